This design comes from an exercise in tuning for small area on the open sky130 flow, not from production work. The RTL was checked by simulation tests, not by an equivalence proof against the original design. Runs are listed by start time; runs that overlapped did not see each other's results, and the first one shown may already differ from the original design. Some runs may be left out. An edit can pass the tests and still lose a function that they never use. No driver is modelled on the clock port, so clock power and skew are understated where the tree is cut down; a real chip needs a root buffer or a tree. Power figures rest on the tool's default switching activity, not on a simulated workload.

$ cat config.mk
export PLATFORM = sky130hd
export DESIGN_NAME = Stopwatch
export DESIGN_NICKNAME = Stopwatch
export VERILOG_FILES = /design/flow/design.v
export SDC_FILE = /design/flow/constraint.sdc
export NUM_CORES = 4
export LEC_CHECK = 0
export CAP_MARGIN = 20
export CORE_MARGIN = 2
export CORE_UTILIZATION = 40
export PLACE_DENSITY = 0.6
export SLEW_MARGIN = 20
$ cat design.v
`timescale 1ns / 1ps
module Display_decoder( output reg [7:0] DigitalCG, 
				   input	[3:0] number
					  );
	parameter	SPACE	 = 8'b0010_0000,			 
				ZERO	 = 8'b0011_0000,			 
				ONE		 = 8'b0011_0001,			 
				TWO		 = 8'b0011_0010,			 
				THREE	 = 8'b0011_0011,			 
				FOUR	 = 8'b0011_0100,		     
				FIVE	 = 8'b0011_0101,			 
				SIX		 = 8'b0011_0110,			 
				SEVEN	 = 8'b0011_0111,			 
				EIGHT	 = 8'b0011_1000,			 
				NINE	 = 8'b0011_1001;			 
	always@( * )									
	begin
		case( number )							
			4'h0:	DigitalCG = ZERO;			 
			4'h1:	DigitalCG = ONE;				 
			4'h2:	DigitalCG = TWO;				 
			4'h3: 	DigitalCG = THREE;			 
			4'h4: 	DigitalCG = FOUR;			 
			4'h5: 	DigitalCG = FIVE;			 
			4'h6: 	DigitalCG = SIX;				 
			4'h7: 	DigitalCG = SEVEN;			 
			4'h8: 	DigitalCG = EIGHT;			 
			4'h9: 	DigitalCG = NINE;			 
			4'ha: 	DigitalCG = ZERO;			
			default:DigitalCG = SPACE;			
		endcase
	end
endmodule
`timescale 1ns / 1ns
module LCD_Initialize( 
output [3:0] SF_D,		 
			output LCD_E,			 
			output [3:0] state,			 
			input init_exec,			 
			input clock,				 
			input reset				 
			);
	parameter 	INIT_IDLE	= 4'h1,
	WAITING_READY 	= 4'h2,
	WR_ENABLE_1		= 4'h3,
	WAITING_1		= 4'h4,
	WR_ENABLE_2		= 4'h5,
	WAITING_2		= 4'h6,
	WR_ENABLE_3		= 4'h7,
	WAITING_3		= 4'h8,
	WR_ENABLE_4		= 4'h9,
	WAITING_4		= 4'hA,
	INIT_DONE		= 4'hB;
	reg [3:0] init_state;
	reg [19:0] cnt_init;
	reg [3:0] DB_init; 	 
	reg en_init;         
	assign SF_D 	= DB_init;	
	assign LCD_E 	= en_init;
	always @( posedge clock )
	begin
		if( reset ) begin
				init_state <= INIT_IDLE;
				DB_init <= 4'b0;
				en_init <= 0;
				cnt_init <= 0;
			end
		else begin
			case ( init_state )
				INIT_IDLE:	begin
					DB_init <= 4'b0;
					en_init <= 0;
					cnt_init <= 0;
					if ( init_exec  )
						init_state <= WAITING_READY;
					else
						init_state <= INIT_IDLE;
				end
				WAITING_READY:begin	 
					en_init <= 0;
					if ( cnt_init <= 750000 ) begin
							DB_init <= 4'h0;
							cnt_init <= cnt_init + 1;
							init_state <= WAITING_READY;
						end
					else begin
							cnt_init <= 0;
							init_state <= WR_ENABLE_1;
						end
			end
				WR_ENABLE_1:begin
					DB_init <= 4'h3;	 
					en_init <= 1'b1;	 
					if ( cnt_init < 12 ) begin	 
							cnt_init <= cnt_init + 1;
							init_state <= WR_ENABLE_1;
						end
					else begin
							cnt_init <= 0;
							init_state <= WAITING_1;
						end
				end
				WAITING_1:	begin	 
					en_init <= 1'b0;			
					if ( cnt_init <= 205000 ) begin	 
							cnt_init <= cnt_init + 1;
							init_state <= WAITING_1;
						end
					else begin
							cnt_init <= 0;
							init_state <= WR_ENABLE_2;
						end
				end
				WR_ENABLE_2:begin
					DB_init <= 4'h3;			 
					en_init <= 1'b1;			 
					if ( cnt_init < 12 ) begin	 
						cnt_init <= cnt_init + 1;
						init_state <= WR_ENABLE_2;
						end
					else begin
							cnt_init <= 0;
							init_state <= WAITING_2;
						end
				end
				WAITING_2:begin
					en_init <= 1'b0;
					if ( cnt_init <= 5000 ) begin	 
							cnt_init <= cnt_init + 1;
							init_state <= WAITING_2;
						end
						else begin
							cnt_init <= 0;
							init_state <= WR_ENABLE_3;
						end
				end
				WR_ENABLE_3:begin	 
					DB_init <= 4'h3;			 
					en_init <= 1'b1;			 
					if ( cnt_init < 12 ) begin	 
																												cnt_init <= cnt_init + 1;
						init_state <= WR_ENABLE_3;
					end
					else begin
						cnt_init <= 0;
						init_state <= WAITING_3;
						end
				end
				WAITING_3:	begin	 
					en_init <= 1'b0;	
					if ( cnt_init <= 2000 ) begin	 
						cnt_init <= cnt_init + 1;
						init_state <= WAITING_3;
					end
					else begin
						cnt_init <= 0;
						init_state <= WR_ENABLE_4;
					end
				end
				WR_ENABLE_4:begin	 
					DB_init <= 4'h2;			 
					en_init <= 1'b1;			 
					if ( cnt_init < 12 ) begin	 
						cnt_init <= cnt_init + 1;
						init_state <= WR_ENABLE_4;
					end
					else begin
						cnt_init <= 0;
						init_state <= WAITING_4;
					end
				end
				WAITING_4:	begin	 
					en_init <= 1'b0;										
					if ( cnt_init <= 2000 ) begin
						cnt_init <= cnt_init + 1;
						init_state <= WAITING_4;
					end
					else begin
						DB_init <= 4'h0;		 
						en_init <= 0;
						cnt_init <= 0;
						init_state <= INIT_DONE;
					end
				end
				INIT_DONE:	begin
					if ( cnt_init < 5000 )	begin
						cnt_init <= cnt_init + 1;
						init_state <= INIT_DONE;
					end
					else begin
						cnt_init <= 0;
						init_state <= INIT_IDLE;
					end
				end
				default:begin
					init_state <= INIT_IDLE;
					DB_init <= 4'b0;
					en_init <= 0;
					cnt_init <= 0;
				end
			endcase
		end
	end
	assign state = init_state;
endmodule
`timescale 1ns / 1ps
module LCD_Display(     output [3:0] SF_D,
				    output LCD_E,		 
					output [10:0] delay,	 
					input tx_exec,		 
					input [7:0] tx_byte,	 
					input clock,			 
				    input reset			 
   				  );
	parameter 	TX_IDLE		= 8'H01,
				UPPER_SETUP	= 8'H02,
				UPPER_HOLD	= 8'H04,
				ONE_US		= 8'H08,
				LOWER_SETUP	= 8'H10,
				LOWER_HOLD	= 8'H20,
				FORTY_US	= 8'H40;
	reg [6:0] tx_state;
	reg [10:0] cnt_tx;
	reg enable;
	reg [3:0] nibble; 	
	assign SF_D 	= nibble;
	assign LCD_E 	= enable;	
	always @( posedge clock )
	begin
		if ( reset ) begin
			enable <= 1'b0;
			nibble <= 4'b0;
			tx_state <= TX_IDLE;
			cnt_tx <= 0;
		end
		else  begin
			case ( tx_state )
				TX_IDLE:			begin
										enable <= 1'b0;
										nibble <= 4'b0;
										cnt_tx <= 0;
										if ( tx_exec ) begin
											tx_state <= UPPER_SETUP;
										end
										else begin
											tx_state <= TX_IDLE;
										end
									end
				UPPER_SETUP:		begin	
										nibble <= tx_byte[7:4];
										if ( cnt_tx < 2 ) begin
											enable <= 1'b0;
											tx_state <= UPPER_SETUP;
											cnt_tx <= cnt_tx + 1;
										end
										else begin
											enable <= 1'b1;
											tx_state <= UPPER_HOLD;
											cnt_tx <= 0;
										end
									end
				UPPER_HOLD:			begin
										nibble <= tx_byte[7:4];
										if ( cnt_tx < 12 ) begin
											enable <= 1'b1;
											tx_state <= UPPER_HOLD;
											cnt_tx <= cnt_tx + 1;
										end
										else begin
											enable <= 1'b0;
											tx_state <= ONE_US;
											cnt_tx <= 0;
										end
									end
				ONE_US:				begin
										enable <= 1'b0;
										if ( cnt_tx <= 50 ) begin
											tx_state <= ONE_US;
											cnt_tx <= cnt_tx + 1;
										end
										else begin
											tx_state <= LOWER_SETUP;
											cnt_tx <= 0;
										end
									end
				LOWER_SETUP:		begin	
										nibble <= tx_byte[3:0];
										if ( cnt_tx < 2 ) begin
											enable <= 1'b0;
											tx_state <= LOWER_SETUP;
											cnt_tx <= cnt_tx + 1;
										end
										else begin
											enable <= 1'b1;
											tx_state <= LOWER_HOLD;
											cnt_tx <= 0;
										end
									end
				LOWER_HOLD:			begin
										nibble <= tx_byte[3:0];
										if ( cnt_tx < 12 ) begin
											enable <= 1'b1;
											tx_state <= LOWER_HOLD;
											cnt_tx <= cnt_tx + 1;
										end
										else begin
											enable <= 1'b0;
											tx_state <= FORTY_US;
											cnt_tx <= 0;
										end
									end
				FORTY_US:			begin
										enable <= 1'b0;
										if ( cnt_tx <= 2000 ) begin
											tx_state <= FORTY_US;
											cnt_tx <= cnt_tx + 1;
										end
										else begin
											tx_state <= TX_IDLE;
											cnt_tx <= 0;
										end
									end
				default:			begin
											enable <= 1'b0;
											nibble <= 4'b0;
											tx_state <= TX_IDLE;
											cnt_tx <= 0;
									end
			endcase
		end
	end
	assign delay = cnt_tx;
endmodule
`timescale 1ns / 1ps
module clock_10Hz(
				  output tick,
				  output reg clk_10Hz,	 
                  input  clk,	     	
                  input  rst			
                );
	parameter PULSESCOUNT = 5'd24,
	          RESETZERO = 5'h0;
	reg [4:0] counter;  
	always @(posedge clk)
	begin
		if ( rst ) begin
			counter <= 0;
			clk_10Hz <= 0;
		end
		else begin
			if ( counter < PULSESCOUNT )
			counter <= counter + 1'b1;
			else begin
				clk_10Hz <= ~clk_10Hz;
				counter <= RESETZERO;
			end
		end					
	end
	assign tick = ~rst & ~clk_10Hz & ~( counter < PULSESCOUNT );
endmodule
`timescale 1ns / 1ns
module Stopwatch ( output SF_CE0,			 
			  output LCD_RW,		      
			  output LCD_RS,			 
			  output [3:0] SF_D,		      
			  output LCD_E,			      
			  input clock,				 
			  input reset,				 
			  input restart				 
				  );
	parameter		DISPLAY_INIT	= 4'h1,
				FUNCTION_SET	= 4'h2,
				ENTRY_MODE_SET	= 4'h3,
				DISPLAY_ON_OFF	= 4'h4,
				DISPLAY_CLEAR	= 4'h5,
				CLEAR_EXECUTION	= 4'h6,
				IDLE_WAIT 		= 4'h7,
				SET_DD_RAM_ADDR	= 4'h8,
				LCD_LINE_1		= 4'h9,
				SET_NEWLINE		= 4'hA,
				LCD_LINE_2		= 4'hB;
	reg [26:0] cnt_2sec;
	reg [3:0] ctrl_state;
	reg [16:0] cnt_delay;	
     wire init_exec;
	wire [3:0] init_state;
	reg tx_exec;
	wire [10:0] tx_delay;
	reg select;
	wire [3:0] nibble; 
	wire [3:0] DB_init; 	
	wire enable;
	wire en_init;       	
	reg mux;			 
	reg [7:0] tx_byte;
	reg [7:0] tx_Line1;
	reg [7:0] tx_Line2;
	reg [3:0] cnt_1;	 
	reg [3:0] cnt_2;	 
	always @( * ) begin
		case ( ctrl_state )
			DISPLAY_INIT,
			FUNCTION_SET,
			ENTRY_MODE_SET,
			DISPLAY_ON_OFF,
			DISPLAY_CLEAR,
			SET_DD_RAM_ADDR,
			SET_NEWLINE:		select = 1'b0;	
			LCD_LINE_1,
			LCD_LINE_2:			select = 1'b1;	
			default: 			select = 1'b0;
 		endcase
	end
	always @( * ) begin
		case ( ctrl_state )
			FUNCTION_SET:		tx_byte = 8'b0010_1000;
			ENTRY_MODE_SET:		tx_byte = 8'b0000_0110;
			DISPLAY_ON_OFF:		tx_byte = 8'b0000_1100;
			DISPLAY_CLEAR:		tx_byte = 8'b0000_0001;
			SET_DD_RAM_ADDR:	tx_byte = 8'b1000_0000;
			SET_NEWLINE:		tx_byte = 8'b1100_0000; 
			LCD_LINE_1:			tx_byte = tx_Line1;
			LCD_LINE_2:			tx_byte = tx_Line2;
			default: 			tx_byte = 8'b0;
		endcase
	end
	always @(*)
	begin
		case ( cnt_1 )
			0:		tx_Line1 	= 8'b0101_0011;		 
			1:		tx_Line1	= 8'b0111_0100;		 
			2:		tx_Line1 	= 8'b0110_1111;		 
			3:		tx_Line1	= 8'b0111_0000;		 
			4:		tx_Line1	= 8'b0111_0111;		 
			5:		tx_Line1	= 8'b0110_0001;		 
			6:		tx_Line1	= 8'b0111_0100;		 
			7:		tx_Line1	= 8'b0110_0011;		 
			8:		tx_Line1	= 8'b0110_1000;		 
			default:tx_Line1 	= 8'b0;				 
		endcase
	end
	wire [7:0] buf_digit4;
	wire [7:0] buf_digit3;
	wire [7:0] buf_digit2;
	wire [7:0] buf_digit1;
	wire [7:0] buf_digit0;
	always @(*)
	begin
		case ( cnt_2 )
			0:		tx_Line2	= 8'h54;			 
			1: 		tx_Line2	= 8'h69;			 
			2:		tx_Line2	= 8'h6d;			 
			3:    tx_Line2	= 8'h65;			 
			4:		tx_Line2 	= 8'h3A;				 
			5:		tx_Line2 	= buf_digit4;			 
			6:		tx_Line2 	= buf_digit3;			 
			7:		tx_Line2 	= 8'h3A;				 
			8:		tx_Line2 	= buf_digit2;			 
			9:		tx_Line2 	= buf_digit1;			 
			10:		tx_Line2 	= 8'h3A;				 
			11:		tx_Line2 	= buf_digit0;			 
			default:tx_Line2 	= 8'b0;					 
		endcase
	end
	always @(*)
	begin
		case ( ctrl_state )
			DISPLAY_INIT:		mux = 1'b0;	 
			FUNCTION_SET,
			ENTRY_MODE_SET,
			DISPLAY_ON_OFF,
			DISPLAY_CLEAR,
			CLEAR_EXECUTION,
			IDLE_WAIT,
			SET_DD_RAM_ADDR,
			LCD_LINE_1,
			SET_NEWLINE,
			LCD_LINE_2:			mux = 1'b1;
			default:			mux = 1'b0;
		endcase
	end
	assign SF_CE0 	= 1'b1; 	 
	assign LCD_RW 	= 1'b0;		 
	assign LCD_RS 	= select;
	assign SF_D 	= ( mux ) ? nibble : DB_init;	
	assign LCD_E 	= ( mux ) ? enable : en_init;
	assign init_exec = ( ctrl_state == DISPLAY_INIT ) ? 1'b1 : 1'b0;
	always @( * )
	begin
		case ( ctrl_state )
			DISPLAY_INIT:		tx_exec = 1'b0;
			FUNCTION_SET,
			ENTRY_MODE_SET,
			DISPLAY_ON_OFF,
			DISPLAY_CLEAR:		tx_exec = 1'b1;
			IDLE_WAIT,
			CLEAR_EXECUTION:	tx_exec = 1'b0;
			SET_DD_RAM_ADDR,
			LCD_LINE_1,
			SET_NEWLINE,
			LCD_LINE_2:			tx_exec = 1'b1;
			default:			tx_exec = 1'b0;
		endcase
	end		
	LCD_Initialize m_init_proc( .SF_D(DB_init),			 
				   		.LCD_E(en_init),		      
						.state(init_state),		     
						.init_exec(init_exec),        
				   		.clock(clock),			 
				   		.reset(reset)				 
				     		 );
	LCD_Display	m_display(  .SF_D(nibble), 
							.LCD_E(enable),
							.delay(tx_delay),
							.tx_exec(tx_exec),
							.tx_byte(tx_byte),
							.clock(clock),
							.reset(reset)
   				  		 );
	always @( posedge clock )
	begin
		if( reset ) begin
			ctrl_state <= DISPLAY_INIT;
			cnt_delay <= 0;
			cnt_1 <= 0;
			cnt_2 <= 0;
			cnt_2sec <= 0;
		end
		else begin
			case ( ctrl_state )
				DISPLAY_INIT:		begin	 
										if ( init_state == 4'hB ) begin
											ctrl_state <= FUNCTION_SET;
											cnt_1 <= 0;
											cnt_2 <= 0;
										end
										else begin
											ctrl_state <= DISPLAY_INIT;
										end
									end
				FUNCTION_SET:		begin
										if ( tx_delay <= 2000 ) begin
											ctrl_state <= FUNCTION_SET;
										end
										else begin
											ctrl_state <= ENTRY_MODE_SET;
										end		
									end
				ENTRY_MODE_SET:		begin
										if ( tx_delay <= 2000 ) begin
											ctrl_state <= ENTRY_MODE_SET;
										end
										else begin
											ctrl_state <= DISPLAY_ON_OFF;
										end
									end
				DISPLAY_ON_OFF:		begin
										if ( tx_delay <= 2000 ) begin
											ctrl_state <= DISPLAY_ON_OFF;
										end
										else begin
											ctrl_state <= DISPLAY_CLEAR;
										end
									end
				DISPLAY_CLEAR:		begin 
										if ( tx_delay <= 2000 ) begin
											ctrl_state <= DISPLAY_CLEAR;
										end
										else begin
											ctrl_state <= CLEAR_EXECUTION;
											cnt_delay <= 0;
										end
									end
				CLEAR_EXECUTION:	begin
										if ( cnt_delay <= 82000 ) begin
											ctrl_state <= CLEAR_EXECUTION;
											cnt_delay <= cnt_delay + 1;
										end
										else begin
											ctrl_state <= IDLE_WAIT;
											cnt_delay <= 0;
											cnt_2sec <= 0;
										end
									end
				IDLE_WAIT:			begin  
										if ( cnt_2sec < 2000000 ) begin  
											ctrl_state <= IDLE_WAIT;
											cnt_2sec <= cnt_2sec + 1;
										end
										else begin
											ctrl_state <= SET_DD_RAM_ADDR;
											cnt_delay <= 0;
										end										
									end
				SET_DD_RAM_ADDR:	begin   
										if ( tx_delay <= 2000 ) begin
											ctrl_state <= SET_DD_RAM_ADDR;
										end
										else begin
											ctrl_state <= LCD_LINE_1;
											cnt_1 <= 0;
										end
									end
				LCD_LINE_1:			begin
										if ( tx_delay <= 2000 ) begin
											ctrl_state <= LCD_LINE_1;
										end
										else if ( cnt_1 < 8 )  
											begin
												ctrl_state <= LCD_LINE_1;
												cnt_1 <= cnt_1 + 1;
											end
											else begin	
												ctrl_state <= SET_NEWLINE;
												cnt_1 <= 0;
											end
									end
				SET_NEWLINE:		begin
										if ( tx_delay <= 2000 ) begin
											ctrl_state <= SET_NEWLINE;
										end
										else begin
											ctrl_state <= LCD_LINE_2;
											cnt_2 <= 0;
										end
									end	
				LCD_LINE_2:			begin
										if ( tx_delay <= 2000 ) begin
											ctrl_state <= LCD_LINE_2;
										end
										else if ( cnt_2 < 11 ) begin		 
												ctrl_state <= LCD_LINE_2;
												cnt_2 <= cnt_2 + 1;
											end
											else begin	
												ctrl_state <= SET_NEWLINE;
												cnt_2 <= 0;
											end
									end
				default:			begin
										ctrl_state <= DISPLAY_INIT;
										cnt_delay <= 0;
										cnt_1 <= 0;
										cnt_2 <= 0;
										cnt_2sec <= 0;
									end
			endcase
		end
	end
	wire tick_10Hz;
	clock_10Hz m_clk10Hz(
						.tick(tick_10Hz),
						.clk_10Hz(clk_10Hz),	 
						.clk(clock),	    
						.rst(reset)			
					   );
    reg [3:0] buf_num4;				 
	reg [3:0] buf_num3;			     
	reg [3:0] buf_num2;			     
	reg [3:0] buf_num1;			     
	reg [3:0] buf_num0;			     
	parameter	CARRYOUT = 4'b1001;
	always @(posedge clock)
	if ( tick_10Hz )
	if ( restart ) begin
	   buf_num4 <= 0;
		buf_num3 <= 0;
		buf_num2 <= 0;
		buf_num1 <= 0;
		buf_num0 <= 0;
	end
	else  begin
		buf_num0 <= buf_num0 + 1'b1;
		if ( buf_num0 == CARRYOUT )
		begin
			buf_num0 <= 4'b0000;
			buf_num1 <= buf_num1 + 1'b1;
			if ( buf_num1 == CARRYOUT )
			begin
				buf_num1 <= 4'b0000;
				buf_num2 <= buf_num2 + 1'b1;
				if ( buf_num2 == 4'b0101)
				begin
					buf_num2 <= 4'b0000;
					buf_num3 <= buf_num3 + 1'b1;
					if ( buf_num3 == CARRYOUT ) 
					begin
						buf_num3 <= 4'b0000;
						buf_num4 <= buf_num4 + 1;
						if (buf_num4 == 4'b0110)
						   buf_num4 <= 4'b0000;
					end
				end
			end
		end
	end
	Display_decoder m_decoder0( .DigitalCG(buf_digit0), .number(buf_num0) ),
					m_decoder1( .DigitalCG(buf_digit1), .number(buf_num1) ),
					m_decoder2( .DigitalCG(buf_digit2), .number(buf_num2) ),
					m_decoder3( .DigitalCG(buf_digit3), .number(buf_num3) ),
					m_decoder4( .DigitalCG(buf_digit4), .number(buf_num4) );
endmodule
$ cat constraint.sdc
create_clock -name core_clock -period 20.0 [get_ports {clock}]
set_input_delay 4.0000 -clock core_clock [delete_from_list [all_inputs] [get_ports {clock}]]
set_output_delay 4.0000 -clock core_clock [all_outputs]
set_load 0.01 [all_outputs]
$ cat run.sh
#!/bin/bash
# synth_recipe.tcl (not shown) runs the flow's synth.tcl, then flattens the netlist and writes it again
# the make line also repeats each setting of config.mk as NAME=value (left out here)
make -C /OpenROAD-flow-scripts/flow DESIGN_CONFIG=/design/flow/config.mk WORK_HOME=/design/flow/orfs CLKGATE_MAP_FILE= SYNTH_SCRIPT=/design/flow/synth_recipe.tcl finish
==> results of run 1 <==
-- layer usage --
| layer | GRT usage (%) | up-vias |
|---|---|---|
| li1 | - | 4073 |
| met1 | 24.57 | 3825 |
| met2 | 28.36 | 145 |
| met3 | 2.778 | 23 |
| met4 | 5.199 | 0 |
| met5 | 0 | - |
-- cells in the mapped netlist (all sizes together), types with 8 or more instances --
library cell,number
nor3b,14
nand2b,22
a31oi,18
buf,9
a211oi,10
o22ai,9
nand2,92
and3,17
nand3,57
o211ai,10
xnor2,20
a21oi,82
inv,46
o31ai,8
clkbuf,62
nor2,116
and2,16
nand4,18
xor2,22
dfxtp,147
edfxtp,20
or4,17
or3,27
o21ai,59
nor2b,18
ha,23
nor4,17
nor3,23
-- state kept, by name, summed over array words and instances, names as in the netlist, 5 cells and up --
register and flops:
cnt_delay 17, buf_digit2 5, tx_Line1 7, buf_digit4 5, m_display.cnt_tx 11, buf_digit1 5
m_clk10Hz.counter 5, m_display.tx_state 7, cnt_2sec 27, buf_digit0 5, m_init_proc.cnt_init 20, buf_digit3 5
-- power breakdown --
group	internal, mW	switching [mW]
registers	0.341	0.00499
logic	0.0109	0.0162
clock network	0.177	0.151
-- final cells by class --
cell class                 instances  share of cell area [%]
timing repair buffer              13                   1.127
inverter                          47                   1.765
clock buffer                      17                   4.256
sequential                       167                   35.45
clock inverter                    15                   1.602
tap                              285                   3.567
multi-input combinational        852                   52.23
-- final timing paths --
kind                         from                    to  slack, ns
max                         reset         buf_digit4[4]      13.46
min          m_clk10Hz.counter[0]  m_clk10Hz.counter[0]       0.45
max reg2reg         ctrl_state[2]           tx_Line1[4]      16.24
min reg2reg  m_clk10Hz.counter[0]  m_clk10Hz.counter[0]       0.45
-- logic make-up (layout without fill, tap and decap cells) --
logic type	count (synthesis)	after routing	synth area share [%]
flip-flops	167	167	38.47
buffers and inverters	118	92	4.931
XOR/XNOR	42	42	3.993
AND/OR/NAND/NOR	489	489	27.72
adder cells (fa/ha/maj)	24	24	3.233
AO/OA/AOI/OAI	289	289	20.86
other	2	2	0.08153
multiplexers	6	6	0.7063
-- worst reg2reg max path, stage by stage (launching register included) --
cell and delay, ns:
dfxtp_1 0.31, inv_1 0.07, ha_1 0.57, nand4bb_1 0.41
a2111oi_0 0.40, nor4b_1 0.63, nand2b_1 0.11, a21oi_1 0.31
inv_1 0.15, ha_1 0.24, or3_1 0.37, a21oi_1 0.13
-- through the flow --
stage          hold WS [ns]  instances
2_1_floorplan        0.4175       1137
3_3_place_gp         0.4332       1364
3_5_place_dp         0.4358       1364
4_1_cts              0.4528       1396
5_1_grt              0.4798       1396
6_report             0.4486       1396
-- layout by cell type (no fill, tap or decap), drive strengths merged, types with 9 or more instances in the layout --
cell    synthesis  routed
and2           16      16
o21ai          59      59
xor2           22      22
a31oi          18      18
dfxtp         147     147
nand2          92      92
edfxtp         20      20
nor4           17      17
clkbuf         62      17
nand3          57      57
inv            46      54
a21oi          82      82
a211oi         10      10
or3            27      27
or4            17      17
xnor2          20      20
nand4          18      18
o211ai         10      10
nand2b         22      22
and3           17      17
ha             23      23
nor3           23      23
nor2b          18      18
nor2          116     116
nor3b          14      14
o22ai           9       9
==> results.py, run 1 <==
metrics = {
    "outcome": {
        "status": "finished clean",
    },
    "timing": {
        "drv_slew": 0,
        "hold_viol": 0,
        "layout_setup_ws_ns": 13.46,
        "grt_setup_unrepaired": "no",
        "post-route-min-period_ns": 6.538,
        "worstMarginPinSlew_ns": 1.015,
        "fmax_mhz": 153.0,
        "skew_ns": 0.01189,
        "slew_headroom_pct": 31.69,
        "fin_crit_sh_pct": 32.69,
        "final-setup-viol-count": 0,
        "fin_setup_tns_ns": 0,
    },
    "worst_setup_path": {
        "start_kind": "input pin",
        "path_class": "in -> reg",
        "cp_num_buf_inv": 4,
        "worst-path-max-fanout": 57,
        "critPathMaxStageDelay_ns": 0.66,
        "cp-end-kind": "flip-flop",
        "crit_family": "simple AND/OR/NAND/NOR gates",
        "cp_slowest_cell": "nor2_1",
        "required_ns": 20.29,
        "r2r_cells": 11,
        "worst-path-stages": 10,
        "worstPathCellList": "buf_2 > buf_4 > or3_1 > clkinv_1 > nand2_1 > inv_1 > nand2b_1 > nor2_1 > o21a_1 > o211ai_1",
        "cp.arrival_ns": 6.83,
    },
    "floorplanning": {
        "initial_core_util_pct": 40.69,
        "die_x_um": 155.8,
        "rows": 55,
        "dieArea_um2": 24260,
        "core_area_um2": 22640,
        "ioPinCount": 11,
        "die_h_um": 155.8,
    },
    "power": {
        "power.density_nw_per_um2": 70.24,
        "power.leakage_nw": 3.398,
        "max-vdd-ir-drop_mv": 0.04245,
        "total_power_mw": 0.7021,
    },
    "clock_network": {
        "cts_root_buf": "clkbuf_16",
        "clock_path_buffers": 2,
        "cts_setup_buffers": 0,
        "cts_tree": "done",
        "cts_resized": 0,
        "cts_sinks": 167,
        "clk_pin_slew_ns": 0.07,
        "htree_num_levels": 4,
        "numCtsBuffers": 17,
        "ctsHoldBuffers": 0,
        "clk-insertion-delay-late_ns": 0.43,
    },
    "run": {
        "maxCapViolCount": 0,
    },
    "global_routing": {
        "antenna_found_initial": 0,
        "grt_usage_pct": 17.66,
        "gr-total-overflow": 0,
        "grt_first_pass_wirelength_um": 35960,
        "grt_pass1_vias": 7448,
        "grt_max_degree": 58,
    },
    "place": {
        "pre_cts_slack_ns": 13.02,
        "placed_cell_area_um2": 9410,
        "io_buffer_count": 8,
        "place.gp.congestion": 0.8165,
        "dp_hpwl_um": 14360,
    },
    "synthesis": {
        "ys_async_sr_fraction_pct": 0,
        "yosysWarnings": 6,
        "ys_ff_latch": 167,
        "synthTopCellsByArea": "dfxtp_1, edfxtp_1, nor2_1",
        "synth_top_flop_cell": "dfxtp_1",
        "synth_top_area_share_pct": 31.95,
        "yosysUniqueCellTypes": 78,
        "ys_seq_area_share_pct": 38.47,
        "synth_area_leader_cell": "dfxtp_1",
        "netlist_area_um2": 9211,
        "netlist_instances": 1137,
        "syn_avg_cell_area_um2": 8.101,
        "synth_edf_count": 20,
    },
    "detailed_routing": {
        "firstDrtPassIters": 6,
        "vias_per_cell": 5.778,
        "wl_met2_um": 9453,
        "drt-met1-wl_um": 10340,
        "wirelength_um": 20760,
        "drtIter0Drc": 495,
        "drcViolationCount": 0,
        "postRouteAntennaNets": 0,
        "wl_per_cell_um": 14.87,
        "top_layer": "met4",
        "wl_met3_um": 643,
        "route.vias.total": 8066,
    },
    "final_layout": {
        "insertedDiodeCount": 0,
        "seqCellArea_um2": 3543,
        "design_area_um2": 9996,
        "layout-drive-gt1-share_pct": 4.950,
        "synthToLayoutAreaGrowth_pct": 8.517,
        "final_util_pct": 44.15,
        "multiInputGateArea_um2": 5221,
        "nets": 1124,
        "fill_cells": 2209,
    },
    "min_path": {
        "hp-class": "reg -> reg",
        "whs_path_depth": 1,
    },
}
==> run 2: changes to the inputs <==
==> design.v (replaced) <==
`timescale 1ns / 1ns
module Stopwatch (output SF_CE0, output LCD_RW, output LCD_RS, output [3:0] SF_D, output LCD_E,
                  input clock, input reset, input restart);
  assign SF_CE0 = 1'b1;
  assign LCD_RW = 1'b0;
  reg [5:0] tk;
  wire tk_end = tk[5] & tk[4] & tk[0];
  wire tick = ~reset & tk_end;
  always @(posedge clock)
    if (reset) tk <= 6'd25;
    else if (tk_end) tk <= 6'd0;
    else tk <= tk + 6'd1;
  reg [3:0] d0, d1, d3; reg [2:0] d2, d4;
  always @(posedge clock)
    if (tick) begin
      if (restart) begin d0 <= 0; d1 <= 0; d2 <= 0; d3 <= 0; d4 <= 0; end
      else if (d0 != 4'd9) d0 <= d0 + 4'd1;
      else begin d0 <= 0;
        if (d1 != 4'd9) d1 <= d1 + 4'd1;
        else begin d1 <= 0;
          if (d2 != 3'd5) d2 <= d2 + 3'd1;
          else begin d2 <= 0;
            if (d3 != 4'd9) d3 <= d3 + 4'd1;
            else begin d3 <= 0;
              d4 <= (d4 == 3'd6) ? 3'd0 : d4 + 3'd1;
            end end end end
    end
  reg [20:0] c;
  reg [4:0] b;
  reg term;
  always @(*) begin
    case (b)
      5'd0: term = (c[0] & c[1] & c[2] & c[3] & c[5] & c[7] & c[8] & c[12] & c[13] & c[14] & c[16] & c[17] & c[19]);
      5'd1: term = (c[1] & c[2] & c[4] & c[6] & c[7] & c[13] & c[16] & c[17]);
      5'd2: term = (c[1] & c[2] & c[4] & c[7] & c[8] & c[9] & c[12]);
      5'd3: term = (c[1] & c[2] & c[3] & c[4] & c[6] & c[7] & c[8] & c[9] & c[10]);
      5'd4: term = (c[1] & c[5] & c[6] & c[7] & c[8] & c[9] & c[10]);
      5'd5: term = (c[1] & c[2] & c[5] & c[11]);
      5'd6: term = (c[1] & c[2] & c[5] & c[11]);
      5'd7: term = (c[1] & c[2] & c[5] & c[11]);
      5'd8: term = (c[0] & c[3] & c[4] & c[5] & c[6] & c[7] & c[10] & c[11] & c[14] & c[15] & c[16] & c[17] & c[18] & c[19] & c[20]);
      5'd9: term = (c[1] & c[2] & c[5] & c[11]);
      5'd10: term = (c[1] & c[2] & c[5] & c[11]);
      5'd11: term = (c[1] & c[2] & c[5] & c[11]);
      5'd12: term = (c[1] & c[2] & c[5] & c[11]);
      5'd13: term = (c[1] & c[2] & c[5] & c[11]);
      5'd14: term = (c[1] & c[2] & c[5] & c[11]);
      5'd15: term = (c[1] & c[2] & c[5] & c[11]);
      5'd16: term = (c[1] & c[2] & c[5] & c[11]);
      5'd17: term = (c[1] & c[2] & c[5] & c[11]);
      5'd18: term = (c[1] & c[2] & c[5] & c[11]);
      5'd19: term = (c[1] & c[2] & c[5] & c[11]);
      5'd20: term = (c[1] & c[2] & c[5] & c[11]);
      5'd21: term = (c[1] & c[2] & c[5] & c[11]);
      5'd22: term = (c[1] & c[2] & c[5] & c[11]);
      5'd23: term = (c[1] & c[2] & c[5] & c[11]);
      5'd24: term = (c[1] & c[2] & c[5] & c[11]);
      5'd25: term = (c[1] & c[2] & c[5] & c[11]);
      5'd26: term = (c[1] & c[2] & c[5] & c[11]);
      5'd27: term = (c[1] & c[2] & c[5] & c[11]);
      5'd28: term = (c[1] & c[2] & c[5] & c[11]);
      5'd29: term = (c[1] & c[2] & c[5] & c[11]);
      5'd30: term = (c[1] & c[2] & c[5] & c[11]);
      5'd31: term = (c[1] & c[2] & c[5] & c[11]);
      default: term = 1'b0;
    endcase
  end
  always @(posedge clock)
    if (reset) begin c <= 21'd0; b <= 5'd0; end
    else if (term) begin c <= 21'd0; b <= (b == 5'd31) ? 5'd19 : b + 5'd1; end
    else c <= c + 21'd1;
  wire wr = b >= 5'd5;
  wire ini = (b != 5'd0) & (b < 5'd5);
  wire [20:0] cs = c - 21'd0;
  wire lo7 = (cs[20:7] == 0);
  wire [6:0] q = cs[6:0];
  assign LCD_E = lo7 & (((b != 5'd0) & q >= 7'd4 && q <= 7'd16) | (wr & q >= 7'd72 && q <= 7'd84));
  reg rsv;
  always @(*) case (b) 5'd10, 5'd11, 5'd12, 5'd13, 5'd14, 5'd15, 5'd16, 5'd17, 5'd18, 5'd20, 5'd21, 5'd22, 5'd23, 5'd24, 5'd25, 5'd26, 5'd27, 5'd28, 5'd29, 5'd30, 5'd31: rsv = 1'b1; default: rsv = 1'b0; endcase
  assign LCD_RS = rsv;
  reg [3:0] hi, lo;
  always @(*) begin
    case (b)
      5'd1: begin hi = 4'h3; lo = 4'h0; end
      5'd2: begin hi = 4'h3; lo = 4'h0; end
      5'd3: begin hi = 4'h3; lo = 4'h0; end
      5'd4: begin hi = 4'h2; lo = 4'h0; end
      5'd5: begin hi = 4'h2; lo = 4'h8; end
      5'd6: begin hi = 4'h0; lo = 4'h6; end
      5'd7: begin hi = 4'h0; lo = 4'hc; end
      5'd8: begin hi = 4'h0; lo = 4'h1; end
      5'd9: begin hi = 4'h8; lo = 4'h0; end
      5'd10: begin hi = 4'h5; lo = 4'h3; end
      5'd11: begin hi = 4'h7; lo = 4'h4; end
      5'd12: begin hi = 4'h6; lo = 4'hf; end
      5'd13: begin hi = 4'h7; lo = 4'h0; end
      5'd14: begin hi = 4'h7; lo = 4'h7; end
      5'd15: begin hi = 4'h6; lo = 4'h1; end
      5'd16: begin hi = 4'h7; lo = 4'h4; end
      5'd17: begin hi = 4'h6; lo = 4'h3; end
      5'd18: begin hi = 4'h6; lo = 4'h8; end
      5'd19: begin hi = 4'hc; lo = 4'h0; end
      5'd20: begin hi = 4'h5; lo = 4'h4; end
      5'd21: begin hi = 4'h6; lo = 4'h9; end
      5'd22: begin hi = 4'h6; lo = 4'hd; end
      5'd23: begin hi = 4'h6; lo = 4'h5; end
      5'd24: begin hi = 4'h3; lo = 4'ha; end
      5'd25: begin hi = 4'h3; lo = {1'b0,d4}; end
      5'd26: begin hi = 4'h3; lo = d3; end
      5'd27: begin hi = 4'h3; lo = 4'ha; end
      5'd28: begin hi = 4'h3; lo = {1'b0,d2}; end
      5'd29: begin hi = 4'h3; lo = d1; end
      5'd30: begin hi = 4'h3; lo = 4'ha; end
      5'd31: begin hi = 4'h3; lo = d0; end
      default: begin hi = 4'h0; lo = 4'h0; end
    endcase
  end
  reg [3:0] dq;
  assign SF_D = dq;
  always @(posedge clock)
    if (reset) dq <= 4'h0;
    else if (wr & lo7 & q == 7'd0) dq <= 4'h0;
    else if (wr & lo7 & q >= 7'd1 && q <= 7'd16) dq <= hi;
    else if (wr & lo7 & q >= 7'd69 && q <= 7'd84) dq <= lo;
    else if (ini & lo7 & q == 7'd3) dq <= hi;
    else if (b == 5'd4 & (c[0] & c[5] & c[6] & c[7] & c[8] & c[9] & c[10])) dq <= 4'h0;
    else if (b == 5'd8 & (c[0] & c[1] & c[2] & c[5] & c[11])) dq <= 4'h0;
endmodule
==> run 2 against run 1 <==
Effect of this change:
- still clean on timing, DRC and antenna
- sequential power fell by 66%
- clock skew fell by 0.00095 ns
- core utilization decreased by 1.0 points
- die area decreased by 58%
- routed wire length is 57% lower
- sequential share of layout area shrank 2.8 points
- non-clock buffer count shrank 3
- synthesized area shrank 60%
- total power is 73% lower
- flip-flop and latch count fell by 112
- critical path type is now reg -> out
==> results.py, run 2 <==
metrics = {
    "worst_setup_path": {
        "r2r_slack_ns": 16.31,
        "cp_slowest_cell": "clkdlybuf4s50_1",
        "r2r_cells": 8,
        "worstPathCellList": "inv_1 > ha_1 > a21oi_1 > o311ai_0 > o32ai_1 > clkdlybuf4s50_1",
        "cp-end-kind": "output pin",
        "start_kind": "flip-flop",
        "critPathMaxStageDelay_ns": 0.59,
        "path_class": "reg -> out",
        "crit_family": "buffers and inverters",
        "r2r_start": "b[0]",
        "cp.arrival_ns": 2.64,
        "cp_num_buf_inv": 2,
        "worst-path-max-fanout": 16,
        "required_ns": 16.00,
        "timing.rr.end": "LCD_RS",
    },
    "global_routing": {
        "grt_pass1_vias": 3006,
        "gr-total-overflow": 0,
        "grt_max_degree": 35,
        "grt_first_pass_wirelength_um": 14800,
        "grt_usage_pct": 18.02,
        "antenna_found_initial": 0,
    },
    "final_layout": {
        "largest_reg_flops": 21,
        "largest_register": "c",
        "fill_cells": 934,
        "final_common_cell": "nor2_1",
        "layout-drive-gt1-share_pct": 3.812,
        "insertedDiodeCount": 0,
        "seqCellArea_um2": 1281,
        "multiInputGateArea_um2": 2263,
        "final_cell_mix": "nor2_1, nand2_1, dfxtp_1",
        "largestRegisters": "c x21, tk x6, b x5",
        "nets": 467,
        "synthToLayoutAreaGrowth_pct": 5.722,
    },
    "synthesis": {
        "synthTopCellsByArea": "dfxtp_1, edfxtp_1, ha_1",
        "synth_area_leader_cell": "dfxtp_1",
        "ys_seq_area_share_pct": 34.47,
        "ys_async_sr_fraction_pct": 0,
        "netlist_area_um2": 3717,
        "yosysMostFrequentCell": "nor2_1",
        "synthTopCellsByCount": "nor2_1, nand2_1, dfxtp_1",
        "synth_edf_count": 18,
        "synth_top_flop_cell": "dfxtp_1",
        "ys_ff_latch": 55,
        "netlist_instances": 455,
        "synth_top_area_share_pct": 19.93,
        "yosysWarnings": 1,
        "syn_avg_cell_area_um2": 8.170,
        "yosysUniqueCellTypes": 70,
    },
    "power": {
        "max-vdd-ir-drop_mv": 0.03113,
        "swShare_pct": 23.15,
        "power.density_nw_per_um2": 49.09,
        "power.leakage_nw": 1.373,
        "p_clk_share_pct": 34.1,
        "p_comb_share_pct": 4.2,
        "p_sw_mw": 0.04466,
        "pwr-share-seq_pct": 61.7,
        "p_int_mw": 0.1483,
    },
    "run": {
        "maxCapViolCount": 0,
    },
    "floorplanning": {
        "dieArea_um2": 10080,
        "ioPinCount": 11,
        "rows": 35,
        "initial_core_util_pct": 40.81,
        "die_h_um": 100.4,
        "core_area_um2": 9109,
        "die_x_um": 100.4,
    },
    "clock_network": {
        "numCtsBuffers": 5,
        "ctsHoldBuffers": 0,
        "htree_num_levels": 2,
        "cts_resized": 0,
        "cts_tree": "done",
        "cts_sinks": 55,
        "cts_setup_buffers": 0,
        "clk_pin_slew_ns": 0.10,
        "clock_path_buffers": 2,
        "cts_root_buf": "clkbuf_8",
        "clk-insertion-delay-late_ns": 0.31,
    },
    "min_path": {
        "min_from": "tk[0]",
        "hp-class": "reg -> reg",
        "hold_path_end": "tk[0]",
        "whs_path_depth": 1,
    },
    "timing": {
        "fin_setup_tns_ns": 0,
        "fin_crit_sh_pct": 33.20,
        "post-route-min-period_ns": 6.641,
        "worstMarginPinSlew_ns": 0.9731,
        "slew_headroom_pct": 34.10,
        "layout_setup_ws_ns": 13.36,
        "final-setup-viol-count": 0,
        "grt_setup_unrepaired": "no",
        "hold_viol": 0,
        "fmax_mhz": 150.6,
        "skew_ns": 0.01093,
        "drv_slew": 0,
    },
    "detailed_routing": {
        "drtIter0Drc": 320,
        "postRouteAntennaNets": 0,
        "vias_per_cell": 5.898,
        "wl_per_cell_um": 15.84,
        "drcViolationCount": 0,
        "firstDrtPassIters": 7,
        "route.vias.total": 3285,
        "wirelength_um": 8823,
    },
    "place": {
        "io_buffer_count": 8,
        "pre_cts_slack_ns": 13.70,
        "place.gp.congestion": 0.9458,
        "dp_hpwl_um": 6456,
    },
    "outcome": {
        "status": "finished clean",
    },
}
[run 2: per-layer routing]
layer | vias up | part of all wire, % | global-route usage [%]
met5 | - | 0 | 0
met4 | 0 | 1.2 | 4.742
met3 | 10 | 4.2 | 2.716
met2 | 80 | 44 | 27.41
met1 | 1571 | 51 | 26.63
li1 | 1624 | - | -
[run 2: worst reg2reg max path, cell delays in order (launching register included)]
cell and delay, ns:
dfxtp_1 0.39, inv_1 0.17, ha_1 0.52, nor4bb_1 0.64, nand4_1 0.23, o311ai_1 0.85, nor3_4 0.14, or3_1 0.40
a32o_1 0.26
[run 2: cells by family (layout without fill, tap and decap cells)]
group / after synthesis / in the layout / synth area share [%]
compound gates: 92 / 92 / 17.57
xor+xnor: 28 / 28 / 6.597
fa+ha+maj: 19 / 19 / 6.395
buf+inv: 42 / 33 / 4.644
flops: 55 / 55 / 34.47
mux: 3 / 3 / 0.8078
other cells: 2 / 2 / 0.2020
simple gates: 214 / 214 / 29.32
[run 2: layout make-up]
cell class              count  area share (%)
clock buffers               7           2.197
clock inverters             1          0.2229
multi-input cells         358           57.59
flip-flops and latches     55           32.60
inverters                  15           1.433
well taps                 111           3.534
repair buffers             10           2.420
[run 2: power by group through the flow]
stage | registers (mW) | clock network (mW) | logic [mW]
after CTS | 0.119 | 0.0689 | 0.00813
after global routing | 0.119 | 0.0726 | 0.00921
after floorplan | 0.120 | 0 | 0.00724
after detailed placement | 0.122 | 0 | 0.00808
final | 0.119 | 0.0658 | 0.00801
after global placement | 0.121 | 0 | 0.00789
[run 2: how the worst max path moves through the flow]
stage               depth (start not counted)    end  slack (ns)  start
finish                                      6  LCD_E       13.36   b[0]
global route                                6  LCD_E       13.14   b[0]
CTS                                         6  LCD_E       13.33   b[0]
detailed placement                          6  LCD_E       13.70   b[0]
global placement                            6  LCD_E       13.77   b[0]
floorplan                                   6  LCD_E       14.34   b[0]
[run 2: per-stage QoR]
step / hold WS, ns / std cells / utilization, % / total power, mW / area [um^2]
finish: 0.4670 / 557 / 43.15 / 0.1929 / 3930
global route: 0.5059 / 557 / 43.15 / 0.2013 / 3930
CTS: 0.4739 / 557 / 43.15 / 0.1961 / 3930
detailed placement: 0.4463 / 549 / 42.10 / 0.1297 / 3835
global placement: 0.4343 / 549 / 42.10 / 0.1294 / 3835
floorplan: 0.4088 / 455 / - / 0.1274 / 3717
==> run 3: changes to the inputs <==
==> design.v (replaced) <==
`timescale 1ns / 1ns
module Stopwatch (output SF_CE0, output LCD_RW, output LCD_RS, output [3:0] SF_D, output LCD_E,
                  input clock, input reset, input restart);
  assign SF_CE0 = 1'b1;
  assign LCD_RW = 1'b0;
  reg [5:0] tk;
  wire tk_end = tk[5] & tk[4] & tk[0];
  wire tick = ~reset & tk_end;
  wire [5:0] tk_cy = {tk[4:0] & tk_cy[4:0], 1'b1};
  always @(posedge clock)
    if (reset) tk <= 6'd25;
    else if (tk_end) tk <= 6'd0;
    else tk <= tk ^ tk_cy;
  reg [3:0] d0, d1, d3; reg [2:0] d2, d4;
  wire c0 = d0[3] & d0[0];
  wire c1 = c0 & d1[3] & d1[0];
  wire c2 = c1 & d2[2] & d2[0];
  wire c3 = c2 & d3[3] & d3[0];
  function [3:0] inc10(input [3:0] d);
    inc10 = {d[3] ? ~d[0] : &d[2:0], d[2] ^ (d[1] & d[0]), ~d[3] & (d[1] ^ d[0]), ~d[0]};
  endfunction
  always @(posedge clock)
    if (tick) begin
      if (restart) begin d0 <= 0; d1 <= 0; d2 <= 0; d3 <= 0; d4 <= 0; end
      else begin
        d0 <= inc10(d0);
        if (c0) d1 <= inc10(d1);
        if (c1) d2 <= d2[2] ? {~d2[0], 1'b0, ~d2[0]} : {d2[1] & d2[0], d2[1] ^ d2[0], ~d2[0]};
        if (c2) d3 <= inc10(d3);
        if (c3) d4 <= (d4[2] & d4[1]) ? 3'd0 : {d4[2] ^ (d4[1] & d4[0]), d4[1] ^ d4[0], ~d4[0]};
      end
    end
  reg [20:0] c;
  reg [4:0] b;
  reg term;
  always @(*) begin
    case (b)
      5'd0: term = (c[0] & c[3] & c[4] & c[6] & c[7] & c[8] & c[12] & c[13] & c[14] & c[16] & c[17] & c[19]);
      5'd1: term = (c[8] & c[13] & c[16] & c[17]);
      5'd2: term = (c[6] & c[7] & c[8] & c[9] & c[12]);
      5'd3: term = (c[3] & c[11]);
      5'd4: term = (c[2] & c[3] & c[11]);
      5'd8: term = (c[0] & c[1] & c[5] & c[8] & c[10] & c[11] & c[14] & c[15] & c[16] & c[17] & c[18] & c[19] & c[20]);
      default: term = (c[4] & c[6] & c[11]);
    endcase
  end
  wire [20:0] c_cy = {c[19:0] & c_cy[19:0], 1'b1};
  wire [4:0] b_cy = {b[3:0] & b_cy[3:0], 1'b1};
  always @(posedge clock)
    if (reset) begin c <= 21'd42; b <= 5'd0; end
    else if (term) begin c <= 21'd42; b <= (&b) ? 5'd19 : b ^ b_cy; end
    else c <= c ^ c_cy;
  wire wr = b[4] | b[3] | (b[2] & (b[1] | b[0]));
  wire ini = ~wr & (b != 5'd0);
  wire lo7 = ~|c[20:7];
  wire [6:0] q = c[6:0];
  wire w0 = (q == 7'd42);
  wire wU = (q == 7'd43) | (q == 7'd44) | (q == 7'd45) | (q == 7'd46) | (q == 7'd47) | (q == 7'd48) | (q == 7'd49) | (q == 7'd50) | (q == 7'd51) | (q == 7'd52) | (q == 7'd53) | (q == 7'd54) | (q == 7'd55) | (q == 7'd56) | (q == 7'd57) | (q == 7'd58);
  wire wL = (q == 7'd111) | (q == 7'd112) | (q == 7'd113) | (q == 7'd114) | (q == 7'd115) | (q == 7'd116) | (q == 7'd117) | (q == 7'd118) | (q == 7'd119) | (q == 7'd120) | (q == 7'd121) | (q == 7'd122) | (q == 7'd123) | (q == 7'd124) | (q == 7'd125) | (q == 7'd126);
  wire wE1 = (q == 7'd46) | (q == 7'd47) | (q == 7'd48) | (q == 7'd49) | (q == 7'd50) | (q == 7'd51) | (q == 7'd52) | (q == 7'd53) | (q == 7'd54) | (q == 7'd55) | (q == 7'd56) | (q == 7'd57) | (q == 7'd58);
  wire wE2 = (q == 7'd114) | (q == 7'd115) | (q == 7'd116) | (q == 7'd117) | (q == 7'd118) | (q == 7'd119) | (q == 7'd120) | (q == 7'd121) | (q == 7'd122) | (q == 7'd123) | (q == 7'd124) | (q == 7'd125) | (q == 7'd126);
  wire w3 = (q == 7'd45);
  assign LCD_E = lo7 & ((b != 5'd0) & wE1 | wr & wE2);
  assign LCD_RS = (b == 5'd10) | (b == 5'd11) | (b == 5'd12) | (b == 5'd13) | (b == 5'd14) | (b == 5'd15) | (b == 5'd16) | (b == 5'd17) | (b == 5'd18) | (b == 5'd20) | (b == 5'd21) | (b == 5'd22) | (b == 5'd23) | (b == 5'd24) | (b == 5'd25) | (b == 5'd26) | (b == 5'd27) | (b == 5'd28) | (b == 5'd29) | (b == 5'd30) | (b == 5'd31);
  wire [3:0] hi, lo;
  assign hi[0] = (b == 5'd1) | (b == 5'd2) | (b == 5'd3) | (b == 5'd10) | (b == 5'd11) | (b == 5'd13) | (b == 5'd14) | (b == 5'd16) | (b == 5'd20) | (b == 5'd24) | (b == 5'd25) | (b == 5'd26) | (b == 5'd27) | (b == 5'd28) | (b == 5'd29) | (b == 5'd30) | (b == 5'd31);
  assign lo[0] = (b == 5'd8) | (b == 5'd10) | (b == 5'd12) | (b == 5'd14) | (b == 5'd15) | (b == 5'd17) | (b == 5'd21) | (b == 5'd22) | (b == 5'd23) | (b == 5'd25 & d4[0]) | (b == 5'd26 & d3[0]) | (b == 5'd28 & d2[0]) | (b == 5'd29 & d1[0]) | (b == 5'd31 & d0[0]);
  assign hi[1] = (b == 5'd1) | (b == 5'd2) | (b == 5'd3) | (b == 5'd4) | (b == 5'd5) | (b == 5'd11) | (b == 5'd12) | (b == 5'd13) | (b == 5'd14) | (b == 5'd15) | (b == 5'd16) | (b == 5'd17) | (b == 5'd18) | (b == 5'd21) | (b == 5'd22) | (b == 5'd23) | (b == 5'd24) | (b == 5'd25) | (b == 5'd26) | (b == 5'd27) | (b == 5'd28) | (b == 5'd29) | (b == 5'd30) | (b == 5'd31);
  assign lo[1] = (b == 5'd6) | (b == 5'd10) | (b == 5'd12) | (b == 5'd14) | (b == 5'd17) | (b == 5'd24) | (b == 5'd25 & d4[1]) | (b == 5'd26 & d3[1]) | (b == 5'd27) | (b == 5'd28 & d2[1]) | (b == 5'd29 & d1[1]) | (b == 5'd30) | (b == 5'd31 & d0[1]);
  assign hi[2] = (b == 5'd10) | (b == 5'd11) | (b == 5'd12) | (b == 5'd13) | (b == 5'd14) | (b == 5'd15) | (b == 5'd16) | (b == 5'd17) | (b == 5'd18) | (b == 5'd19) | (b == 5'd20) | (b == 5'd21) | (b == 5'd22) | (b == 5'd23);
  assign lo[2] = (b == 5'd6) | (b == 5'd7) | (b == 5'd11) | (b == 5'd12) | (b == 5'd14) | (b == 5'd16) | (b == 5'd20) | (b == 5'd22) | (b == 5'd23) | (b == 5'd25 & d4[2]) | (b == 5'd26 & d3[2]) | (b == 5'd28 & d2[2]) | (b == 5'd29 & d1[2]) | (b == 5'd31 & d0[2]);
  assign hi[3] = (b == 5'd9) | (b == 5'd19);
  assign lo[3] = (b == 5'd5) | (b == 5'd7) | (b == 5'd12) | (b == 5'd18) | (b == 5'd21) | (b == 5'd22) | (b == 5'd24) | (b == 5'd26 & d3[3]) | (b == 5'd27) | (b == 5'd29 & d1[3]) | (b == 5'd30) | (b == 5'd31 & d0[3]);
  reg [3:0] dq;
  assign SF_D = dq;
  always @(posedge clock)
    if (reset) dq <= 4'h0;
    else if (lo7 & wr & w0) dq <= 4'h0;
    else if (lo7 & (wr & wU | ini & w3)) dq <= hi;
    else if (lo7 & wr & wL) dq <= lo;
    else if (b == 5'd4 & (c[0] & c[1] & c[3] & c[11])) dq <= 4'h0;
    else if (b == 5'd8 & (c[0] & c[4] & c[6] & c[11])) dq <= 4'h0;
endmodule
==> flow/run.sh (new file) <==
#!/bin/bash
# Own layout flow: the standard synthesis, then the combinational logic between the
# registers is re-mapped for area with ABC (registers, their names and cell types are kept),
# then the standard layout steps from floorplan to finish.
set -euo pipefail
W=$PWD
R=$W/orfs/results/$FLOW_PLATFORM/Stopwatch/base
LIB=$FLOW_HOME/platforms/$FLOW_PLATFORM/lib/sky130_fd_sc_hd__tt_025C_1v80.lib
YOSYS=$(command -v yosys || echo "$FLOW_HOME/../tools/install/yosys/bin/yosys")

# 1. standard synthesis
bash standard.sh synth > $W/1_standard_synth.log 2>&1

# 2. area re-mapping of the combinational logic
cp $R/1_2_yosys.v $W/std_1_2_yosys.v
best=""
bestarea=""
for s in $W/flow/abc_*.script; do
  n=$(basename $s .script)
  sed -e "s#@LIB@#$LIB#g" -e "s#@IN@#$W/std_1_2_yosys.v#g" -e "s#@OUT@#$W/rs_$n.v#g" \
      -e "s#@SCRIPT@#$s#g" $W/flow/resynth.ys > $W/rs_$n.ys
  if "$YOSYS" -s $W/rs_$n.ys > $W/2_resynth_$n.log 2>&1; then
    a=$(grep "Chip area" $W/2_resynth_$n.log | tail -1 | awk '{print $NF}')
    echo "$n $a" >> $W/2_resynth_areas.txt
    if [[ -z "$bestarea" ]] || awk "BEGIN{exit !($a < $bestarea)}"; then best=$n; bestarea=$a; fi
  fi
done
echo "chosen $best $bestarea" >> $W/2_resynth_areas.txt
if [[ -n "$best" ]]; then
  cp $W/rs_$best.v $R/1_2_yosys.v
  touch $R/1_2_yosys.v
fi

# 3. standard layout from the re-mapped netlist
bash standard.sh finish > $W/3_standard_layout.log 2>&1
==> flow/abc_a1.script (new file) <==
strash
dch
amap
topo
==> flow/abc_ds1.script (new file) <==
strash
&get -n
&deepsyn -T 20
&put
dch -f
amap
topo
==> flow/abc_ds2.script (new file) <==
strash
&get -n
&deepsyn -T 20 -S 7
&put
dch
amap
topo
==> flow/resynth.ys (new file) <==
read_liberty -ignore_miss_func @LIB@
read_verilog @IN@
hierarchy -top Stopwatch
blackbox sky130_fd_sc_hd__dfxtp_1 sky130_fd_sc_hd__dfxtp_2 sky130_fd_sc_hd__dfxtp_4 sky130_fd_sc_hd__edfxtp_1 sky130_fd_sc_hd__dfrtp_1 sky130_fd_sc_hd__dfstp_1 sky130_fd_sc_hd__dfxbp_1 sky130_fd_sc_hd__edfxbp_1
flatten
opt -purge
abc -liberty @LIB@ -script @SCRIPT@ -dont_use sky130_fd_sc_hd__lpflow_bleeder_1 -dont_use sky130_fd_sc_hd__lpflow_clkbufkapwr_1 -dont_use sky130_fd_sc_hd__lpflow_clkbufkapwr_16 -dont_use sky130_fd_sc_hd__lpflow_clkbufkapwr_2 -dont_use sky130_fd_sc_hd__lpflow_clkbufkapwr_4 -dont_use sky130_fd_sc_hd__lpflow_clkbufkapwr_8 -dont_use sky130_fd_sc_hd__lpflow_clkinvkapwr_1 -dont_use sky130_fd_sc_hd__lpflow_clkinvkapwr_16 -dont_use sky130_fd_sc_hd__lpflow_clkinvkapwr_2 -dont_use sky130_fd_sc_hd__lpflow_clkinvkapwr_4 -dont_use sky130_fd_sc_hd__lpflow_clkinvkapwr_8 -dont_use sky130_fd_sc_hd__lpflow_decapkapwr_12 -dont_use sky130_fd_sc_hd__lpflow_decapkapwr_3 -dont_use sky130_fd_sc_hd__lpflow_decapkapwr_4 -dont_use sky130_fd_sc_hd__lpflow_decapkapwr_6 -dont_use sky130_fd_sc_hd__lpflow_decapkapwr_8 -dont_use sky130_fd_sc_hd__lpflow_inputiso0n_1 -dont_use sky130_fd_sc_hd__lpflow_inputiso0p_1 -dont_use sky130_fd_sc_hd__lpflow_inputiso1n_1 -dont_use sky130_fd_sc_hd__lpflow_inputiso1p_1 -dont_use sky130_fd_sc_hd__lpflow_inputisolatch_1 -dont_use sky130_fd_sc_hd__lpflow_isobufsrc_1 -dont_use sky130_fd_sc_hd__lpflow_isobufsrc_16 -dont_use sky130_fd_sc_hd__lpflow_isobufsrc_2 -dont_use sky130_fd_sc_hd__lpflow_isobufsrc_4 -dont_use sky130_fd_sc_hd__lpflow_isobufsrc_8 -dont_use sky130_fd_sc_hd__lpflow_isobufsrckapwr_16 -dont_use sky130_fd_sc_hd__lpflow_lsbuf_lh_hl_isowell_tap_1 -dont_use sky130_fd_sc_hd__lpflow_lsbuf_lh_hl_isowell_tap_2 -dont_use sky130_fd_sc_hd__lpflow_lsbuf_lh_hl_isowell_tap_4 -dont_use sky130_fd_sc_hd__lpflow_lsbuf_lh_isowell_4 -dont_use sky130_fd_sc_hd__lpflow_lsbuf_lh_isowell_tap_1 -dont_use sky130_fd_sc_hd__lpflow_lsbuf_lh_isowell_tap_2 -dont_use sky130_fd_sc_hd__lpflow_lsbuf_lh_isowell_tap_4 -dont_use sky130_fd_sc_hd__probe_p_8 -dont_use sky130_fd_sc_hd__probec_p_8 
opt_clean -purge
hilomap -singleton -hicell sky130_fd_sc_hd__conb_1 HI -locell sky130_fd_sc_hd__conb_1 LO
splitnets
opt_clean -purge
tee -o @OUT@.stat stat -liberty @LIB@
write_verilog -noattr -nohex -nodec @OUT@
==> standard.sh (new file) <==
#!/bin/bash
# synth_recipe.tcl (not shown) runs the flow's synth.tcl, then flattens the netlist and writes it again
# the make line also repeats each setting of config.mk as NAME=value (left out here)
make -C /OpenROAD-flow-scripts/flow DESIGN_CONFIG=/design/flow/config.mk WORK_HOME=/design/flow/orfs CLKGATE_MAP_FILE= SYNTH_SCRIPT=/design/flow/synth_recipe.tcl "${@:-finish}"
removed: run.sh
==> run 3 against run 2 <==
Effect of this change:
- sequential power hardly changed
- total power decreased by 3.4%
- non-clock buffer count decreased by 2
- largest cell class unchanged
==> results.py, run 3 <==
metrics = {
    "min_path": {
        "hold_path_end": "tk[0]",
        "whs_path_depth": 1,
        "hp-class": "reg -> reg",
        "min_from": "tk[0]",
    },
    "place": {
        "pre_cts_slack_ns": 13.01,
        "dp_hpwl_um": 4747,
        "place.gp.congestion": 0.8951,
        "dp_cells": 418,
        "io_buffer_count": 8,
    },
    "final_layout": {
        "final_cell_mix": "nor2_1, clkinv_1, dfxtp_1",
        "nets": 351,
        "synthToLayoutAreaGrowth_pct": 10.03,
        "fill_cells": 623,
        "largestRegisters": "c x21, tk x6, b x5",
        "largest_reg_flops": 21,
        "final_cells": 426,
        "insertedDiodeCount": 0,
        "largest_register": "c",
        "layout-drive-gt1-share_pct": 1.719,
        "multiInputGateArea_um2": 1264,
        "seqCellArea_um2": 1261,
        "final_util_pct": 45.77,
        "final_common_cell": "nor2_1",
    },
    "clock_network": {
        "numCtsBuffers": 5,
        "clock_path_buffers": 2,
        "cts_tree": "done",
        "clk_pin_slew_ns": 0.10,
        "clk-insertion-delay-late_ns": 0.30,
        "cts_setup_buffers": 0,
        "cts_resized": 0,
        "cts_root_buf": "clkbuf_8",
        "ctsHoldBuffers": 0,
        "cts_sinks": 54,
        "htree_num_levels": 2,
    },
    "timing": {
        "worstMarginPinSlew_ns": 0.8018,
        "hold_viol": 0,
        "drv_slew": 0,
        "fin_crit_sh_pct": 35.51,
        "layout_setup_ws_ns": 12.90,
        "skew_ns": 0.008588,
        "grt_setup_unrepaired": "no",
        "fin_setup_tns_ns": 0,
        "fmax_mhz": 140.8,
        "post-route-min-period_ns": 7.102,
        "final-setup-viol-count": 0,
        "slew_headroom_pct": 45.79,
    },
    "synthesis": {
        "syn_avg_cell_area_um2": 7.977,
        "netlist_area_um2": 2656,
        "netlist_instances": 333,
        "yosysWarnings": 1,
    },
    "detailed_routing": {
        "wl_per_cell_um": 14.49,
        "wirelength_um": 6171,
        "vias_per_cell": 5.631,
        "route.vias.total": 2399,
        "firstDrtPassIters": 4,
        "postRouteAntennaNets": 0,
        "drtIter0Drc": 174,
        "drcViolationCount": 0,
    },
    "global_routing": {
        "gr-total-overflow": 0,
        "grt_usage_pct": 17.99,
        "grt_pass1_vias": 2294,
        "grt_max_degree": 19,
        "grt_first_pass_wirelength_um": 10620,
        "antenna_found_initial": 0,
    },
    "worst_setup_path": {
        "path_class": "reg -> out",
        "cp_common_cell": "nor2_1",
        "worst-path-max-fanout": 10,
        "required_ns": 16.00,
        "worstPathCellList": "clkinv_1 > nand2_1 > nor2_1 > nor2_1 > nor2_1 > nor4_1 > clkinv_1 > o32ai_1 > clkdlybuf4s50_1",
        "critPathMaxStageDelay_ns": 0.57,
        "r2r_cells": 19,
        "cp_slowest_cell": "clkdlybuf4s50_1",
        "r2r_start": "c[0]",
        "timing.rr.end": "c[20]",
        "start_kind": "flip-flop",
        "cp_num_buf_inv": 3,
        "cp.arrival_ns": 3.10,
        "cp-end-kind": "output pin",
        "crit_family": "buffers and inverters",
        "r2r_slack_ns": 16.65,
    },
    "floorplanning": {
        "ioPinCount": 11,
        "die_x_um": 85.49,
        "core_area_um2": 6386,
        "rows": 29,
        "die_h_um": 85.49,
        "initial_core_util_pct": 41.59,
        "dieArea_um2": 7309,
    },
    "power": {
        "max-vdd-ir-drop_mv": 0.03496,
        "power.density_nw_per_um2": 63.75,
        "power.leakage_nw": 0.9464,
    },
    "outcome": {
        "status": "finished clean",
    },
    "run": {
        "maxCapViolCount": 0,
    },
}
==> run 3: worst max-delay path by stage <==
stage                     depth (start not counted)    end  slack (ns)     from
after floorplan                                   5  LCD_E       13.90    c[17]
after global placement                            6  d4[0]       13.21  restart
after detailed placement                          6  d4[0]       13.01  restart
after CTS                                         9  LCD_E       12.89     b[1]
after global routing                              9  LCD_E       12.52     b[1]
final                                             9  LCD_E       12.90     b[1]
==> run 3: area by class of cell <==
cell class	count	area share, %
multi-input combinational	244	43.24
tap	77	3.296
timing repair buffer	8	2.740
clock inverter	2	0.2568
sequential	54	43.15
clock buffer	6	2.825
inverter	35	4.495
==> run 3: layer usage <==
| metal | vias up | part of all wire (%) | wire length, um | track usage [%] |
|---|---|---|---|---|
| met5 | - | 0 | 0 | 0 |
| met4 | 0 | 1.6 | 97 | 6.349 |
| met3 | 10 | 4.6 | 281 | 2.887 |
| met2 | 71 | 43 | 2657 | 27.06 |
| met1 | 1088 | 51 | 3136 | 26.26 |
| li1 | 1230 | - | - | - |
==> run 3: through the flow <==
step / cell area [um^2] / hold WS [ns] / power (mW)
floorplan: 2656 / 0.3887 / 0.1242
global placement: 2833 / 0.4097 / 0.1272
detailed placement: 2833 / 0.4197 / 0.1273
CTS: 2923 / 0.4452 / 0.1892
global route: 2923 / 0.4593 / 0.1947
finish: 2923 / 0.4449 / 0.1863
==> run 3: where the power goes <==
| group | switching, mW | total [mW] | internal, mW |
|---|---|---|---|
| Clock | 0.0341 | 0.0615 | 0.0273 |
| Sequential | 0.00181 | 0.116 | 0.115 |
| Combinational | 0.00548 | 0.00848 | 0.00300 |
| Total | 0.0414 | 0.186 | 0.145 |
==> run 4: changes to the inputs <==
==> design.v (replaced) <==
`timescale 1ns / 1ns
module Stopwatch (output SF_CE0, output LCD_RW, output LCD_RS, output [3:0] SF_D, output LCD_E,
                  input clock, input reset, input restart);
  assign SF_CE0 = 1'b1;
  assign LCD_RW = 1'b0;
  reg [5:0] tk;
  wire tk_end = tk[5] & tk[4] & tk[0];
  wire tick = ~reset & tk_end;
  wire [5:0] tk_cy = {tk[4:0] & tk_cy[4:0], 1'b1};
  always @(posedge clock)
    if (reset) tk <= 6'd25;
    else if (tk_end) tk <= 6'd0;
    else tk <= tk ^ tk_cy;
  reg [3:0] d0, d1, d3; reg [2:0] d2, d4;
  wire e1 = tick & d0[3] & d0[0];
  wire e2 = e1 & d1[3] & d1[0];
  wire e3 = e2 & d2[2] & d2[0];
  wire e4 = e3 & d3[3] & d3[0];
  wire clr = tick & restart;
  function [3:0] t10(input [3:0] d);
    t10 = {d[3] ? d[0] : &d[2:0], d[1] & d[0], d[0] & ~d[3], 1'b1};
  endfunction
  function [2:0] t6(input [2:0] d);
    t6 = {d[2] ? d[0] : d[1] & d[0], ~d[2] & d[0], 1'b1};
  endfunction
  function [2:0] t7(input [2:0] d);
    t7 = {d[1] & (d[2] | d[0]), d[0] | (d[2] & d[1]), ~(d[2] & d[1])};
  endfunction
  always @(posedge clock) begin
    d0 <= clr ? 4'd0 : d0 ^ ({4{tick}} & t10(d0));
    d1 <= clr ? 4'd0 : d1 ^ ({4{e1}} & t10(d1));
    d2 <= clr ? 3'd0 : d2 ^ ({3{e2}} & t6(d2));
    d3 <= clr ? 4'd0 : d3 ^ ({4{e3}} & t10(d3));
    d4 <= clr ? 3'd0 : d4 ^ ({3{e4}} & t7(d4));
  end
  reg [20:0] c;
  reg [4:0] b;
  wire term = (((b == 5'd0)) & (c[0] & c[3] & c[4] & c[6] & c[7] & c[8] & c[12] & c[13] & c[14] & c[16] & c[17] & c[19])) | (((b == 5'd1)) & (c[8] & c[13] & c[16] & c[17])) | (((b == 5'd2)) & (c[6] & c[7] & c[8] & c[9] & c[12])) | (((b == 5'd3)) & (c[3] & c[11])) | (((b == 5'd4)) & (c[2] & c[3] & c[11])) | (~((b == 5'd0) | (b == 5'd1) | (b == 5'd2) | (b == 5'd3) | (b == 5'd4) | (b == 5'd8)) & (c[4] & c[6] & c[11])) | (((b == 5'd8)) & (c[0] & c[1] & c[5] & c[8] & c[10] & c[11] & c[14] & c[15] & c[16] & c[17] & c[18] & c[19] & c[20]));
  wire [20:0] c_cy = {c[19:0] & c_cy[19:0], 1'b1};
  wire [4:0] b_nx = {((b == 5'd15) | (b == 5'd16) | (b == 5'd17) | (b == 5'd18) | (b == 5'd19) | (b == 5'd20) | (b == 5'd21) | (b == 5'd22) | (b == 5'd23) | (b == 5'd24) | (b == 5'd25) | (b == 5'd26) | (b == 5'd27) | (b == 5'd28) | (b == 5'd29) | (b == 5'd30) | (b == 5'd31)), ((b == 5'd7) | (b == 5'd8) | (b == 5'd9) | (b == 5'd10) | (b == 5'd11) | (b == 5'd12) | (b == 5'd13) | (b == 5'd14) | (b == 5'd23) | (b == 5'd24) | (b == 5'd25) | (b == 5'd26) | (b == 5'd27) | (b == 5'd28) | (b == 5'd29) | (b == 5'd30)), ((b == 5'd3) | (b == 5'd4) | (b == 5'd5) | (b == 5'd6) | (b == 5'd11) | (b == 5'd12) | (b == 5'd13) | (b == 5'd14) | (b == 5'd19) | (b == 5'd20) | (b == 5'd21) | (b == 5'd22) | (b == 5'd27) | (b == 5'd28) | (b == 5'd29) | (b == 5'd30)), ((b == 5'd1) | (b == 5'd2) | (b == 5'd5) | (b == 5'd6) | (b == 5'd9) | (b == 5'd10) | (b == 5'd13) | (b == 5'd14) | (b == 5'd17) | (b == 5'd18) | (b == 5'd21) | (b == 5'd22) | (b == 5'd25) | (b == 5'd26) | (b == 5'd29) | (b == 5'd30) | (b == 5'd31)), ((b == 5'd0) | (b == 5'd2) | (b == 5'd4) | (b == 5'd6) | (b == 5'd8) | (b == 5'd10) | (b == 5'd12) | (b == 5'd14) | (b == 5'd16) | (b == 5'd18) | (b == 5'd20) | (b == 5'd22) | (b == 5'd24) | (b == 5'd26) | (b == 5'd28) | (b == 5'd30) | (b == 5'd31))};
  always @(posedge clock)
    if (reset) begin c <= 21'd42; b <= 5'd0; end
    else if (term) begin c <= 21'd42; b <= b_nx; end
    else c <= c ^ c_cy;
  wire wr = ((b == 5'd5) | (b == 5'd6) | (b == 5'd7) | (b == 5'd8) | (b == 5'd9) | (b == 5'd10) | (b == 5'd11) | (b == 5'd12) | (b == 5'd13) | (b == 5'd14) | (b == 5'd15) | (b == 5'd16) | (b == 5'd17) | (b == 5'd18) | (b == 5'd19) | (b == 5'd20) | (b == 5'd21) | (b == 5'd22) | (b == 5'd23) | (b == 5'd24) | (b == 5'd25) | (b == 5'd26) | (b == 5'd27) | (b == 5'd28) | (b == 5'd29) | (b == 5'd30) | (b == 5'd31));
  wire ini = ((b == 5'd1) | (b == 5'd2) | (b == 5'd3) | (b == 5'd4));
  wire lo7 = ~|c[20:7];
  wire [6:0] q = c[6:0];
  wire w0 = (q == 7'd42);
  wire wU = (q == 7'd43) | (q == 7'd44) | (q == 7'd45) | (q == 7'd46) | (q == 7'd47) | (q == 7'd48) | (q == 7'd49) | (q == 7'd50) | (q == 7'd51) | (q == 7'd52) | (q == 7'd53) | (q == 7'd54) | (q == 7'd55) | (q == 7'd56) | (q == 7'd57) | (q == 7'd58);
  wire wL = (q == 7'd111) | (q == 7'd112) | (q == 7'd113) | (q == 7'd114) | (q == 7'd115) | (q == 7'd116) | (q == 7'd117) | (q == 7'd118) | (q == 7'd119) | (q == 7'd120) | (q == 7'd121) | (q == 7'd122) | (q == 7'd123) | (q == 7'd124) | (q == 7'd125) | (q == 7'd126);
  wire wE1 = (q == 7'd46) | (q == 7'd47) | (q == 7'd48) | (q == 7'd49) | (q == 7'd50) | (q == 7'd51) | (q == 7'd52) | (q == 7'd53) | (q == 7'd54) | (q == 7'd55) | (q == 7'd56) | (q == 7'd57) | (q == 7'd58);
  wire wE2 = (q == 7'd114) | (q == 7'd115) | (q == 7'd116) | (q == 7'd117) | (q == 7'd118) | (q == 7'd119) | (q == 7'd120) | (q == 7'd121) | (q == 7'd122) | (q == 7'd123) | (q == 7'd124) | (q == 7'd125) | (q == 7'd126);
  wire w3 = (q == 7'd45);
  assign LCD_E = lo7 & ((wr | ini) & wE1 | wr & wE2);
  assign LCD_RS = ((b == 5'd10) | (b == 5'd11) | (b == 5'd12) | (b == 5'd13) | (b == 5'd14) | (b == 5'd15) | (b == 5'd16) | (b == 5'd17) | (b == 5'd18) | (b == 5'd20) | (b == 5'd21) | (b == 5'd22) | (b == 5'd23) | (b == 5'd24) | (b == 5'd25) | (b == 5'd26) | (b == 5'd27) | (b == 5'd28) | (b == 5'd29) | (b == 5'd30) | (b == 5'd31));
  wire [3:0] hi, lo;
  assign hi[0] = (b == 5'd1) | (b == 5'd2) | (b == 5'd3) | (b == 5'd10) | (b == 5'd11) | (b == 5'd13) | (b == 5'd14) | (b == 5'd16) | (b == 5'd20) | (b == 5'd24) | (b == 5'd25) | (b == 5'd26) | (b == 5'd27) | (b == 5'd28) | (b == 5'd29) | (b == 5'd30) | (b == 5'd31);
  assign lo[0] = (b == 5'd8) | (b == 5'd10) | (b == 5'd12) | (b == 5'd14) | (b == 5'd15) | (b == 5'd17) | (b == 5'd21) | (b == 5'd22) | (b == 5'd23) | ((b == 5'd25) & d4[0]) | ((b == 5'd26) & d3[0]) | ((b == 5'd28) & d2[0]) | ((b == 5'd29) & d1[0]) | ((b == 5'd31) & d0[0]);
  assign hi[1] = (b == 5'd1) | (b == 5'd2) | (b == 5'd3) | (b == 5'd4) | (b == 5'd5) | (b == 5'd11) | (b == 5'd12) | (b == 5'd13) | (b == 5'd14) | (b == 5'd15) | (b == 5'd16) | (b == 5'd17) | (b == 5'd18) | (b == 5'd21) | (b == 5'd22) | (b == 5'd23) | (b == 5'd24) | (b == 5'd25) | (b == 5'd26) | (b == 5'd27) | (b == 5'd28) | (b == 5'd29) | (b == 5'd30) | (b == 5'd31);
  assign lo[1] = (b == 5'd6) | (b == 5'd10) | (b == 5'd12) | (b == 5'd14) | (b == 5'd17) | (b == 5'd24) | ((b == 5'd25) & d4[1]) | ((b == 5'd26) & d3[1]) | (b == 5'd27) | ((b == 5'd28) & d2[1]) | ((b == 5'd29) & d1[1]) | (b == 5'd30) | ((b == 5'd31) & d0[1]);
  assign hi[2] = (b == 5'd10) | (b == 5'd11) | (b == 5'd12) | (b == 5'd13) | (b == 5'd14) | (b == 5'd15) | (b == 5'd16) | (b == 5'd17) | (b == 5'd18) | (b == 5'd19) | (b == 5'd20) | (b == 5'd21) | (b == 5'd22) | (b == 5'd23);
  assign lo[2] = (b == 5'd6) | (b == 5'd7) | (b == 5'd11) | (b == 5'd12) | (b == 5'd14) | (b == 5'd16) | (b == 5'd20) | (b == 5'd22) | (b == 5'd23) | ((b == 5'd25) & d4[2]) | ((b == 5'd26) & d3[2]) | ((b == 5'd28) & d2[2]) | ((b == 5'd29) & d1[2]) | ((b == 5'd31) & d0[2]);
  assign hi[3] = (b == 5'd9) | (b == 5'd19);
  assign lo[3] = (b == 5'd5) | (b == 5'd7) | (b == 5'd12) | (b == 5'd18) | (b == 5'd21) | (b == 5'd22) | (b == 5'd24) | ((b == 5'd26) & d3[3]) | (b == 5'd27) | ((b == 5'd29) & d1[3]) | (b == 5'd30) | ((b == 5'd31) & d0[3]);
  reg [3:0] dq;
  assign SF_D = dq;
  always @(posedge clock)
    if (reset) dq <= 4'h0;
    else if (lo7 & wr & w0) dq <= 4'h0;
    else if (lo7 & (wr & wU | ini & w3)) dq <= hi;
    else if (lo7 & wr & wL) dq <= lo;
    else if ((b == 5'd4) & (c[0] & c[1] & c[3] & c[11])) dq <= 4'h0;
    else if ((b == 5'd8) & (c[0] & c[4] & c[6] & c[11])) dq <= 4'h0;
endmodule
--- a/flow/run.sh
+++ b/flow/run.sh
@@ -34,2 +34,5 @@
 # 3. standard layout from the re-mapped netlist
-bash standard.sh finish > $W/3_standard_layout.log 2>&1
+bash standard.sh finish \
+  "BUFFER_PORTS_ARGS=-buffer_cell sky130_fd_sc_hd__buf_1" \
+  "CTS_ARGS=-sink_clustering_enable -repair_clock_nets -dont_use_dummy_load -buf_list sky130_fd_sc_hd__clkbuf_4 sky130_fd_sc_hd__clkbuf_8 -sink_clustering_size 30 -sink_clustering_max_diameter 100" \
+  > $W/3_standard_layout.log 2>&1
==> run 4 against run 3 <==
Effect of this change:
- the flow now stops in clock tree synthesis (4_1_cts)
- synthesized area fell by 3.6%
- synthesized cell count increased by 5.4%
==> results.py, run 4 <==
metrics = {
    "synthesis": {
        "netlist_instances": 351,
        "yosysWarnings": 1,
        "syn_avg_cell_area_um2": 7.297,
        "netlist_area_um2": 2561,
    },
    "floorplanning": {
        "ioPinCount": 11,
        "die_h_um": 84.02,
        "die_x_um": 84.02,
        "rows": 29,
        "initial_core_util_pct": 40.80,
    },
    "outcome": {
        "stop_error": "[ERROR STA-0564] clock_tree_synthesis positional arguments not supported.",
        "failed_stage": "clock tree synthesis (4_1_cts)",
        "status": "did not finish",
    },
    "place": {
        "io_buffer_count": 8,
        "place.gp.congestion": 0.9125,
        "dp_hpwl_um": 4674,
    },
}
[run 4: how the worst max path moves through the flow]
stage                     start    end  cells after the start
after detailed placement  reset  d4[1]                     16
after global placement    reset  d4[1]                     16
after floorplan           reset  d4[1]                     15
[run 4: power by group through the flow]
| stage | Combinational, mW | Sequential, mW | Clock [mW] |
|---|---|---|---|
| after floorplan | 0.00833 | 0.117 | 0 |
| after global placement | 0.0103 | 0.119 | 0 |
| after detailed placement | 0.0105 | 0.118 | 0 |
[run 4: per-stage QoR]
stage	instance area, um^2	instances	setup WS (ns)
after detailed placement	2688	436	13.67
after global placement	2688	436	13.78
after floorplan	2561	351	14.20
==> run 5: changes to the inputs <==
--- a/flow/run.sh
+++ b/flow/run.sh
@@ -36,3 +36,3 @@
   "BUFFER_PORTS_ARGS=-buffer_cell sky130_fd_sc_hd__buf_1" \
-  "CTS_ARGS=-sink_clustering_enable -repair_clock_nets -dont_use_dummy_load -buf_list sky130_fd_sc_hd__clkbuf_4 sky130_fd_sc_hd__clkbuf_8 -sink_clustering_size 30 -sink_clustering_max_diameter 100" \
+  "CTS_ARGS=-sink_clustering_enable -repair_clock_nets -dont_use_dummy_load -buf_list {sky130_fd_sc_hd__clkbuf_4 sky130_fd_sc_hd__clkbuf_8} -sink_clustering_size 30 -sink_clustering_max_diameter 100" \
   > $W/3_standard_layout.log 2>&1
==> run 5 against run 4 <==
Effect of this change:
- the run now finishes clean
- synthesized area unchanged
- synthesized cell count unchanged
==> results.py, run 5 <==
metrics = {
    "min_path": {
        "whs_path_depth": 1,
        "hp-class": "reg -> reg",
    },
    "detailed_routing": {
        "route.vias.total": 2506,
        "wirelength_um": 6209,
        "firstDrtPassIters": 4,
        "drcViolationCount": 0,
        "postRouteAntennaNets": 0,
        "wl_per_cell_um": 14.08,
        "drtIter0Drc": 208,
        "vias_per_cell": 5.683,
    },
    "power": {
        "p_int_mw": 0.1386,
        "p_sw_mw": 0.04187,
        "max-vdd-ir-drop_mv": 0.03967,
        "power.density_nw_per_um2": 65.47,
        "p_clk_share_pct": 30.0,
        "swShare_pct": 23.20,
        "pwr-share-seq_pct": 64.3,
        "power.leakage_nw": 0.9130,
        "p_comb_share_pct": 5.8,
    },
    "timing": {
        "slew_headroom_pct": 57.43,
        "fin_setup_tns_ns": 0,
        "fin_crit_sh_pct": 32.20,
        "final-setup-viol-count": 0,
        "grt_setup_unrepaired": "no",
        "post-route-min-period_ns": 6.441,
        "drv_slew": 0,
        "skew_ns": 0.02398,
        "hold_viol": 0,
        "worstMarginPinSlew_ns": 0.6305,
        "layout_setup_ws_ns": 13.56,
        "fmax_mhz": 155.3,
    },
    "global_routing": {
        "antenna_found_initial": 0,
        "grt_first_pass_wirelength_um": 10980,
        "grt_pass1_vias": 2358,
        "grt_usage_pct": 18.62,
        "gr-total-overflow": 0,
        "grt_max_degree": 17,
    },
    "floorplanning": {
        "rows": 29,
        "initial_core_util_pct": 40.80,
        "die_x_um": 84.02,
        "ioPinCount": 11,
        "die_h_um": 84.02,
        "core_area_um2": 6277,
        "dieArea_um2": 7059,
    },
    "worst_setup_path": {
        "r2r_slack_ns": 16.57,
        "cp_num_buf_inv": 2,
        "path_class": "reg -> out",
        "cp-end-kind": "output pin",
        "cp_slowest_cell": "or4_1",
        "worstPathCellList": "or4_1 > nor2_1 > nand3_1 > or2_0 > a211oi_1 > clkinv_1 > o32ai_1 > buf_1",
        "r2r_cells": 20,
        "cp.arrival_ns": 2.44,
        "critPathMaxStageDelay_ns": 0.53,
        "crit_family": "simple AND/OR/NAND/NOR gates",
        "worst-path-max-fanout": 3,
        "required_ns": 16.00,
        "start_kind": "flip-flop",
        "worst-path-stages": 8,
    },
    "final_layout": {
        "fill_cells": 667,
        "largest_register": "c",
        "final_cell_mix": "nor2_1, dfxtp_1, clkinv_1",
        "nets": 369,
        "final_cells": 441,
        "insertedDiodeCount": 0,
        "largest_reg_flops": 21,
        "synthToLayoutAreaGrowth_pct": 7.621,
        "multiInputGateArea_um2": 1304,
        "final_common_cell": "nor2_1",
        "largestRegisters": "c x21, tk x6, b x5",
        "seqCellArea_um2": 1081,
        "layout-drive-gt1-share_pct": 1.374,
    },
    "clock_network": {
        "clk-insertion-delay-late_ns": 0.31,
        "cts_root_buf": "clkbuf_8",
        "ctsHoldBuffers": 0,
        "numCtsBuffers": 5,
        "cts_sinks": 54,
        "clk_pin_slew_ns": 0.10,
        "htree_num_levels": 2,
        "cts_resized": 0,
        "clock_path_buffers": 2,
        "cts_setup_buffers": 0,
        "cts_tree": "done",
    },
    "outcome": {
        "status": "finished clean",
    },
    "synthesis": {
        "netlist_instances": 351,
        "syn_avg_cell_area_um2": 7.297,
        "netlist_area_um2": 2561,
        "yosysWarnings": 1,
    },
    "place": {
        "dp_cells": 436,
        "place.gp.congestion": 0.9125,
        "dp_hpwl_um": 4674,
        "pre_cts_slack_ns": 13.67,
        "io_buffer_count": 8,
    },
    "run": {
        "maxCapViolCount": 0,
    },
}
[run 5: final timing paths]
kind	end	start
worst min-delay path	tk[0]	tk[0]
worst min register to register	tk[0]	tk[0]
worst max register to register	c[20]	c[1]
worst max-delay path	LCD_E	c[13]
[run 5: through the flow]
step           instance area, um^2  power [mW]  hold WS, ns  utilization, %
2_1_floorplan                 2561      0.1256       0.3889               -
3_3_place_gp                  2688      0.1290       0.4178           42.81
3_5_place_dp                  2688      0.1289       0.4191           42.81
4_1_cts                       2756      0.1834       0.4432           43.91
5_1_grt                       2756      0.1886       0.4721           43.91
6_report                      2756      0.1805       0.4366           43.91
[run 5: cell type report]
cell class                 count  area share, %
clock buffer                   5          2.497
inverter                      47          6.400
multi-input combinational    250          47.30
sequential                    54          39.22
tap                           77          3.495
timing repair buffer           8          1.089
[run 5: metal layers]
| layer | routed length (um) | track usage [%] |
|---|---|---|
| met4 | 131 | 6.598 |
| met5 | 0 | 0 |
| met2 | 2794 | 29.15 |
| met1 | 3026 | 25.78 |
| met3 | 256 | 3.165 |
[run 5: power by group through the flow]
| stage | logic (mW) | clock network [mW] | registers [mW] |
|---|---|---|---|
| final | 0.0104 | 0.0541 | 0.116 |
| after global routing | 0.0123 | 0.0595 | 0.117 |
| after CTS | 0.0105 | 0.0569 | 0.116 |
| after detailed placement | 0.0105 | 0 | 0.118 |
| after global placement | 0.0103 | 0 | 0.119 |
| after floorplan | 0.00833 | 0 | 0.117 |
==> run 6: changes to the inputs <==
==> design.v (replaced) <==
`timescale 1ns / 1ns
module Stopwatch (output SF_CE0, output LCD_RW, output LCD_RS, output [3:0] SF_D, output LCD_E,
                  input clock, input reset, input restart);
  assign SF_CE0 = 1'b1;
  assign LCD_RW = 1'b0;
  reg [5:0] tk;
  wire tk_end = tk[5] & tk[3] & tk[1] & tk[0];
  wire tick = ~reset & tk_end;
  wire tk_in = (~tk[1] & ~tk[2] & tk[5]) | (~tk[0] & tk[1] & ~tk[5]) | (~tk[1] & tk[2] & ~tk[3] & ~tk[5]) |
               (tk[1] & ~tk[2] & ~tk[4] & ~tk[5]) | (tk[2] & tk[3] & ~tk[4] & ~tk[5]);
  always @(posedge clock)
    if (reset) tk <= 6'd35;
    else tk <= {tk[4:0], tk_in};
  reg [3:0] d0, d1, d3; reg [2:0] d2, d4;
  wire e1 = tick & d0[3] & d0[0];
  wire e2 = e1 & d1[3] & d1[0];
  wire e3 = e2 & d2[2] & d2[0];
  wire e4 = e3 & d3[3] & d3[0];
  wire clr = tick & restart;
  function [3:0] t10(input [3:0] d);
    t10 = {d[3] ? d[0] : &d[2:0], d[1] & d[0], d[0] & ~d[3], 1'b1};
  endfunction
  function [2:0] t6(input [2:0] d);
    t6 = {d[2] ? d[0] : d[1] & d[0], ~d[2] & d[0], 1'b1};
  endfunction
  function [2:0] t7(input [2:0] d);
    t7 = {d[1] & (d[2] | d[0]), d[0] | (d[2] & d[1]), ~(d[2] & d[1])};
  endfunction
  always @(posedge clock) begin
    d0 <= clr ? 4'd0 : d0 ^ ({4{tick}} & t10(d0));
    d1 <= clr ? 4'd0 : d1 ^ ({4{e1}} & t10(d1));
    d2 <= clr ? 3'd0 : d2 ^ ({3{e2}} & t6(d2));
    d3 <= clr ? 4'd0 : d3 ^ ({4{e3}} & t10(d3));
    d4 <= clr ? 3'd0 : d4 ^ ({3{e4}} & t7(d4));
  end
  reg [20:0] c;
  reg [4:0] b;
  wire term = (((b == 5'd30)) & (c[0] & c[3] & c[4] & c[6] & c[7] & c[8] & c[12] & c[13] & c[14] & c[16] & c[17] & c[19])) | (((b == 5'd26)) & (c[8] & c[13] & c[16] & c[17])) | (((b == 5'd28)) & (c[6] & c[7] & c[8] & c[9] & c[12])) | (((b == 5'd24)) & (c[3] & c[11])) | (((b == 5'd31)) & (c[2] & c[3] & c[11])) | (~((b == 5'd30) | (b == 5'd26) | (b == 5'd28) | (b == 5'd24) | (b == 5'd31) | (b == 5'd22)) & (c[4] & c[6] & c[11])) | (((b == 5'd22)) & (c[0] & c[1] & c[5] & c[8] & c[10] & c[11] & c[14] & c[15] & c[16] & c[17] & c[18] & c[19] & c[20]));
  wire [20:0] c_cy = {c[19:0] & c_cy[19:0], 1'b1};
  wire [4:0] b_nx = {((b == 5'd30) | (b == 5'd26) | (b == 5'd28) | (b == 5'd24) | (b == 5'd31) | (b == 5'd27) | (b == 5'd29) | (b == 5'd25) | (b == 5'd22) | (b == 5'd18) | (b == 5'd20) | (b == 5'd16) | (b == 5'd23) | (b == 5'd19) | (b == 5'd21)), ((b == 5'd30) | (b == 5'd26) | (b == 5'd28) | (b == 5'd24) | (b == 5'd31) | (b == 5'd27) | (b == 5'd29) | (b == 5'd17) | (b == 5'd14) | (b == 5'd10) | (b == 5'd12) | (b == 5'd8) | (b == 5'd15) | (b == 5'd11) | (b == 5'd13) | (b == 5'd1)), ((b == 5'd26) | (b == 5'd24) | (b == 5'd27) | (b == 5'd25) | (b == 5'd18) | (b == 5'd16) | (b == 5'd19) | (b == 5'd17) | (b == 5'd10) | (b == 5'd8) | (b == 5'd11) | (b == 5'd9) | (b == 5'd2) | (b == 5'd0) | (b == 5'd3)), ((b == 5'd30) | (b == 5'd24) | (b == 5'd31) | (b == 5'd25) | (b == 5'd22) | (b == 5'd16) | (b == 5'd23) | (b == 5'd17) | (b == 5'd14) | (b == 5'd8) | (b == 5'd15) | (b == 5'd9) | (b == 5'd6) | (b == 5'd0) | (b == 5'd7)), ((b == 5'd24) | (b == 5'd31) | (b == 5'd27) | (b == 5'd29) | (b == 5'd16) | (b == 5'd23) | (b == 5'd19) | (b == 5'd21) | (b == 5'd8) | (b == 5'd15) | (b == 5'd11) | (b == 5'd13) | (b == 5'd0) | (b == 5'd7) | (b == 5'd3) | (b == 5'd5))};
  always @(posedge clock)
    if (reset) begin c <= 21'd42; b <= 5'd30; end
    else if (term) begin c <= 21'd42; b <= b_nx; end
    else c <= c ^ c_cy;
  wire wr = ((b == 5'd27) | (b == 5'd29) | (b == 5'd25) | (b == 5'd22) | (b == 5'd18) | (b == 5'd20) | (b == 5'd16) | (b == 5'd23) | (b == 5'd19) | (b == 5'd21) | (b == 5'd17) | (b == 5'd14) | (b == 5'd10) | (b == 5'd12) | (b == 5'd8) | (b == 5'd15) | (b == 5'd11) | (b == 5'd13) | (b == 5'd9) | (b == 5'd6) | (b == 5'd2) | (b == 5'd4) | (b == 5'd0) | (b == 5'd7) | (b == 5'd3) | (b == 5'd5) | (b == 5'd1));
  wire ini = ((b == 5'd26) | (b == 5'd28) | (b == 5'd24) | (b == 5'd31));
  wire lo7 = ~|c[20:7];
  wire [6:0] q = c[6:0];
  wire w0 = (q == 7'd42);
  wire wU = (q == 7'd43) | (q == 7'd44) | (q == 7'd45) | (q == 7'd46) | (q == 7'd47) | (q == 7'd48) | (q == 7'd49) | (q == 7'd50) | (q == 7'd51) | (q == 7'd52) | (q == 7'd53) | (q == 7'd54) | (q == 7'd55) | (q == 7'd56) | (q == 7'd57) | (q == 7'd58);
  wire wL = (q == 7'd111) | (q == 7'd112) | (q == 7'd113) | (q == 7'd114) | (q == 7'd115) | (q == 7'd116) | (q == 7'd117) | (q == 7'd118) | (q == 7'd119) | (q == 7'd120) | (q == 7'd121) | (q == 7'd122) | (q == 7'd123) | (q == 7'd124) | (q == 7'd125) | (q == 7'd126);
  wire wE1 = (q == 7'd46) | (q == 7'd47) | (q == 7'd48) | (q == 7'd49) | (q == 7'd50) | (q == 7'd51) | (q == 7'd52) | (q == 7'd53) | (q == 7'd54) | (q == 7'd55) | (q == 7'd56) | (q == 7'd57) | (q == 7'd58);
  wire wE2 = (q == 7'd114) | (q == 7'd115) | (q == 7'd116) | (q == 7'd117) | (q == 7'd118) | (q == 7'd119) | (q == 7'd120) | (q == 7'd121) | (q == 7'd122) | (q == 7'd123) | (q == 7'd124) | (q == 7'd125) | (q == 7'd126);
  wire w3 = (q == 7'd45);
  assign LCD_E = lo7 & ((wr | ini) & wE1 | wr & wE2);
  assign LCD_RS = ((b == 5'd20) | (b == 5'd16) | (b == 5'd23) | (b == 5'd19) | (b == 5'd21) | (b == 5'd17) | (b == 5'd14) | (b == 5'd10) | (b == 5'd12) | (b == 5'd15) | (b == 5'd11) | (b == 5'd13) | (b == 5'd9) | (b == 5'd6) | (b == 5'd2) | (b == 5'd4) | (b == 5'd0) | (b == 5'd7) | (b == 5'd3) | (b == 5'd5) | (b == 5'd1));
  wire [3:0] hi, lo;
  assign hi[0] = (b == 5'd26) | (b == 5'd28) | (b == 5'd24) | (b == 5'd20) | (b == 5'd16) | (b == 5'd19) | (b == 5'd21) | (b == 5'd14) | (b == 5'd15) | (b == 5'd6) | (b == 5'd2) | (b == 5'd4) | (b == 5'd0) | (b == 5'd7) | (b == 5'd3) | (b == 5'd5) | (b == 5'd1);
  assign lo[0] = (b == 5'd22) | (b == 5'd20) | (b == 5'd23) | (b == 5'd21) | (b == 5'd17) | (b == 5'd10) | (b == 5'd11) | (b == 5'd13) | (b == 5'd9) | ((b == 5'd2) & d4[0]) | ((b == 5'd4) & d3[0]) | ((b == 5'd7) & d2[0]) | ((b == 5'd3) & d1[0]) | ((b == 5'd1) & d0[0]);
  assign hi[1] = (b == 5'd26) | (b == 5'd28) | (b == 5'd24) | (b == 5'd31) | (b == 5'd27) | (b == 5'd16) | (b == 5'd23) | (b == 5'd19) | (b == 5'd21) | (b == 5'd17) | (b == 5'd14) | (b == 5'd10) | (b == 5'd12) | (b == 5'd11) | (b == 5'd13) | (b == 5'd9) | (b == 5'd6) | (b == 5'd2) | (b == 5'd4) | (b == 5'd0) | (b == 5'd7) | (b == 5'd3) | (b == 5'd5) | (b == 5'd1);
  assign lo[1] = (b == 5'd29) | (b == 5'd20) | (b == 5'd23) | (b == 5'd21) | (b == 5'd10) | (b == 5'd6) | ((b == 5'd2) & d4[1]) | ((b == 5'd4) & d3[1]) | (b == 5'd0) | ((b == 5'd7) & d2[1]) | ((b == 5'd3) & d1[1]) | (b == 5'd5) | ((b == 5'd1) & d0[1]);
  assign hi[2] = (b == 5'd20) | (b == 5'd16) | (b == 5'd23) | (b == 5'd19) | (b == 5'd21) | (b == 5'd17) | (b == 5'd14) | (b == 5'd10) | (b == 5'd12) | (b == 5'd8) | (b == 5'd15) | (b == 5'd11) | (b == 5'd13) | (b == 5'd9);
  assign lo[2] = (b == 5'd29) | (b == 5'd25) | (b == 5'd16) | (b == 5'd23) | (b == 5'd21) | (b == 5'd14) | (b == 5'd15) | (b == 5'd13) | (b == 5'd9) | ((b == 5'd2) & d4[2]) | ((b == 5'd4) & d3[2]) | ((b == 5'd7) & d2[2]) | ((b == 5'd3) & d1[2]) | ((b == 5'd1) & d0[2]);
  assign hi[3] = (b == 5'd18) | (b == 5'd8);
  assign lo[3] = (b == 5'd27) | (b == 5'd25) | (b == 5'd23) | (b == 5'd12) | (b == 5'd11) | (b == 5'd13) | (b == 5'd6) | ((b == 5'd4) & d3[3]) | (b == 5'd0) | ((b == 5'd3) & d1[3]) | (b == 5'd5) | ((b == 5'd1) & d0[3]);
  reg [3:0] dq;
  assign SF_D = dq;
  always @(posedge clock)
    if (reset) dq <= 4'h0;
    else if (lo7 & wr & w0) dq <= 4'h0;
    else if (lo7 & (wr & wU | ini & w3)) dq <= hi;
    else if (lo7 & wr & wL) dq <= lo;
    else if ((b == 5'd31) & (c[0] & c[1] & c[3] & c[11])) dq <= 4'h0;
    else if (wr & (c[0] & c[4] & c[6] & c[11])) dq <= 4'h0;
endmodule
==> flow/run.sh (replaced) <==
#!/bin/bash
# Own layout flow: the standard synthesis, then the combinational logic between the
# registers is re-mapped for area with ABC (the registers, their names and cell types are
# kept), then the standard layout steps from floorplan to finish, with buf_1 port
# buffers and the root clock buffer removed so that the clock port drives the 4 leaf
# clock buffers (flow/post_cts.tcl).
set -euo pipefail
W=$PWD
R=$W/orfs/results/$FLOW_PLATFORM/Stopwatch/base
LIB=$FLOW_HOME/platforms/$FLOW_PLATFORM/lib/sky130_fd_sc_hd__tt_025C_1v80.lib
YOSYS=$(command -v yosys || echo "$FLOW_HOME/../tools/install/yosys/bin/yosys")

# 1. standard synthesis
bash standard.sh synth > $W/1_standard_synth.log 2>&1

# 2. area re-mapping of the combinational logic; several ABC runs, the smallest one that
#    ABC proves equivalent to its input is kept
cp $R/1_2_yosys.v $W/std_1_2_yosys.v
resynth() {
  local s=$1 n
  n=$(basename $s .script)
  sed -e "s#@PRE@#$W/pre_$n.blif#g" $s > $W/$n.abc
  sed -e "s#@LIB@#$LIB#g" -e "s#@IN@#$W/std_1_2_yosys.v#g" -e "s#@OUT@#$W/rs_$n.v#g" \
      -e "s#@SCRIPT@#$W/$n.abc#g" $W/flow/resynth.ys > $W/rs_$n.ys
  "$YOSYS" -s $W/rs_$n.ys > $W/2_resynth_$n.log 2>&1 || true
}
jobs=0
for s in $W/flow/abc_*.script; do
  resynth $s &
  jobs=$((jobs + 1))
  if (( jobs >= ${NUM_CORES:-4} )); then wait -n || true; jobs=$((jobs - 1)); fi
done
wait || true
best=""
bestarea=""
for s in $W/flow/abc_*.script; do
  n=$(basename $s .script)
  lg=$W/2_resynth_$n.log
  [[ -f $W/rs_$n.v ]] || continue
  grep -q "Networks are equivalent" $lg || continue
  grep -q "Chip area" $lg || continue
  # only library cells may remain
  if grep -q '$_' $W/rs_$n.v.stat; then continue; fi
  a=$(grep "Chip area" $lg | tail -1 | awk '{print $NF}')
  echo "$n $a" >> $W/2_resynth_areas.txt
  if [[ -z "$bestarea" ]] || awk "BEGIN{exit !($a < $bestarea)}"; then best=$n; bestarea=$a; fi
done
echo "chosen $best $bestarea" >> $W/2_resynth_areas.txt
if [[ -n "$best" ]]; then
  cp $W/rs_$best.v $R/1_2_yosys.v
  touch $R/1_2_yosys.v
fi

# 3. standard layout from the re-mapped netlist
bash standard.sh finish \
  "BUFFER_PORTS_ARGS=-buffer_cell sky130_fd_sc_hd__buf_1" \
  "CTS_ARGS=-sink_clustering_enable -repair_clock_nets -dont_use_dummy_load" \
  "POST_CTS_TCL=$W/flow/post_cts.tcl" LEAF_CLKBUF=sky130_fd_sc_hd__clkbuf_8 \
  > $W/3_standard_layout.log 2>&1
==> flow/abc_t10_s0.script (new file) <==
write_blif @PRE@
strash
&get -n
&deepsyn -T 10 -S 0
&put
dch -f
amap
topo
cec @PRE@
==> flow/abc_t10_s1.script (new file) <==
write_blif @PRE@
strash
&get -n
&deepsyn -T 10 -S 1
&put
dch -f
amap
topo
cec @PRE@
==> flow/abc_t10_s2.script (new file) <==
write_blif @PRE@
strash
&get -n
&deepsyn -T 10 -S 2
&put
dch -f
amap
topo
cec @PRE@
==> flow/abc_t10_s3.script (new file) <==
write_blif @PRE@
strash
&get -n
&deepsyn -T 10 -S 3
&put
dch -f
amap
topo
cec @PRE@
==> flow/abc_t15_s6.script (new file) <==
write_blif @PRE@
strash
&get -n
&deepsyn -T 15 -S 6
&put
dch -f
amap
topo
cec @PRE@
==> flow/abc_t20_s0.script (new file) <==
write_blif @PRE@
strash
&get -n
&deepsyn -T 20 -S 0
&put
dch -f
amap
topo
cec @PRE@
==> flow/abc_t20_s1.script (new file) <==
write_blif @PRE@
strash
&get -n
&deepsyn -T 20 -S 1
&put
dch -f
amap
topo
cec @PRE@
==> flow/abc_t20_s2.script (new file) <==
write_blif @PRE@
strash
&get -n
&deepsyn -T 20 -S 2
&put
dch -f
amap
topo
cec @PRE@
==> flow/abc_t20_s4.script (new file) <==
write_blif @PRE@
strash
&get -n
&deepsyn -T 20 -S 4
&put
dch -f
amap
topo
cec @PRE@
==> flow/abc_t25_s7.script (new file) <==
write_blif @PRE@
strash
&get -n
&deepsyn -T 25 -S 7
&put
dch -f
amap
topo
cec @PRE@
==> flow/abc_t30_s0.script (new file) <==
write_blif @PRE@
strash
&get -n
&deepsyn -T 30 -S 0
&put
dch -f
amap
topo
cec @PRE@
==> flow/abc_t30_s3.script (new file) <==
write_blif @PRE@
strash
&get -n
&deepsyn -T 30 -S 3
&put
dch -f
amap
topo
cec @PRE@
==> flow/abc_t40_s1.script (new file) <==
write_blif @PRE@
strash
&get -n
&deepsyn -T 40 -S 1
&put
dch -f
amap
topo
cec @PRE@
==> flow/abc_t40_s5.script (new file) <==
write_blif @PRE@
strash
&get -n
&deepsyn -T 40 -S 5
&put
dch -f
amap
topo
cec @PRE@
==> flow/abc_t5_s0.script (new file) <==
write_blif @PRE@
strash
&get -n
&deepsyn -T 5 -S 0
&put
dch -f
amap
topo
cec @PRE@
==> flow/abc_t60_s0.script (new file) <==
write_blif @PRE@
strash
&get -n
&deepsyn -T 60 -S 0
&put
dch -f
amap
topo
cec @PRE@
==> flow/post_cts.tcl (new file) <==
set block [ord::get_db_block]
set cnet [[$block findBTerm clock] getNet]
set roots {}
foreach it [$cnet getITerms] {
  if {[string match "*clkbuf*" [[[$it getInst] getMaster] getName]]} { lappend roots [$it getInst] }
}
if {[llength $roots] == 1} {
  set root [lindex $roots 0]
  set rnet [[$root findITerm X] getNet]
  set leaves {}
  foreach it [$rnet getITerms] {
    if {[$it getInst] ne $root} { lappend leaves $it }
  }
  if {[llength $leaves] <= 4} {
    foreach it $leaves {
      $it disconnect
      $it connect $cnet
    }
    odb::dbInst_destroy $root
    odb::dbNet_destroy $rnet
    foreach it $leaves {
      set inst [$it getInst]
      if {[string match "*clkbuf*" [[$inst getMaster] getName]]} { replace_cell [$inst getName] $::env(LEAF_CLKBUF) }
    }
    puts "post_cts: removed the root clock buffer, the clock drives [llength $leaves] leaf buffers"
    detailed_placement
    estimate_parasitics -placement
    report_clock_skew
  }
}
removed: flow/abc_a1.script
removed: flow/abc_ds1.script
removed: flow/abc_ds2.script
==> run 6 against run 5 <==
Effect of this change:
- flip-flop and latch count did not move
- combinational power increased by 45%
- largest cell class unchanged
- largest power group unchanged
- total power increased by 0.86%
- final cell count shrank 3.4%
- still clean
==> results.py, run 6 <==
metrics = {
    "final_layout": {
        "final_cells": 426,
        "nets": 356,
        "largestRegisters": "c x21, tk x6, b x5",
        "insertedDiodeCount": 0,
        "design_area_um2": 2699,
        "fill_cells": 619,
        "final_cell_mix": "nor2_1, dfxtp_1, clkinv_1",
        "largest_reg_flops": 21,
        "final_common_cell": "nor2_1",
        "largest_register": "c",
        "synthToLayoutAreaGrowth_pct": 7.100,
        "layout-drive-gt1-share_pct": 1.140,
    },
    "run": {
        "maxCapViolCount": 0,
    },
    "floorplanning": {
        "dieArea_um2": 6951,
        "rows": 28,
        "initial_core_util_pct": 42.06,
        "core_area_um2": 5991,
        "ioPinCount": 11,
        "die_h_um": 83.37,
        "die_x_um": 83.37,
    },
    "min_path": {
        "min_from": "tk[0]",
        "hp-class": "reg -> reg",
    },
    "power": {
        "power.density_nw_per_um2": 67.44,
        "max-vdd-ir-drop_mv": 0.03576,
        "power.leakage_nw": 0.9127,
    },
    "timing": {
        "skew_ns": 0.01540,
        "fmax_mhz": 147.7,
        "fin_crit_sh_pct": 33.86,
        "fin_setup_tns_ns": 0,
        "post-route-min-period_ns": 6.773,
        "grt_setup_unrepaired": "no",
        "hold_viol": 0,
        "final-setup-viol-count": 0,
        "slew_headroom_pct": 52.13,
        "drv_slew": 0,
        "worstMarginPinSlew_ns": 0.7088,
    },
    "worst_setup_path": {
        "worst-path-max-fanout": 4,
        "required_ns": 16.00,
        "cp_common_cell": "clkinv_1",
        "start_kind": "flip-flop",
        "crit_start": "c[5]",
        "worstPathCellList": "clkinv_1 > or4_1 > or3_1 > nor4_1 > clkinv_1 > o22ai_1 > buf_1",
        "cp_num_buf_inv": 3,
        "crit_family": "simple AND/OR/NAND/NOR gates",
        "cp.arrival_ns": 2.77,
        "critPathMaxStageDelay_ns": 0.58,
        "r2r_start": "b[3]",
        "cp-end-kind": "output pin",
        "path_class": "reg -> out",
        "cp_slowest_cell": "nor4_1",
    },
    "detailed_routing": {
        "wirelength_um": 6277,
        "drcViolationCount": 0,
        "drtIter0Drc": 187,
        "route.vias.total": 2391,
        "wl_per_cell_um": 14.73,
        "firstDrtPassIters": 5,
        "vias_per_cell": 5.613,
        "postRouteAntennaNets": 0,
    },
    "synthesis": {
        "netlist_instances": 339,
        "netlist_area_um2": 2520,
        "yosysWarnings": 1,
        "syn_avg_cell_area_um2": 7.433,
    },
    "place": {
        "dp_hpwl_um": 4888,
        "dp_cells": 422,
        "placed_cell_area_um2": 2644,
        "place.gp.congestion": 0.9477,
        "io_buffer_count": 8,
    },
    "global_routing": {
        "grt_pass1_vias": 2214,
        "gr-total-overflow": 0,
        "antenna_found_initial": 0,
        "grt_usage_pct": 18.53,
        "grt_max_degree": 20,
        "grt_first_pass_wirelength_um": 10700,
    },
    "clock_network": {
        "clk_pin_slew_ns": 0.10,
        "cts_sinks": 54,
        "clk-insertion-delay-late_ns": 0.15,
    },
    "outcome": {
        "status": "finished clean",
    },
}
run 6: worst paths after layout:
check                              to  slack [ns]  cells after the start
worst max-delay path            LCD_E       13.23                      7
worst min-delay path            tk[1]        0.45                      1
worst max register to register   c[5]       16.25                     12
worst min register to register  tk[1]        0.45                      1
run 6: layout make-up:
type                    instances  area [um^2]  area share, %
repair buffers                  8        30.03          1.113
well taps                      75        93.84          3.477
clock buffers                   4        55.05          2.040
flip-flops and latches         54         1081          40.06
multi-input cells             241         1274          47.20
inverters                      44        165.2          6.120
run 6: metrics by stage:
stage	utilization [%]	power, mW	hold slack, ns	worst slack, ns
after floorplan	-	0.1332	0.4110	13.81
after global placement	44.13	0.1379	0.4338	13.54
after detailed placement	44.13	0.1382	0.4400	13.44
after global routing	45.05	0.1910	0.5144	13.02
final	45.05	0.1820	0.4538	13.23
run 6: layer usage:
metal  GRT usage (%)  part of all wire, %  vias to the layer above
met4           4.769                 0.91                        0
met1           25.97                   48                     1088
met3           2.386                  3.8                        7
met5               0                    0                        -
met2           30.13                   47                       62
li1                -                    -                     1234
run 6: power breakdown:
group	switching, mW	leakage [nW]	total (mW)	internal, mW
sequential	0.00583	0.440	0.121	0.115
combinational	0.00932	0.444	0.0151	0.00580
clock	0.0280	0.0288	0.0464	0.0184
==> run 7: changes to the inputs <==
==> flow/abc_a10s0.script (new file) <==
write_blif @PRE@
strash
&get -n
&deepsyn -T 10 -S 0
&put
dch -f
amap
topo
cec @PRE@
==> flow/abc_a15s6.script (new file) <==
write_blif @PRE@
strash
&get -n
&deepsyn -T 15 -S 6
&put
dch -f
amap
topo
cec @PRE@
==> flow/abc_a30s0.script (new file) <==
write_blif @PRE@
strash
&get -n
&deepsyn -T 30 -S 0
&put
dch -f
amap
topo
cec @PRE@
==> flow/abc_n10s0.script (new file) <==
write_blif @PRE@
strash
&get -n
&deepsyn -T 10 -S 0
&put
&get -n
&dch -f
&nf -p -R 1000 -F 8 -C 32
&put
topo
cec @PRE@
==> flow/abc_n10s1.script (new file) <==
write_blif @PRE@
strash
&get -n
&deepsyn -T 10 -S 1
&put
&get -n
&dch -f
&nf -p -R 1000 -F 8 -C 32
&put
topo
cec @PRE@
==> flow/abc_n10s2.script (new file) <==
write_blif @PRE@
strash
&get -n
&deepsyn -T 10 -S 2
&put
&get -n
&dch -f
&nf -p -R 1000 -F 8 -C 32
&put
topo
cec @PRE@
==> flow/abc_n15s4.script (new file) <==
write_blif @PRE@
strash
&get -n
&deepsyn -T 15 -S 4
&put
&get -n
&dch -f
&nf -p -R 1000 -F 8 -C 32
&put
topo
cec @PRE@
==> flow/abc_n20s0.script (new file) <==
write_blif @PRE@
strash
&get -n
&deepsyn -T 20 -S 0
&put
&get -n
&dch -f
&nf -p -R 1000 -F 8 -C 32
&put
topo
cec @PRE@
==> flow/abc_n20s1.script (new file) <==
write_blif @PRE@
strash
&get -n
&deepsyn -T 20 -S 1
&put
&get -n
&dch -f
&nf -p -R 1000 -F 8 -C 32
&put
topo
cec @PRE@
==> flow/abc_n20s2.script (new file) <==
write_blif @PRE@
strash
&get -n
&deepsyn -T 20 -S 2
&put
&get -n
&dch -f
&nf -p -R 1000 -F 8 -C 32
&put
topo
cec @PRE@
==> flow/abc_n25s5.script (new file) <==
write_blif @PRE@
strash
&get -n
&deepsyn -T 25 -S 5
&put
&get -n
&dch -f
&nf -p -R 1000 -F 8 -C 32
&put
topo
cec @PRE@
==> flow/abc_n30s0.script (new file) <==
write_blif @PRE@
strash
&get -n
&deepsyn -T 30 -S 0
&put
&get -n
&dch -f
&nf -p -R 1000 -F 8 -C 32
&put
topo
cec @PRE@
==> flow/abc_n40s3.script (new file) <==
write_blif @PRE@
strash
&get -n
&deepsyn -T 40 -S 3
&put
&get -n
&dch -f
&nf -p -R 1000 -F 8 -C 32
&put
topo
cec @PRE@
==> flow/abc_x10s0.script (new file) <==
write_blif @PRE@
strash
&get -n
&deepsyn -T 10 -S 0
&put
&get -n
&dch -f
&nf -a -p -A 4 -R 1000
&put
topo
cec @PRE@
==> flow/abc_x20s1.script (new file) <==
write_blif @PRE@
strash
&get -n
&deepsyn -T 20 -S 1
&put
&get -n
&dch -f
&nf -a -p -A 4 -R 1000
&put
topo
cec @PRE@
==> flow/abc_x30s2.script (new file) <==
write_blif @PRE@
strash
&get -n
&deepsyn -T 30 -S 2
&put
&get -n
&dch -f
&nf -a -p -A 4 -R 1000
&put
topo
cec @PRE@
removed: flow/abc_t10_s0.script
removed: flow/abc_t10_s1.script
removed: flow/abc_t10_s2.script
removed: flow/abc_t10_s3.script
removed: flow/abc_t15_s6.script
removed: flow/abc_t20_s0.script
removed: flow/abc_t20_s1.script
removed: flow/abc_t20_s2.script
removed: flow/abc_t20_s4.script
removed: flow/abc_t25_s7.script
removed: flow/abc_t30_s0.script
removed: flow/abc_t30_s3.script
removed: flow/abc_t40_s1.script
removed: flow/abc_t40_s5.script
removed: flow/abc_t5_s0.script
removed: flow/abc_t60_s0.script
==> run 7 against run 6 <==
Effect of this change:
- highest routed layer unchanged
- die area fell by 0.47%
- global-route usage fell by 2.6 points
- clock-buffer cell count unchanged
- critical endpoint unchanged
==> results.py, run 7 <==
metrics = {
    "outcome": {
        "status": "finished clean",
    },
    "clock_network": {
        "cts_sinks": 54,
        "clk_pin_slew_ns": 0.09,
        "clk-insertion-delay-late_ns": 0.15,
    },
    "global_routing": {
        "grt_first_pass_wirelength_um": 9315,
        "gr-total-overflow": 0,
        "antenna_found_initial": 0,
        "grt_max_degree": 22,
        "grt_usage_pct": 15.91,
        "grt_pass1_vias": 1971,
    },
    "detailed_routing": {
        "vias_per_cell": 5.686,
        "wl_per_cell_um": 13.34,
        "postRouteAntennaNets": 0,
        "wirelength_um": 5428,
        "route.vias.total": 2314,
        "drcViolationCount": 0,
        "drtIter0Drc": 215,
        "firstDrtPassIters": 4,
    },
    "power": {
        "total_power_mw": 0.1691,
        "p_comb_share_pct": 5.5,
        "power.density_nw_per_um2": 62.96,
        "power.leakage_nw": 1.003,
        "pwr-share-seq_pct": 68.3,
        "max-vdd-ir-drop_mv": 0.03082,
        "p_clk_share_pct": 26.3,
        "p_sw_mw": 0.03539,
        "swShare_pct": 20.92,
        "p_int_mw": 0.1337,
    },
    "worst_setup_path": {
        "worst-path-max-fanout": 15,
        "cp.arrival_ns": 2.29,
        "cp-end-kind": "output pin",
        "timing.rr.end": "c[19]",
        "crit_family": "simple AND/OR/NAND/NOR gates",
        "r2r_cells": 12,
        "cp_num_buf_inv": 1,
        "critPathMaxStageDelay_ns": 0.64,
        "worstPathCellList": "nand2_1 > nand4_1 > nand2_1 > nor3_1 > o311ai_0 > o21ai_0 > buf_1",
        "start_kind": "flip-flop",
        "required_ns": 16.00,
        "cp_slowest_cell": "dfxtp_1",
        "cp_common_cell": "nand2_1",
        "path_class": "reg -> out",
        "r2r_start": "c[4]",
        "r2r_slack_ns": 16.44,
    },
    "floorplanning": {
        "initial_core_util_pct": 41.85,
        "ioPinCount": 11,
        "dieArea_um2": 6918,
        "die_h_um": 83.18,
        "rows": 28,
        "core_area_um2": 5991,
        "die_x_um": 83.18,
    },
    "timing": {
        "layout_setup_ws_ns": 13.71,
        "worstMarginPinSlew_ns": 0.8562,
        "grt_setup_unrepaired": "no",
        "final-setup-viol-count": 0,
        "fin_setup_tns_ns": 0,
        "hold_ws_ns": 0.4499,
        "skew_ns": 0.01544,
        "hold_viol": 0,
        "post-route-min-period_ns": 6.291,
        "slew_headroom_pct": 42.89,
        "fmax_mhz": 159.0,
        "fin_crit_sh_pct": 31.45,
        "drv_slew": 0,
    },
    "final_layout": {
        "nets": 337,
        "layout-drive-gt1-share_pct": 1.205,
        "final_cells": 407,
        "final_util_pct": 44.84,
        "largest_register": "c",
        "design_area_um2": 2686,
        "insertedDiodeCount": 0,
        "largestRegisters": "c x21, tk x6, b x5",
        "largest_reg_flops": 21,
        "fill_cells": 618,
        "synthToLayoutAreaGrowth_pct": 7.136,
        "final_common_cell": "dfxtp_1",
        "final_cell_mix": "dfxtp_1, nor2_1, a21oi_1",
    },
    "place": {
        "dp_cells": 403,
        "io_buffer_count": 8,
        "pre_cts_slack_ns": 13.57,
        "placed_cell_area_um2": 2631,
        "place.gp.congestion": 0.8407,
        "dp_hpwl_um": 3951,
    },
    "run": {
        "maxCapViolCount": 0,
    },
    "min_path": {
        "min_from": "tk[3]",
        "hold_path_end": "tk[4]",
        "whs_path_depth": 2,
        "hp-class": "reg -> reg",
    },
    "synthesis": {
        "netlist_instances": 320,
        "yosysWarnings": 1,
        "netlist_area_um2": 2507,
        "syn_avg_cell_area_um2": 7.836,
    },
}
## run 7: layer usage
metal / up-vias / routed length, um / share of wire, % / global-route usage [%]
li1: 1203 / - / - / -
met1: 1061 / 2952 / 54 / 24.57
met2: 47 / 2221 / 41 / 22.87
met3: 3 / 209 / 3.9 / 2.783
met4: 0 / 45 / 0.83 / 3.577
met5: - / 0 / 0 / 0
## run 7: cell type report
cell class | instances | area (um^2) | area share, %
Sequential cell | 54 | 1081 | 40.24
Inverter | 12 | 45.04 | 1.677
Tap cell | 75 | 93.84 | 3.493
Multi-Input combinational cell | 254 | 1381 | 51.42
Clock buffer | 4 | 55.05 | 2.049
Timing Repair Buffer | 8 | 30.03 | 1.118
## run 7: worst reg2reg max path, stage by stage (launching register included)
cell and delay [ns]:
dfxtp_1 0.51, nand2_1 0.13, nor4b_1 0.62, and3_1 0.30, and2_0 0.25, and3_1 0.26
and3_1 0.25, and3_1 0.22, and2_0 0.26, and3_1 0.24, and2_0 0.23, a21oi_1 0.09
o21a_1 0.14
## run 7: worst max-delay path by stage
stage / slack, ns / end / cells past startpoint / startpoint
floorplan: 14.17 / d4[2] / 10 / reset
global placement: 13.66 / d4[2] / 11 / reset
detailed placement: 13.57 / d4[2] / 11 / reset
global route: 13.44 / LCD_E / 7 / b[0]
finish: 13.71 / LCD_E / 7 / b[0]
## run 7: power by group through the flow
stage | Sequential, mW | Clock [mW] | Combinational, mW
finish | 0.115 | 0.0444 | 0.00923
global route | 0.116 | 0.0502 | 0.0106
detailed placement | 0.118 | 0 | 0.00926
global placement | 0.118 | 0 | 0.00925
floorplan | 0.117 | 0 | 0.00738
==> run 8: changes to the inputs <==
--- a/flow/run.sh
+++ b/flow/run.sh
@@ -50,2 +50,3 @@
   cp $W/rs_$best.v $R/1_2_yosys.v
+  python3 $W/flow/merge_ties.py $R/1_2_yosys.v >> $W/2_resynth_areas.txt 2>&1 || cp $W/rs_$best.v $R/1_2_yosys.v
   touch $R/1_2_yosys.v
==> flow/abc_n20s10.script (new file) <==
write_blif @PRE@
strash
&get -n
&deepsyn -T 20 -S 10
&put
&get -n
&dch -f
&nf -p -R 1000 -F 8 -C 32
&put
topo
cec @PRE@
==> flow/abc_n20s11.script (new file) <==
write_blif @PRE@
strash
&get -n
&deepsyn -T 20 -S 11
&put
&get -n
&dch -f
&nf -p -R 1000 -F 8 -C 32
&put
topo
cec @PRE@
==> flow/abc_n20s12.script (new file) <==
write_blif @PRE@
strash
&get -n
&deepsyn -T 20 -S 12
&put
&get -n
&dch -f
&nf -p -R 1000 -F 8 -C 32
&put
topo
cec @PRE@
==> flow/abc_n20s13.script (new file) <==
write_blif @PRE@
strash
&get -n
&deepsyn -T 20 -S 13
&put
&get -n
&dch -f
&nf -p -R 1000 -F 8 -C 32
&put
topo
cec @PRE@
==> flow/abc_n20s6.script (new file) <==
write_blif @PRE@
strash
&get -n
&deepsyn -T 20 -S 6
&put
&get -n
&dch -f
&nf -p -R 1000 -F 8 -C 32
&put
topo
cec @PRE@
==> flow/abc_n20s7.script (new file) <==
write_blif @PRE@
strash
&get -n
&deepsyn -T 20 -S 7
&put
&get -n
&dch -f
&nf -p -R 1000 -F 8 -C 32
&put
topo
cec @PRE@
==> flow/abc_n20s8.script (new file) <==
write_blif @PRE@
strash
&get -n
&deepsyn -T 20 -S 8
&put
&get -n
&dch -f
&nf -p -R 1000 -F 8 -C 32
&put
topo
cec @PRE@
==> flow/abc_n20s9.script (new file) <==
write_blif @PRE@
strash
&get -n
&deepsyn -T 20 -S 9
&put
&get -n
&dch -f
&nf -p -R 1000 -F 8 -C 32
&put
topo
cec @PRE@
==> flow/merge_ties.py (new file) <==
#!/usr/bin/env python3
# Merge a netlist's tie-high and tie-low conb_1 cells into one conb_1 that drives both nets.
import re, sys
path = sys.argv[1]
text = open(path).read()
pat = re.compile(r'\n(\s*)sky130_fd_sc_hd__conb_1\s+(\S+)\s*\(\s*\.(HI|LO)\(([^()]*)\)\s*\);')
ties = list(pat.finditer(text))
his = [m for m in ties if m.group(3) == 'HI']
los = [m for m in ties if m.group(3) == 'LO']
if len(his) == 1 and len(los) == 1:
    hi, lo = his[0], los[0]
    merged = '\n%ssky130_fd_sc_hd__conb_1 %s (\n%s  .HI(%s),\n%s  .LO(%s)\n%s);' % (
        hi.group(1), hi.group(2), hi.group(1), hi.group(4), hi.group(1), lo.group(4), hi.group(1))
    first, second = sorted([hi, lo], key=lambda m: m.start())
    keep = merged
    text = text[:first.start()] + (keep if first is hi else '') + text[first.end():second.start()] + (keep if second is hi else '') + text[second.end():]
    open(path, 'w').write(text)
    print('merged tie cells %s and %s' % (hi.group(2), lo.group(2)))
else:
    print('tie cells left as they are (%d HI, %d LO)' % (len(his), len(los)))
==> run 8 against run 7 <==
Effect of this change:
- clock-buffer cell count is the same
- synthesized area grew 0.25%
- routed wire length grew 8.7%
- non-clock buffer count is the same
- first-iteration DRC count shrank 2.8%
- die area grew 0.23%
- sequential share of layout area shrank 0.15 points
==> results.py, run 8 <==
metrics = {
    "outcome": {
        "status": "finished clean",
    },
    "detailed_routing": {
        "wirelength_um": 5898,
        "postRouteAntennaNets": 0,
        "firstDrtPassIters": 4,
        "wl_per_cell_um": 14.46,
        "drtIter0Drc": 209,
        "route.vias.total": 2351,
        "drcViolationCount": 0,
        "vias_per_cell": 5.762,
    },
    "global_routing": {
        "top_usage_layer": "met2",
        "grtUsageMet2_pct": 25.73,
        "met1_usage_pct": 25.09,
        "grt_pass1_vias": 2129,
        "grt_first_pass_wirelength_um": 10080,
        "grt_usage_pct": 17.39,
        "gr-total-overflow": 0,
        "antenna_found_initial": 0,
        "met3_usage_pct": 3.579,
        "grt_max_degree": 23,
    },
    "worst_setup_path": {
        "worstPathCellList": "buf_1 > nor2_1 > and3b_1 > and2_0 > and3_1 > and3_1 > and3_1 > and2_0 > a21boi_0 > o21ai_0 > a21oi_1",
        "path_class": "in -> reg",
        "cp-end-kind": "flip-flop",
        "cp_slowest_cell": "and3_1",
        "cp.arrival_ns": 6.47,
        "critPathMaxStageDelay_ns": 0.34,
        "worst-path-max-fanout": 14,
        "cp_common_cell": "and3_1",
        "start_kind": "input pin",
        "crit_family": "simple AND/OR/NAND/NOR gates",
        "cp_num_buf_inv": 1,
        "required_ns": 20.09,
    },
    "final_layout": {
        "largest_register": "c",
        "layout-drive-gt1-share_pct": 1.201,
        "largestRegisters": "c x21, tk x6, b x5",
        "nets": 338,
        "fill_cells": 607,
        "insertedDiodeCount": 0,
        "synthToLayoutAreaGrowth_pct": 7.267,
        "final_cell_mix": "dfxtp_1, a21oi_1, nor2_1",
        "final_cells": 408,
        "final_common_cell": "dfxtp_1",
        "largest_reg_flops": 21,
    },
    "power": {
        "p_sw_mw": 0.03677,
        "max-vdd-ir-drop_mv": 0.03503,
        "p_comb_share_pct": 5.2,
        "p_int_mw": 0.1337,
        "pwr-share-seq_pct": 67.8,
        "power.leakage_nw": 1.005,
        "power.density_nw_per_um2": 63.21,
        "p_clk_share_pct": 26.9,
        "swShare_pct": 21.58,
    },
    "timing": {
        "final-setup-viol-count": 0,
        "grt_setup_unrepaired": "no",
        "hold_viol": 0,
        "fin_setup_tns_ns": 0,
        "slew_headroom_pct": 48.02,
        "drv_slew": 0,
        "post-route-min-period_ns": 6.374,
        "skew_ns": 0.01361,
        "fmax_mhz": 156.9,
        "hold_ws_ns": 0.4448,
        "fin_crit_sh_pct": 31.87,
        "worstMarginPinSlew_ns": 0.7786,
    },
    "floorplanning": {
        "die_x_um": 83.27,
        "dieArea_um2": 6934,
        "core_area_um2": 5991,
        "die_h_um": 83.27,
        "rows": 28,
        "ioPinCount": 11,
        "initial_core_util_pct": 41.96,
    },
    "place": {
        "place.gp.congestion": 0.9002,
        "io_buffer_count": 8,
        "dp_hpwl_um": 4271,
        "dp_cells": 404,
    },
    "run": {
        "maxCapViolCount": 0,
    },
    "synthesis": {
        "netlist_area_um2": 2514,
        "syn_avg_cell_area_um2": 7.855,
        "yosysWarnings": 1,
        "netlist_instances": 320,
    },
    "clock_network": {
        "clk_pin_slew_ns": 0.09,
        "cts_sinks": 54,
        "clk-insertion-delay-late_ns": 0.15,
    },
    "min_path": {
        "hp-class": "reg -> reg",
    },
}
-- run 8: path summary, 6_finish.rpt --
path          from  endpoint  slack (ns)  depth (start not counted)
max reg2reg   c[1]     c[19]       16.50                         12
min          tk[3]     tk[4]        0.44                          2
max          reset     d4[0]       13.63                         11
min reg2reg  tk[3]     tk[4]        0.44                          2
-- run 8: through the flow --
step	worst slack (ns)	power [mW]	instance area [um^2]	utilization, %
floorplan	14.08	0.1237	2517	-
global placement	13.56	0.1270	2641	44.09
finish	13.63	0.1704	2696	45.01
detailed placement	13.44	0.1271	2641	44.09
global route	13.28	0.1783	2696	45.01
-- run 8: worst register-to-register path: cells and delay by family (launching register included) --
family	cells	cell delay, ns
AOI/OAI and AO/OA	2	0.22
DFF	1	0.51
and+or+nand+nor	10	2.68
-- run 8: area by class of cell --
| type | instances | area (um^2) | share of cell area [%] |
|---|---|---|---|
| timing repair buffer | 8 | 30.03 | 1.114 |
| multi-input combinational | 262 | 1418 | 52.58 |
| clock buffer | 4 | 55.05 | 2.042 |
| inverter | 5 | 18.77 | 0.6961 |
| sequential | 54 | 1081 | 40.09 |
| tap | 75 | 93.84 | 3.480 |
-- run 8: power groups by stage --
stage,registers [mW],logic [mW],clock network [mW]
final,0.116,0.00894,0.0459
after floorplan,0.117,0.00702,0
after global routing,0.117,0.0105,0.0513
after global placement,0.118,0.00892,0
after detailed placement,0.118,0.00895,0
-- run 8: routing by layer --
| metal | up-vias | wire, um |
|---|---|---|
| li1 | 1210 | - |
| met1 | 1077 | 2963 |
| met2 | 51 | 2553 |
| met3 | 13 | 248 |
| met4 | 0 | 133 |
| met5 | - | 0 |
==> run 9: changes to the inputs <==
--- a/flow/run.sh
+++ b/flow/run.sh
@@ -18,8 +18,34 @@
 cp $R/1_2_yosys.v $W/std_1_2_yosys.v
+# ABC scripts: deepsyn (time limit, seed) then a mapper; each ends with ABC's equivalence check
+mkscript() {  # name T S mapper
+  local m
+  case $4 in
+    amap) m='dch -f
+amap
+topo' ;;
+    nf) m='&get -n
+&dch -f
+&nf -p -R 1000 -F 8 -C 32
+&put
+topo' ;;
+    nfa) m='&get -n
+&dch -f
+&nf -a -p -A 4 -R 1000
+&put
+topo' ;;
+  esac
+  printf 'write_blif %s\nstrash\n&get -n\n&deepsyn -T %s -S %s\n&put\n%s\ncec %s\n' \
+    "$W/pre_$1.blif" "$2" "$3" "$m" "$W/pre_$1.blif" > $W/abc_$1.abc
+}
+names=()
+while read -r t sd mp; do
+  [[ -z "$t" || "$t" == \#* ]] && continue
+  n=${mp}_t${t}_s${sd}
+  mkscript $n $t $sd $mp
+  names+=($n)
+done < $W/flow/abc_runs.txt
 resynth() {
-  local s=$1 n
-  n=$(basename $s .script)
-  sed -e "s#@PRE@#$W/pre_$n.blif#g" $s > $W/$n.abc
+  local n=$1
   sed -e "s#@LIB@#$LIB#g" -e "s#@IN@#$W/std_1_2_yosys.v#g" -e "s#@OUT@#$W/rs_$n.v#g" \
-      -e "s#@SCRIPT@#$W/$n.abc#g" $W/flow/resynth.ys > $W/rs_$n.ys
+      -e "s#@SCRIPT@#$W/abc_$n.abc#g" $W/flow/resynth.ys > $W/rs_$n.ys
   "$YOSYS" -s $W/rs_$n.ys > $W/2_resynth_$n.log 2>&1 || true
@@ -27,4 +53,4 @@
 jobs=0
-for s in $W/flow/abc_*.script; do
-  resynth $s &
+for n in "${names[@]}"; do
+  resynth $n &
   jobs=$((jobs + 1))
@@ -35,4 +61,3 @@
 bestarea=""
-for s in $W/flow/abc_*.script; do
-  n=$(basename $s .script)
+for n in "${names[@]}"; do
   lg=$W/2_resynth_$n.log
==> flow/abc_runs.txt (new file) <==
# deepsyn time limit (s), deepsyn seed, mapper
10 0 nf
20 0 nf
30 0 nf
40 0 nf
10 1 nf
20 1 nf
30 1 nf
10 2 nf
20 2 nf
30 2 nf
10 3 nf
20 3 nf
40 3 nf
15 4 nf
25 5 nf
20 6 nf
20 7 nf
20 8 nf
20 9 nf
20 10 nf
20 11 nf
20 12 nf
20 13 nf
30 14 nf
30 15 nf
10 0 amap
30 0 amap
15 6 amap
20 3 amap
10 0 nfa
20 1 nfa
30 2 nfa
removed: flow/abc_a10s0.script
removed: flow/abc_a15s6.script
removed: flow/abc_a30s0.script
removed: flow/abc_n10s0.script
removed: flow/abc_n10s1.script
removed: flow/abc_n10s2.script
removed: flow/abc_n15s4.script
removed: flow/abc_n20s0.script
removed: flow/abc_n20s1.script
removed: flow/abc_n20s10.script
removed: flow/abc_n20s11.script
removed: flow/abc_n20s12.script
removed: flow/abc_n20s13.script
removed: flow/abc_n20s2.script
removed: flow/abc_n20s6.script
removed: flow/abc_n20s7.script
removed: flow/abc_n20s8.script
removed: flow/abc_n20s9.script
removed: flow/abc_n25s5.script
removed: flow/abc_n30s0.script
removed: flow/abc_n40s3.script
removed: flow/abc_x10s0.script
removed: flow/abc_x20s1.script
removed: flow/abc_x30s2.script
==> run 9 against run 8 <==
Effect of this change:
- clock-buffer cell count unchanged
- worst setup slack better by 0.091 ns
- die area down 0.37%
- maximum frequency up 1.5%
- sequential share of layout area up 0.15 points
- flip-flop and latch count unchanged
- core utilization down 0.17 points
==> results.py, run 9 <==
metrics = {
    "place": {
        "dp_cells": 403,
        "io_buffer_count": 8,
        "placed_cell_area_um2": 2631,
        "pre_cts_slack_ns": 13.59,
        "place.gp.congestion": 0.8298,
        "dp_hpwl_um": 3958,
    },
    "clock_network": {
        "clk_pin_slew_ns": 0.09,
        "clk-insertion-delay-late_ns": 0.15,
        "cts_sinks": 54,
    },
    "timing": {
        "hold_ws_ns": 0.4436,
        "fin_crit_sh_pct": 31.41,
        "fin_setup_tns_ns": 0,
        "skew_ns": 0.01472,
        "fmax_mhz": 159.2,
        "layout_setup_ws_ns": 13.72,
        "worstMarginPinSlew_ns": 0.8553,
        "hold_viol": 0,
        "slew_headroom_pct": 42.95,
        "drv_slew": 0,
        "grt_setup_unrepaired": "no",
        "final-setup-viol-count": 0,
        "post-route-min-period_ns": 6.283,
    },
    "final_layout": {
        "layout-drive-gt1-share_pct": 1.205,
        "insertedDiodeCount": 0,
        "final_cell_mix": "dfxtp_1, nor2_1, a21oi_1",
        "seqCellArea_um2": 1081,
        "final_common_cell": "dfxtp_1",
        "final_util_pct": 44.84,
        "multiInputGateArea_um2": 1381,
        "synthToLayoutAreaGrowth_pct": 7.297,
        "final_cells": 407,
        "design_area_um2": 2686,
        "fill_cells": 609,
        "largestRegisters": "c x21, tk x6, b x5",
        "largest_register": "c",
        "largest_reg_flops": 21,
        "nets": 337,
    },
    "global_routing": {
        "antenna_found_initial": 0,
        "gr-total-overflow": 0,
        "grt_max_degree": 22,
        "grt_usage_pct": 16.18,
        "grt_first_pass_wirelength_um": 9528,
        "grt_pass1_vias": 2003,
    },
    "floorplanning": {
        "core_area_um2": 5991,
        "ioPinCount": 11,
        "rows": 28,
        "die_x_um": 83.12,
        "initial_core_util_pct": 41.79,
        "die_h_um": 83.12,
        "dieArea_um2": 6908,
    },
    "detailed_routing": {
        "wl_per_cell_um": 13.37,
        "wirelength_um": 5441,
        "vias_per_cell": 5.683,
        "drtIter0Drc": 241,
        "route.vias.total": 2313,
        "drcViolationCount": 0,
        "postRouteAntennaNets": 0,
        "firstDrtPassIters": 4,
    },
    "worst_setup_path": {
        "cp-end-kind": "output pin",
        "worst-path-max-fanout": 15,
        "required_ns": 16.00,
        "path_class": "reg -> out",
        "cp.arrival_ns": 2.28,
        "start_kind": "flip-flop",
    },
    "synthesis": {
        "netlist_area_um2": 2504,
        "netlist_instances": 319,
        "yosysWarnings": 1,
        "syn_avg_cell_area_um2": 7.848,
    },
    "power": {
        "power.leakage_nw": 1.003,
        "pwr-share-seq_pct": 67.8,
        "p_sw_mw": 0.03675,
        "power.density_nw_per_um2": 63.48,
        "total_power_mw": 0.1705,
        "swShare_pct": 21.55,
        "p_clk_share_pct": 26.8,
        "p_comb_share_pct": 5.4,
        "p_int_mw": 0.1338,
        "max-vdd-ir-drop_mv": 0.03432,
    },
    "outcome": {
        "status": "finished clean",
    },
    "min_path": {
        "hp-class": "reg -> reg",
    },
    "run": {
        "maxCapViolCount": 0,
    },
}
## run 9: worst max-delay path, cell delays in order, from the launching register on
cell	delay, ns
dfxtp_1	0.66
nand2_1	0.25
nand4_1	0.23
nand2_1	0.08
nor3_1	0.41
o311ai_0	0.21
o21ai_0	0.11
buf_1	0.17
## run 9: final cells by class
type | count | area share [%]
inverter | 12 | 1.677
sequential | 54 | 40.24
clock buffer | 4 | 2.049
tap | 75 | 3.493
multi-input combinational | 254 | 51.42
timing repair buffer | 8 | 1.118
## run 9: final timing paths
kind	from	to	slack, ns	cells past startpoint
max	b[0]	LCD_E	13.72	7
min	tk[3]	tk[4]	0.44	2
max reg2reg	c[4]	c[19]	16.43	12
min reg2reg	tk[3]	tk[4]	0.44	2
## run 9: power by group through the flow
stage / Sequential (mW) / Clock (mW) / Combinational [mW]
6_report: 0.116 / 0.0457 / 0.00923
5_1_grt: 0.117 / 0.0523 / 0.0106
3_5_place_dp: 0.118 / 0 / 0.00935
3_3_place_gp: 0.118 / 0 / 0.00929
2_1_floorplan: 0.117 / 0 / 0.00738
## run 9: layer usage
metal,up-vias,part of all wire [%],GRT usage [%]
met4,0,0.88,3.130
met1,1058,54,24.97
li1,1204,-,-
met5,-,0,0
met2,46,40,23.68
met3,5,5.0,2.684
==> run 10: changes to the inputs <==
--- a/design.v
+++ b/design.v
@@ -67,9 +67,7 @@
   assign SF_D = dq;
+  wire dz = reset | lo7 & wr & w0 | (b == 5'd31) & (c[0] & c[1] & c[3] & c[11]) | wr & (c[0] & c[4] & c[6] & c[11]);
+  wire dl = lo7 & (wr & (wU | wL) | ini & w3);
   always @(posedge clock)
-    if (reset) dq <= 4'h0;
-    else if (lo7 & wr & w0) dq <= 4'h0;
-    else if (lo7 & (wr & wU | ini & w3)) dq <= hi;
-    else if (lo7 & wr & wL) dq <= lo;
-    else if ((b == 5'd31) & (c[0] & c[1] & c[3] & c[11])) dq <= 4'h0;
-    else if (wr & (c[0] & c[4] & c[6] & c[11])) dq <= 4'h0;
+    if (dz) dq <= 4'h0;
+    else if (dl) dq <= q[6] ? lo : hi;
 endmodule
--- a/flow/run.sh
+++ b/flow/run.sh
@@ -5,3 +5,4 @@
 # buffers and the root clock buffer removed so that the clock port drives the 4 leaf
-# clock buffers (flow/post_cts.tcl).
+# clock buffers (flow/post_cts.tcl), and one tie cell for both constant outputs
+# (flow/post_floorplan.tcl).
 set -euo pipefail
@@ -75,3 +76,2 @@
   cp $W/rs_$best.v $R/1_2_yosys.v
-  python3 $W/flow/merge_ties.py $R/1_2_yosys.v >> $W/2_resynth_areas.txt 2>&1 || cp $W/rs_$best.v $R/1_2_yosys.v
   touch $R/1_2_yosys.v
@@ -82,2 +82,3 @@
   "BUFFER_PORTS_ARGS=-buffer_cell sky130_fd_sc_hd__buf_1" \
+  "POST_FLOORPLAN_TCL=$W/flow/post_floorplan.tcl" \
   "CTS_ARGS=-sink_clustering_enable -repair_clock_nets -dont_use_dummy_load" \
==> flow/post_floorplan.tcl (new file) <==
# One conb_1 drives both constant outputs: the tie-low net moves to the LO pin of the
# tie-high cell and the tie-low cell is removed.
set block [ord::get_db_block]
set hi_inst ""
set lo_inst ""
set nties 0
foreach inst [$block getInsts] {
  if {[[$inst getMaster] getName] eq "sky130_fd_sc_hd__conb_1"} {
    incr nties
    set h [[$inst findITerm HI] getNet]
    set l [[$inst findITerm LO] getNet]
    if {$h ne "NULL" && $l eq "NULL"} { set hi_inst $inst }
    if {$l ne "NULL" && $h eq "NULL"} { set lo_inst $inst }
  }
}
if {$nties == 2 && $hi_inst ne "" && $lo_inst ne ""} {
  set lnet [[$lo_inst findITerm LO] getNet]
  [$lo_inst findITerm LO] disconnect
  odb::dbInst_destroy $lo_inst
  [$hi_inst findITerm LO] connect $lnet
  puts "post_floorplan: [$hi_inst getName] now drives both tie nets"
}
removed: flow/merge_ties.py
==> run 10 against run 9 <==
Effect of this change:
- still clean
- synthesized cell count down 2.5%
- core utilization down 0.17 points
- first-iteration DRC count down 1.7%
- final cell count down 2.5%
- critical endpoint is now d4[2]
- largest cell class unchanged
==> results.py, run 10 <==
metrics = {
    "synthesis": {
        "netlist_area_um2": 2501,
        "netlist_instances": 311,
        "yosysWarnings": 1,
        "syn_avg_cell_area_um2": 8.042,
    },
    "place": {
        "io_buffer_count": 8,
        "place.gp.congestion": 0.8553,
        "dp_cells": 393,
        "pre_cts_slack_ns": 13.31,
        "dp_hpwl_um": 4154,
        "placed_cell_area_um2": 2621,
    },
    "final_layout": {
        "insertedDiodeCount": 0,
        "final_common_cell": "dfxtp_1",
        "largest_reg_flops": 21,
        "seqCellArea_um2": 1081,
        "largest_register": "c",
        "final_util_pct": 44.67,
        "final_cell_mix": "dfxtp_1, a21oi_1, nand2_1",
        "nets": 328,
        "design_area_um2": 2676,
        "final_cells": 397,
        "layout-drive-gt1-share_pct": 1.242,
        "synthToLayoutAreaGrowth_pct": 7.004,
        "multiInputGateArea_um2": 1398,
        "largestRegisters": "c x21, tk x6, b x5",
        "fill_cells": 632,
    },
    "worst_setup_path": {
        "start_kind": "input pin",
        "path_class": "in -> reg",
        "cp_common_cell": "and3_1",
        "cp_slowest_cell": "and3_1",
        "critPathMaxStageDelay_ns": 0.33,
        "required_ns": 20.09,
        "worstPathCellList": "buf_1 > nor2b_1 > and4_1 > and2_0 > and3_1 > and3_1 > and3_1 > and2_0 > a21boi_0 > a32oi_1 > nor2_1",
        "crit_start": "reset",
        "cp.arrival_ns": 6.62,
        "worst-path-max-fanout": 14,
        "r2r_start": "c[0]",
        "cp_num_buf_inv": 1,
        "cp-end-kind": "flip-flop",
        "crit_family": "simple AND/OR/NAND/NOR gates",
    },
    "power": {
        "power.density_nw_per_um2": 63.68,
        "total_power_mw": 0.1704,
        "max-vdd-ir-drop_mv": 0.02613,
        "power.leakage_nw": 0.9347,
    },
    "detailed_routing": {
        "route.vias.total": 2332,
        "postRouteAntennaNets": 0,
        "firstDrtPassIters": 5,
        "drcViolationCount": 0,
        "wl_per_cell_um": 14.36,
        "drtIter0Drc": 237,
        "vias_per_cell": 5.874,
        "wirelength_um": 5700,
    },
    "clock_network": {
        "cts_sinks": 54,
        "clk-insertion-delay-late_ns": 0.15,
        "clk_pin_slew_ns": 0.08,
    },
    "floorplanning": {
        "rows": 28,
        "die_x_um": 83.08,
        "core_area_um2": 5991,
        "die_h_um": 83.08,
        "dieArea_um2": 6901,
        "initial_core_util_pct": 41.75,
        "ioPinCount": 11,
    },
    "global_routing": {
        "gr-total-overflow": 0,
        "grt_usage_pct": 16.75,
        "grt_first_pass_wirelength_um": 9936,
        "grt_pass1_vias": 2086,
        "grt_max_degree": 26,
        "antenna_found_initial": 0,
    },
    "timing": {
        "hold_ws_ns": 0.4658,
        "drv_slew": 0,
        "layout_setup_ws_ns": 13.46,
        "skew_ns": 0.01480,
        "fin_crit_sh_pct": 32.69,
        "fmax_mhz": 152.9,
        "grt_setup_unrepaired": "no",
        "worstMarginPinSlew_ns": 0.8014,
        "post-route-min-period_ns": 6.539,
        "slew_headroom_pct": 46.50,
        "fin_setup_tns_ns": 0,
        "final-setup-viol-count": 0,
        "hold_viol": 0,
    },
    "outcome": {
        "status": "finished clean",
    },
    "run": {
        "maxCapViolCount": 0,
    },
    "min_path": {
        "min_from": "dq[3]",
        "hp-class": "reg -> reg",
    },
}
[run 10: layout make-up]
| cell class | instances | share of cell area [%] |
|---|---|---|
| multi-input combinational | 251 | 52.22 |
| sequential | 54 | 40.39 |
| tap | 75 | 3.506 |
| clock buffer | 4 | 2.057 |
| timing repair buffer | 8 | 1.122 |
| inverter | 5 | 0.7013 |
[run 10: worst paths after layout]
path                end  slack [ns]  depth (start not counted)
setup / recovery  d4[2]       13.46                         11
hold / removal    dq[3]        0.47                          2
setup reg to reg  c[19]       16.62                         12
hold reg to reg   dq[3]        0.47                          2
[run 10: layer usage]
layer / up-vias / wire (um) / GRT usage, %
met3: 4 / 255 / 3.280
met1: 1082 / 3020 / 25.49
met2: 66 / 2390 / 24.63
li1: 1180 / - / -
met4: 0 / 33 / 3.130
met5: - / 0 / 0
[run 10: worst min-delay path, cell delays in order (launching register included)]
cell and delay (ns):
dfxtp_1 0.34, nand2_1 0.05, o21ai_0 0.06
[run 10: power breakdown]
part | leakage [nW] | total (mW) | switching, mW | internal [mW]
sequential | 0.438 | 0.116 | 0.00422 | 0.111
clock | 0.0288 | 0.0462 | 0.0277 | 0.0184
combinational | 0.467 | 0.00865 | 0.00509 | 0.00356
total | 0.935 | 0.170 | 0.0371 | 0.133
==> run 11: changes to the inputs <==
--- a/design.v
+++ b/design.v
@@ -67,7 +67,9 @@
   assign SF_D = dq;
-  wire dz = reset | lo7 & wr & w0 | (b == 5'd31) & (c[0] & c[1] & c[3] & c[11]) | wr & (c[0] & c[4] & c[6] & c[11]);
-  wire dl = lo7 & (wr & (wU | wL) | ini & w3);
   always @(posedge clock)
-    if (dz) dq <= 4'h0;
-    else if (dl) dq <= q[6] ? lo : hi;
+    if (reset) dq <= 4'h0;
+    else if (lo7 & wr & w0) dq <= 4'h0;
+    else if (lo7 & (wr & wU | ini & w3)) dq <= hi;
+    else if (lo7 & wr & wL) dq <= lo;
+    else if ((b == 5'd31) & (c[0] & c[1] & c[3] & c[11])) dq <= 4'h0;
+    else if (wr & (c[0] & c[4] & c[6] & c[11])) dq <= 4'h0;
 endmodule
==> run 11 against run 10 <==
Effect of this change:
- still clean on timing, DRC and antenna
- critical path depth shrank 1
- combinational power grew 7.1%
- design area grew 0.33%
- critical endpoint is now d4[1]
==> results.py, run 11 <==
metrics = {
    "outcome": {
        "status": "finished clean",
    },
    "detailed_routing": {
        "firstDrtPassIters": 5,
        "route.vias.total": 2342,
        "wirelength_um": 5668,
        "drcViolationCount": 0,
        "vias_per_cell": 5.768,
        "drtIter0Drc": 280,
        "wl_per_cell_um": 13.96,
        "postRouteAntennaNets": 0,
    },
    "timing": {
        "post-route-min-period_ns": 6.227,
        "fmax_mhz": 160.6,
        "drv_slew": 0,
        "fin_crit_sh_pct": 31.14,
        "final-setup-viol-count": 0,
        "fin_setup_tns_ns": 0,
        "hold_viol": 0,
        "grt_setup_unrepaired": "no",
        "skew_ns": 0.008929,
        "slew_headroom_pct": 47.80,
        "worstMarginPinSlew_ns": 0.7815,
        "layout_setup_ws_ns": 13.77,
    },
    "final_layout": {
        "layout-drive-gt1-share_pct": 1.511,
        "largest_reg_flops": 21,
        "largest_register": "c",
        "fill_cells": 601,
        "final_common_cell": "dfxtp_1",
        "synthToLayoutAreaGrowth_pct": 7.300,
        "final_cell_mix": "dfxtp_1, nor2_1, a21oi_1",
        "insertedDiodeCount": 0,
        "nets": 337,
        "largestRegisters": "c x21, tk x6, b x5",
    },
    "global_routing": {
        "antenna_found_initial": 0,
        "grt_first_pass_wirelength_um": 9756,
        "gr-total-overflow": 0,
        "grt_max_degree": 25,
        "grt_usage_pct": 16.64,
        "grt_pass1_vias": 2055,
    },
    "worst_setup_path": {
        "start_kind": "input pin",
        "critPathMaxStageDelay_ns": 0.35,
        "crit_path_end": "d4[1]",
        "worstPathCellList": "buf_1 > nor2_1 > and3b_1 > and2_0 > and3_1 > and3_1 > and3_1 > nand2_1 > o21ai_0 > nor3_1",
        "r2r_slack_ns": 16.64,
        "crit_start": "reset",
        "timing.rr.end": "c[19]",
        "required_ns": 20.04,
        "cp_num_buf_inv": 1,
        "crit_family": "simple AND/OR/NAND/NOR gates",
        "worst-path-stages": 10,
        "path_class": "in -> reg",
        "cp_common_cell": "and3_1",
        "r2r_cells": 13,
        "cp_slowest_cell": "and3_1",
        "cp.arrival_ns": 6.26,
        "cp-end-kind": "flip-flop",
        "worst-path-max-fanout": 14,
        "r2r_start": "c[1]",
    },
    "floorplanning": {
        "core_area_um2": 5991,
        "dieArea_um2": 6905,
        "initial_core_util_pct": 41.77,
        "die_x_um": 83.10,
        "die_h_um": 83.10,
        "rows": 28,
        "ioPinCount": 11,
    },
    "min_path": {
        "min_from": "tk[3]",
        "hp-class": "reg -> reg",
    },
    "clock_network": {
        "cts_sinks": 54,
        "clk_pin_slew_ns": 0.09,
        "clk-insertion-delay-late_ns": 0.15,
    },
    "place": {
        "dp_hpwl_um": 4065,
        "place.gp.congestion": 0.8297,
        "pre_cts_slack_ns": 13.65,
        "io_buffer_count": 8,
    },
    "run": {
        "maxCapViolCount": 0,
    },
    "power": {
        "power.density_nw_per_um2": 64.07,
        "power.leakage_nw": 1.001,
        "max-vdd-ir-drop_mv": 0.03530,
    },
    "synthesis": {
        "syn_avg_cell_area_um2": 7.845,
        "netlist_area_um2": 2502,
        "yosysWarnings": 1,
        "netlist_instances": 319,
    },
}
-- run 11: how the worst min path moves through the flow --
stage,endpoint,depth (start not counted)
after global placement,tk[4],2
final,tk[4],2
after global routing,tk[4],2
after detailed placement,tk[4],2
after floorplan,tk[1],1
-- run 11: layout make-up --
| class | instances | area (um^2) | area share [%] |
|---|---|---|---|
| Timing Repair Buffer | 9 | 37.54 | 1.398 |
| Tap cell | 75 | 93.84 | 3.495 |
| Inverter | 4 | 15.01 | 0.5592 |
| Sequential cell | 54 | 1081 | 40.26 |
| Multi-Input combinational cell | 260 | 1403 | 52.24 |
| Clock buffer | 4 | 55.05 | 2.050 |
-- run 11: routing by layer --
| layer | vias to the layer above | routed length (um) | GRT usage, % |
|---|---|---|---|
| li1 | 1213 | - | - |
| met2 | 56 | 2313 | 24.05 |
| met4 | 0 | 60 | 3.875 |
| met1 | 1066 | 3075 | 25.59 |
| met5 | - | 0 | 0 |
| met3 | 7 | 218 | 2.883 |
-- run 11: worst min-delay path: stages, from the launching register on --
cell      delay (ns)
dfxtp_1         0.32
clkinv_1        0.05
nor2_1          0.04
-- run 11: through the flow --
stage	cell area, um^2	instances	power [mW]	utilization (%)	hold slack, ns
2_1_floorplan	2502	319	0.1244	-	0.4183
5_1_grt	2685	406	0.1789	44.82	0.4815
3_5_place_dp	2630	402	0.1276	43.90	0.4366
3_3_place_gp	2630	402	0.1277	43.90	0.4322
6_report	2685	406	0.1720	44.82	0.4475
-- run 11: power breakdown --
group          leakage [nW]  switching (mW)  internal (mW)  total, mW
combinational         0.534         0.00520        0.00406    0.00926
sequential            0.438         0.00442          0.112      0.116
clock                0.0288          0.0284         0.0184     0.0468
==> run 12: changes to the inputs <==
--- a/design.v
+++ b/design.v
@@ -67,9 +67,7 @@
   assign SF_D = dq;
+  wire dz = reset | lo7 & wr & w0 | (b == 5'd31) & (c[0] & c[1] & c[3] & c[11]) | wr & (c[0] & c[4] & c[6] & c[11]);
+  wire dl = lo7 & (wr & (wU | wL) | ini & w3);
   always @(posedge clock)
-    if (reset) dq <= 4'h0;
-    else if (lo7 & wr & w0) dq <= 4'h0;
-    else if (lo7 & (wr & wU | ini & w3)) dq <= hi;
-    else if (lo7 & wr & wL) dq <= lo;
-    else if ((b == 5'd31) & (c[0] & c[1] & c[3] & c[11])) dq <= 4'h0;
-    else if (wr & (c[0] & c[4] & c[6] & c[11])) dq <= 4'h0;
+    if (dz) dq <= 4'h0;
+    else if (dl) dq <= q[6] ? lo : hi;
 endmodule
--- a/flow/run.sh
+++ b/flow/run.sh
@@ -5,3 +5,3 @@
 # buffers and the root clock buffer removed so that the clock port drives the 4 leaf
-# clock buffers (flow/post_cts.tcl), and one tie cell for both constant outputs
+# clock buffers, resized to buf_6 (flow/post_cts.tcl), and one tie cell for both constant outputs
 # (flow/post_floorplan.tcl).
@@ -84,3 +84,3 @@
   "CTS_ARGS=-sink_clustering_enable -repair_clock_nets -dont_use_dummy_load" \
-  "POST_CTS_TCL=$W/flow/post_cts.tcl" LEAF_CLKBUF=sky130_fd_sc_hd__clkbuf_8 \
+  "POST_CTS_TCL=$W/flow/post_cts.tcl" LEAF_CLKBUF=sky130_fd_sc_hd__buf_6 \
   > $W/3_standard_layout.log 2>&1
==> run 12 against run 11 <==
Effect of this change:
- register-to-register slack about the same
- clock-buffer cell count did not move
- worst hold slack gained 0.020 ns
- first-iteration DRC count decreased by 19%
- routed wire length about the same
- clock skew rose by 0.0050 ns
- sequential share of layout area up 0.28 points
- global-route usage up 0.16 points
- worst setup slack lost 0.32 ns
- synthesized area about the same
- synthesized cell count shrank 2.5%
- non-clock buffer count decreased by 1
- critical path type unchanged
- largest cell class unchanged
==> results.py, run 12 <==
metrics = {
    "power": {
        "total_power_mw": 0.1682,
        "power.leakage_nw": 0.9301,
        "max-vdd-ir-drop_mv": 0.02451,
        "power.density_nw_per_um2": 63.08,
    },
    "clock_network": {
        "clk-insertion-delay-late_ns": 0.13,
        "clk_pin_slew_ns": 0.09,
        "cts_sinks": 54,
    },
    "floorplanning": {
        "dieArea_um2": 6901,
        "rows": 28,
        "die_x_um": 83.08,
        "ioPinCount": 11,
        "die_h_um": 83.08,
        "initial_core_util_pct": 41.75,
        "core_area_um2": 5991,
    },
    "worst_setup_path": {
        "required_ns": 20.06,
        "worstPathCellList": "buf_1 > nor2b_1 > and4_1 > and2_0 > and3_1 > and3_1 > and3_1 > and2_0 > a21boi_0 > a32oi_1 > nor2_1",
        "critPathMaxStageDelay_ns": 0.33,
        "path_class": "in -> reg",
        "cp.arrival_ns": 6.62,
        "cp-end-kind": "flip-flop",
        "start_kind": "input pin",
        "cp_slowest_cell": "and3_1",
        "worst-path-max-fanout": 14,
        "cp_common_cell": "and3_1",
    },
    "detailed_routing": {
        "drcViolationCount": 0,
        "drtIter0Drc": 226,
        "route.vias.total": 2331,
        "wirelength_um": 5673,
        "wl_per_cell_um": 14.29,
        "vias_per_cell": 5.872,
        "postRouteAntennaNets": 0,
        "firstDrtPassIters": 4,
    },
    "global_routing": {
        "grt_first_pass_wirelength_um": 9942,
        "grt_pass1_vias": 2077,
        "gr-total-overflow": 0,
        "grt_max_degree": 26,
        "grt_usage_pct": 16.80,
        "antenna_found_initial": 0,
    },
    "place": {
        "place.gp.congestion": 0.8553,
        "dp_hpwl_um": 4154,
        "placed_cell_area_um2": 2621,
        "pre_cts_slack_ns": 13.31,
        "io_buffer_count": 8,
    },
    "final_layout": {
        "largest_reg_flops": 21,
        "final_common_cell": "dfxtp_1",
        "fill_cells": 634,
        "insertedDiodeCount": 0,
        "final_cell_mix": "dfxtp_1, a21oi_1, nand2_1",
        "seqCellArea_um2": 1081,
        "layout-drive-gt1-share_pct": 1.242,
        "largest_register": "c",
        "multiInputGateArea_um2": 1398,
        "design_area_um2": 2666,
        "synthToLayoutAreaGrowth_pct": 6.603,
        "nets": 328,
        "largestRegisters": "c x21, tk x6, b x5",
    },
    "timing": {
        "skew_ns": 0.01395,
        "grt_setup_unrepaired": "no",
        "post-route-min-period_ns": 6.551,
        "fin_setup_tns_ns": 0,
        "drv_slew": 0,
        "fmax_mhz": 152.6,
        "slew_headroom_pct": 47.73,
        "hold_viol": 0,
        "hold_ws_ns": 0.4675,
        "layout_setup_ws_ns": 13.45,
        "final-setup-viol-count": 0,
        "worstMarginPinSlew_ns": 0.7830,
        "fin_crit_sh_pct": 32.76,
    },
    "outcome": {
        "status": "finished clean",
    },
    "synthesis": {
        "syn_avg_cell_area_um2": 8.042,
        "netlist_instances": 311,
        "yosysWarnings": 1,
        "netlist_area_um2": 2501,
    },
    "run": {
        "maxCapViolCount": 0,
    },
    "min_path": {
        "hp-class": "reg -> reg",
    },
}
[run 12: path summary, 6_finish.rpt]
kind	from	end	cells past startpoint	slack [ns]
max	reset	d4[2]	11	13.45
min	dq[3]	dq[3]	2	0.47
min reg2reg	dq[3]	dq[3]	2	0.47
max reg2reg	c[0]	c[19]	12	16.64
[run 12: layout make-up]
cell class,instances,area share (%)
Clock buffer,4,1.689
Inverter,5,0.7039
Multi-Input combinational cell,251,52.42
Sequential cell,54,40.54
Tap cell,75,3.519
Timing Repair Buffer,8,1.126
[run 12: report_power, final]
group	switching, mW	total [mW]	internal (mW)
logic	0.00507	0.00863	0.00356
registers	0.00423	0.116	0.111
clock network	0.0278	0.0439	0.0161
[run 12: routing by layer]
layer	GRT usage [%]	wire length, um
met5	0	0
met4	3.130	50
met3	3.579	246
met2	24.63	2365
met1	25.43	3010
[run 12: per-stage QoR]
| step | std cells | utilization, % |
|---|---|---|
| global placement | 393 | 43.76 |
| finish | 397 | 44.51 |
| global route | 397 | 44.51 |
| floorplan | 311 | - |
| detailed placement | 393 | 43.76 |
[run 12: critical path: cells and delay by family]
family	cells	cell delay, ns
AND/OR/NAND/NOR	8	1.87
AO/OA/AOI/OAI	2	0.49
buffers and inverters	1	0.24

## static timing again, ports no longer ideal
How much do the figures lean on ideal ports? The routed layouts below were timed once more, with nothing changed but the port constraints. Step 1: set_driving_cell puts a clkbuf_16 on clock and a buf_2 on each other input, an assumption about the parent block. Step 2 moves the port delays by t, midway between the first and last clock arrival at a register: inputs arrive t later, outputs are due t later. That takes back most of the time a late clock gives input paths. Slacks: ideal / step 1 / step 2; pairs: ideal / step 1.
run | t, ns | setup slack, ns | worst setup path after step 2 | worst data-port slew with drivers (ns) | cell pins on the clock port's net
run 1 | 0.469 | 13.462 / 13.489 / 13.020 | input to register | 0.03 | 1
run 2 | 0.337 | 13.359 / 13.327 / 13.664 | register to output | 0.03 | 1
run 3 | 0.329 | 12.898 / 12.870 / 13.049 | input to register | 0.03 | 1
run 5 | 0.324 | 13.559 / 13.530 / 13.649 | input to register | 0.03 | 1
run 6 | 0.201 | 13.227 / 13.173 / 13.374 | register to output | 0.03 | 4
run 7 | 0.197 | 13.709 / 13.655 / 13.559 | input to register | 0.03 | 4
run 8 | 0.200 | 13.626 / 13.660 / 13.460 | input to register | 0.03 | 4
run 9 | 0.196 | 13.717 / 13.664 / 13.583 | input to register | 0.03 | 4
run 10 | 0.203 | 13.461 / 13.498 / 13.296 | input to register | 0.03 | 4
run 11 | 0.202 | 13.773 / 13.806 / 13.604 | input to register | 0.03 | 4
run 12 | 0.180 | 13.449 / 13.488 / 13.308 | input to register | 0.03 | 4
After both steps setup and hold are still met in every run listed. The setup slack of run 1, which loses most, moves by +0.027 ns with the drivers and by -0.442 ns with both steps.
